Context: an optimization exercise on an open-source flow, tuned for small area and a short achievable clock period. The choices shown serve that exercise and are no tape-out recipe.
At most, simulation tests tie the RTL to the original design; equivalence was not proved.
The runs stand in the order in which they began. Some may have run side by side, so a run need not build on the results above it, and the first need not be the original design.
Not every run is shown, and edits may drop behaviour that the tests do not exercise.
No functional check of the RTL was part of run 3.
Power is estimated from default activity; no workload was simulated.

===== design.v =====
module adder #(
    parameter size = 8
) (
    input [size-1:0] a,
    input [size-1:0] b,
    input cin,
    output cout,
    output [size-1:0] sum
);
    assign {cout, sum} = a + b + cin;
endmodule
module mux2to1 #(
    parameter size = 8
) (
    input [size-1:0] i0, 
    input [size-1:0] i1,
    input sel,
    output [size-1:0] y
);
    assign y = (sel == 1'b1) ? i1 : i0;
endmodule
module mux4to1 #(
    parameter size = 8
) (
    input [size-1:0] i0, 
    input [size-1:0] i1,
    input [size-1:0] i2,
    input [size-1:0] i3,
    input [1:0] sel,
    output [size-1:0] y
);
    assign y = (sel == 2'b00) ? i0 :
               (sel == 2'b01) ? i1 :
               (sel == 2'b10) ? i2 :
               i3;
endmodule
module register #(
    parameter size = 8
) (
    input clk,
    input rst,
    input clr,
    input ld,
    input [size-1:0] d_in,
    output reg [size-1:0] d_out
);
    always @(posedge clk, posedge rst) begin
        if (rst)
            d_out <= {{size}{1'b0}};
        else if (clr==1'b1)
            d_out <= {{size}{1'b0}};
        else if (ld)
            d_out <= d_in;
    end
endmodule
module sign_ext (
    input sgn,
    input [15:0] d_in,
    output [31:0] d_out
);
    assign d_out = (sgn == 1'b1) ? {{16{d_in[15]}}, d_in} : {16'b0, d_in};
endmodule
module alu #(
    parameter size=32
) (
    input [size-1:0] a, 
    input [size-1:0] b,
    input [3:0] ctrl,
    output [size-1:0] y,
    output zero
);
    wire [32:0] res;
    wire [32:0] opA;
    wire [32:0] opB;
    wire [63:0] opSRA;
    wire ov;
    assign res = opA + opB;
    assign ov = (opA[32] & opB[32] & (~res[32])) | ((~opA[32]) & (~opB[32]) & res[32]);
    assign y = (ctrl == 4'b0000) ? (a & b) :
               (ctrl == 4'b0001) ? (a | b) :
               (ctrl == 4'b0010) ? (a ^ b) : 
               (ctrl == 4'b0011) ? ~(a | b) : 
               (ctrl == 4'b0100) ? res[31:0] :
               (ctrl == 4'b0101) ? res[31:0] :
               (ctrl == 4'b0110) ? res[31:0] :
               (ctrl == 4'b0111) ? res[31:0] :
               (ctrl == 4'b1000) ? {31'b0, res[32]} :
               (ctrl == 4'b1001) ? {31'b0, res[32]} : 
               (ctrl == 4'b1010) ? b << a[4:0] :
               (ctrl == 4'b1011) ? b >> a[4:0] : 
               (ctrl == 4'b1100) ? opSRA[31:0] :
               (ctrl == 4'b1101) ? {b[15:0], 16'b0} :  
               32'd0;
    assign opA = (ctrl == 4'b0000) ? 33'b0 :
                 (ctrl == 4'b0001) ? 33'b0 : 
                 (ctrl == 4'b0010) ? 33'b0 : 
                 (ctrl == 4'b0011) ? 33'b0 : 
                 (ctrl == 4'b0100) ? {a[31], a} :
                 (ctrl == 4'b0101) ? {1'b0, a} :
                 (ctrl == 4'b0110) ? {a[31], a} :
                 (ctrl == 4'b0111) ? {1'b0, a} :
                 (ctrl == 4'b1000) ? {a[31], a} :
                 (ctrl == 4'b1001) ? {1'b0, a} :
                 33'd0;
    assign opB = (ctrl == 4'b0000) ? 33'b0 :
                 (ctrl == 4'b0001) ? 33'b0 : 
                 (ctrl == 4'b0010) ? 33'b0 : 
                 (ctrl == 4'b0011) ? 33'b0 : 
                 (ctrl == 4'b0100) ? {b[31], b} :
                 (ctrl == 4'b0101) ? {1'b0, b} :
                 (ctrl == 4'b0110) ? (~{b[31], b} + 1'b1):
                 (ctrl == 4'b0111) ? (~{1'b0, b} + 1'b1) :
                 (ctrl == 4'b1000) ? (~{b[31], b} + 1'b1) :
                 (ctrl == 4'b1001) ? (~{1'b0, b} + 1'b1) :
                 33'd0;
    assign opSRA = (ctrl == 4'b1100) ? ({{32{b[31]}},b} >> a[4:0]) : 64'b0;
    assign zero = (y == 32'd0) ? 1'b1 : 1'b0;
endmodule
module reg_file (
    input clk,
    input rst,
    input reg_write,  
    input [4:0] rd_reg1, 
    input [4:0] rd_reg2, 
    input [4:0] wr_reg,
    input [31:0] wr_data,
    output [31:0] rd_data1, 
    output [31:0] rd_data2  
);
    reg [31:0] register_file [0:31];
    integer i;
    assign rd_data1 = register_file[rd_reg1];
    assign rd_data2 = register_file[rd_reg2];    
    always @(negedge clk, posedge rst)begin
        if (rst == 1'b1)
            for (i=0; i<32; i=i+1 )
                register_file[i] <= 32'd0;
        else if (reg_write == 1'b1)
            if(wr_reg != 5'd0)begin
                register_file[wr_reg] <= wr_data;
            end
    end
endmodule
module datapath (
    input clk,
    input rst,
    input PC_stall,
    input NOP,
    input IF_ID_en,
    input IF_flush,
    input ID_flush,
    input PC_src,
    input immSgn,
    input [1:0] jal_en,
    input[1:0] jump,
    input[1:0] forwardSrc1, 
    input[1:0] forwardSrc2,
    input[10:0] control_signals,
    input[31:0] inst, 
    input[31:0] data_in,
    output are_equal, 
    output zero, 
    output ID_EX_memread, 
    output ID_EX_reg_write, 
    output EX_MEM_reg_write, 
    output MEM_WB_reg_write, 
    output mem_read, 
    output mem_write,
    output[5:0] opcode, 
    output[5:0] func,
    output[4:0] ID_EX_rs,
    output[4:0] ID_EX_rt,
    output[4:0] ID_EX_rw,
    output[4:0] IF_ID_rs,
    output[4:0] IF_ID_rt,
    output[4:0] EX_MEM_rd,
    output[4:0] MEM_WB_rd,
    output[31:0] inst_adr, 
    output[31:0] data_adr, 
    output[31:0] data_out
);
    wire MEM_WB_rf_write_en;
    wire ALU_src_OP2;
    wire ID_EX_rd_src;
    wire EX_MEM_mem_to_reg;
    wire shft;
    wire link;
    wire [4:0] ID_rd_link;
    wire [31:0] ID_ALU_Src1_S;
    wire [31:0] ID_ALU_Src2_S;
    wire [3:0] ID_EX_memory_signals;
    wire [3:0] ALU_OPERATION;
    wire [4:0] ID_rf_src1;
    wire [4:0] ID_rf_src2;
    wire [4:0] ID_rf_rd;
    wire [4:0] shamnt;
    wire [4:0] EX_WrReg4RF;
    wire [4:0] ID_EX_rd;
    wire [4:0] RF_WR_Src;
    wire [4:0] MEM_WB_rf_rw;
    wire [10:0] control_signals_nop;
    wire [15:0] Inst4SgnExt;
    wire [25:0] jump_immediate;
    wire [27:0] jump_immediate_00;
    wire [31:0] IF_PC_In;
    wire [31:0] IF_PC_Out;
    wire [31:0] ID_PCplus4;
    wire [31:0] ID_EX_rf_src2_data;
    wire [31:0] MEM_WB_rf_data;
    wire [31:0] jump_address;
    wire [31:0] ALU_OP1;
    wire [31:0] ALU_OP2;
    wire [31:0] ID_ALU_Src1_L1;
    wire [31:0] ID_ALU_Src2_L1;
    wire [31:0] ID_ALU_Src1;
    wire [31:0] ID_ALU_Src2;
    wire [31:0] RF_src1_data;
    wire [31:0] RF_src2_data;
    wire [31:0] PCplus4;
    wire [31:0] BEQ_address;
    wire [31:0] alu_out;
    wire [31:0] sgn_ext_out;
    wire [31:0] sgn_ext_out_00;
    wire [31:0] EX_MEM_ALU_Out;
    wire [31:0] RF_WR_Data;
    wire [31:0] MEM_rf_data;
    wire [63:0] IF_ID_out; 
    wire [37:0] MEM_WB_out; 
    wire [73:0] EX_MEM_out;
    wire [121:0] ID_EX_out;
    register #(
        .size(32)
    ) PC (
        .clk(clk),
        .rst(rst),
        .clr(1'b0),
        .ld(PC_stall),
        .d_in(IF_PC_In),
        .d_out(IF_PC_Out)
    );
    adder #(
        .size(32)
    ) PCC_ADDER (
        .a(IF_PC_Out),
        .b(32'd4),
        .cin(1'b0),
        .cout(),
        .sum(PCplus4)
    );
    mux2to1 #(
        .size(32)
    ) PC_Input_Src_MUX (
        .i0(PCplus4), 
        .i1(jump_address),
        .sel(PC_src),
        .y(IF_PC_In)
    );
    mux4to1 #(
        .size(32)
    ) JUMP_ADDRESS_MUX (
        .i0(BEQ_address), 
        .i1({IF_ID_out[63:60], jump_immediate_00}),
        .i2(ID_ALU_Src1_L1),
        .i3(sgn_ext_out_00),
        .sel(jump),
        .y(jump_address)
    );
    register #(
        .size(64)
    ) IF_ID_reg (
        .clk(clk),
        .rst(rst),
        .clr(IF_flush),
        .ld(IF_ID_en),
        .d_in({PCplus4, inst}),
        .d_out(IF_ID_out)
    );
    assign func = IF_ID_out[5:0];
    assign Inst4SgnExt = IF_ID_out[15:0];
    assign jump_immediate = IF_ID_out[25:0];
    assign shamnt = IF_ID_out[10:6];
    assign ID_rf_rd = IF_ID_out[15:11];
    assign ID_rf_src2 = IF_ID_out[20:16];
    assign ID_rf_src1 = IF_ID_out[25:21];
    assign opcode = IF_ID_out[31:26];
    assign ID_PCplus4 = IF_ID_out[63:32];
    assign IF_ID_rs = ID_rf_src1;
    assign IF_ID_rt = ID_rf_src2;
    assign ID_EX_rw = EX_WrReg4RF;
    assign shft = control_signals_nop[10];
    assign inst_adr = IF_PC_Out;
    assign ALU_src_OP2 = control_signals_nop[5];
    assign are_equal = (ID_ALU_Src1_L1 == ID_ALU_Src2_L1) ? 1'b1 : 1'b0;
    reg_file RF (
        .clk(clk),
        .rst(rst),
        .reg_write(MEM_WB_rf_write_en),  
        .rd_reg1(ID_rf_src1), 
        .rd_reg2(ID_rf_src2), 
        .wr_reg(RF_WR_Src),
        .wr_data(RF_WR_Data),
        .rd_data1(RF_src1_data), 
        .rd_data2(RF_src2_data)
    );
    assign RF_WR_Data = MEM_WB_rf_data;
    assign RF_WR_Src = MEM_WB_rf_rw;
    assign link = jal_en[1] | jal_en[0];
    assign ID_rd_link = jal_en[0] ? 5'b11111 : ID_rf_rd;
    sign_ext SGN_EXT (
        .sgn(immSgn),
        .d_in(Inst4SgnExt),
        .d_out(sgn_ext_out)
    );
    assign sgn_ext_out_00 = {sgn_ext_out[29:0], 2'b00};
    assign jump_immediate_00 = {jump_immediate, 2'b00};
    adder #(
        .size(32)
    ) BEQ_ADDRESS_ADDER (
        .a(ID_PCplus4),
        .b(sgn_ext_out_00),
        .cin(1'b0),
        .cout(),
        .sum(BEQ_address)
    );
    mux2to1 #(
        .size(11)
    ) STALL_MUX (
        .i0(control_signals), 
        .i1(11'b0),
        .sel(NOP),
        .y(control_signals_nop)
    );
    mux4to1 #(
        .size(32)
    ) MUX_ALU_Src1_L1 (
        .i0(RF_src1_data), 
        .i1(alu_out),
        .i2(MEM_rf_data),
        .i3(MEM_WB_rf_data),
        .sel(forwardSrc1),
        .y(ID_ALU_Src1_L1)
    );
    mux2to1 #(
        .size(32)
    ) MUX_ALU_Src1 (
        .i0(ID_ALU_Src1_L1), 
        .i1({27'b0, shamnt}),
        .sel(shft),
        .y(ID_ALU_Src1_S)
    );
    mux4to1 #(
        .size(32)
    ) MUX_ALU_Src2_L1 (
        .i0(RF_src2_data), 
        .i1(alu_out),
        .i2(MEM_rf_data),
        .i3(MEM_WB_rf_data),
        .sel(forwardSrc2),
        .y(ID_ALU_Src2_L1)
    );
    mux2to1 #(
        .size(32)
    ) MUX_ALU_Src2 (
        .i0(ID_ALU_Src2_L1), 
        .i1(sgn_ext_out),
        .sel(ALU_src_OP2),
        .y(ID_ALU_Src2_S)
    );
    assign ID_ALU_Src1 = link ? ID_PCplus4 : ID_ALU_Src1_S;
    assign ID_ALU_Src2 = link ? 32'd0 : ID_ALU_Src2_S;
    register #(
        .size(122)
    ) ID_EX_reg (
        .clk(clk),
        .rst(rst),
        .clr(ID_flush),
        .ld(1'b1),
        .d_in({ID_rf_src1, ID_rf_src2, ID_rd_link, ID_ALU_Src2_L1, control_signals_nop, ID_ALU_Src2, ID_ALU_Src1}),
        .d_out(ID_EX_out)
    );
    assign ALU_OP1 = ID_EX_out[31:0];
    assign ALU_OP2 = ID_EX_out[63:32];
    assign ALU_OPERATION = ID_EX_out[68:65];
    assign ID_EX_memread = ID_EX_out[70];
    assign ID_EX_rs = ID_EX_out[121:117];
    assign ID_EX_rt = ID_EX_out[116:112];
    assign ID_EX_rd = ID_EX_out[111:107];
    assign ID_EX_reg_write = ID_EX_out[72];
    assign ID_EX_rf_src2_data = ID_EX_out[106:75];
    assign ID_EX_rd_src = ID_EX_out[64];
    assign ID_EX_memory_signals = ID_EX_out[73:70];
    alu #(
        .size(32)
    ) ALU (
        .a(ALU_OP1), 
        .b(ALU_OP2),
        .ctrl(ALU_OPERATION),
        .y(alu_out),
        .zero(zero)
    );
    mux2to1 #(
        .size(5)
    ) MUX6 (
        .i0(ID_EX_rt), 
        .i1(ID_EX_rd),
        .sel(ID_EX_rd_src),
        .y(EX_WrReg4RF)
    );       
    register #(
        .size(74)
    ) EX_MEM_reg (
        .clk(clk),
        .rst(rst),
        .clr(1'b0),
        .ld(1'b1),
        .d_in({ID_EX_memory_signals, zero, alu_out, ID_EX_rf_src2_data, EX_WrReg4RF}),
        .d_out(EX_MEM_out)
    );
    assign EX_MEM_ALU_Out = EX_MEM_out[68:37];
    assign EX_MEM_mem_to_reg = EX_MEM_out[73];
    assign EX_MEM_reg_write = EX_MEM_out[72];
    assign EX_MEM_rd = EX_MEM_out[4:0];
    assign mem_read = EX_MEM_out[70];
    assign mem_write = EX_MEM_out[71];
    assign data_adr = EX_MEM_ALU_Out;
    assign data_out = EX_MEM_out[36:5];
    mux2to1 #(
        .size(32)
    ) MUX7 (
        .i0(data_in), 
        .i1(EX_MEM_ALU_Out),
        .sel(EX_MEM_mem_to_reg),
        .y(MEM_rf_data)
    );
    register #(
        .size(38)
    ) MEM_WB_reg (
        .clk(clk),
        .rst(rst),
        .clr(1'b0),
        .ld(1'b1),
        .d_in({EX_MEM_reg_write, MEM_rf_data, EX_MEM_rd}),
        .d_out(MEM_WB_out)
    );
    assign MEM_WB_rf_rw = MEM_WB_out[4:0];
    assign MEM_WB_rf_data = MEM_WB_out[36:5];
    assign MEM_WB_rf_write_en = MEM_WB_out[37];
    assign MEM_WB_reg_write = MEM_WB_rf_write_en;
    assign MEM_WB_rd = MEM_WB_rf_rw; 
endmodule
module alu_controller (
    input [3:0] alu_op,
    input [5:0] func,
    output [3:0] operation
);
    wire [3:0] op;
    assign operation = (alu_op == 4'b0000) ? 4'b0100  :  
                       (alu_op == 4'b0001) ? 4'b0110 :   
                       (alu_op == 4'b0010) ? op :        
                       (alu_op == 4'b0011) ? 4'b1000 :   
                       (alu_op == 4'b0110) ? 4'b1001 :   
                       (alu_op == 4'b0100) ? 4'b0100 :   
                       (alu_op == 4'b0101) ? 4'b0101 :   
                       (alu_op == 4'b0111) ? 4'b0000 :   
                       (alu_op == 4'b1000) ? 4'b0001 :   
                       (alu_op == 4'b1001) ? 4'b0010 :   
                       (alu_op == 4'b1010) ? 4'b1101 :   
                       4'b0000;                          
    assign op = (func == 6'b100100) ? 4'b0000 :  
                (func == 6'b100101) ? 4'b0001 :  
                (func == 6'b100110) ? 4'b0010 :  
                (func == 6'b100111) ? 4'b0011 :  
                (func == 6'b100000) ? 4'b0100 :  
                (func == 6'b100001) ? 4'b0101 :  
                (func == 6'b100010) ? 4'b0110 :  
                (func == 6'b100011) ? 4'b0111 :  
                (func == 6'b101010) ? 4'b1000 :  
                (func == 6'b101011) ? 4'b1001 :  
                (func == 6'b000100) ? 4'b1010 :  
                (func == 6'b000110) ? 4'b1011 :  
                (func == 6'b000111) ? 4'b1100 :  
                (func == 6'b000000) ? 4'b1010 :  
                (func == 6'b000011) ? 4'b1100 :  
                (func == 6'b000010) ? 4'b1011 :  
                4'b0000;                         
endmodule
module hazard_unit (
    input ID_EX_memread,
    input[4:0] ID_EX_rt, 
    input[4:0] IF_ID_rs, 
    input[4:0] IF_ID_rt,
    output pc_en, 
    output IF_ID_en, 
    output c_or_nop
);
    assign {pc_en, IF_ID_en, c_or_nop} = (ID_EX_memread == 1 && (ID_EX_rt == IF_ID_rs || ID_EX_rt == IF_ID_rt)) ? 3'b001 : 3'b110;
endmodule
module forwarding_unit (
    input ID_EX_reg_write, 
    input EX_MEM_reg_write, 
    input MEM_WB_reg_write,
    input[4:0] IF_ID_rs, 
    input[4:0] IF_ID_rt, 
    input[4:0] ID_EX_rw, 
    input[4:0] EX_MEM_rd, 
    input[4:0] MEM_WB_rd,
    output [1:0] forwardSrc1,
    output [1:0] forwardSrc2
);
    assign forwardSrc1 = (ID_EX_reg_write == 1'b1 && IF_ID_rs == ID_EX_rw && ID_EX_rw != 5'b0)    ? 2'b01 :
                      (EX_MEM_reg_write == 1'b1 && IF_ID_rs == EX_MEM_rd && EX_MEM_rd != 5'b0) ? 2'b10 :
                      (MEM_WB_reg_write == 1'b1 && IF_ID_rs == MEM_WB_rd && MEM_WB_rd != 5'b0) ? 2'b11 : 
                      2'b00;
    assign forwardSrc2 = (ID_EX_reg_write == 1'b1 && IF_ID_rt == ID_EX_rw && ID_EX_rw != 5'b0)    ? 2'b01 :
                      (EX_MEM_reg_write == 1'b1 && IF_ID_rt == EX_MEM_rd && EX_MEM_rd != 5'b0) ? 2'b10 :
                      (MEM_WB_reg_write == 1'b1 && IF_ID_rt == MEM_WB_rd && MEM_WB_rd != 5'b0) ? 2'b11 : 
                      2'b00;
endmodule
module controller ( 
    input are_equal,
    input zero,
    input ID_EX_memread,
    input ID_EX_reg_write,
    input EX_MEM_reg_write,
    input MEM_WB_reg_write,
    input [4:0] ID_EX_rs, 
    input [4:0] ID_EX_rt, 
    input [4:0] ID_EX_rw, 
    input [4:0] IF_ID_rs, 
    input [4:0] IF_ID_rt, 
    input [4:0] EX_MEM_rd, 
    input [4:0] MEM_WB_rd,
    input [5:0] opcode,
    input [5:0] func,
    output PC_stall,
    output NOP,
    output IF_ID_en,
    output ID_flush,
    output IF_flush, 
    output PC_src,
    output immSgn,
    output [1:0] jal_en,
    output [1:0] jump,
    output [1:0] forwardSrc1,
    output [1:0] forwardSrc2,
    output [10:0] control_signals
);
    wire alu_src_b;
    wire mem_read;
    wire mem_write;
    wire reg_write;
    wire reg_dst;
    wire mem_to_reg;
    wire ID_flush_taken;
    wire IF_flush_dec;
    wire h1_pce;
    wire h1_ie;
    wire beq_taken;
    wire bne_taken;
    wire [3:0] alu_op;       
    wire [3:0] operation;
    alu_controller ALU_CTRL (
            .alu_op(alu_op),
            .func(func),
            .operation(operation)
    );
    hazard_unit MEMORY_HU (
        .ID_EX_memread(ID_EX_memread),
        .ID_EX_rt(ID_EX_rt), 
        .IF_ID_rs(IF_ID_rs), 
        .IF_ID_rt(IF_ID_rt),
        .pc_en(h1_pce), 
        .IF_ID_en(h1_ie), 
        .c_or_nop(NOP)
    );
    forwarding_unit ID_FU (
        .ID_EX_reg_write(ID_EX_reg_write), 
        .EX_MEM_reg_write(EX_MEM_reg_write), 
        .MEM_WB_reg_write(MEM_WB_reg_write),
        .IF_ID_rs(IF_ID_rs), 
        .IF_ID_rt(IF_ID_rt), 
        .ID_EX_rw(ID_EX_rw), 
        .EX_MEM_rd(EX_MEM_rd), 
        .MEM_WB_rd(MEM_WB_rd),
        .forwardSrc1(forwardSrc1),
        .forwardSrc2(forwardSrc2)
    );
    assign {IF_flush_dec, ID_flush_taken, immSgn, mem_to_reg, reg_write, mem_write, mem_read, alu_src_b, reg_dst, alu_op, PC_src, jump, jal_en, shft} =
        (opcode == 6'b000000 && func == 6'b001000) ? 19'b1_1_0_0_0_0_0_0_0_0000_1_10_00_0 :  
        (opcode == 6'b000000 && func == 6'b001001) ? 19'b1_0_0_1_1_0_0_0_1_0101_1_10_10_0 : 
        (opcode == 6'b000000 && func == 6'b000000) ? 19'b0_0_0_1_1_0_0_0_1_0010_0_00_00_1 :
        (opcode == 6'b000000 && func == 6'b000011) ? 19'b0_0_0_1_1_0_0_0_1_0010_0_00_00_1 :
        (opcode == 6'b000000 && func == 6'b000010) ? 19'b0_0_0_1_1_0_0_0_1_0010_0_00_00_1 : 
        (opcode == 6'b000011) ? 19'b1_0_0_1_1_0_0_0_1_0101_1_01_01_0 :
        (opcode == 6'b000000) ? 19'b0_0_0_1_1_0_0_0_1_0010_0_00_00_0 : 
        (opcode == 6'b100011) ? 19'b0_0_0_0_1_0_1_1_0_0000_0_00_00_0 : 
        (opcode == 6'b101011) ? 19'b0_0_0_1_0_1_0_1_0_0000_0_00_00_0 : 
        (opcode == 6'b000100) ? {beq_taken, beq_taken, 11'b1_0_0_0_0_0_0_0000, beq_taken, 2'b00, 2'b00, 1'b0} : 
        (opcode == 6'b000101) ? {bne_taken, bne_taken, 11'b1_0_0_0_0_0_0_0000, bne_taken, 2'b00, 2'b00, 1'b0} : 
        (opcode == 6'b001000) ? 19'b0_0_1_1_1_0_0_1_0_0100_0_00_00_0 : 
        (opcode == 6'b001001) ? 19'b0_0_0_1_1_0_0_1_0_0101_0_00_00_0 : 
        (opcode == 6'b001010) ? 19'b0_0_1_1_1_0_0_1_0_0011_0_00_00_0 : 
        (opcode == 6'b001011) ? 19'b0_0_0_1_1_0_0_1_0_0110_0_00_00_0 : 
        (opcode == 6'b000010) ? 19'b1_1_0_0_0_0_0_0_0_0000_1_01_00_0 : 
        (opcode == 6'b001100) ? 19'b0_0_1_1_1_0_0_1_0_0111_0_00_00_0 : 
        (opcode == 6'b001101) ? 19'b0_0_1_1_1_0_0_1_0_1000_0_00_00_0 : 
        (opcode == 6'b001110) ? 19'b0_0_1_1_1_0_0_1_0_1001_0_00_00_0 : 
        (opcode == 6'b001111) ? 19'b0_0_1_1_1_0_0_1_0_1010_0_00_00_0 : 
                                19'b0_0_0_0_0_0_0_0_0_1010_0_00_00_0;
    assign beq_taken = are_equal;
    assign bne_taken = ~are_equal;
    assign control_signals = {shft, mem_to_reg, reg_write, mem_write, mem_read, alu_src_b, operation, reg_dst}; 
    assign IF_flush = IF_flush_dec & ~NOP;
    assign PC_stall = h1_pce;
    assign IF_ID_en = h1_ie;
    assign ID_flush = ID_flush_taken;
endmodule
module mips_pipeline (
    input clk,
    input rst,
    input [31:0] inst,
    input  [31:0] data_in,
    output mem_read,
    output mem_write,       
    output [31:0] inst_adr,
    output [31:0] data_adr,
    output [31:0] data_out
);
    wire PC_stall;
    wire NOP;
    wire IF_ID_en;
    wire IF_flush;
    wire ID_flush;
    wire PC_src;
    wire ID_EX_memread;
    wire ID_EX_reg_write;
    wire EX_MEM_reg_write;
    wire MEM_WB_reg_write;
    wire are_equal;
    wire zero;
    wire immSgn;
    wire [1:0] jump; 
    wire [1:0] forwardSrc1;
    wire [1:0] forwardSrc2;
    wire [1:0] jal_en;
    wire [2:0] alu_ctrl;
    wire [4:0] ID_EX_rw;
    wire [4:0] IF_ID_rs;
    wire [4:0] IF_ID_rt;
    wire [4:0] ID_EX_rs;
    wire [4:0] ID_EX_rt;
    wire [4:0] EX_MEM_rd;
    wire [4:0] MEM_WB_rd;
    wire [5:0] opcode;
    wire [5:0] func;
    wire [10:0] control_signals; 
    datapath DP (
        .clk(clk),
        .rst(rst),
        .control_signals(control_signals),
        .PC_stall(PC_stall),
        .NOP(NOP),
        .IF_ID_en(IF_ID_en),
        .IF_flush(IF_flush),
        .ID_flush(ID_flush),
        .PC_src(PC_src),
        .immSgn(immSgn),
        .jal_en(jal_en),
        .jump(jump),
        .ID_EX_memread(ID_EX_memread),
        .ID_EX_rw(ID_EX_rw),
        .IF_ID_rs(IF_ID_rs),
        .IF_ID_rt(IF_ID_rt),
        .ID_EX_rs(ID_EX_rs),
        .ID_EX_rt(ID_EX_rt),
        .EX_MEM_rd(EX_MEM_rd),
        .ID_EX_reg_write(ID_EX_reg_write),
        .EX_MEM_reg_write(EX_MEM_reg_write),
        .MEM_WB_reg_write(MEM_WB_reg_write),
        .MEM_WB_rd(MEM_WB_rd),
        .forwardSrc1(forwardSrc1),
        .forwardSrc2(forwardSrc2),
        .mem_read(mem_read),
        .mem_write(mem_write),
        .are_equal(are_equal),
        .zero(zero),
        .inst_adr(inst_adr),
        .data_adr(data_adr),
        .data_out(data_out),
        .inst(inst),
        .data_in(data_in),
        .opcode(opcode),
        .func(func)
    );
    controller CU ( 
        .PC_stall(PC_stall),
        .NOP(NOP),
        .IF_ID_en(IF_ID_en),
        .IF_flush(IF_flush),
        .ID_flush(ID_flush),
        .PC_src(PC_src),
        .immSgn(immSgn),
        .jal_en(jal_en),
        .forwardSrc1(forwardSrc1),
        .forwardSrc2(forwardSrc2),
        .jump(jump),
        .control_signals(control_signals),
        .are_equal(are_equal),
        .zero(zero),
        .ID_EX_memread(ID_EX_memread),
        .ID_EX_reg_write(ID_EX_reg_write),
        .EX_MEM_reg_write(EX_MEM_reg_write),
        .MEM_WB_reg_write(MEM_WB_reg_write),
        .ID_EX_rs(ID_EX_rs),
        .ID_EX_rt(ID_EX_rt),
        .ID_EX_rw(ID_EX_rw),
        .IF_ID_rs(IF_ID_rs),
        .IF_ID_rt(IF_ID_rt),
        .EX_MEM_rd(EX_MEM_rd),
        .MEM_WB_rd(MEM_WB_rd),
        .opcode(opcode),
        .func(func)
    );
endmodule

===== run.sh =====
#!/bin/bash
# synth_recipe.tcl (not shown) runs the flow's synth.tcl, then flattens the netlist and writes it again
# the make line also repeats each setting of config.mk as NAME=value (left out here)
make -C /OpenROAD-flow-scripts/flow DESIGN_CONFIG=/design/flow/config.mk WORK_HOME=/design/flow/orfs CLKGATE_MAP_FILE= SYNTH_SCRIPT=/design/flow/synth_recipe.tcl finish

===== config.mk =====
export PLATFORM = sky130hd
export DESIGN_NAME = mips_pipeline
export DESIGN_NICKNAME = mips_pipeline
export VERILOG_FILES = /design/flow/design.v
export SDC_FILE = /design/flow/constraint.sdc
export NUM_CORES = 4
export LEC_CHECK = 0
export CAP_MARGIN = 20
export CORE_MARGIN = 2
export CORE_UTILIZATION = 30
export PLACE_DENSITY = 0.45
export SETUP_SLACK_MARGIN = 0.1
export SLEW_MARGIN = 20

===== constraint.sdc =====
create_clock -name core_clock -period 13.0 [get_ports {clk}]
set_input_delay 2.6000 -clock core_clock [delete_from_list [all_inputs] [get_ports {clk}]]
set_output_delay 2.6000 -clock core_clock [all_outputs]
set_load 0.01 [all_outputs]

==> metrics.md, run 1 <==
| Metric | Value |
|---|---|
| Portion of synthesized cell area occupied by the leading cell type | 31.6% |
| Number of fillers in the final layout | 27,200 |
| RePlAce Congestion | 0.993 |
| Top cell family by delay on the critical path | compound AO/OA/AOI/OAI gates |
| Width of the die | 524 um |
| TritonCTS clock tree | done |
| Distinct cell type count after synthesis | 119 |
| Power density normalized to cell area | 172 nW/um^2 |
| Main area contributors after synthesis | dfrtn_1 32%, mux2_2 15%, dfrtp_1 9.9%, a22oi_1 5.6%, nor2_1 2.5% |
| Antenna viol nets, final | 0 |
| Cell type of the slowest stage on the worst timing path | a2111oi_0 |
| Library cell appearing most often on the critical path | nand4_1 |
| Wire length of the first global-routing pass | 672,000 um |
| Async set-reset flop share out of synthesis | 100% |
| Number of sinks driven by the clock tree | 1,346 |
| Detailed-router iteration count before antenna repair | 7 |
| Most used standard cell by instance count after synthesis | mux2_2 |
| Summed area of non-filler cells in the final layout | 93,100 um^2 |
| VDD IR max | 0.124 mV |
| Post-synthesis cell count | 8,093 |
| Reg clk slew, reported paths | 0.06 ns |
| Number of enable flip-flop cells after synthesis | 0 |
| Later-pin clock latency in the skew report | 0.90 ns |
| Crit path buffers/inverters | 0 |
| Net count reported at finish | 8,169 |
| Syn Area/Cell | 10.0 um^2 |
| Max Fanout on Critical Path | 7 |
| Clk root buf | clkbuf_16 |
| Max transition margin | 6.27% |
| Die ar. | 275,000 um^2 |
| Count of yosys warnings during synthesis | 8 |
| Area leader, netlist | dfrtn_1 |
| Number of maximum-capacitance violations | 0 |
| Outcome | no timing/DRC/antenna violations |
| Cell area after synthesis | 81,200 um^2 |
| PortBufs | 163 |
| Final number of hold-violating endpoints | 0 |
| Total power draw | 0.0160 W |
| Core box area | 270,000 um^2 |
| Number of clock buffers inserted by TritonCTS | 164 |
| I/O pin total | 164 |
| Total cell area at the placement stage | 87,500 um^2 |
| Post-Route Hold Slack | 0.296 ns |
| Number of post-CTS setup repair buffers | 0 |
| Max clock buf depth | 4 |
| Quantity of gates resized following cts | 0 |
| Via count of the first global-routing pass | 74,600 |
| Starting density of the core | 30.1% |
| Syn_nets | 8,289 |
| Aggregate global routing overflow | 0 |
| Stage delay of the slowest cell on the critical path | 0.98 ns |
| Main flop type after synthesis | dfrtn_1 |
| Number of vias in the routed layout | 80,200 |
| Vertical die dimension | 524 um |
| Worst setup EP type | register |
| CP cell instances | mux2_2, a32oi_1, nand4_1, a2111oi_0, a211oi_1, o32ai_1, a31oi_1, o211ai_1, nor4bb_1, nand4_1, nor4_2, nand2_2, mux2i_4, nor3_1, a221oi_1 |
| Classification of the worst setup path | register to register |
| Register bit count reported by yosys | 1,346 |
| Final core utilization | 34.5% |
| Number of H-tree levels | 4 |
| Pin count of the biggest net entering global routing | 110 |
| Type of the most critical hold path | register to register |
| Final Slew Violations | 0 |
| Setup TNS Final | 0 ns |
| Initial antenna violation count | 57 |
| Global-route total usage across every layer | 35.5% |
| Routed via count divided by cell count | 6.86 |
| Pleak | 41.0 nW |
| Setup slack of the most critical reg-to-reg path | 0.44 ns |
| Critical Path AT | 13.19 ns |
| Fin Clk Skew | 0.126 ns |
| Hold-fix buffer count after cts | 0 |
| Std-Cell Rows | 191 |
| Total Wirelength | 502,000 um |
| Slew at the pin closest to its max-slew limit | 1.40 ns |
| Setup Viol. Count Final | 0 |
| Worst endpoint required time | 13.63 ns |
| Layout overhead on the synthesized area | 14.6% |
| Residual DRC count | 0 |
| Post-synth top cells | 1,059 x mux2_2, 1,024 x dfrtn_1, 606 x a22oi_1, 542 x nor2_1, 486 x clkbuf_1 |
| Initial DRC Count | 13,200 |
| Setup repair after global routing missed its margin | no |
| Register area share after synthesis | 41.5% |
| Detailed-route wire length per cell | 42.9 um |
| Startpoint kind of the worst setup timing path | register |
| Placed wire-length estimate | 327,000 um |
| Share of cells above drive strength 1 | 24.4% |
==> final timing paths <==
| path | start | end | cells after the start |
|---|---|---|---|
| min in group asynchronous | rst | DP.IF_ID_reg.d_out[22] | 3 |
| setup reg to reg | DP.RF.register_file[19][13] | DP.PC.d_out[15] | 15 |
| hold reg to reg | DP.ID_EX_reg.d_out[100] | DP.EX_MEM_reg.d_out[30] | 0 |
| max in group asynchronous | rst | DP.RF.register_file[26][29] | 5 |
| setup / recovery | DP.RF.register_file[19][13] | DP.PC.d_out[15] | 15 |
| hold / removal | DP.ID_EX_reg.d_out[100] | DP.EX_MEM_reg.d_out[30] | 0 |
==> cells in the final DEF, fill, tap and decap left out, types with 271 or more instances in the layout <==
master | netlist | layout
nand2_1 | 416 | 404
and3_1 | 296 | 292
nand3_1 | 314 | 312
a22oi_1 | 606 | 606
dfrtp_1 | 322 | 295
nor2_1 | 542 | 465
mux2_2 | 1059 | 1059
buf_4 | 26 | 336
dfrtn_1 | 1024 | 1024
a21oi_1 | 271 | 271
==> power breakdown <==
part | total (W) | leakage, nW | switching [W] | internal [W]
clock | 0.00485 | 2.65 | 0.00202 | 0.00282
combinational | 0.00512 | 20.4 | 0.00324 | 0.00188
sequential | 0.00606 | 17.9 | 0.00103 | 0.00503
==> final cells by class <==
class	instances	area (um^2)	share of cell area [%]
Antenna cell	43	108	0.116
Clock buffer	229	4710	5.06
Clock inverter	51	708	0.761
Inverter	165	623	0.670
Multi-Input combinational cell	5782	44300	47.6
Sequential cell	1346	33700	36.2
Tap cell	3570	4470	4.80
Timing Repair Buffer	514	4450	4.79
==> flip-flops by register name (all words and copies together), names as in the netlist <==
register             flops
DP.EX_MEM_reg.d_out     73
DP.ID_EX_reg.d_out     115
DP.IF_ID_reg.d_out      64
DP.MEM_WB_reg.d_out     38
DP.PC.d_out             32
DP.RF.register_file   1024
==> cell families (layout without fill, tap and decap cells) <==
| logic type | Yosys count | after routing | share of synthesized area [%] |
|---|---|---|---|
| AND/OR/NAND/NOR | 2272 | 2272 | 14.3 |
| AO/OA/AOI/OAI | 1981 | 1981 | 17.6 |
| flip-flops | 1346 | 1346 | 41.5 |
| multiplexers | 1242 | 1242 | 17.9 |
| buffers and inverters | 965 | 959 | 5.02 |
| XOR/XNOR | 157 | 157 | 1.70 |
| adder cells (fa/ha/maj) | 130 | 130 | 2.02 |
| other | 0 | 43 | 0 |
==> metal layers <==
layer  vias to the layer above  track usage, %  wire length [um]
met5                         -          0.0173               167
met2                      6830            49.6            204000
met4                        24            22.3             38000
li1                      30400               -                 -
met3                      1872            13.4             67300
met1                     41200            45.7            193000
==> through the flow <==
stage | cells | setup WS (ns)
3_5_place_dp | 11400 | 0.752
6_report | 11700 | 0.436
5_1_grt | 11700 | 0.336
4_1_cts | 11700 | 0.716
3_3_place_gp | 11400 | 0.658
2_1_floorplan | 8093 | -14.24
==> run 2, diff against run 1 <==
==> design.v (replaced) <==
module reg_file (
    input clk,
    input rst,
    input we,
    input [4:0] wa,
    input [31:0] wd,
    input [4:0] ra1,
    input [4:0] ra2,
    output [31:0] rd1,
    output [31:0] rd2
);
    reg [31:0] r [1:31];
    reg [31:1] valid;
    genvar i;
    generate
        for (i = 1; i < 32; i = i + 1) begin : g_reg
            always @(posedge clk)
                if (we && wa == i)
                    r[i] <= wd;
        end
    endgenerate
    always @(posedge clk or posedge rst)
        if (rst)
            valid <= 31'b0;
        else if (we)
            valid[wa] <= 1'b1;
    reg [31:0] o1, o2;
    integer k;
    always @(*) begin
        o1 = 32'b0;
        o2 = 32'b0;
        for (k = 1; k < 32; k = k + 1) begin
            o1 = o1 | ({32{(ra1 == k) & valid[k]}} & r[k]);
            o2 = o2 | ({32{(ra2 == k) & valid[k]}} & r[k]);
        end
    end
    assign rd1 = o1;
    assign rd2 = o2;
endmodule
module mips_pipeline (
    input clk,
    input rst,
    input [31:0] inst,
    input  [31:0] data_in,
    output mem_read,
    output mem_write,
    output [31:0] inst_adr,
    output [31:0] data_adr,
    output [31:0] data_out
);
    reg [31:0] pc;
    reg [31:0] ifid_inst;
    reg        ifid_v;           
    reg [31:0] idex_a, idex_b, idex_sd;
    reg [4:0]  idex_rw;
    reg        idex_rwe, idex_mr, idex_mw;
    reg        idex_cin, idex_add, idex_slt, idex_sgn, idex_sr, idex_sl, idex_sra;
    reg [1:0]  idex_lop;
    reg [31:0] exmem_y, exmem_sd;
    reg [4:0]  exmem_rw;
    reg        exmem_rwe, exmem_mr, exmem_mw;
    wire [5:0]  op  = ifid_inst[31:26];
    wire [4:0]  rs  = ifid_inst[25:21];
    wire [4:0]  rt  = ifid_inst[20:16];
    wire [4:0]  rd  = ifid_inst[15:11];
    wire [4:0]  sh  = ifid_inst[10:6];
    wire [5:0]  fn  = ifid_inst[5:0];
    wire [15:0] imm = ifid_inst[15:0];
    wire rtype  = (op == 6'h00);
    wire i_jr   = rtype & (fn == 6'h08);
    wire i_jalr = rtype & (fn == 6'h09);
    wire i_j    = (op == 6'h02);
    wire i_jal  = (op == 6'h03);
    wire i_beq  = (op == 6'h04);
    wire i_bne  = (op == 6'h05);
    wire i_lw   = (op == 6'h23);
    wire i_sw   = (op == 6'h2b);
    wire i_addi = (op == 6'h08);
    wire i_addiu= (op == 6'h09);
    wire i_slti = (op == 6'h0a);
    wire i_sltiu= (op == 6'h0b);
    wire i_andi = (op == 6'h0c);
    wire i_ori  = (op == 6'h0d);
    wire i_xori = (op == 6'h0e);
    wire i_lui  = (op == 6'h0f);
    wire r_and  = rtype & (fn == 6'h24);
    wire r_or   = rtype & (fn == 6'h25);
    wire r_xor  = rtype & (fn == 6'h26);
    wire r_nor  = rtype & (fn == 6'h27);
    wire r_add  = rtype & (fn[5:1] == 5'b10000);    
    wire r_sub  = rtype & (fn[5:1] == 5'b10001);    
    wire r_slt  = rtype & (fn == 6'h2a);
    wire r_sltu = rtype & (fn == 6'h2b);
    wire r_sll  = rtype & ((fn == 6'h00) | (fn == 6'h04));
    wire r_srl  = rtype & ((fn == 6'h02) | (fn == 6'h06));
    wire r_sra  = rtype & ((fn == 6'h03) | (fn == 6'h07));
    wire r_shim = rtype & ((fn == 6'h00) | (fn == 6'h02) | (fn == 6'h03));
    wire link   = i_jal | i_jalr;
    wire imm_b  = i_lw | i_sw | i_addi | i_addiu | i_slti | i_sltiu | i_andi | i_ori | i_xori;
    wire sgn_imm= i_addi | i_slti | i_andi | i_ori | i_xori;
    wire inv_b  = r_sub | r_slt | r_sltu | i_slti | i_sltiu;
    wire d_rwe_raw = (rtype & ~i_jr) | i_jal | i_lw | i_addi | i_addiu | i_slti |
                     i_sltiu | i_andi | i_ori | i_xori | i_lui;
    wire [4:0] d_rw = i_jal ? 5'd31 : (rtype ? rd : rt);
    wire [31:0] rf1, rf2;
    wire [31:0] mval = exmem_mr ? data_in : exmem_y;
    reg_file RF (
        .clk(clk), .rst(rst),
        .we(exmem_rwe), .wa(exmem_rw), .wd(mval),
        .ra1(rs), .ra2(rt),
        .rd1(rf1), .rd2(rf2)
    );
    wire [31:0] alu_y;
    wire f1ex  = idex_rwe  & (idex_rw  == rs);
    wire f1mem = exmem_rwe & (exmem_rw == rs);
    wire f2ex  = idex_rwe  & (idex_rw  == rt);
    wire f2mem = exmem_rwe & (exmem_rw == rt);
    wire [31:0] v1 = f1ex ? alu_y : f1mem ? mval : rf1;
    wire [31:0] v2 = f2ex ? alu_y : f2mem ? mval : rf2;
    wire stall = idex_mr & ((idex_rw == rs) | (idex_rw == rt));
    wire eq    = (v1 == v2);
    wire jmp   = ifid_v & (i_j | i_jal | i_jr | i_jalr);
    wire br    = ifid_v & ((i_beq & eq) | (i_bne & ~eq));
    wire taken = jmp | br;
    wire [31:0] pc4   = pc + 32'd4;                        
    wire [31:0] sext  = {{16{imm[15]}}, imm};
    wire [31:0] bt    = pc + {sext[29:0], 2'b00};
    wire [31:0] jt    = (i_jr | i_jalr) ? v1 : {pc[31:28], ifid_inst[25:0], 2'b00};
    wire [31:0] pc_nx = br ? bt : (jmp ? jt : pc4);
    wire [31:0] ext = sgn_imm ? sext : {16'b0, imm};
    wire [31:0] d_a = link  ? pc :
                      i_lui ? {imm, 16'b0} :
                      r_shim ? {27'b0, sh} : v1;
    wire [31:0] bsel = imm_b ? ext : v2;
    wire [31:0] v2r, slr, srr;
    genvar gi;
    generate
        for (gi = 0; gi < 32; gi = gi + 1) begin : g_rev
            assign v2r[gi] = v2[31-gi];
            assign slr[gi] = srr[31-gi];
        end
    endgenerate
    wire [31:0] d_b = (link | i_lui) ? 32'b0 :
                      r_sll ? v2r :
                      inv_b ? ~bsel : bsel;
    wire d_add = r_add | r_sub | i_lw | i_sw | i_addi | i_addiu;
    wire d_slt = r_slt | r_sltu | i_slti | i_sltiu;
    wire d_sgn = r_slt | i_slti;
    wire [1:0] d_lop = (r_or | i_ori | i_lui | link) ? 2'b01 :
                       (r_xor | i_xori) ? 2'b10 :
                       r_nor ? 2'b11 : 2'b00;
    wire ctl_ok = ifid_v & ~stall;
    wire [33:0] sum34 = {1'b0, idex_a, idex_cin} + {1'b0, idex_b, idex_cin};
    wire [31:0] sum = sum34[32:1];
    wire c32 = sum34[33];
    wire lt = idex_sgn ? (idex_a[31] ^ idex_b[31] ^ c32) : ~c32;
    wire [31:0] lres = (idex_lop == 2'b00) ? (idex_a & idex_b) :
                       (idex_lop == 2'b01) ? (idex_a | idex_b) :
                       (idex_lop == 2'b10) ? (idex_a ^ idex_b) : ~(idex_a | idex_b);
    wire [63:0] sr64 = {{32{idex_sra & idex_b[31]}}, idex_b} >> idex_a[4:0];
    assign srr = sr64[31:0];
    assign alu_y = idex_add ? sum :
                   idex_slt ? {31'b0, lt} :
                   idex_sr  ? srr :
                   idex_sl  ? slr : lres;
    always @(posedge clk or posedge rst) begin
        if (rst) begin
            pc <= 32'b0;
            ifid_v <= 1'b0;
            idex_rwe <= 1'b0; idex_mr <= 1'b0; idex_mw <= 1'b0;
            exmem_rwe <= 1'b0; exmem_mr <= 1'b0; exmem_mw <= 1'b0;
        end else begin
            if (!stall) begin
                pc <= pc_nx;
                ifid_v <= ~taken;
            end
            idex_rwe <= ctl_ok & d_rwe_raw & (d_rw != 5'd0);
            idex_mr  <= ctl_ok & i_lw;
            idex_mw  <= ctl_ok & i_sw;
            exmem_rwe <= idex_rwe;
            exmem_mr  <= idex_mr;
            exmem_mw  <= idex_mw;
        end
    end
    always @(posedge clk) begin
        if (!stall)
            ifid_inst <= inst;
        idex_a   <= d_a;
        idex_b   <= d_b;
        idex_sd  <= v2;
        idex_rw  <= d_rw;
        idex_add <= d_add;
        idex_slt <= d_slt;
        idex_cin <= inv_b;
        idex_sgn <= d_sgn;
        idex_sr  <= r_srl | r_sra;
        idex_sl  <= r_sll;
        idex_sra <= r_sra;
        idex_lop <= d_lop;
        exmem_y  <= alu_y;
        exmem_sd <= idex_sd;
        exmem_rw <= idex_rw;
    end
    assign inst_adr = pc;
    assign mem_read = exmem_mr;
    assign mem_write = exmem_mw;
    assign data_adr = exmem_y;
    assign data_out = exmem_sd;
endmodule
==> metrics.md, run 2 <==
| Metric | Value |
|---|---|
| Detailed-route wire length per cell | 52.4 um (+22%) |
| Worst setup EP type | register |
| Async set-reset flop share out of synthesis | 5.50% (-95 points) |
| Global-route total usage across every layer | 42.3% (+6.8 points) |
| Total number of cells along the worst setup path | 18 (+3) |
| Number of H-tree levels | 4 (unchanged) |
| Clk root buf | clkbuf_16 |
| Setup repair after global routing missed its margin | no |
| Die ar. | 228,000 um^2 (-17%) |
| Number of clock buffers inserted by TritonCTS | 155 (-5.5%) |
| Worst endpoint required time | 13.73 ns (+0.10 ns) |
| Max clock buf depth | 3 (-1) |
| Vertical die dimension | 477 um (-9.0%) |
| Crit path buffers/inverters | 2 (+2) |
| Aggregate global routing overflow | 0 (unchanged) |
| Fin Clk Skew | 0.0441 ns (-0.0823 ns) |
| Post-synthesis cell count | 6,136 (-24%) |
| Net count reported at finish | 6,504 (-20%) |
| Combinational power share | 22.4% (-9.5 points) |
| Area share of and/or/nand/nor cells after synthesis | 17.8% (+3.5 points) |
| P_int | 0.00810 W (-17%) |
| Std-Cell Rows | 173 (-9.4%) |
| Outcome | failed layout checks |
| VDD IR max | 0.138 mV (+12%) |
| Final Slew Violations | 0 (unchanged) |
| Number of sinks driven by the clock tree | 1,273 (-5.4%) |
| Cell type of the slowest stage on the worst timing path | nor3_1 |
| Commonest non-fill, non-tap cell in the layout | edfxtp_1 |
| Pin count of the biggest net entering global routing | 59 (-46%) |
| Final worst-path cycle share | 64.9% |
| Register area share after synthesis | 53.8% (+12 points) |
| Reg clk slew, reported paths | 0.06 ns (about the same) |
| Placement-stage worst setup slack | 4.62 ns (+3.87 ns) |
| Quantity of gates resized following cts | 0 (unchanged) |
| Highest-count cells in the layout ignoring fill and taps | 1,024 x edfxtp_1, 512 x nand2_1, 368 x nand4_1 |
| Library cell appearing most often on the critical path | o2111ai_1 |
| Pleak | 27.2 nW (-34%) |
| Syn_nets | 6,310 (-24%) |
| F_max | 119 MHz |
| Number of maximum-capacitance violations | 0 (unchanged) |
| Count of yosys warnings during synthesis | 3 (-5) |
| Number of cells on the worst hold path | 0 (unchanged) |
| Clock period minus worst slack | 8.43 ns |
| Compound-gate portion of the synthesized area | 17.2% (-0.45 points) |
| Residual DRC count | 0 (unchanged) |
| Width of the die | 477 um (-9.0%) |
| Number of post-CTS setup repair buffers | 0 (unchanged) |
| Register bit count reported by yosys | 1,273 (-5.4%) |
| Proportion of power drawn by the clock network | 37.9% (+7.7 points) |
| Setup Viol. Count Final | 0 (unchanged) |
| Syn Area/Cell | 10.9 um^2 (+9.0%) |
| Total Wirelength | 500,000 um (-0.56%) |
| Most used standard cell by instance count after synthesis | edfxtp_1 |
| Layout overhead on the synthesized area | 18.4% |
| Classification of the worst setup path | register to register |
| Number of vias in the routed layout | 69,900 (-13%) |
| Switching share of power | 34.4% (-4.9 points) |
| Routed via count divided by cell count | 7.33 (+6.9%) |
| Max Fanout on Critical Path | 49 (+42) |
| I/O pin total | 164 (unchanged) |
| Hold wc startpoint | idex_sd[12] |
| Register bank with the most flops | RF.r |
| Net switching power of the design | 0.00425 W (-32%) |
| Share of cells above drive strength 1 | 14.4% (-10 points) |
| Adder and majority gate portion of the synthesized area | 2.04% (+0.014 points) |
| R2r endpoint | pc[23] |
| Main area contributors after synthesis | edfxtp_1 46%, dfxtp_1 5.3%, a22oi_1 4.1%, nand4_1 3.4%, nand2_1 2.9% |
| Type of the most critical hold path | register to register |
| PortBufs | 163 (unchanged) |
| Main flop type after synthesis | edfxtp_1 |
| Placed wire-length estimate | 335,000 um (+2.7%) |
| Core box area | 222,000 um^2 (-18%) |
| CP cell instances | buf_4, and3b_1, buf_4, nand2_1, o2111ai_1, or4_1, nor3_1, o22ai_1, nor3b_1, a2111oi_0, o2111ai_1, nor4_2, o2111ai_1, nor3_2, nand4_1, mux2_4, nand2b_4, o221a_2 |
| Number of enable flip-flop cells after synthesis | 1,024 (+1,024) |
| SO Faults | antenna rules |
| Critical path launch point | ifid_inst[16] |
| Wire length of the first global-routing pass | 639,000 um (-4.9%) |
| Power density normalized to cell area | 155 nW/um^2 (-9.8%) |
| Proportion of synthesized area in mux cells | 3.33% (-15 points) |
| Later-pin clock latency in the skew report | 0.88 ns (-0.02 ns) |
| Initial antenna violation count | 82 (+44%) |
| Stage delay of the slowest cell on the critical path | 0.99 ns (about the same) |
| Final core utilization | 35.7% (+1.3 points) |
| Via count of the first global-routing pass | 62,700 (-16%) |
| Endpoint, Worst Hold | exmem_sd[12] |
| Starting density of the core | 30.2% (+0.12 points) |
| Slew at the pin closest to its max-slew limit | 1.36 ns (-0.0481 ns) |
| Top cell family by delay on the critical path | simple AND/OR/NAND/NOR gates |
| Final number of hold-violating endpoints | 0 (unchanged) |
| Main combinational cell family by area after synthesis | simple AND/OR/NAND/NOR gates |
| Part of the power in registers | 39.7% (+1.9 points) |
| Initial DRC Count | 15,000 (+13%) |
| Antenna viol nets, final | 1 (+1) |
| Critical Path AT | 9.17 ns (-4.02 ns) |
| Detailed-router iteration count before antenna repair | 10 (+3) |
| Setup slack of the most critical reg-to-reg path | 4.57 ns (+4.13 ns) |
| Total cell area at the placement stage | 73,900 um^2 (-16%) |
| Crit Reg-Reg Startpoint | ifid_inst[16] |
| Startpoint kind of the worst setup timing path | register |
| Max FFs per register | 992 (-3.1%) |
| Hold-fix buffer count after cts | 0 (unchanged) |
| Distinct cell type count after synthesis | 110 (-7.6%) |
| Setup TNS Final | 0 ns (unchanged) |
| Area leader, netlist | edfxtp_1 |
| Logic depth of the worst register-to-register path | 18 (+3) |
| Summed area of non-filler cells in the final layout | 79,500 um^2 (-15%) |
| Max transition margin | 9.58% (+3.3 points) |
| TritonCTS clock tree | done |
| Slack of the critical path | 4.57 ns (+4.13 ns) |
| Portion of synthesized cell area occupied by the leading cell type | 45.8% (+14 points) |
| Post-synth top cells | 1,024 x edfxtp_1, 514 x nand2_1, 368 x clkbuf_1, 368 x nand4_1, 366 x a22oi_1 |
| Cell area after synthesis | 67,100 um^2 (-17%) |
| Xor/xnor cell area share of the yosys netlist | 1.93% (+0.23 points) |
| RePlAce Congestion | 1.11 (+12%) |
## run 2: changes by cell type after synthesis, moves of 183 or more
cell and delta:
dfrtp_1 -252, dfrtn_1 -1024, mux2_2 -996, nor2_1 -217
nand4_1 +183, edfxtp_1 +1024, a22oi_1 -240
## run 2: stage by stage
stage / hold WS (ns) / cells / power (W)
6_report: 0.325 / 9532 / 0.0123
5_1_grt: 0.331 / 9447 / 0.0125
2_1_floorplan: 0.310 / 6136 / 0.00615
3_5_place_dp: 0.312 / 9145 / 0.00757
3_3_place_gp: 0.312 / 9139 / 0.00757
4_1_cts: 0.326 / 9433 / 0.0122
## run 2: layer usage
metal  share of wire [%]  wire [um]  vias to the layer above  track usage [%]
li1                    -          -                    24900                -
met1                  37     185000                    35300             52.6
met2                  39     194000                     7498             56.9
met3                  15      75500                     2166             19.9
met4                 8.9      44500                       34             29.4
met5                0.14        706                        -             1.87
## run 2: area by class of cell
| class | instances | area [um^2] |
|---|---|---|
| clock inverter | 94 | 1170 |
| sequential | 1273 | 36100 |
| multi-input combinational | 4214 | 29000 |
| clock buffer | 194 | 4150 |
| inverter | 150 | 567 |
| tap | 2975 | 3720 |
| fill | 22000 | 143000 |
| antenna | 96 | 240 |
| timing repair buffer | 536 | 4490 |
## run 2: kinds of logic after synthesis
group	Yosys count
fa+ha+maj	108
compound gates	1529
simple gates	2268
buf+inv	649
flops	1273
mux	161
xor+xnor	148
## run 2: how the worst max path moves through the flow
stage	to	slack, ns
final	pc[23]	4.57
after global routing	pc[3]	4.63
after CTS	pc[23]	4.68
after detailed placement	pc[12]	4.62
after global placement	pc[12]	4.34
after floorplan	pc[11]	7.23
## run 2: power groups by stage
stage                     logic (W)  clock network, W  registers (W)
after floorplan             0.00132                 0        0.00483
after global placement      0.00260                 0        0.00498
after detailed placement    0.00259                 0        0.00498
after CTS                   0.00260           0.00467        0.00489
after global routing        0.00278           0.00482        0.00491
final                       0.00277           0.00468        0.00490
==> run 3, diff against run 2 <==
--- a/design.v
+++ b/design.v
@@ -117,9 +117,16 @@
     wire f2mem = exmem_rwe & (exmem_rw == rt);
-    wire [31:0] v1 = f1ex ? alu_y : f1mem ? mval : rf1;
-    wire [31:0] v2 = f2ex ? alu_y : f2mem ? mval : rf2;
+    wire s1d = ~f1ex & f1mem & exmem_mr;            
+    wire s2d = ~f2ex & f2mem & exmem_mr;
+    wire [31:0] v1n = f1ex ? alu_y : f1mem ? exmem_y : rf1;    
+    wire [31:0] v2n = f2ex ? alu_y : f2mem ? exmem_y : rf2;
+    wire [31:0] v1 = s1d ? data_in : v1n;
+    wire [31:0] v2 = s2d ? data_in : v2n;
     wire stall = idex_mr & ((idex_rw == rs) | (idex_rw == rt));
-    wire eq    = (v1 == v2);
+    wire [31:0] kd = s1d ? v2n : v1n;
+    wire eq_d  = (data_in == kd);
+    wire eq_n  = (v1n == v2n);
+    wire eq    = (s1d & s2d) | ((s1d | s2d) ? eq_d : eq_n);
     wire jmp   = ifid_v & (i_j | i_jal | i_jr | i_jalr);
-    wire br    = ifid_v & ((i_beq & eq) | (i_bne & ~eq));
-    wire taken = jmp | br;
+    wire isbeq = ifid_v & i_beq;
+    wire isbne = ifid_v & i_bne;
     wire [31:0] pc4   = pc + 32'd4;                        
@@ -128,3 +135,7 @@
     wire [31:0] jt    = (i_jr | i_jalr) ? v1 : {pc[31:28], ifid_inst[25:0], 2'b00};
-    wire [31:0] pc_nx = br ? bt : (jmp ? jt : pc4);
+    wire [31:0] pc_jn = jmp ? jt : pc4;
+    wire [31:0] pc_e1 = stall ? pc : isbeq ? bt : pc_jn;
+    wire [31:0] pc_e0 = stall ? pc : isbne ? bt : pc_jn;
+    wire v_e1 = stall ? ifid_v : ~(jmp | isbeq);
+    wire v_e0 = stall ? ifid_v : ~(jmp | isbne);
     wire [31:0] ext = sgn_imm ? sext : {16'b0, imm};
@@ -172,6 +183,4 @@
         end else begin
-            if (!stall) begin
-                pc <= pc_nx;
-                ifid_v <= ~taken;
-            end
+            pc <= eq ? pc_e1 : pc_e0;
+            ifid_v <= eq ? v_e1 : v_e0;
             idex_rwe <= ctl_ok & d_rwe_raw & (d_rw != 5'd0);
==> flow/run.sh (new file) <==
#!/bin/bash
set -euo pipefail
bash standard.sh SETUP_SLACK_MARGIN=9 CORE_UTILIZATION=55 PLACE_DENSITY=0.65 finish > flow_make.log 2>&1
==> standard.sh (new file) <==
#!/bin/bash
# synth_recipe.tcl (not shown) runs the flow's synth.tcl, then flattens the netlist and writes it again
# the make line also repeats each setting of config.mk as NAME=value (left out here)
make -C /OpenROAD-flow-scripts/flow DESIGN_CONFIG=/design/flow/config.mk WORK_HOME=/design/flow/orfs CLKGATE_MAP_FILE= SYNTH_SCRIPT=/design/flow/synth_recipe.tcl "${@:-finish}"
removed: run.sh
==> metrics.md, run 3 <==
| Metric | Value |
|---|---|
| Main area contributors after synthesis | edfxtp_1 45%, dfxtp_1 5.2%, a22oi_1 3.5%, nand2_1 3.2%, nand4_1 2.8% |
| Aggregate global routing overflow | 9 |
| Max clock buf depth | 3 (unchanged) |
| Global-route total usage across every layer | 79.3% |
| Clk root buf | clkbuf_16 |
| Xor/xnor cell area share of the yosys netlist | 2.23% (+0.30 points) |
| Width of the die | 358 um (-25%) |
| Adder and majority gate portion of the synthesized area | 1.98% (-0.056 points) |
| Number of enable flip-flop cells after synthesis | 1,024 (unchanged) |
| Hold-fix buffer count after cts | 0 (unchanged) |
| PortBufs | 163 (unchanged) |
| Portion of synthesized cell area occupied by the leading cell type | 44.6% (-1.3 points) |
| Syn_nets | 6,647 (+5.3%) |
| Starting density of the core | 55.6% (+25 points) |
| Std-Cell Rows | 129 (-25%) |
| Total cell area at the placement stage | 73,400 um^2 (-0.59%) |
| Main flop type after synthesis | edfxtp_1 |
| Compound-gate portion of the synthesized area | 17.4% (+0.26 points) |
| Placed wire-length estimate | 289,000 um (-14%) |
| Main combinational cell family by area after synthesis | simple AND/OR/NAND/NOR gates |
| Vertical die dimension | 358 um (-25%) |
| Most used standard cell by instance count after synthesis | edfxtp_1 |
| Async set-reset flop share out of synthesis | 5.50% (unchanged) |
| Cell area after synthesis | 69,000 um^2 (+2.8%) |
| Number of sinks driven by the clock tree | 1,273 (unchanged) |
| Error Message | [ERROR GRT-0232] Routing congestion too high. Check the congestion heatmap in the GUI. |
| Syn Area/Cell | 10.7 um^2 (-2.5%) |
| Number of clock buffers inserted by TritonCTS | 135 (-13%) |
| RePlAce Congestion | 1.21 (+8.9%) |
| Failing step | 5_1_grt |
| Area share of and/or/nand/nor cells after synthesis | 17.9% (+0.16 points) |
| Number of H-tree levels | 4 (unchanged) |
| Proportion of synthesized area in mux cells | 4.31% (+0.98 points) |
| Outcome | did not finish |
| Pin count of the biggest net entering global routing | 83 |
| Count of yosys warnings during synthesis | 3 (unchanged) |
| Post-synth top cells | 1,024 x edfxtp_1, 588 x nand2_1, 421 x nor2_1, 411 x clkbuf_1, 319 x a22oi_1 |
| Post-synthesis cell count | 6,473 (+5.5%) |
| I/O pin total | 164 (unchanged) |
| Register area share after synthesis | 52.3% (-1.5 points) |
| Area leader, netlist | edfxtp_1 |
| Register bit count reported by yosys | 1,273 (unchanged) |
| Distinct cell type count after synthesis | 96 (-13%) |
## run 3: cell types whose count changed after synthesis, moves of 26 or more
cell      before  now
nor2_1       325  421
nand2_1      514  588
nand4_1      368  311
mux2i_1       54  107
a22oi_1      366  319
clkbuf_1     368  411
or3_1         58   96
o21ai_0      177  208
o22ai_1       25   53
a21o_1        15   42
nand3_1      333  307
## run 3: worst max-delay path by stage
stage,from,end,slack (ns),cells past startpoint
floorplan,data_in[7],pc[22],7.73,11
global placement,idex_a[3],pc[13],5.69,20
CTS,ifid_inst[22],pc[31],7.19,21
detailed placement,idex_a[1],pc[13],5.66,20
## run 3: power by group through the flow
stage                     clock (W)  sequential (W)  combinational (W)
after floorplan                   0         0.00484            0.00143
after global placement            0         0.00498            0.00253
after detailed placement          0         0.00498            0.00257
after CTS                   0.00408         0.00481            0.00303
## run 3: cell families after synthesis
kind of cell | count (synthesis)
compound gates | 1617
flops | 1273
buf+inv | 664
mux | 228
xor+xnor | 176
fa+ha+maj | 108
simple gates | 2407
## run 3: layer usage
metal / GRT usage (%) / GRT overflow
met3: 67.5 / 0
met5: 44.9 / 0
met2: 91.7 / 0
met1: 79.5 / 0
met4: 79.5 / 9
## run 3: metrics by stage
stage               setup WS [ns]  power, W  std cells  util (%)
floorplan                    7.73   0.00627       6473         -
global placement             5.69   0.00751       8058      59.2
CTS                          7.19    0.0119       8556      67.7
detailed placement           5.66   0.00755       8058      59.2
## run 3: what timing repair did
action	CTS
gates cloned	25
buffers inserted	228
endpoints found under the setup margin	269
resized for setup	1203
pin swaps	115
==> run 4, diff against run 3 <==
--- a/design.v
+++ b/design.v
@@ -1 +1,36 @@
+module alu (
+    input [31:0] a,
+    input [31:0] b,
+    input [4:0] sa,          
+    input cin,
+    input add,               
+    input slt,               
+    input sgn,               
+    input sr,                
+    input sl,                
+    input sra,               
+    input [1:0] lop,         
+    output [31:0] y,
+    output [31:0] yn,        
+    output lt
+);
+    wire [33:0] sum34 = {1'b0, a, cin} + {1'b0, b, cin};
+    wire [31:0] sum = sum34[32:1];
+    wire c32 = sum34[33];
+    assign lt = sgn ? (a[31] ^ b[31] ^ c32) : ~c32;
+    wire [31:0] lres = (lop == 2'b00) ? (a & b) :
+                       (lop == 2'b01) ? (a | b) :
+                       (lop == 2'b10) ? (a ^ b) : ~(a | b);
+    wire [63:0] sr64 = {{32{sra & b[31]}}, b} >> sa;
+    wire [31:0] srr = sr64[31:0];
+    wire [31:0] slr;
+    genvar i;
+    generate
+        for (i = 0; i < 32; i = i + 1) begin : g_rev
+            assign slr[i] = srr[31-i];
+        end
+    endgenerate
+    assign yn = sr ? srr : sl ? slr : lres;
+    assign y = add ? sum : slt ? {31'b0, lt} : yn;
+endmodule
 module reg_file (
@@ -6,4 +41,4 @@
     input [31:0] wd,
-    input [4:0] ra1,
-    input [4:0] ra2,
+    input [31:1] sel1,       
+    input [31:1] sel2,
     output [31:0] rd1,
@@ -32,4 +67,4 @@
         for (k = 1; k < 32; k = k + 1) begin
-            o1 = o1 | ({32{(ra1 == k) & valid[k]}} & r[k]);
-            o2 = o2 | ({32{(ra2 == k) & valid[k]}} & r[k]);
+            o1 = o1 | ({32{sel1[k] & valid[k]}} & r[k]);
+            o2 = o2 | ({32{sel2[k] & valid[k]}} & r[k]);
         end
@@ -38,2 +73,42 @@
     assign rd2 = o2;
+endmodule
+module branch_unit (
+    input [31:0] qa,         
+    input [31:0] qb,
+    input add,
+    input slt,
+    input [31:0] yn,         
+    input lt,                
+    input [31:0] din,
+    input [31:0] v1f,
+    input [31:0] v2f,
+    input s1e,
+    input s2e,
+    input s1d,
+    input s2d,
+    output eq
+);
+    wire kd = s1e ? s2d : s1d;
+    wire [31:0] k = kd ? din : (s1e ? v2f : v1f);
+    wire [31:0] kp = {k[30:0], 1'b0};
+    wire eq_add = &(k ^ ((kp & qa) | (~kp & qb)));
+    wire eq_slt = ~|k[31:1] & (k[0] == lt);
+    wire eq_oth = (yn == k);
+    wire eq_e = add ? eq_add : slt ? eq_slt : eq_oth;
+    wire eq_d = (din == (s1d ? v2f : v1f));
+    wire eq_f = (v1f == v2f);
+    wire eq_x = (s1d & s2d) | ((s1d | s2d) ? eq_d : eq_f);
+    assign eq = (s1e & s2e) | ((s1e | s2e) ? eq_e : eq_x);
+endmodule
+module cmp_pre (
+    input [31:0] a,
+    input [31:0] b,
+    input cin,
+    output [31:0] qa,
+    output [31:0] qb
+);
+    wire [31:0] p = a ^ b;
+    wire [31:0] g = a & b;
+    assign qa = ~(p ^ {g[30:0], cin});
+    assign qb = ~(p ^ {g[30:0] | p[30:0], cin});
 endmodule
@@ -50,5 +125,9 @@
 );
-    reg [31:0] pc;
+    reg [31:0] pc_a, pc_b;
+    reg        pc_eq;
+    reg        ifv_a, ifv_b;
+    wire [31:0] pc = pc_eq ? pc_a : pc_b;
     reg [31:0] ifid_inst;
-    reg        ifid_v;           
+    wire       ifid_v = pc_eq ? ifv_a : ifv_b;    
+    reg [31:1] ifid_s1, ifid_s2;   
     reg [31:0] idex_a, idex_b, idex_sd;
@@ -56,2 +135,3 @@
     reg        idex_rwe, idex_mr, idex_mw;
+    reg [4:0]  idex_sa;
     reg        idex_cin, idex_add, idex_slt, idex_sgn, idex_sr, idex_sl, idex_sra;
@@ -61,2 +141,3 @@
     reg        exmem_rwe, exmem_mr, exmem_mw;
+    reg        exmem_ld;         
     wire [5:0]  op  = ifid_inst[31:26];
@@ -104,4 +185,11 @@
     wire [4:0] d_rw = i_jal ? 5'd31 : (rtype ? rd : rt);
+    reg [31:1] dec_rs, dec_rt;
+    integer di;
+    always @(*)
+        for (di = 1; di < 32; di = di + 1) begin
+            dec_rs[di] = (inst[25:21] == di);
+            dec_rt[di] = (inst[20:16] == di);
+        end
     wire [31:0] rf1, rf2;
-    wire [31:0] mval = exmem_mr ? data_in : exmem_y;
+    wire [31:0] mval = exmem_ld ? data_in : exmem_y;
     reg_file RF (
@@ -109,6 +197,7 @@
         .we(exmem_rwe), .wa(exmem_rw), .wd(mval),
-        .ra1(rs), .ra2(rt),
+        .sel1(ifid_s1), .sel2(ifid_s2),
         .rd1(rf1), .rd2(rf2)
     );
-    wire [31:0] alu_y;
+    wire [31:0] alu_y, alu_yn;
+    wire alu_lt;
     wire f1ex  = idex_rwe  & (idex_rw  == rs);
@@ -117,16 +206,16 @@
     wire f2mem = exmem_rwe & (exmem_rw == rt);
-    wire s1d = ~f1ex & f1mem & exmem_mr;            
-    wire s2d = ~f2ex & f2mem & exmem_mr;
-    wire [31:0] v1n = f1ex ? alu_y : f1mem ? exmem_y : rf1;    
-    wire [31:0] v2n = f2ex ? alu_y : f2mem ? exmem_y : rf2;
-    wire [31:0] v1 = s1d ? data_in : v1n;
-    wire [31:0] v2 = s2d ? data_in : v2n;
+    wire s1d = ~f1ex & f1mem & exmem_ld;            
+    wire s2d = ~f2ex & f2mem & exmem_ld;
+    wire [31:0] v1f = f1mem ? exmem_y : rf1;
+    wire [31:0] v2f = f2mem ? exmem_y : rf2;
+    wire [31:0] o1 = s1d ? data_in : v1f;           
+    wire [31:0] o2 = s2d ? data_in : v2f;
+    wire [31:0] v1 = f1ex ? alu_y : o1;
+    wire [31:0] v2 = f2ex ? alu_y : o2;
     wire stall = idex_mr & ((idex_rw == rs) | (idex_rw == rt));
-    wire [31:0] kd = s1d ? v2n : v1n;
-    wire eq_d  = (data_in == kd);
-    wire eq_n  = (v1n == v2n);
-    wire eq    = (s1d & s2d) | ((s1d | s2d) ? eq_d : eq_n);
-    wire jmp   = ifid_v & (i_j | i_jal | i_jr | i_jalr);
+    wire i_jx  = i_jr | i_jalr;
+    wire jmp   = ifid_v & (i_j | i_jal | i_jx);
     wire isbeq = ifid_v & i_beq;
     wire isbne = ifid_v & i_bne;
+    wire jr_go = ~stall & ifid_v & i_jx;
     wire [31:0] pc4   = pc + 32'd4;                        
@@ -134,4 +223,3 @@
     wire [31:0] bt    = pc + {sext[29:0], 2'b00};
-    wire [31:0] jt    = (i_jr | i_jalr) ? v1 : {pc[31:28], ifid_inst[25:0], 2'b00};
-    wire [31:0] pc_jn = jmp ? jt : pc4;
+    wire [31:0] pc_jn = (ifid_v & (i_j | i_jal)) ? {pc[31:28], ifid_inst[25:0], 2'b00} : pc4;
     wire [31:0] pc_e1 = stall ? pc : isbeq ? bt : pc_jn;
@@ -140,2 +228,12 @@
     wire v_e0 = stall ? ifid_v : ~(jmp | isbne);
+    wire eq;
+    wire [31:0] cmp_qa, cmp_qb;
+    cmp_pre CP (.a(idex_a), .b(idex_b), .cin(idex_cin), .qa(cmp_qa), .qb(cmp_qb));
+    branch_unit BU (
+        .qa(cmp_qa), .qb(cmp_qb), .add(idex_add), .slt(idex_slt),
+        .yn(alu_yn), .lt(alu_lt),
+        .din(data_in), .v1f(v1f), .v2f(v2f),
+        .s1e(f1ex), .s2e(f2ex), .s1d(s1d), .s2d(s2d),
+        .eq(eq)
+    );
     wire [31:0] ext = sgn_imm ? sext : {16'b0, imm};
@@ -145,3 +243,3 @@
     wire [31:0] bsel = imm_b ? ext : v2;
-    wire [31:0] v2r, slr, srr;
+    wire [31:0] v2r;
     genvar gi;
@@ -150,3 +248,2 @@
             assign v2r[gi] = v2[31-gi];
-            assign slr[gi] = srr[31-gi];
         end
@@ -163,24 +260,23 @@
     wire ctl_ok = ifid_v & ~stall;
-    wire [33:0] sum34 = {1'b0, idex_a, idex_cin} + {1'b0, idex_b, idex_cin};
-    wire [31:0] sum = sum34[32:1];
-    wire c32 = sum34[33];
-    wire lt = idex_sgn ? (idex_a[31] ^ idex_b[31] ^ c32) : ~c32;
-    wire [31:0] lres = (idex_lop == 2'b00) ? (idex_a & idex_b) :
-                       (idex_lop == 2'b01) ? (idex_a | idex_b) :
-                       (idex_lop == 2'b10) ? (idex_a ^ idex_b) : ~(idex_a | idex_b);
-    wire [63:0] sr64 = {{32{idex_sra & idex_b[31]}}, idex_b} >> idex_a[4:0];
-    assign srr = sr64[31:0];
-    assign alu_y = idex_add ? sum :
-                   idex_slt ? {31'b0, lt} :
-                   idex_sr  ? srr :
-                   idex_sl  ? slr : lres;
+    alu ALU (
+        .a(idex_a), .b(idex_b), .sa(idex_sa), .cin(idex_cin),
+        .add(idex_add), .slt(idex_slt), .sgn(idex_sgn),
+        .sr(idex_sr), .sl(idex_sl), .sra(idex_sra), .lop(idex_lop),
+        .y(alu_y), .yn(alu_yn), .lt(alu_lt)
+    );
     always @(posedge clk or posedge rst) begin
         if (rst) begin
-            pc <= 32'b0;
-            ifid_v <= 1'b0;
+            pc_a <= 32'b0;
+            pc_b <= 32'b0;
+            pc_eq <= 1'b0;
+            ifv_a <= 1'b0;
+            ifv_b <= 1'b0;
             idex_rwe <= 1'b0; idex_mr <= 1'b0; idex_mw <= 1'b0;
-            exmem_rwe <= 1'b0; exmem_mr <= 1'b0; exmem_mw <= 1'b0;
+            exmem_rwe <= 1'b0; exmem_mr <= 1'b0; exmem_mw <= 1'b0; exmem_ld <= 1'b0;
         end else begin
-            pc <= eq ? pc_e1 : pc_e0;
-            ifid_v <= eq ? v_e1 : v_e0;
+            pc_a <= jr_go ? v1 : pc_e1;
+            pc_b <= jr_go ? v1 : pc_e0;
+            pc_eq <= eq;
+            ifv_a <= v_e1;
+            ifv_b <= v_e0;
             idex_rwe <= ctl_ok & d_rwe_raw & (d_rw != 5'd0);
@@ -190,2 +286,3 @@
             exmem_mr  <= idex_mr;
+            exmem_ld  <= idex_mr & idex_rwe;
             exmem_mw  <= idex_mw;
@@ -194,5 +291,9 @@
     always @(posedge clk) begin
-        if (!stall)
+        if (!stall) begin
             ifid_inst <= inst;
+            ifid_s1 <= dec_rs;
+            ifid_s2 <= dec_rt;
+        end
         idex_a   <= d_a;
+        idex_sa  <= (r_sll | r_srl | r_sra) ? d_a[4:0] : 5'b0;    
         idex_b   <= d_b;
==> flow/run.sh (replaced) <==
#!/bin/bash
# Standard ORFS layout (standard.sh; its synthesis unchanged, with
# config.mk's settings) with:
#  - port buffers of a plain buffer cell (buffer_ports otherwise picks a
#    delay cell), and sizing not limited to the same footprint,
#  - clock tree sink clusters of up to 30 flip-flops within 80 um,
#  - repair_timing aiming at a larger setup slack than config.mk asks for,
set -euo pipefail
bash standard.sh SETUP_SLACK_MARGIN=8.5 \
    BUFFER_PORTS_ARGS="-buffer_cell sky130_fd_sc_hd__buf_4" MATCH_CELL_FOOTPRINT=0 \
    CTS_CLUSTER_SIZE=30 CTS_CLUSTER_DIAMETER=80 CTS_BUF_LIST=sky130_fd_sc_hd__clkbuf_16 \
    MAX_REPAIR_ANTENNAS_ITER_DRT=10 \
    finish > flow_make.log 2>&1
--- a/config.mk
+++ b/config.mk
@@ -9,5 +9,7 @@
 export CORE_MARGIN = 2
-export CORE_UTILIZATION = 30
-export PLACE_DENSITY = 0.45
+export CORE_UTILIZATION = 50
+export PLACE_DENSITY = 0.62
 export SETUP_SLACK_MARGIN = 0.1
 export SLEW_MARGIN = 20
+export SYNTH_HIERARCHICAL = 1
+export SYNTH_MINIMUM_KEEP_SIZE = 0
==> metrics.md, run 4 <==
| Metric | Value |
|---|---|
| Clock period minus worst slack | 4.73 ns |
| Final Slew Violations | 0 |
| Width of the die | 383 um (+6.8%) |
| Cell area after synthesis | 71,700 um^2 (+3.9%) |
| Wire length of the first global-routing pass | 473,000 um |
| Power density normalized to cell area | 144 nW/um^2 |
| Logic depth of the worst register-to-register path | 15 |
| Total Wirelength | 354,000 um |
| M1 GR Usage | 56.8% |
| Clk root buf | clkbuf_16 |
| Final number of hold-violating endpoints | 0 |
| Main flop type after synthesis | edfxtp_1 |
| Hold-fix buffer count after cts | 0 (unchanged) |
| Fin Clk Skew | 0.0969 ns |
| Final worst-path cycle share | 36.4% |
| Pleak | 28.2 nW |
| Pin count of the biggest net entering global routing | 71 |
| Number of clock buffers inserted by TritonCTS | 75 (-44%) |
| Post-synth top cells | 1,086 x edfxtp_1, 473 x a22oi_1, 318 x clkbuf_1, 286 x nand2_1, 268 x nor2_1 |
| Max Fanout on Critical Path | 30 |
| Busiest layer in global routing | met2 |
| Reg clk slew, reported paths | 0.11 ns |
| Endpoint, Worst Hold | exmem_sd[30] |
| I/O pin total | 164 (unchanged) |
| Fraction of met2 tracks used by global routing | 68.9% |
| Distinct cell type count after synthesis | 124 (+29%) |
| Register bit count reported by yosys | 1,375 (+8.0%) |
| Vertical die dimension | 383 um (+6.8%) |
| Number of sinks driven by the clock tree | 1,375 (+8.0%) |
| Initial antenna violation count | 21 |
| Most used standard cell by instance count after synthesis | edfxtp_1 |
| Number of H-tree levels | 3 (-1) |
| Starting density of the core | 50.5% (-5.1 points) |
| Async set-reset flop share out of synthesis | 7.64% (+2.1 points) |
| Worst setup EP type | register |
| Max transition margin | 18.2% |
| Net count reported at finish | 6,328 |
| Outcome | no timing/DRC/antenna violations |
| Highest-count cells in the layout ignoring fill and taps | 1,086 x edfxtp_1, 473 x a22oi_1, 296 x buf_4 |
| Setup TNS Final | 0 ns |
| Die ar. | 146,000 um^2 |
| VDD IR max | 0.166 mV |
| Layout overhead on the synthesized area | 11.2% |
| Portion of synthesized cell area occupied by the leading cell type | 45.5% (+0.92 points) |
| Initial DRC Count | 11,800 |
| Worst endpoint required time | 13.61 ns |
| Classification of the worst setup path | register to register |
| Count of yosys warnings during synthesis | 9 (+6) |
| Setup Viol. Count Final | 0 |
| Antenna viol nets, final | 0 |
| Number of vias in the routed layout | 62,000 |
| Number of fillers in the final layout | 12,000 |
| Area leader, netlist | edfxtp_1 |
| Via count of the first global-routing pass | 57,400 |
| Max FFs per register | 992 |
| Setup repair after global routing missed its margin | yes |
| Routed via count divided by cell count | 7.68 |
| Later-pin clock latency in the skew report | 0.79 ns |
| Startpoint kind of the worst setup timing path | register |
| Number of cells on the worst hold path | 0 |
| Final core utilization | 56.2% |
| Syn Area/Cell | 11.8 um^2 (+11%) |
| Detailed-router iteration count before antenna repair | 9 |
| Type of the most critical hold path | register to register |
| PortBufs | 163 (unchanged) |
| Number of enable flip-flop cells after synthesis | 1,086 (+6.1%) |
| Max clock buf depth | 3 (unchanged) |
| Slew at the pin closest to its max-slew limit | 1.23 ns |
| Number of maximum-capacitance violations | 0 |
| Aggregate global routing overflow | 0 |
| Detailed-route wire length per cell | 43.8 um |
| Residual DRC count | 0 |
| RePlAce Congestion | 1.01 (-17%) |
| Register bank with the most flops | RF.r |
| Setup slack of the most critical reg-to-reg path | 8.27 ns |
| F_max | 211 MHz |
| R2r endpoint | pc_eq |
| TritonCTS clock tree | done |
| Share of cells above drive strength 1 | 16.2% |
| Core box area | 142,000 um^2 |
| Global-route track usage on met3 | 16.5% |
| Crit Reg-Reg Startpoint | RF.valid[4] |
| Register area share after synthesis | 54.3% (+2.0 points) |
| Commonest non-fill, non-tap cell in the layout | edfxtp_1 |
| Post-synthesis cell count | 6,062 (-6.3%) |
| Hold wc startpoint | idex_sd[30] |
| Global-route total usage across every layer | 46.9% |
| Placed wire-length estimate | 217,000 um (-25%) |
| Syn_nets | 6,298 (-5.3%) |
| Critical Path AT | 5.34 ns |
| Main area contributors after synthesis | edfxtp_1 45%, dfxtp_1 5.1%, a22oi_1 5.0%, dfrtp_1 3.7%, mux2i_1 3.6% |
| Std-Cell Rows | 138 (+7.0%) |
run 4: cell count changes after synthesis, moves of 152 or more:
cell / delta
a221oi_1: +178
nand4_1: -163
a22o_1: +154
nand3_1: -152
a22oi_1: +154
nor2_1: -153
nand2_1: -302
run 4: report_power, final:
group	total, W	internal, W	switching [W]
registers	0.00525	0.00497	0.000277
logic	0.00327	0.00130	0.00197
clock network	0.00297	0.00125	0.00173
run 4: layout make-up:
cell class | count | area [um^2] | share of cell area (%)
sequential | 1375 | 38900 | 48.8
multi-input combinational | 4026 | 31300 | 39.2
timing repair buffer | 395 | 3510 | 4.40
tap | 1890 | 2360 | 2.96
clock buffer | 77 | 1930 | 2.42
clock inverter | 58 | 838 | 1.05
inverter | 219 | 832 | 1.04
antenna | 26 | 65.1 | 0.0816
run 4: worst max-delay path by stage:
stage | startpoint | endpoint | slack (ns) | depth (start not counted)
global route | RF.valid[4] | pc_eq | 8.30 | 15
global placement | exmem_rw[3] | pc_eq | 7.37 | 16
finish | RF.valid[4] | pc_eq | 8.27 | 15
detailed placement | exmem_rw[3] | pc_eq | 7.35 | 16
CTS | ifid_s2[16] | pc_eq | 8.28 | 15
floorplan | rst | exmem_ld | 8.52 | 1
run 4: kinds of logic (layout without fill, tap and decap cells):
family | count (synthesis) | after routing | share of synthesized area [%]
muxes | 408 | 408 | 6.23
DFF | 1375 | 1375 | 54.3
and+or+nand+nor | 1263 | 1264 | 9.22
AOI/OAI and AO/OA | 1844 | 1844 | 19.3
other | 0 | 26 | 0
xor gates and xnor gates | 340 | 340 | 4.21
buffers and inverters | 662 | 749 | 3.82
adders and majority gates | 170 | 170 | 2.99
run 4: through the flow:
step	hold slack, ns	instance area (um^2)	total power (W)	setup WS (ns)	cells
floorplan	0.310	71700	0.00698	8.52	6062
global placement	0.312	74900	0.00805	7.37	7823
detailed placement	0.312	74900	0.00807	7.35	7823
CTS	0.335	78700	0.0112	8.28	8006
global route	0.341	79700	0.0118	8.30	8044
finish	0.334	79800	0.0115	8.27	8066
run 4: per-layer routing:
metal  part of all wire (%)  wire (um)
met1                     33     118000
met4                     10      35900
met2                     42     147000
met3                     15      52100
met5                  0.053        189
run 4: worst max-delay path, cell delays in order, from the launching register on:
cell and delay [ns]:
dfrtp_1 0.50, and2_2 0.25, buf_6 0.27, a22o_1 0.31, a221oi_1 0.34, nand4_1 0.16
or3_1 0.50, mux2_2 0.41, mux2i_2 0.28, mux2i_4 0.18, a21o_1 0.22, mux2i_1 0.26
o221ai_1 0.20, a31oi_2 0.24, nand4_1 0.19, a22oi_1 0.19
run 4: Yosys stat by module (local to each module, per instance):
module	cell area, um^2	cells inside	copies in the design	flops+latches
cmp_pre	1600	188	1	0
mips_pipeline	18000	1848	1	352
branch_unit	3590	412	1	0
reg_file	42600	2716	1	1023
alu	5990	898	1	0
run 4: what timing repair did:
item	in CTS	in global routing
gates resized for setup	144	195
pin swaps	3	5
buffers inserted	43	33
endpoints found under the setup margin	52	73
gates cloned	5	1
==> run 5, diff against run 4 <==
--- a/design.v
+++ b/design.v
@@ -1 +1,19 @@
+module pc_sel #(
+    parameter size = 8
+) (
+    input clk,
+    input rst,
+    input eq,
+    input [size-1:0] a,
+    input [size-1:0] b,
+    output [size-1:0] y
+);
+    reg eqr;
+    always @(posedge clk, posedge rst)
+        if (rst)
+            eqr <= 1'b0;
+        else
+            eqr <= eq;
+    assign y = eqr ? a : b;
+endmodule
 module alu (
@@ -126,7 +144,17 @@
     reg [31:0] pc_a, pc_b;
-    reg        pc_eq;
     reg        ifv_a, ifv_b;
-    wire [31:0] pc = pc_eq ? pc_a : pc_b;
+    wire [31:0] pc;              
+    wire       ifid_v;           
+    wire [31:0] pc_o;            
+    wire eq;
     reg [31:0] ifid_inst;
-    wire       ifid_v = pc_eq ? ifv_a : ifv_b;    
+    pc_sel #(.size(33)) PCS (.clk(clk), .rst(rst), .eq(eq),
+        .a({ifv_a, pc_a}), .b({ifv_b, pc_b}), .y({ifid_v, pc}));
+    genvar po;
+    generate
+        for (po = 0; po < 4; po = po + 1) begin : g_pco
+            pc_sel #(.size(8)) PCO (.clk(clk), .rst(rst), .eq(eq),
+                .a(pc_a[po*8 +: 8]), .b(pc_b[po*8 +: 8]), .y(pc_o[po*8 +: 8]));
+        end
+    endgenerate
     reg [31:1] ifid_s1, ifid_s2;   
@@ -228,3 +256,2 @@
     wire v_e0 = stall ? ifid_v : ~(jmp | isbne);
-    wire eq;
     wire [31:0] cmp_qa, cmp_qb;
@@ -270,3 +297,2 @@
             pc_b <= 32'b0;
-            pc_eq <= 1'b0;
             ifv_a <= 1'b0;
@@ -278,3 +304,2 @@
             pc_b <= jr_go ? v1 : pc_e0;
-            pc_eq <= eq;
             ifv_a <= v_e1;
@@ -313,3 +338,3 @@
     end
-    assign inst_adr = pc;
+    assign inst_adr = pc_o;
     assign mem_read = exmem_mr;
==> metrics.md, run 5 <==
| Metric | Value |
|---|---|
| Width of the die | 386 um (+0.73%) |
| Setup repair after global routing missed its margin | yes |
| Cell area after synthesis | 72,800 um^2 (+1.5%) |
| Main area contributors after synthesis | edfxtp_1 45%, dfxtp_1 5.1%, a22oi_1 5.0%, dfrtp_1 3.7%, mux2i_1 3.2% |
| Clk root buf | clkbuf_16 |
| Core box area | 144,000 um^2 (+1.5%) |
| Clock period minus worst slack | 4.68 ns (-0.0532 ns) |
| Syn_nets | 6,430 (+2.1%) |
| Number of enable flip-flop cells after synthesis | 1,086 (unchanged) |
| Final core utilization | 56.0% (-0.19 points) |
| Layout overhead on the synthesized area | 10.8% |
| Later-pin clock latency in the skew report | 0.80 ns (about the same) |
| Initial DRC Count | 12,300 (+4.3%) |
| Outcome | no timing/DRC/antenna violations |
| Setup slack of the most critical reg-to-reg path | 8.32 ns (+0.05 ns) |
| Antenna viol nets, final | 0 (unchanged) |
| Fin Clk Skew | 0.120 ns (+0.0235 ns) |
| TritonCTS clock tree | done |
| Global-route track usage on met3 | 20.2% (+3.7 points) |
| Max Fanout on Critical Path | 47 (+57%) |
| Global-route total usage across every layer | 48.3% (+1.5 points) |
| Top cell family by delay on the critical path | compound AO/OA/AOI/OAI gates |
| Total Wirelength | 371,000 um (+4.9%) |
| Total number of cells along the worst setup path | 11 (-4) |
| Startpoint kind of the worst setup timing path | register |
| Initial antenna violation count | 27 (+29%) |
| Share of cells above drive strength 1 | 16.0% (-0.18 points) |
| Distinct cell type count after synthesis | 112 (-9.7%) |
| Slew at the pin closest to its max-slew limit | 1.26 ns (+0.0318 ns) |
| Area leader, netlist | edfxtp_1 |
| Pleak | 28.9 nW (+2.1%) |
| Starting density of the core | 50.5% (about the same) |
| Portion of synthesized cell area occupied by the leading cell type | 44.8% (-0.67 points) |
| F_max | 214 MHz (+1.1%) |
| Async set-reset flop share out of synthesis | 7.90% (+0.27 points) |
| Logic depth of the worst register-to-register path | 11 (-4) |
| Worst setup EP type | register |
| VDD IR max | 0.141 mV (-15%) |
| Register bank with the most flops | RF.r |
| Setup Viol. Count Final | 0 (unchanged) |
| Wire length of the first global-routing pass | 491,000 um (+3.7%) |
| Critical Path AT | 5.19 ns (-0.15 ns) |
| Cell type of the slowest stage on the worst timing path | nor2b_1 |
| Placed wire-length estimate | 237,000 um (+9.3%) |
| Worst endpoint required time | 13.51 ns (-0.10 ns) |
| Max FFs per register | 992 (unchanged) |
| Final worst-path cycle share | 36.0% (-0.41 points) |
| Number of H-tree levels | 3 (unchanged) |
| Stage delay of the slowest cell on the critical path | 0.54 ns (+0.04 ns) |
| M1 GR Usage | 59.2% (+2.4 points) |
| Commonest non-fill, non-tap cell in the layout | edfxtp_1 |
| Detailed-router iteration count before antenna repair | 15 (+6) |
| Routed via count divided by cell count | 7.82 (+1.8%) |
| Final number of hold-violating endpoints | 0 (unchanged) |
| Register bit count reported by yosys | 1,379 (+0.29%) |
| Number of vias in the routed layout | 63,700 (+2.9%) |
| Number of maximum-capacitance violations | 0 (unchanged) |
| Highest-count cells in the layout ignoring fill and taps | 1,086 x edfxtp_1, 481 x a22oi_1, 310 x nand2_1 |
| Main flop type after synthesis | edfxtp_1 |
| Power density normalized to cell area | 143 nW/um^2 (-1.0%) |
| Syn Area/Cell | 11.7 um^2 (-0.68%) |
| Pin count of the biggest net entering global routing | 71 (unchanged) |
| Register area share after synthesis | 53.6% (-0.66 points) |
| Post-Route Hold Slack | 0.332 ns (-0.00238 ns) |
| Reg clk slew, reported paths | 0.10 ns (about the same) |
| Vertical die dimension | 386 um (+0.73%) |
| Number of clock buffers inserted by TritonCTS | 79 (+5.3%) |
| Aggregate global routing overflow | 0 (unchanged) |
| Max clock buf depth | 3 (unchanged) |
| Type of the most critical hold path | register to register |
| Detailed-route wire length per cell | 45.5 um (+3.8%) |
| Classification of the worst setup path | register to register |
| I/O pin total | 164 (unchanged) |
| Number of cells on the worst hold path | 0 (unchanged) |
| RePlAce Congestion | 1.04 (+3.1%) |
| Crit path buffers/inverters | 1 (unchanged) |
| Most used standard cell by instance count after synthesis | edfxtp_1 |
| Max transition margin | 15.8% (-2.3 points) |
| Number of sinks driven by the clock tree | 1,379 (+0.29%) |
| Post-synth top cells | 1,086 x edfxtp_1, 482 x a22oi_1, 347 x clkbuf_1, 320 x nand2_1, 244 x nor2_1 |
| Busiest layer in global routing | met2 |
| Fraction of met2 tracks used by global routing | 70.1% (+1.2 points) |
| Post-synthesis cell count | 6,194 (+2.2%) |
| Via count of the first global-routing pass | 58,500 (+2.1%) |
| Std-Cell Rows | 139 (+0.72%) |
| Net count reported at finish | 6,399 (+1.1%) |
| Die ar. | 149,000 um^2 (+1.5%) |
| Count of yosys warnings during synthesis | 11 (+2) |
| Setup TNS Final | 0 ns (unchanged) |
| Final Slew Violations | 0 (unchanged) |
| PortBufs | 163 (unchanged) |
| Residual DRC count | 0 (unchanged) |
| CP cell instances | buf_6, mux2i_1, mux2_2, mux4_2, o21ai_1, a2bb2oi_1, a22o_1, nor2_1, a21o_1, a21oi_1, nor2b_1 |
==> run 5: cell types whose count changed in the layout (fill, tap and decap cells not counted), sizes merged, moves of 34 or more <==
cell	change
nand3	+44
a21o	+48
mux2	+34
o21ai	+40
xnor2	-36
==> run 5: layout make-up <==
type	count	area, um^2
repair buffers	365	3400
diodes	23	57.6
flip-flops and latches	1379	39100
well taps	1903	2380
clock inverters	62	888
clock buffers	81	2030
inverters	195	742
fillers	12100	63400
multi-input cells	4143	32100
==> run 5: layer usage <==
metal	vias to the layer above	routed length, um
met5	-	517
met4	28	33900
met3	2036	57400
met2	6524	153000
met1	30800	126000
li1	24300	-
==> run 5: timing repair <==
item	in CTS	in global routing
pin swaps	4	33
resized for setup	176	217
cloned	0	6
hold buffers	0	0
setup buffers	5	35
endpoints found under the setup margin	95	54
==> run 5: modules after synthesis, one instance, submodules excluded, excerpt <==
module	cells inside	cell area, um^2	flops+latches	times used
alu	898	5990	0	1
branch_unit	412	3590	0	1
cmp_pre	188	1600	0	1
mips_pipeline	1897	17800	351	1
reg_file	2716	42600	1023	1
==> run 5: worst reg2reg max path: stages, from the launching register on <==
cell	delay, ns
dfxtp_2	0.35
buf_6	0.40
mux2i_1	0.32
mux2_2	0.37
mux4_2	0.51
o21ai_1	0.48
a2bb2oi_1	0.51
a22o_1	0.30
nor2_1	0.07
a21o_1	0.32
a21oi_1	0.27
nor2b_1	0.54
==> run 5: through the flow <==
| step | instance area, um^2 | setup slack, ns | total power, W | std cells |
|---|---|---|---|---|
| 2_1_floorplan | 72800 | 8.51 | 0.00716 | 6194 |
| 3_3_place_gp | 75800 | 7.54 | 0.00833 | 7938 |
| 3_5_place_dp | 75800 | 7.51 | 0.00834 | 7938 |
| 4_1_cts | 79300 | 8.50 | 0.0113 | 8086 |
| 5_1_grt | 80600 | 8.44 | 0.0118 | 8132 |
| 6_report | 80700 | 8.32 | 0.0115 | 8151 |
==> run 5: where the power goes <==
group / leakage [nW] / internal [W] / total [W] / switching, W
Combinational: 14.3 / 0.00121 / 0.00320 / 0.00199
Sequential: 13.1 / 0.00499 / 0.00526 / 0.000268
Clock: 1.42 / 0.00129 / 0.00304 / 0.00175
==> run 5: cells by family (layout without fill, tap and decap cells) <==
| kind of cell | after synthesis | after routing | synth area share (%) |
|---|---|---|---|
| compound gates | 1888 | 1888 | 19.4 |
| flops | 1379 | 1379 | 53.6 |
| simple gates | 1355 | 1356 | 9.65 |
| buf+inv | 673 | 703 | 3.95 |
| mux | 420 | 420 | 6.67 |
| xor+xnor | 309 | 309 | 3.78 |
| fa+ha+maj | 170 | 170 | 2.94 |
| other cells | 0 | 23 | 0 |
==> run 5: worst paths after layout <==
path	to	startpoint
worst max-delay path	idex_sa[2]	idex_sa[1]
worst min-delay path	exmem_sd[1]	idex_sd[1]
worst max register to register	idex_sa[2]	idex_sa[1]
worst min register to register	exmem_sd[1]	idex_sd[1]
max in group asynchronous	pc_a[6]	rst
min in group asynchronous	PCS.eqr	rst
==> run 6, diff against run 5 <==
--- a/design.v
+++ b/design.v
@@ -32,4 +32,10 @@
     output [31:0] yn,        
-    output lt
+    output lt,
+    output [31:0] qa,        
+    output [31:0] qb         
 );
+    wire [31:0] p = a ^ b;
+    wire [31:0] g = a & b;
+    assign qa = ~(p ^ {g[30:0], cin});
+    assign qb = ~(p ^ {g[30:0] | p[30:0], cin});
     wire [33:0] sum34 = {1'b0, a, cin} + {1'b0, b, cin};
@@ -60,3 +66,4 @@
     input [31:1] sel1,       
-    input [31:1] sel2,
+    input [31:1] sel2,       
+    output [31:1] vnext,     
     output [31:0] rd1,
@@ -79,2 +86,8 @@
             valid[wa] <= 1'b1;
+    genvar j;
+    generate
+        for (j = 1; j < 32; j = j + 1) begin : g_vn
+            assign vnext[j] = valid[j] | (we && wa == j);
+        end
+    endgenerate
     reg [31:0] o1, o2;
@@ -85,4 +98,4 @@
         for (k = 1; k < 32; k = k + 1) begin
-            o1 = o1 | ({32{sel1[k] & valid[k]}} & r[k]);
-            o2 = o2 | ({32{sel2[k] & valid[k]}} & r[k]);
+            o1 = o1 | ({32{sel1[k]}} & r[k]);
+            o2 = o2 | ({32{sel2[k]}} & r[k]);
         end
@@ -120,14 +133,2 @@
 endmodule
-module cmp_pre (
-    input [31:0] a,
-    input [31:0] b,
-    input cin,
-    output [31:0] qa,
-    output [31:0] qb
-);
-    wire [31:0] p = a ^ b;
-    wire [31:0] g = a & b;
-    assign qa = ~(p ^ {g[30:0], cin});
-    assign qb = ~(p ^ {g[30:0] | p[30:0], cin});
-endmodule
 module mips_pipeline (
@@ -213,10 +214,4 @@
     wire [4:0] d_rw = i_jal ? 5'd31 : (rtype ? rd : rt);
-    reg [31:1] dec_rs, dec_rt;
-    integer di;
-    always @(*)
-        for (di = 1; di < 32; di = di + 1) begin
-            dec_rs[di] = (inst[25:21] == di);
-            dec_rt[di] = (inst[20:16] == di);
-        end
     wire [31:0] rf1, rf2;
+    wire [31:1] rf_vnext;
     wire [31:0] mval = exmem_ld ? data_in : exmem_y;
@@ -225,3 +220,3 @@
         .we(exmem_rwe), .wa(exmem_rw), .wd(mval),
-        .sel1(ifid_s1), .sel2(ifid_s2),
+        .sel1(ifid_s1), .sel2(ifid_s2), .vnext(rf_vnext),
         .rd1(rf1), .rd2(rf2)
@@ -230,8 +225,4 @@
     wire alu_lt;
-    wire f1ex  = idex_rwe  & (idex_rw  == rs);
-    wire f1mem = exmem_rwe & (exmem_rw == rs);
-    wire f2ex  = idex_rwe  & (idex_rw  == rt);
-    wire f2mem = exmem_rwe & (exmem_rw == rt);
-    wire s1d = ~f1ex & f1mem & exmem_ld;            
-    wire s2d = ~f2ex & f2mem & exmem_ld;
+    reg f1ex, f1mem, f2ex, f2mem;
+    reg s1d, s2d;                                    
     wire [31:0] v1f = f1mem ? exmem_y : rf1;
@@ -248,2 +239,11 @@
     wire jr_go = ~stall & ifid_v & i_jx;
+    wire [4:0] nx_rs = stall ? ifid_inst[25:21] : inst[25:21];
+    wire [4:0] nx_rt = stall ? ifid_inst[20:16] : inst[20:16];
+    reg [31:1] dec_rs, dec_rt;
+    integer di;
+    always @(*)
+        for (di = 1; di < 32; di = di + 1) begin
+            dec_rs[di] = (nx_rs == di);
+            dec_rt[di] = (nx_rt == di);
+        end
     wire [31:0] pc4   = pc + 32'd4;                        
@@ -257,3 +257,2 @@
     wire [31:0] cmp_qa, cmp_qb;
-    cmp_pre CP (.a(idex_a), .b(idex_b), .cin(idex_cin), .qa(cmp_qa), .qb(cmp_qb));
     branch_unit BU (
@@ -287,2 +286,7 @@
     wire ctl_ok = ifid_v & ~stall;
+    wire n_idex_rwe = ctl_ok & d_rwe_raw & (d_rw != 5'd0);
+    wire n_f1ex  = n_idex_rwe & (d_rw == nx_rs);
+    wire n_f2ex  = n_idex_rwe & (d_rw == nx_rt);
+    wire n_f1mem = idex_rwe & (idex_rw == nx_rs);
+    wire n_f2mem = idex_rwe & (idex_rw == nx_rt);
     alu ALU (
@@ -291,3 +295,3 @@
         .sr(idex_sr), .sl(idex_sl), .sra(idex_sra), .lop(idex_lop),
-        .y(alu_y), .yn(alu_yn), .lt(alu_lt)
+        .y(alu_y), .yn(alu_yn), .lt(alu_lt), .qa(cmp_qa), .qb(cmp_qb)
     );
@@ -300,2 +304,4 @@
             idex_rwe <= 1'b0; idex_mr <= 1'b0; idex_mw <= 1'b0;
+            f1ex <= 1'b0; f1mem <= 1'b0; f2ex <= 1'b0; f2mem <= 1'b0;
+            s1d <= 1'b0; s2d <= 1'b0;
             exmem_rwe <= 1'b0; exmem_mr <= 1'b0; exmem_mw <= 1'b0; exmem_ld <= 1'b0;
@@ -306,3 +312,9 @@
             ifv_b <= v_e0;
-            idex_rwe <= ctl_ok & d_rwe_raw & (d_rw != 5'd0);
+            idex_rwe <= n_idex_rwe;
+            f1ex  <= n_f1ex;
+            f2ex  <= n_f2ex;
+            f1mem <= n_f1mem;
+            f2mem <= n_f2mem;
+            s1d   <= ~n_f1ex & n_f1mem & idex_mr;       
+            s2d   <= ~n_f2ex & n_f2mem & idex_mr;
             idex_mr  <= ctl_ok & i_lw;
@@ -316,7 +328,6 @@
     always @(posedge clk) begin
-        if (!stall) begin
+        if (!stall)
             ifid_inst <= inst;
-            ifid_s1 <= dec_rs;
-            ifid_s2 <= dec_rt;
-        end
+        ifid_s1 <= dec_rs & rf_vnext;
+        ifid_s2 <= dec_rt & rf_vnext;
         idex_a   <= d_a;
==> metrics.md, run 6 <==
| Metric | Value |
|---|---|
| Highest-count cells in the layout ignoring fill and taps | 1,024 x edfxtp_1, 734 x a22oi_1, 297 x buf_4 |
| Aggregate global routing overflow | 0 (unchanged) |
| Slack of the critical path | 8.40 ns (+0.0789 ns) |
| Cell area after synthesis | 72,000 um^2 (-1.1%) |
| Register bit count reported by yosys | 1,385 (+0.44%) |
| Endpoint, Worst Hold | exmem_sd[20] |
| Total cell area at the placement stage | 75,300 um^2 (-0.68%) |
| Number of H-tree levels | 3 (unchanged) |
| Later-pin clock latency in the skew report | 0.78 ns (-0.02 ns) |
| Setup Viol. Count Final | 0 (unchanged) |
| Syn Area/Cell | 11.8 um^2 (+0.59%) |
| TritonCTS clock tree | done |
| Detailed-route wire length per cell | 43.2 um (-5.1%) |
| RePlAce Congestion | 1.05 (+1.7%) |
| Initial antenna violation count | 33 (+22%) |
| Most used standard cell by instance count after synthesis | edfxtp_1 |
| Layout overhead on the synthesized area | 9.65% |
| Critical Path AT | 5.25 ns (+0.06 ns) |
| Starting density of the core | 50.2% (-0.31 points) |
| Routed via count divided by cell count | 7.68 (-1.8%) |
| Residual DRC count | 0 (unchanged) |
| Vertical die dimension | 383 um (-0.55%) |
| Pin count of the biggest net entering global routing | 80 (+13%) |
| Clk root buf | clkbuf_16 |
| Count of yosys warnings during synthesis | 11 (unchanged) |
| Net count reported at finish | 6,319 (-1.3%) |
| Std-Cell Rows | 139 (unchanged) |
| Syn_nets | 6,324 (-1.6%) |
| I/O pin total | 164 (unchanged) |
| Post-synth top cells | 1,024 x edfxtp_1, 735 x a22oi_1, 308 x clkbuf_1, 287 x nor2_1, 283 x nand2_1 |
| Final number of hold-violating endpoints | 0 (unchanged) |
| Portion of synthesized cell area occupied by the leading cell type | 42.7% (-2.1 points) |
| Register bank with the most flops | RF.r |
| Number of cells on the worst hold path | 0 (unchanged) |
| Final Slew Violations | 0 (unchanged) |
| Total Wirelength | 348,000 um (-6.1%) |
| Clock period minus worst slack | 4.60 ns (-0.0789 ns) |
| Max transition margin | 16.5% (+0.64 points) |
| Reg clk slew, reported paths | 0.10 ns (about the same) |
| Detailed-router iteration count before antenna repair | 8 (-7) |
| Initial DRC Count | 12,100 (-1.6%) |
| Type of the most critical hold path | register to register |
| Startpoint kind of the worst setup timing path | register |
| Width of the die | 383 um (-0.55%) |
| Core box area | 143,000 um^2 (-0.48%) |
| Final worst-path cycle share | 35.4% (-0.61 points) |
| Area leader, netlist | edfxtp_1 |
| Setup slack of the most critical reg-to-reg path | 8.40 ns (+0.08 ns) |
| Via count of the first global-routing pass | 56,700 (-3.1%) |
| F_max | 217 MHz (+1.7%) |
| Fin Clk Skew | 0.103 ns (-0.0178 ns) |
| Classification of the worst setup path | register to register |
| Placed wire-length estimate | 218,000 um (-8.2%) |
| Antenna viol nets, final | 0 (unchanged) |
| Placement-stage worst setup slack | 7.64 ns (+0.125 ns) |
| Number of sinks driven by the clock tree | 1,385 (+0.44%) |
| Post-synthesis cell count | 6,090 (-1.7%) |
| Summed area of non-filler cells in the final layout | 78,900 um^2 (-2.1%) |
| Met2 WL | 134,000 um (-12%) |
| Pleak | 27.4 nW (-5.1%) |
| Metal3 WL | 59,800 um (+4.2%) |
| Worst endpoint required time | 13.65 ns (+0.14 ns) |
| PortBufs | 163 (unchanged) |
| Global-route total usage across every layer | 46.2% (-2.1 points) |
| Number of vias in the routed layout | 61,900 (-2.9%) |
| VDD IR max | 0.145 mV (+2.9%) |
| Setup repair after global routing missed its margin | no |
| Share of cells above drive strength 1 | 15.6% (-0.38 points) |
| Number of maximum-capacitance violations | 0 (unchanged) |
| Worst setup EP type | register |
| Die ar. | 147,000 um^2 (-1.1%) |
| Distinct cell type count after synthesis | 109 (-2.7%) |
| Main flop type after synthesis | edfxtp_1 |
| Async set-reset flop share out of synthesis | 8.30% (+0.40 points) |
| Commonest non-fill, non-tap cell in the layout | edfxtp_1 |
| Power density normalized to cell area | 139 nW/um^2 (-2.7%) |
| R2r endpoint | g_pco[0].PCO.eqr |
| Hold-fix buffer count after cts | 0 (unchanged) |
| Routed metal-1 wirelength | 130,000 um (+2.9%) |
| Slew at the pin closest to its max-slew limit | 1.24 ns (-0.0197 ns) |
| Outcome | no timing/DRC/antenna violations |
| Register area share after synthesis | 53.6% (-0.057 points) |
| Uppermost layer routed | met5 |
| Crit Reg-Reg Startpoint | ifid_s1[25] |
| Wire length of the first global-routing pass | 469,000 um (-4.4%) |
| Max FFs per register | 992 (unchanged) |
| Number of clock buffers inserted by TritonCTS | 81 (+2.5%) |
| Setup TNS Final | 0 ns (unchanged) |
| Number of enable flip-flop cells after synthesis | 1,024 (-5.7%) |
| Max clock buf depth | 3 (unchanged) |
| Hold wc startpoint | idex_sd[20] |
| Max Fanout on Critical Path | 17 (-64%) |
| Main area contributors after synthesis | edfxtp_1 43%, a22oi_1 7.7%, dfxtp_1 6.8%, dfrtp_1 4.0%, mux2i_1 3.0% |
| Logic depth of the worst register-to-register path | 14 (+3) |
run 6: changes by cell type in the layout (fill, tap and decap cells not counted), sizes merged, moves of 49 or more:
cell | before | now
a21o | 73 | 24
a221oi | 226 | 91
a22o | 226 | 106
a22oi | 482 | 735
and2 | 85 | 19
and3 | 20 | 91
dfxtp | 184 | 246
edfxtp | 1086 | 1024
run 6: area by class of cell:
class                           instances  area (um^2)
Antenna cell                           14         35.0
Tap cell                             1903         2380
Timing Repair Buffer                  336         2690
Inverter                              181          686
Sequential cell                      1385        38700
Clock inverter                         61          870
Multi-Input combinational cell       4100        31500
Clock buffer                           83         2080
Fill cell                           12100        64400
run 6: through the flow:
stage / power, W / cells / utilization [%] / hold WS, ns
final: 0.0110 / 8063 / 55.1 / 0.333
after global routing: 0.0113 / 8057 / 55.1 / 0.337
after global placement: 0.00783 / 7891 / 52.5 / 0.312
after detailed placement: 0.00784 / 7893 / 52.5 / 0.313
after floorplan: 0.00688 / 6090 / - / 0.310
after CTS: 0.0108 / 8038 / 54.7 / 0.334
run 6: layer usage:
metal	vias to the layer above	GRT usage, %
met3	1401	18.6
li1	23900	-
met2	6118	61.0
met4	34	23.4
met1	30400	64.8
met5	-	0.325
run 6: worst max-delay path, cell delays in order (launching register included):
cell,delay (ns)
dfxtp_2,0.98
buf_4,0.60
a221oi_1,0.19
nand4_1,0.12
or3_1,0.18
mux2_2,0.21
nor2b_1,0.20
a211oi_1,0.07
a21oi_1,0.68
xnor2_1,0.24
nand4_1,0.25
nor4_4,0.27
a31oi_1,0.15
a22oi_2,0.16
buf_4,0.19
run 6: cells by family after synthesis:
kind of cell    after synthesis  share of synthesized area [%]
buf+inv                     605                           3.62
flops                      1385                           53.6
simple gates               1331                           9.54
xor+xnor                    317                           3.96
mux                         453                           7.85
fa+ha+maj                   169                           3.28
compound gates             1830                           18.2
run 6: worst max-delay path by stage:
stage	startpoint	endpoint	slack, ns
2_1_floorplan	data_in[0]	PCS.eqr	8.82
3_3_place_gp	data_in[30]	PCS.eqr	7.70
3_5_place_dp	data_in[17]	PCS.eqr	7.64
4_1_cts	g_pco[1].PCO.eqr	inst_adr[12]	8.50
5_1_grt	ifid_s2[5]	PCS.eqr	8.50
6_report	ifid_s1[25]	g_pco[0].PCO.eqr	8.40
run 6: modules after synthesis (local to each module, per instance), a selection:
module / flip-flops and latches / copies in the design / area (um^2) / cells inside
alu: 0 / 1 / 7340 / 942
branch_unit: 0 / 1 / 3590 / 412
mips_pipeline: 357 / 1 / 17700 / 1937
reg_file: 1023 / 1 / 42200 / 2716
run 6: timing repair:
action                     4_1_cts  5_1_grt
pin swaps                        2        9
resized for setup               48      116
cloned                           0        0
setup endpoints to repair       99       73
buffers inserted                 1        9
run 6: power by group:
part,internal (W),switching (W)
registers,0.00493,0.000204
clock network,0.00130,0.00176
logic,0.00107,0.00169
==> run 7, diff against run 6 <==
--- a/design.v
+++ b/design.v
@@ -299,5 +299,3 @@
         if (rst) begin
-            pc_a <= 32'b0;
             pc_b <= 32'b0;
-            ifv_a <= 1'b0;
             ifv_b <= 1'b0;
@@ -308,5 +306,3 @@
         end else begin
-            pc_a <= jr_go ? v1 : pc_e1;
             pc_b <= jr_go ? v1 : pc_e0;
-            ifv_a <= v_e1;
             ifv_b <= v_e0;
@@ -328,2 +324,4 @@
     always @(posedge clk) begin
+        pc_a  <= jr_go ? v1 : pc_e1;
+        ifv_a <= v_e1;
         if (!stall)
--- a/flow/run.sh
+++ b/flow/run.sh
@@ -9,3 +9,3 @@
 bash standard.sh SETUP_SLACK_MARGIN=8.5 \
-    BUFFER_PORTS_ARGS="-buffer_cell sky130_fd_sc_hd__buf_4" MATCH_CELL_FOOTPRINT=0 \
+    BUFFER_PORTS_ARGS="-buffer_cell sky130_fd_sc_hd__buf_2" MATCH_CELL_FOOTPRINT=0 \
     CTS_CLUSTER_SIZE=30 CTS_CLUSTER_DIAMETER=80 CTS_BUF_LIST=sky130_fd_sc_hd__clkbuf_16 \
==> metrics.md, run 7 <==
| Metric | Value |
|---|---|
| Outcome | no timing/DRC/antenna violations |
| Async set-reset flop share out of synthesis | 5.92% (-2.4 points) |
| Commonest non-fill, non-tap cell in the layout | edfxtp_1 |
| Type of the most critical hold path | register to register |
| Reg clk slew, reported paths | 0.11 ns (about the same) |
| Initial antenna violation count | 37 (+12%) |
| Number of sinks driven by the clock tree | 1,385 (unchanged) |
| Post-synthesis cell count | 6,041 (-0.80%) |
| Register area share after synthesis | 53.6% (+0.068 points) |
| Antenna viol nets, final | 0 (unchanged) |
| Net count reported at finish | 6,243 (-1.2%) |
| Pleak | 26.7 nW (-2.6%) |
| Clock period minus worst slack | 4.62 ns (+0.0180 ns) |
| I/O pin total | 164 (unchanged) |
| Part of the power in registers | 48.0% (+1.1 points) |
| Max transition margin | 16.5% (-0.020 points) |
| Max FFs per register | 992 (unchanged) |
| Number of enable flip-flop cells after synthesis | 1,024 (unchanged) |
| Die ar. | 146,000 um^2 (-0.55%) |
| Area leader, netlist | edfxtp_1 |
| RePlAce Congestion | 1.05 (-0.68%) |
| Aggregate global routing overflow | 0 (unchanged) |
| Portion of synthesized cell area occupied by the leading cell type | 43.0% (+0.24 points) |
| Placed wire-length estimate | 204,000 um (-6.3%) |
| Cell area after synthesis | 71,600 um^2 (-0.55%) |
| Number of maximum-capacitance violations | 0 (unchanged) |
| Global-route total usage across every layer | 44.8% (-1.4 points) |
| Classification of the worst setup path | register to register |
| F_max | 217 MHz (-0.39%) |
| Post-synth top cells | 1,024 x edfxtp_1, 736 x a22oi_1, 353 x nand2_1, 316 x clkbuf_1, 279 x dfxtp_1 |
| Net switching power of the design | 0.00350 W (-4.2%) |
| Max Fanout on Critical Path | 32 (+15) |
| Number of vias in the routed layout | 60,900 (-1.6%) |
| Highest-count cells in the layout ignoring fill and taps | 1,024 x edfxtp_1, 735 x a22oi_1, 353 x nand2_1 |
| Summed area of non-filler cells in the final layout | 77,700 um^2 (-1.5%) |
| Detailed-router iteration count before antenna repair | 14 (+6) |
| Pin count of the biggest net entering global routing | 107 (+34%) |
| Final number of hold-violating endpoints | 0 (unchanged) |
| Startpoint kind of the worst setup timing path | register |
| Main area contributors after synthesis | edfxtp_1 43%, dfxtp_1 7.8%, a22oi_1 7.7%, mux2i_1 3.0%, dfrtp_1 2.9% |
| Total power draw | 0.0107 W (-2.5%) |
| Vertical die dimension | 382 um (-0.27%) |
| Setup TNS Final | 0 ns (unchanged) |
| Number of H-tree levels | 3 (unchanged) |
| Clk root buf | clkbuf_16 |
| Final Slew Violations | 0 (unchanged) |
| Core box area | 142,000 um^2 (-1.1%) |
| Detailed-route wire length per cell | 42.2 um (-2.2%) |
| Critical Path AT | 5.27 ns (+0.02 ns) |
| Max clock buf depth | 3 (unchanged) |
| Combinational power share | 24.1% (-1.1 points) |
| Count of yosys warnings during synthesis | 11 (unchanged) |
| PortBufs | 163 (unchanged) |
| Syn Area/Cell | 11.8 um^2 (+0.25%) |
| Via count of the first global-routing pass | 56,100 (-1.2%) |
| Fin Clk Skew | 0.0729 ns (-0.0297 ns) |
| Register bank with the most flops | RF.r |
| Layout overhead on the synthesized area | 8.56% |
| Syn_nets | 6,275 (-0.77%) |
| Register bit count reported by yosys | 1,385 (unchanged) |
| Proportion of power drawn by the clock network | 27.9% (about the same) |
| Total cell area at the placement stage | 74,300 um^2 (-1.3%) |
| Final worst-path cycle share | 35.5% (+0.14 points) |
| Worst setup EP type | register |
| TritonCTS clock tree | done |
| Slew at the pin closest to its max-slew limit | 1.25 ns (+0.0104 ns) |
| Routed via count divided by cell count | 7.63 (-0.62%) |
| Number of clock buffers inserted by TritonCTS | 77 (-4.9%) |
| Residual DRC count | 0 (unchanged) |
| Power density normalized to cell area | 137 nW/um^2 (-1.0%) |
| Starting density of the core | 50.5% (+0.27 points) |
| Setup Viol. Count Final | 0 (unchanged) |
| Switching share of power | 32.8% (-0.58 points) |
| VDD IR max | 0.188 mV (+30%) |
| Std-Cell Rows | 138 (-0.72%) |
| Initial DRC Count | 11,700 (-3.5%) |
| Worst endpoint required time | 13.66 ns (about the same) |
| Width of the die | 382 um (-0.27%) |
| Wire length of the first global-routing pass | 455,000 um (-3.0%) |
| Most used standard cell by instance count after synthesis | edfxtp_1 |
| Setup repair after global routing missed its margin | yes |
| P_int | 0.00717 W (-1.7%) |
| Total Wirelength | 337,000 um (-3.1%) |
| Main flop type after synthesis | edfxtp_1 |
| Distinct cell type count after synthesis | 105 (-3.7%) |
| Share of cells above drive strength 1 | 14.6% (-1.0 points) |
| Later-pin clock latency in the skew report | 0.78 ns (about the same) |
==> run 7: cell count changes after synthesis, moves of 17 or more <==
| cell | change |
|---|---|
| a221oi_1 | +17 |
| dfxtp_1 | +33 |
| a21oi_1 | -49 |
| nor2_1 | -76 |
| nand2_1 | +70 |
| dfrtp_1 | -33 |
==> run 7: cell families (layout without fill, tap and decap cells) <==
kind of cell | Yosys count | count (layout) | share of synthesized area, %
other cells | 0 | 28 | 0
fa+ha+maj | 169 | 169 | 3.30
buf+inv | 602 | 627 | 3.59
compound gates | 1802 | 1802 | 18.2
mux | 454 | 454 | 7.97
simple gates | 1307 | 1307 | 9.39
flops | 1385 | 1385 | 53.6
xor+xnor | 322 | 322 | 3.94
==> run 7: final timing paths <==
check / from / to / slack, ns / depth (start not counted)
max: ifid_s1[9] / g_pco[1].PCO.eqr / 8.38 / 15
min in group asynchronous: rst / g_pco[0].PCO.eqr / 1.80 / 2
max in group asynchronous: rst / s1d / 10.23 / 3
min: idex_sd[23] / exmem_sd[23] / 0.33 / 0
min reg2reg: idex_sd[23] / exmem_sd[23] / 0.33 / 0
max reg2reg: ifid_s1[9] / g_pco[1].PCO.eqr / 8.38 / 15
==> run 7: power by group through the flow <==
| stage | clock network (W) | logic [W] | registers [W] |
|---|---|---|---|
| global placement | 0 | 0.00245 | 0.00520 |
| floorplan | 0 | 0.00171 | 0.00511 |
| global route | 0.00312 | 0.00273 | 0.00513 |
| finish | 0.00298 | 0.00257 | 0.00512 |
| detailed placement | 0 | 0.00246 | 0.00521 |
| CTS | 0.00297 | 0.00249 | 0.00511 |
==> run 7: what timing repair did <==
item                                   4_1_cts  5_1_grt
setup endpoints to repair                   76       73
hold buffers                                 0        0
buffers inserted                             1        1
resized for setup                           36       96
endpoints found under the hold margin        0        0
pin swaps                                    1        5
==> run 7: worst max-delay path, cell delays in order (launching register included) <==
cell and delay, ns:
dfxtp_2 0.33, buf_4 0.35, a22o_1 0.39, a221oi_1 0.25, nand3_1 0.13, or4_1 0.78, mux2_2 0.42, mux2i_1 0.20
mux2i_2 0.22, mux2i_1 0.32, and4b_1 0.25, nor3_2 0.07, nor3_1 0.16, nand4_1 0.18, a22oi_2 0.16, buf_4 0.17
==> run 7: cell type report <==
cell class              instances  area [um^2]
well taps                    1890         2360
fillers                     11900        64100
flip-flops and latches       1385        38500
clock inverters                56          797
multi-input cells            4054        31200
inverters                     186          703
clock buffers                  80         2000
diodes                         28         70.1
repair buffers                305         2000
==> run 7: through the flow <==
step	cells	worst slack [ns]	hold WS (ns)	utilization, %
floorplan	6041	8.82	0.310	-
global placement	7818	7.67	0.310	52.4
detailed placement	7818	7.66	0.312	52.4
CTS	7955	8.44	0.330	54.5
global route	7959	8.47	0.332	54.8
finish	7984	8.38	0.329	54.8
==> run 7: Yosys stat by module (local to each module, per instance), excerpt <==
module         copies in the design  cells  area [um^2]  flops+latches
alu                               1    942         7340              0
branch_unit                       1    412         3590              0
mips_pipeline                     1   1888        17300            357
reg_file                          1   2716        42200           1023
==> run 7: per-layer routing <==
| metal | vias up | track usage, % | part of all wire, % |
|---|---|---|---|
| li1 | 23700 | - | - |
| met1 | 29500 | 54.8 | 34 |
| met3 | 1771 | 16.1 | 15 |
| met5 | - | 0.430 | 0.10 |
| met2 | 5921 | 66.0 | 42 |
| met4 | 27 | 31.0 | 9.6 |
==> run 8, diff against run 7 <==
--- a/config.mk
+++ b/config.mk
@@ -9,4 +9,4 @@
 export CORE_MARGIN = 2
-export CORE_UTILIZATION = 50
-export PLACE_DENSITY = 0.62
+export CORE_UTILIZATION = 58
+export PLACE_DENSITY = 0.68
 export SETUP_SLACK_MARGIN = 0.1
==> metrics.md, run 8 <==
| Metric | Value |
|---|---|
| Register area share after synthesis | 53.6% (unchanged) |
| Initial DRC Count | 12,700 (+9.0%) |
| Count of yosys warnings during synthesis | 11 (unchanged) |
| Worst endpoint required time | 13.68 ns (+0.02 ns) |
| TritonCTS clock tree | done |
| Distinct cell type count after synthesis | 105 (unchanged) |
| Final number of hold-violating endpoints | 0 (unchanged) |
| Most used standard cell by instance count after synthesis | edfxtp_1 |
| Register bank with the most flops | RF.r |
| Final core utilization | 63.0% (+8.2 points) |
| Max transition margin | 17.5% (+1.1 points) |
| Placed wire-length estimate | 201,000 um (-1.6%) |
| Logic depth of the worst register-to-register path | 15 (unchanged) |
| Setup Viol. Count Final | 0 (unchanged) |
| Fin Clk Skew | 0.0673 ns (-0.00563 ns) |
| Critical Path AT | 5.29 ns (+0.02 ns) |
| RePlAce Congestion | 1.06 (+1.6%) |
| Top cell family by delay on the critical path | compound AO/OA/AOI/OAI gates |
| Area leader, netlist | edfxtp_1 |
| VDD IR max | 0.177 mV (-6.2%) |
| Number of sinks driven by the clock tree | 1,385 (unchanged) |
| Pin count of the biggest net entering global routing | 107 (unchanged) |
| Residual DRC count | 0 (unchanged) |
| Syn_nets | 6,275 (unchanged) |
| Crit Reg-Reg Startpoint | idex_a[19] |
| Slew at the pin closest to its max-slew limit | 1.22 ns (-0.0261 ns) |
| R2r endpoint | idex_b[31] |
| Std-Cell Rows | 128 (-7.2%) |
| Total Wirelength | 332,000 um (-1.4%) |
| Number of clock buffers inserted by TritonCTS | 69 (-10%) |
| Cell area after synthesis | 71,600 um^2 (unchanged) |
| Routed via count divided by cell count | 7.99 (+4.7%) |
| Library cell appearing most often on the critical path | nand2_1 |
| Number of vias in the routed layout | 61,500 (+0.96%) |
| Reg clk slew, reported paths | 0.11 ns (about the same) |
| Clock period minus worst slack | 4.61 ns (-0.00458 ns) |
| Clk root buf | clkbuf_16 |
| Crit path buffers/inverters | 1 (-1) |
| Endpoint, Worst Hold | exmem_sd[16] |
| Final worst-path cycle share | 35.5% (about the same) |
| Commonest non-fill, non-tap cell in the layout | edfxtp_1 |
| Worst setup EP type | register |
| Main area contributors after synthesis | edfxtp_1 43%, dfxtp_1 7.8%, a22oi_1 7.7%, mux2i_1 3.0%, dfrtp_1 2.9% |
| Wire length of the first global-routing pass | 449,000 um (-1.4%) |
| Number of maximum-capacitance violations | 0 (unchanged) |
| Setup TNS Final | 0 ns (unchanged) |
| Via count of the first global-routing pass | 56,600 (+1.0%) |
| Share of cells above drive strength 1 | 14.4% (-0.22 points) |
| Syn Area/Cell | 11.8 um^2 (unchanged) |
| Multi-input gate area in the final layout | 31,300 um^2 (+0.13%) |
| Layout overhead on the synthesized area | 7.53% |
| CP cell instances | inv_1, ha_1, nand4_1, o221ai_1, nand2_1, or3_1, o221ai_1, xor2_1, a22o_1, nand2_1, o21ai_0, o21ai_0, xnor2_1, nand2_1, a21oi_1 |
| Number of fillers in the final layout | 9,499 (-20%) |
| Die ar. | 126,000 um^2 (-14%) |
| F_max | 217 MHz (about the same) |
| PortBufs | 163 (unchanged) |
| Initial antenna violation count | 32 (-14%) |
| Vertical die dimension | 355 um (-7.1%) |
| Power density normalized to cell area | 135 nW/um^2 (-1.8%) |
| Footprint of the flip-flops and latches | 38,500 um^2 (about the same) |
| Max Fanout on Critical Path | 7 (-78%) |
| Core box area | 122,000 um^2 (-14%) |
| Startpoint kind of the worst setup timing path | register |
| Number of H-tree levels | 3 (unchanged) |
| Classification of the worst setup path | register to register |
| Hold wc startpoint | idex_sd[16] |
| Register bit count reported by yosys | 1,385 (unchanged) |
| Max FFs per register | 992 (unchanged) |
| Main flop type after synthesis | edfxtp_1 |
| Cell type of the slowest stage on the worst timing path | dfxtp_1 |
| Number of cells on the worst hold path | 0 (unchanged) |
| Outcome | no timing/DRC/antenna violations |
| Async set-reset flop share out of synthesis | 5.92% (unchanged) |
| Post-synth top cells | 1,024 x edfxtp_1, 736 x a22oi_1, 353 x nand2_1, 316 x clkbuf_1, 279 x dfxtp_1 |
| Net count reported at finish | 6,235 (-0.13%) |
| Aggregate global routing overflow | 0 (unchanged) |
| Type of the most critical hold path | register to register |
| Detailed-router iteration count before antenna repair | 12 (-2) |
| Antenna viol nets, final | 0 (unchanged) |
| I/O pin total | 164 (unchanged) |
| Setup slack of the most critical reg-to-reg path | 8.39 ns (about the same) |
| Detailed-route wire length per cell | 43.2 um (+2.2%) |
| Highest-count cells in the layout ignoring fill and taps | 1,024 x edfxtp_1, 735 x a22oi_1, 353 x nand2_1 |
| Global-route total usage across every layer | 51.2% (+6.4 points) |
| Number of enable flip-flop cells after synthesis | 1,024 (unchanged) |
| Setup repair after global routing missed its margin | yes |
| Starting density of the core | 58.6% (+8.1 points) |
| Width of the die | 355 um (-7.1%) |
| Pleak | 26.5 nW (-0.67%) |
| Portion of synthesized cell area occupied by the leading cell type | 43.0% (unchanged) |
| Post-synthesis cell count | 6,041 (unchanged) |
| Final Slew Violations | 0 (unchanged) |
| Later-pin clock latency in the skew report | 0.78 ns (about the same) |
| Stage delay of the slowest cell on the critical path | 0.68 ns (-0.10 ns) |
| Max clock buf depth | 3 (unchanged) |
==> run 8: cells by family (layout without fill, tap and decap cells) <==
group	count (synthesis)	after routing	synth area share (%)
AOI/OAI and AO/OA	1802	1802	18.2
DFF	1385	1385	53.6
and+or+nand+nor	1307	1307	9.39
buffers and inverters	602	603	3.59
muxes	454	454	7.97
xor gates and xnor gates	322	322	3.94
adders and majority gates	169	169	3.30
other	0	33	0
==> run 8: area by class of cell <==
class	instances	share of cell area, %
antenna	33	0.107
clock buffer	71	2.31
clock inverter	41	0.718
inverter	186	0.914
multi-input combinational	4054	40.6
sequential	1385	50.1
tap	1625	2.64
timing repair buffer	305	2.64
==> run 8: per-module statistics from Yosys, one instance, submodules excluded, a selection <==
| module | flops+latches | copies in the design |
|---|---|---|
| alu | 0 | 1 |
| mips_pipeline | 357 | 1 |
| reg_file | 1023 | 1 |
| branch_unit | 0 | 1 |
==> run 8: through the flow <==
step           instances  instance area (um^2)  setup WS (ns)  hold WS, ns  power [W]
2_1_floorplan       6041                 71600           8.82        0.310    0.00681
5_1_grt             7674                 76900           8.33        0.323     0.0106
4_1_cts             7666                 76500           8.50        0.325     0.0102
6_report            7700                 77000           8.39        0.324     0.0104
3_3_place_gp        7553                 74000           7.84        0.311    0.00760
3_5_place_dp        7553                 74000           7.80        0.312    0.00762
==> run 8: layer usage <==
metal | wire length (um) | track usage [%]
met1 | 107000 | 62.4
met3 | 54600 | 20.1
met5 | 408 | 0
met4 | 35600 | 38.3
met2 | 134000 | 73.5
==> run 8: worst max-delay path by stage <==
stage	from	slack, ns	to	depth (start not counted)
6_report	idex_a[19]	8.39	idex_b[31]	15
3_5_place_dp	data_in[17]	7.80	PCS.eqr	9
2_1_floorplan	data_in[0]	8.82	PCS.eqr	8
3_3_place_gp	data_in[17]	7.84	PCS.eqr	9
5_1_grt	idex_sra	8.33	idex_b[23]	14
4_1_cts	ifid_s1[2]	8.50	g_pco[2].PCO.eqr	14
==> run 8: what timing repair did <==
item	in CTS	in global routing
hold buffers	0	0
gates resized for setup	40	109
pin swaps	1	6
setup endpoints to repair	94	67
buffers inserted	1	1
hold endpoints to repair	0	0
==> run 8: where the power goes <==
part	total (W)	internal, W	leakage (nW)	switching (W)
Clock	0.00271	0.00111	1.16	0.00160
Combinational	0.00254	0.000990	12.4	0.00155
Sequential	0.00512	0.00493	12.9	0.000197
Total	0.0104	0.00703	26.5	0.00335
==> run 9, diff against run 8 <==
--- a/design.v
+++ b/design.v
@@ -1 +1,11 @@
+module sel_reg #(
+    parameter size = 31
+) (
+    input clk,
+    input [size-1:0] d,
+    output reg [size-1:0] q
+);
+    always @(posedge clk)
+        q <= d;
+endmodule
 module pc_sel #(
@@ -65,4 +75,6 @@
     input [31:0] wd,
-    input [31:1] sel1,       
-    input [31:1] sel2,       
+    input [31:1] sel1l,      
+    input [31:1] sel1h,      
+    input [31:1] sel2l,      
+    input [31:1] sel2h,      
     output [31:1] vnext,     
@@ -98,4 +110,4 @@
         for (k = 1; k < 32; k = k + 1) begin
-            o1 = o1 | ({32{sel1[k]}} & r[k]);
-            o2 = o2 | ({32{sel2[k]}} & r[k]);
+            o1 = o1 | ({{16{sel1h[k]}}, {16{sel1l[k]}}} & r[k]);
+            o2 = o2 | ({{16{sel2h[k]}}, {16{sel2l[k]}}} & r[k]);
         end
@@ -160,3 +172,3 @@
     endgenerate
-    reg [31:1] ifid_s1, ifid_s2;   
+    wire [31:1] ifid_s1l, ifid_s1h, ifid_s2l, ifid_s2h;
     reg [31:0] idex_a, idex_b, idex_sd;
@@ -220,3 +232,4 @@
         .we(exmem_rwe), .wa(exmem_rw), .wd(mval),
-        .sel1(ifid_s1), .sel2(ifid_s2), .vnext(rf_vnext),
+        .sel1l(ifid_s1l), .sel1h(ifid_s1h), .sel2l(ifid_s2l), .sel2h(ifid_s2h),
+        .vnext(rf_vnext),
         .rd1(rf1), .rd2(rf2)
@@ -248,2 +261,8 @@
         end
+    wire [31:1] n_s1 = dec_rs & rf_vnext;
+    wire [31:1] n_s2 = dec_rt & rf_vnext;
+    sel_reg S1L (.clk(clk), .d(n_s1), .q(ifid_s1l));
+    sel_reg S1H (.clk(clk), .d(n_s1), .q(ifid_s1h));
+    sel_reg S2L (.clk(clk), .d(n_s2), .q(ifid_s2l));
+    sel_reg S2H (.clk(clk), .d(n_s2), .q(ifid_s2h));
     wire [31:0] pc4   = pc + 32'd4;                        
@@ -265,6 +284,5 @@
     wire [31:0] ext = sgn_imm ? sext : {16'b0, imm};
-    wire [31:0] d_a = link  ? pc :
-                      i_lui ? {imm, 16'b0} :
-                      r_shim ? {27'b0, sh} : v1;
-    wire [31:0] bsel = imm_b ? ext : v2;
+    wire a_v1 = ~(link | i_lui | r_shim);
+    wire [31:0] a_oth = link ? pc : i_lui ? {imm, 16'b0} : {27'b0, sh};
+    wire [31:0] d_a = (a_v1 & f1ex) ? alu_y : a_v1 ? o1 : a_oth;
     wire [31:0] v2r;
@@ -276,5 +294,6 @@
     endgenerate
-    wire [31:0] d_b = (link | i_lui) ? 32'b0 :
-                      r_sll ? v2r :
-                      inv_b ? ~bsel : bsel;
+    wire b_v2 = ~(link | i_lui | imm_b);
+    wire [31:0] b_oth = (link | i_lui) ? 32'b0 : inv_b ? ~ext : ext;
+    wire [31:0] b_t = r_sll ? v2r : inv_b ? ~v2 : v2;
+    wire [31:0] d_b = b_v2 ? b_t : b_oth;
     wire d_add = r_add | r_sub | i_lw | i_sw | i_addi | i_addiu;
@@ -306,3 +325,3 @@
         end else begin
-            pc_b <= jr_go ? v1 : pc_e0;
+            pc_b <= (jr_go & f1ex) ? alu_y : jr_go ? o1 : pc_e0;
             ifv_b <= v_e0;
@@ -324,3 +343,3 @@
     always @(posedge clk) begin
-        pc_a  <= jr_go ? v1 : pc_e1;
+        pc_a  <= (jr_go & f1ex) ? alu_y : jr_go ? o1 : pc_e1;
         ifv_a <= v_e1;
@@ -328,4 +347,2 @@
             ifid_inst <= inst;
-        ifid_s1 <= dec_rs & rf_vnext;
-        ifid_s2 <= dec_rt & rf_vnext;
         idex_a   <= d_a;
--- a/config.mk
+++ b/config.mk
@@ -9,4 +9,4 @@
 export CORE_MARGIN = 2
-export CORE_UTILIZATION = 58
-export PLACE_DENSITY = 0.68
+export CORE_UTILIZATION = 50
+export PLACE_DENSITY = 0.62
 export SETUP_SLACK_MARGIN = 0.1
==> metrics.md, run 9 <==
| Metric | Value |
|---|---|
| Main flop type after synthesis | edfxtp_1 |
| Syn_nets | 6,478 (+3.2%) |
| Pleak | 28.2 nW (+6.3%) |
| Final Non-Filler Cells | 8,224 (+6.8%) |
| CP cell instances | inv_1, ha_1, a31oi_2, nand2_1, a32oi_4, o211ai_1, o2111ai_1, o311a_1, a21oi_2, and2_0, a31oi_1, nor2b_1 |
| Wire length of the first global-routing pass | 473,000 um (+5.4%) |
| Routed metal-1 wirelength | 129,000 um (+20%) |
| Met2 WL | 134,000 um (-0.47%) |
| Stage delay of the slowest cell on the critical path | 0.53 ns (-0.15 ns) |
| Aggregate global routing overflow | 0 (unchanged) |
| Vertical die dimension | 387 um (+9.0%) |
| Classification of the worst setup path | register to register |
| Post-synth top cells | 1,024 x edfxtp_1, 759 x a22oi_1, 389 x clkbuf_1, 341 x dfxtp_1, 253 x nand2_1 |
| Number of H-tree levels | 3 (unchanged) |
| Max clock buf depth | 3 (unchanged) |
| Max Fanout on Critical Path | 5 (-2) |
| Hold-fix buffer count after cts | 0 (unchanged) |
| Worst setup EP type | register |
| Number of enable flip-flop cells after synthesis | 1,024 (unchanged) |
| Highest-count cells in the layout ignoring fill and taps | 1,024 x edfxtp_1, 757 x a22oi_1, 318 x dfxtp_1 |
| Die ar. | 150,000 um^2 (+19%) |
| Via count of the first global-routing pass | 56,900 (+0.43%) |
| Top cell family by delay on the critical path | compound AO/OA/AOI/OAI gates |
| Number of vias in the routed layout | 62,900 (+2.3%) |
| Dpl cells | 8,051 (+6.6%) |
| Final Slew Violations | 0 (unchanged) |
| Net count reported at finish | 6,456 (+3.5%) |
| Logic depth of the worst register-to-register path | 12 (-3) |
| Total number of cells along the worst setup path | 12 (-3) |
| Core box area | 146,000 um^2 (+19%) |
| Crit path buffers/inverters | 1 (unchanged) |
| Number of cells on the worst hold path | 0 (unchanged) |
| Number of maximum-capacitance violations | 0 (unchanged) |
| Detailed-route wire length per cell | 42.9 um (-0.57%) |
| Portion of synthesized cell area occupied by the leading cell type | 41.9% (-1.1 points) |
| Setup repair after global routing missed its margin | yes |
| Uppermost layer routed | met5 |
| Later-pin clock latency in the skew report | 0.78 ns (about the same) |
| I/O pin total | 164 (unchanged) |
| Clk root buf | clkbuf_16 |
| Final number of hold-violating endpoints | 0 (unchanged) |
| Area leader, netlist | edfxtp_1 |
| Number of sinks driven by the clock tree | 1,447 (+4.5%) |
| Register area share after synthesis | 53.9% (+0.31 points) |
| Cell area after synthesis | 73,500 um^2 (+2.6%) |
| Count of yosys warnings during synthesis | 12 (+1) |
| VDD IR max | 0.144 mV (-18%) |
| Outcome | no timing/DRC/antenna violations |
| PortBufs | 163 (unchanged) |
| Multi-input gate area in the final layout | 31,600 um^2 (+0.94%) |
| Routed via count divided by cell count | 7.65 (-4.2%) |
| Fin Clk Skew | 0.0678 ns (+0.000541 ns) |
| Startpoint kind of the worst setup timing path | register |
| Type of the most critical hold path | register to register |
| Global-route total usage across every layer | 45.4% (-5.8 points) |
| Initial DRC Count | 13,900 (+9.1%) |
| TritonCTS clock tree | done |
| Std-Cell Rows | 140 (+9.4%) |
| Pin count of the biggest net entering global routing | 75 (-30%) |
| Post-synthesis cell count | 6,244 (+3.4%) |
| Footprint of the flip-flops and latches | 39,700 um^2 (+3.0%) |
| Share of cells above drive strength 1 | 14.3% (-0.093 points) |
| Power density normalized to cell area | 139 nW/um^2 (+3.1%) |
| Placed wire-length estimate | 221,000 um (+10%) |
| Antenna viol nets, final | 0 (unchanged) |
| RePlAce Congestion | 1.07 (+0.39%) |
| Metal3 WL | 63,700 um (+17%) |
| Slack of the critical path | 8.38 ns (-0.0109 ns) |
| Distinct cell type count after synthesis | 107 (+1.9%) |
| Critical Path AT | 5.24 ns (-0.05 ns) |
| Setup slack of the most critical reg-to-reg path | 8.38 ns (about the same) |
| Worst endpoint required time | 13.61 ns (-0.07 ns) |
| Slew at the pin closest to its max-slew limit | 1.18 ns (-0.0445 ns) |
| Placement-stage worst setup slack | 7.76 ns (-0.0336 ns) |
| Post-Route Hold Slack | 0.311 ns (-0.0129 ns) |
| Initial antenna violation count | 39 (+22%) |
| Syn Area/Cell | 11.8 um^2 (-0.70%) |
| Number of fillers in the final layout | 12,300 (+30%) |
| Layout overhead on the synthesized area | 9.03% |
| F_max | 216 MHz (-0.24%) |
| Register bank with the most flops | RF.r |
| Width of the die | 387 um (+9.0%) |
| Starting density of the core | 50.4% (-8.2 points) |
| Total Wirelength | 353,000 um (+6.2%) |
| Max transition margin | 21.4% (+3.8 points) |
| Setup TNS Final | 0 ns (unchanged) |
| Detailed-router iteration count before antenna repair | 12 (unchanged) |
| Clock period minus worst slack | 4.62 ns (+0.0109 ns) |
| Main area contributors after synthesis | edfxtp_1 42%, dfxtp_1 9.3%, a22oi_1 7.8%, mux2i_1 3.0%, dfrtp_1 2.8% |
| Number of clock buffers inserted by TritonCTS | 82 (+19%) |
| Cell type of the slowest stage on the worst timing path | o2111ai_1 |
| Final worst-path cycle share | 35.6% (+0.084 points) |
| Reg clk slew, reported paths | 0.11 ns (about the same) |
| Setup Viol. Count Final | 0 (unchanged) |
| Register bit count reported by yosys | 1,447 (+4.5%) |
| Residual DRC count | 0 (unchanged) |
| Most used standard cell by instance count after synthesis | edfxtp_1 |
| Commonest non-fill, non-tap cell in the layout | edfxtp_1 |
| Async set-reset flop share out of synthesis | 5.67% (-0.25 points) |
| Max FFs per register | 992 (unchanged) |
==> run 9: per-stage QoR <==
step	util (%)	power [W]	cell area [um^2]
finish	55.0	0.0111	80100
detailed placement	52.4	0.00786	76400
global placement	52.4	0.00784	76400
CTS	54.7	0.0110	79700
floorplan	-	0.00700	73500
global route	54.9	0.0115	80100
==> run 9: layer usage <==
| layer | GRT usage [%] | vias to the layer above |
|---|---|---|
| li1 | - | 24300 |
| met1 | 62.6 | 30500 |
| met2 | 59.6 | 6424 |
| met3 | 19.9 | 1613 |
| met4 | 24.2 | 30 |
| met5 | 0.287 | - |
==> run 9: final timing paths <==
check                                         to        start
worst max-delay path                  idex_sa[0]    idex_b[1]
worst min-delay path                exmem_sd[20]  idex_sd[20]
worst max register to register        idex_sa[0]    idex_b[1]
worst min register to register      exmem_sd[20]  idex_sd[20]
max in group asynchronous                    s2d          rst
min in group asynchronous       g_pco[1].PCO.eqr          rst
==> run 9: logic make-up (layout without fill, tap and decap cells) <==
family | Yosys count | after routing | share of synthesized area [%]
compound gates | 1869 | 1869 | 18.2
xor+xnor | 320 | 320 | 3.81
fa+ha+maj | 168 | 168 | 3.20
buf+inv | 700 | 747 | 3.98
flops | 1447 | 1447 | 53.9
mux | 452 | 452 | 7.64
other cells | 0 | 16 | 0
simple gates | 1288 | 1288 | 9.19
==> run 9: cell type report <==
class	instances	area share, %
well taps	1917	2.99
multi-input cells	4097	39.4
clock inverters	67	1.21
inverters	217	1.02
diodes	16	0.0500
clock buffers	86	2.69
flip-flops and latches	1447	49.6
repair buffers	377	3.08
==> run 9: repair_timing <==
item | CTS | global route
pin swaps | 1 | 10
resized for setup | 23 | 86
setup buffers | 1 | 3
cloned | 0 | 0
setup endpoints to repair | 83 | 89
==> run 9: power breakdown <==
group / switching (W) / internal [W] / leakage, nW
registers: 0.000184 / 0.00512 / 13.3
logic: 0.00164 / 0.000976 / 13.3
clock network: 0.00184 / 0.00138 / 1.52
total: 0.00366 / 0.00747 / 28.2
==> run 9: worst register-to-register path, stage by stage, from the launching register on <==
cell and delay (ns):
dfxtp_1 0.52, inv_1 0.12, ha_1 0.39, a31oi_2 0.35, nand2_1 0.24, a32oi_4 0.47
o211ai_1 0.23, o2111ai_1 0.53, o311a_1 0.49, a21oi_2 0.17, and2_0 0.20, a31oi_1 0.39
nor2b_1 0.39
==> run 9: per-module statistics from Yosys, one instance, submodules excluded, a selection <==
module	flip-flops and latches	times used	area [um^2]	cells
alu	0	1	7650	978
reg_file	1023	1	42300	2769
sel_reg	31	4	621	31
branch_unit	0	1	3590	412
mips_pipeline	295	1	16200	1878
==> run 10, diff against run 9 <==
==> design.v: back to that of run 7 <==
--- a/flow/run.sh
+++ b/flow/run.sh
@@ -5,3 +5,3 @@
 #    delay cell), and sizing not limited to the same footprint,
-#  - clock tree sink clusters of up to 30 flip-flops within 80 um,
+#  - clock tree sink clusters of up to 30 flip-flops within 70 um,
 #  - repair_timing aiming at a larger setup slack than config.mk asks for,
@@ -10,3 +10,3 @@
     BUFFER_PORTS_ARGS="-buffer_cell sky130_fd_sc_hd__buf_2" MATCH_CELL_FOOTPRINT=0 \
-    CTS_CLUSTER_SIZE=30 CTS_CLUSTER_DIAMETER=80 CTS_BUF_LIST=sky130_fd_sc_hd__clkbuf_16 \
+    CTS_CLUSTER_SIZE=30 CTS_CLUSTER_DIAMETER=70 CTS_BUF_LIST=sky130_fd_sc_hd__clkbuf_16 \
     MAX_REPAIR_ANTENNAS_ITER_DRT=10 \
--- a/config.mk
+++ b/config.mk
@@ -9,4 +9,4 @@
 export CORE_MARGIN = 2
-export CORE_UTILIZATION = 50
-export PLACE_DENSITY = 0.62
+export CORE_UTILIZATION = 58
+export PLACE_DENSITY = 0.68
 export SETUP_SLACK_MARGIN = 0.1
==> metrics.md, run 10 <==
| Metric | Value |
|---|---|
| Worst setup EP type | register |
| Main area contributors after synthesis | edfxtp_1 43%, dfxtp_1 7.8%, a22oi_1 7.7%, mux2i_1 3.0%, dfrtp_1 2.9% |
| Portion of synthesized cell area occupied by the leading cell type | 43.0% (+1.1 points) |
| Pin count of the biggest net entering global routing | 107 (+43%) |
| Stage delay of the slowest cell on the critical path | 0.72 ns (+0.19 ns) |
| Number of maximum-capacitance violations | 0 (unchanged) |
| Core box area | 122,000 um^2 (-16%) |
| Setup Viol. Count Final | 0 (unchanged) |
| Initial antenna violation count | 30 (-23%) |
| Global-route total usage across every layer | 51.4% (+6.0 points) |
| Share of cells above drive strength 1 | 15.3% (+1.0 points) |
| Slew at the pin closest to its max-slew limit | 1.17 ns (-0.00596 ns) |
| Fin Clk Skew | 0.0857 ns (+0.0178 ns) |
| Fraction of met2 tracks used by global routing | 73.6% (+14 points) |
| PortBufs | 163 (unchanged) |
| Placed wire-length estimate | 201,000 um (-9.4%) |
| F_max | 217 MHz (+0.22%) |
| Post-synthesis cell count | 6,041 (-3.3%) |
| Startpoint kind of the worst setup timing path | register |
| Detailed-router iteration count before antenna repair | 15 (+3) |
| M1 GR Usage | 62.7% (+0.15 points) |
| Main flop type after synthesis | edfxtp_1 |
| Summed area of non-filler cells in the final layout | 78,200 um^2 (-2.4%) |
| Type of the most critical hold path | register to register |
| Width of the die | 355 um (-8.3%) |
| Critical Path AT | 5.24 ns (about the same) |
| Std-Cell Rows | 128 (-8.6%) |
| Max clock buf depth | 3 (unchanged) |
| Post-synth top cells | 1,024 x edfxtp_1, 736 x a22oi_1, 353 x nand2_1, 316 x clkbuf_1, 279 x dfxtp_1 |
| Layout overhead on the synthesized area | 9.25% |
| Library cell appearing most often on the critical path | nand4_1 |
| Detailed-route wire length per cell | 43.0 um (+0.17%) |
| Busiest layer in global routing | met2 |
| VDD IR max | 0.191 mV (+32%) |
| Final Slew Violations | 0 (unchanged) |
| Setup repair after global routing missed its margin | yes |
| Max Fanout on Critical Path | 32 (+27) |
| Via count of the first global-routing pass | 56,900 (+0.032%) |
| Area leader, netlist | edfxtp_1 |
| Pleak | 27.0 nW (-4.1%) |
| Antenna viol nets, final | 0 (unchanged) |
| Max transition margin | 21.8% (+0.40 points) |
| Endpoint, Worst Hold | exmem_sd[4] |
| Number of sinks driven by the clock tree | 1,385 (-4.3%) |
| Setup TNS Final | 0 ns (unchanged) |
| Vertical die dimension | 355 um (-8.3%) |
| Global-route track usage on met3 | 20.0% (+0.11 points) |
| Async set-reset flop share out of synthesis | 5.92% (+0.25 points) |
| Final worst-path cycle share | 35.5% (-0.076 points) |
| Number of fillers in the final layout | 9,345 (-24%) |
| Hold wc startpoint | idex_sd[4] |
| Residual DRC count | 0 (unchanged) |
| Number of vias in the routed layout | 61,800 (-1.8%) |
| Number of H-tree levels | 3 (unchanged) |
| Routed via count divided by cell count | 7.97 (+4.2%) |
| Starting density of the core | 58.6% (+8.2 points) |
| Distinct cell type count after synthesis | 105 (-1.9%) |
| R2r endpoint | g_pco[3].PCO.eqr |
| Top cell family by delay on the critical path | simple AND/OR/NAND/NOR gates |
| Register bank with the most flops | RF.r |
| Crit Reg-Reg Startpoint | ifid_s1[29] |
| Clk root buf | clkbuf_16 |
| Register bit count reported by yosys | 1,385 (-4.3%) |
| Clock period minus worst slack | 4.61 ns (-0.00993 ns) |
| Cell area after synthesis | 71,600 um^2 (-2.6%) |
| Crit path buffers/inverters | 1 (unchanged) |
| Total cell area at the placement stage | 74,000 um^2 (-3.2%) |
| Wire length of the first global-routing pass | 451,000 um (-4.7%) |
| Syn_nets | 6,275 (-3.1%) |
| Number of cells on the worst hold path | 0 (unchanged) |
| Syn Area/Cell | 11.8 um^2 (+0.70%) |
| I/O pin total | 164 (unchanged) |
| Classification of the worst setup path | register to register |
| CP cell instances | buf_4, a222oi_1, nand3_1, or4_1, mux2_2, mux2i_1, mux2i_2, xnor2_1, nand4_1, nor4_2, nand4_1, a22oi_2 |
| Cell type of the slowest stage on the worst timing path | or4_1 |
| Register area share after synthesis | 53.6% (-0.31 points) |
| Most used standard cell by instance count after synthesis | edfxtp_1 |
| Number of clock buffers inserted by TritonCTS | 89 (+8.5%) |
| Reg clk slew, reported paths | 0.10 ns (about the same) |
| Number of enable flip-flop cells after synthesis | 1,024 (unchanged) |
| Count of yosys warnings during synthesis | 11 (-1) |
| Net count reported at finish | 6,255 (-3.1%) |
| Worst endpoint required time | 13.63 ns (+0.02 ns) |
| Outcome | no timing/DRC/antenna violations |
| Later-pin clock latency in the skew report | 0.82 ns (+0.04 ns) |
| TritonCTS clock tree | done |
| Setup slack of the most critical reg-to-reg path | 8.39 ns (about the same) |
| Initial DRC Count | 12,800 (-7.6%) |
| Logic depth of the worst register-to-register path | 12 (unchanged) |
| Aggregate global routing overflow | 0 (unchanged) |
| Die ar. | 126,000 um^2 (-16%) |
| Max FFs per register | 992 (unchanged) |
| Commonest non-fill, non-tap cell in the layout | edfxtp_1 |
| Total Wirelength | 333,000 um (-5.6%) |
| Post-Route Hold Slack | 0.316 ns (+0.00562 ns) |
| Final number of hold-violating endpoints | 0 (unchanged) |
| Power density normalized to cell area | 141 nW/um^2 (+1.5%) |
| RePlAce Congestion | 1.06 (-0.38%) |
| Highest-count cells in the layout ignoring fill and taps | 1,024 x edfxtp_1, 735 x a22oi_1, 353 x nand2_1 |
==> run 10: changes by cell type in the layout (fill, tap and decap cells not counted), moves of 28 or more <==
cell / change
buf_4: -112
nand2_1: +101
o21ai_1: -99
dfxtp_1: -115
mux2_1: -28
o21ai_0: +59
buf_6: +32
inv_1: -34
dfxtp_2: +47
==> run 10: power by group <==
part	switching, W	internal, W
clock	0.00189	0.00147
combinational	0.00156	0.000989
sequential	0.000198	0.00493
==> run 10: how the worst max path moves through the flow <==
stage,startpoint,end,cells after the start
floorplan,data_in[0],PCS.eqr,8
CTS,ifid_s2[14],g_pco[1].PCO.eqr,12
global route,idex_b[24],idex_b[30],16
global placement,data_in[17],PCS.eqr,9
detailed placement,data_in[17],PCS.eqr,9
finish,ifid_s1[29],g_pco[3].PCO.eqr,12
==> run 10: timing repair <==
item	CTS	global route
hold buffers	0	0
setup buffers	0	2
pin swaps	2	11
setup endpoints to repair	95	63
gates resized for setup	34	147
==> run 10: layout make-up <==
class / instances / area, um^2 / share of cell area, %
antenna: 31 / 77.6 / 0.0992
tap: 1625 / 2030 / 2.60
timing repair buffer: 305 / 2090 / 2.68
inverter: 186 / 703 / 0.899
clock buffer: 90 / 2250 / 2.88
sequential: 1385 / 38500 / 49.3
clock inverter: 73 / 1170 / 1.49
multi-input combinational: 4054 / 31300 / 40.1
==> run 10: stage by stage <==
| step | total power, W | instances | setup WS, ns | util [%] |
|---|---|---|---|---|
| floorplan | 0.00681 | 6041 | 8.82 | - |
| global placement | 0.00760 | 7553 | 7.84 | 60.5 |
| detailed placement | 0.00762 | 7553 | 7.80 | 60.5 |
| CTS | 0.0109 | 7716 | 8.42 | 63.5 |
| global route | 0.0113 | 7724 | 8.44 | 63.9 |
| finish | 0.0110 | 7749 | 8.39 | 64.0 |
==> run 10: modules after synthesis (local to each module, per instance), excerpt <==
module	flops+latches	copies in the design	cell area, um^2
reg_file	1023	1	42200
alu	0	1	7340
branch_unit	0	1	3590
mips_pipeline	357	1	17300
==> run 10: logic make-up after synthesis <==
group / after synthesis / synth area share [%]
AND/OR/NAND/NOR: 1307 / 9.39
XOR/XNOR: 322 / 3.94
adder cells (fa/ha/maj): 169 / 3.30
AO/OA/AOI/OAI: 1802 / 18.2
flip-flops: 1385 / 53.6
multiplexers: 454 / 7.97
buffers and inverters: 602 / 3.59
==> run 10: routing by layer <==
layer	wire, um	vias to the layer above
met3	55000	2078
met4	36700	28
li1	-	23700
met5	517	-
met2	134000	6558
met1	107000	29300
==> run 11, diff against run 10 <==
--- a/design.v
+++ b/design.v
@@ -36,6 +36,6 @@
 );
-    wire [31:0] p = a ^ b;
-    wire [31:0] g = a & b;
     assign qa = ~(p ^ {g[30:0], cin});
     assign qb = ~(p ^ {g[30:0] | p[30:0], cin});
+    wire [31:0] p = a ^ b;
+    wire [31:0] g = a & b;
     wire [33:0] sum34 = {1'b0, a, cin} + {1'b0, b, cin};
@@ -44,5 +44,6 @@
     assign lt = sgn ? (a[31] ^ b[31] ^ c32) : ~c32;
-    wire [31:0] lres = (lop == 2'b00) ? (a & b) :
-                       (lop == 2'b01) ? (a | b) :
-                       (lop == 2'b10) ? (a ^ b) : ~(a | b);
+    wire [31:0] lor = p | g;
+    wire [31:0] lres = (lop == 2'b00) ? g :
+                       (lop == 2'b01) ? lor :
+                       (lop == 2'b10) ? p : ~lor;
     wire [63:0] sr64 = {{32{sra & b[31]}}, b} >> sa;
--- a/flow/run.sh
+++ b/flow/run.sh
@@ -5,3 +5,3 @@
 #    delay cell), and sizing not limited to the same footprint,
-#  - clock tree sink clusters of up to 30 flip-flops within 70 um,
+#  - clock tree sink clusters of up to 30 flip-flops within 80 um,
 #  - repair_timing aiming at a larger setup slack than config.mk asks for,
@@ -10,3 +10,3 @@
     BUFFER_PORTS_ARGS="-buffer_cell sky130_fd_sc_hd__buf_2" MATCH_CELL_FOOTPRINT=0 \
-    CTS_CLUSTER_SIZE=30 CTS_CLUSTER_DIAMETER=70 CTS_BUF_LIST=sky130_fd_sc_hd__clkbuf_16 \
+    CTS_CLUSTER_SIZE=30 CTS_CLUSTER_DIAMETER=80 CTS_BUF_LIST=sky130_fd_sc_hd__clkbuf_16 \
     MAX_REPAIR_ANTENNAS_ITER_DRT=10 \
--- a/config.mk
+++ b/config.mk
@@ -9,4 +9,4 @@
 export CORE_MARGIN = 2
-export CORE_UTILIZATION = 58
-export PLACE_DENSITY = 0.68
+export CORE_UTILIZATION = 64
+export PLACE_DENSITY = 0.74
 export SETUP_SLACK_MARGIN = 0.1
==> metrics.md, run 11 <==
| Metric | Value |
|---|---|
| Top cell family by delay on the critical path | simple AND/OR/NAND/NOR gates |
| Antenna viol nets, final | 0 (unchanged) |
| Post-synth top cells | 1,024 x edfxtp_1, 735 x a22oi_1, 363 x nand2_1, 309 x clkbuf_1, 279 x dfxtp_1 |
| Pin count of the biggest net entering global routing | 69 (-36%) |
| Number of vias in the routed layout | 62,700 (+1.5%) |
| Classification of the worst setup path | register to register |
| Reg clk slew, reported paths | 0.11 ns (about the same) |
| Area leader, netlist | edfxtp_1 |
| Aggregate global routing overflow | 0 (unchanged) |
| Register bank with the most flops | RF.r |
| Max transition margin | 9.44% (-12 points) |
| M1 GR Usage | 65.1% (+2.3 points) |
| Fraction of met2 tracks used by global routing | 75.4% (+1.8 points) |
| Number of clock buffers inserted by TritonCTS | 61 (-31%) |
| Number of enable flip-flop cells after synthesis | 1,024 (unchanged) |
| I/O pin total | 164 (unchanged) |
| Slew at the pin closest to its max-slew limit | 1.35 ns (+0.173 ns) |
| F_max | 220 MHz (+1.6%) |
| Startpoint kind of the worst setup timing path | register |
| Most used standard cell by instance count after synthesis | edfxtp_1 |
| Commonest non-fill, non-tap cell in the layout | edfxtp_1 |
| Clock period minus worst slack | 4.54 ns (-0.0737 ns) |
| Wire length of the first global-routing pass | 433,000 um (-3.8%) |
| Setup Viol. Count Final | 0 (unchanged) |
| Initial DRC Count | 13,300 (+4.0%) |
| Share of cells above drive strength 1 | 13.9% (-1.4 points) |
| Stage delay of the slowest cell on the critical path | 0.77 ns (+0.05 ns) |
| Final number of hold-violating endpoints | 0 (unchanged) |
| Distinct cell type count after synthesis | 111 (+5.7%) |
| Max FFs per register | 992 (unchanged) |
| Main flop type after synthesis | edfxtp_1 |
| Detailed-router iteration count before antenna repair | 14 (-1) |
| Crit path buffers/inverters | 2 (+1) |
| Cell area after synthesis | 71,400 um^2 (-0.27%) |
| Std-Cell Rows | 122 (-4.7%) |
| VDD IR max | 0.176 mV (-7.7%) |
| Width of the die | 338 um (-4.9%) |
| Hold-fix buffer count after cts | 0 (unchanged) |
| Async set-reset flop share out of synthesis | 5.92% (unchanged) |
| Portion of synthesized cell area occupied by the leading cell type | 43.1% (+0.12 points) |
| Via count of the first global-routing pass | 57,300 (+0.73%) |
| Starting density of the core | 64.5% (+5.9 points) |
| Global-route total usage across every layer | 54.8% (+3.3 points) |
| PortBufs | 163 (unchanged) |
| Number of H-tree levels | 2 (-1) |
| Number of fillers in the final layout | 7,951 (-15%) |
| Worst endpoint required time | 13.70 ns (+0.07 ns) |
| Core box area | 111,000 um^2 (-9.4%) |
| Setup repair after global routing missed its margin | no |
| Layout overhead on the synthesized area | 6.59% |
| Vertical die dimension | 338 um (-4.9%) |
| Setup TNS Final | 0 ns (unchanged) |
| Critical Path AT | 5.24 ns (about the same) |
| Register area share after synthesis | 53.8% (+0.15 points) |
| Placed wire-length estimate | 192,000 um (-4.4%) |
| Highest-count cells in the layout ignoring fill and taps | 1,024 x edfxtp_1, 734 x a22oi_1, 363 x nand2_1 |
| RePlAce Congestion | 1.10 (+3.0%) |
| Final Slew Violations | 0 (unchanged) |
| Die ar. | 114,000 um^2 (-9.5%) |
| TritonCTS clock tree | done |
| Total cell area at the placement stage | 73,600 um^2 (-0.45%) |
| Type of the most critical hold path | register to register |
| CP cell instances | buf_4, a22o_1, a221oi_1, nand3_1, or4_1, mux2_2, mux2i_1, mux2i_1, a311oi_1, o211ai_1, nor4_1, nand4_1, a22oi_2, buf_4 |
| Number of sinks driven by the clock tree | 1,385 (unchanged) |
| Summed area of non-filler cells in the final layout | 76,100 um^2 (-2.7%) |
| Register bit count reported by yosys | 1,385 (unchanged) |
| Max Fanout on Critical Path | 29 (-9.4%) |
| Clk root buf | clkbuf_16 |
| Global-route track usage on met3 | 25.2% (+5.2 points) |
| Count of yosys warnings during synthesis | 11 (unchanged) |
| Cell type of the slowest stage on the worst timing path | or4_1 |
| Main area contributors after synthesis | edfxtp_1 43%, dfxtp_1 7.8%, a22oi_1 7.7%, mux2i_1 3.1%, dfrtp_1 2.9% |
| Total Wirelength | 321,000 um (-3.8%) |
| Busiest layer in global routing | met2 |
| Power density normalized to cell area | 133 nW/um^2 (-5.8%) |
| Residual DRC count | 0 (unchanged) |
| Net count reported at finish | 6,219 (-0.58%) |
| Final worst-path cycle share | 34.9% (-0.57 points) |
| Outcome | no timing/DRC/antenna violations |
| Initial antenna violation count | 35 (+17%) |
| Max clock buf depth | 3 (unchanged) |
| Worst setup EP type | register |
| Fin Clk Skew | 0.103 ns (+0.0171 ns) |
| Pleak | 26.2 nW (-3.0%) |
| Later-pin clock latency in the skew report | 0.82 ns (about the same) |
| Post-synthesis cell count | 6,046 (+0.083%) |
| Number of maximum-capacitance violations | 0 (unchanged) |
| Syn Area/Cell | 11.8 um^2 (-0.36%) |
| Post-Route Hold Slack | 0.312 ns (-0.00473 ns) |
| Routed via count divided by cell count | 8.27 (+3.8%) |
| Detailed-route wire length per cell | 42.3 um (-1.6%) |
| Syn_nets | 6,253 (-0.35%) |
[run 11: path summary, 6_finish.rpt]
| check | depth (start not counted) | from | to | slack (ns) |
|---|---|---|---|---|
| setup / recovery | 14 | ifid_s2[7] | g_pco[3].PCO.eqr | 8.46 |
| hold / removal | 0 | idex_sd[11] | exmem_sd[11] | 0.31 |
| setup reg to reg | 14 | ifid_s2[7] | g_pco[3].PCO.eqr | 8.46 |
| hold reg to reg | 0 | idex_sd[11] | exmem_sd[11] | 0.31 |
| max in group asynchronous | 3 | rst | s2d | 10.27 |
| min in group asynchronous | 2 | rst | g_pco[0].PCO.eqr | 1.78 |
[run 11: metrics by stage]
step	setup WS, ns	util [%]	total power, W	std cells
floorplan	8.82	-	0.00680	6046
global placement	7.90	66.5	0.00757	7432
detailed placement	7.79	66.5	0.00759	7433
CTS	8.50	68.4	0.00994	7535
global route	8.48	68.7	0.0104	7543
finish	8.46	68.8	0.0101	7580
[run 11: routing by layer]
metal	vias up	wire length (um)
met5	-	889
met4	39	39100
met3	2463	57400
met2	7132	124000
met1	29400	98700
li1	23700	-
[run 11: final cells by class]
cell class                      instances  area (um^2)  share of cell area (%)
Antenna cell                           42          105                   0.138
Clock buffer                           62         1550                    2.04
Clock inverter                         39          493                   0.648
Inverter                              198          748                   0.983
Multi-Input combinational cell       4053        30800                    40.5
Sequential cell                      1385        38500                    50.6
Tap cell                             1488         1860                    2.45
Timing Repair Buffer                  313         1990                    2.61
[run 11: Yosys stat by module (local to each module, per instance), a selection]
module,flip-flops and latches,cell area (um^2)
branch_unit,0,3590
reg_file,1023,42200
mips_pipeline,357,17300
alu,0,7140
[run 11: worst reg2reg max path, stage by stage, from the launching register on]
cell,delay [ns]
dfxtp_2,0.38
buf_4,0.38
a22o_1,0.36
a221oi_1,0.21
nand3_1,0.13
or4_1,0.77
mux2_2,0.45
mux2i_1,0.22
mux2i_1,0.22
a311oi_1,0.39
o211ai_1,0.16
nor4_1,0.33
nand4_1,0.15
a22oi_2,0.14
buf_4,0.17
[run 11: cell families (layout without fill, tap and decap cells)]
logic type	Yosys count	after routing	synth area share (%)
flip-flops	1385	1385	53.8
XOR/XNOR	288	288	3.53
buffers and inverters	608	612	3.66
AO/OA/AOI/OAI	1809	1809	18.3
adder cells (fa/ha/maj)	142	142	2.83
multiplexers	470	470	8.27
AND/OR/NAND/NOR	1344	1344	9.62
other	0	42	0
[run 11: power breakdown]
| group | switching [W] | leakage [nW] | internal, W | total (W) |
|---|---|---|---|---|
| Sequential | 0.000198 | 12.9 | 0.00493 | 0.00512 |
| Combinational | 0.00153 | 12.3 | 0.000981 | 0.00251 |
| Clock | 0.00153 | 1.03 | 0.000940 | 0.00247 |
[run 11: timing repair]
item                                    CTS  global route
endpoints found under the setup margin   64            80
pin swaps                                 1             2
resized for setup                        18            54
buffers inserted                          1             2

## afterwards: timing with drivers on the ports
Ports are ideal in the flow. The routed layouts listed here were re-timed in OpenROAD.
Step 1 (the two cells are an assumption about what drives the block):
set clk [get_ports {clk}]
set_driving_cell -lib_cell sky130_fd_sc_hd__clkbuf_16 $clk
set_driving_cell -lib_cell sky130_fd_sc_hd__buf_2 [delete_from_list [all_inputs] $clk]
Step 2 adds t to the input delays and takes it off the output delays; t is the mean of the earliest and latest rising clock arrival at the registers after step 1. Input paths then give back, and output paths get back, about the clock's delay inside the block.
Three values: ideal, step 1, step 2; two values: the first two.
| run | shift t [ns] | slack for setup (ns) | clock arrival spread, ns | cell pins on the clock port's net |
|---|---|---|---|---|
| run 2 | 0.964 | 4.569 / 4.569 / 4.411 | 0.044 / 0.044 | 1 |
| run 4 | 0.817 | 8.269 / 8.266 / 8.036 | 0.098 / 0.098 | 1 |
| run 5 | 0.828 | 8.323 / 8.323 / 7.991 | 0.129 / 0.129 | 1 |
| run 6 | 0.819 | 8.402 / 8.402 / 7.925 | 0.123 / 0.124 | 1 |
| run 7 | 0.822 | 8.384 / 8.384 / 7.896 | 0.086 / 0.085 | 1 |
| run 8 | 0.828 | 8.388 / 8.388 / 7.873 | 0.070 / 0.069 | 1 |
| run 9 | 0.839 | 8.377 / 8.377 / 7.710 | 0.071 / 0.072 | 1 |
| run 10 | 0.865 | 8.387 / 8.387 / 7.791 | 0.093 / 0.093 | 1 |
| run 11 | 0.847 | 8.461 / 8.427 / 8.012 | 0.104 / 0.104 | 1 |
For run 9, which loses most, drivers alone change the setup slack by 0.000 ns; drivers and shift together by -0.667 ns.
